Background: an optimization exercise with open tools, aiming at a short achievable clock period and few clock cycles. Do not read the settings as production practice.
Only simulation tests tie the RTL to the original design; equivalence was not proved.
Runs are listed by start time; runs that overlapped did not see each other's results, and the first one shown may already differ from the original design.
Not every run is shown, and edits may drop behaviour that the tests do not exercise.
No activity file was given, so power comes from the tool's default toggle rates.

--- flow/run.sh ---
#!/bin/bash
# synth_recipe.tcl (not shown) runs the flow's synth.tcl, then flattens the netlist and writes it again
# the make line also repeats each setting of config.mk as NAME=value (left out here)
make -C /OpenROAD-flow-scripts/flow DESIGN_CONFIG=/design/flow/config.mk WORK_HOME=/design/flow/orfs CLKGATE_MAP_FILE= SYNTH_SCRIPT=/design/flow/synth_recipe.tcl finish
--- flow/config.mk ---
export PLATFORM = sky130hd
export DESIGN_NAME = zmips
export DESIGN_NICKNAME = zmips
export VERILOG_FILES = /design/flow/design.v
export SDC_FILE = /design/flow/constraint.sdc
export NUM_CORES = 4
export LEC_CHECK = 0
export CAP_MARGIN = 20
export CORE_MARGIN = 2
export CORE_UTILIZATION = 40
export SLEW_MARGIN = 20
--- flow/constraint.sdc ---
create_clock -name core_clock -period 9.0 [get_ports {clk}]
set_input_delay 1.8000 -clock core_clock [delete_from_list [all_inputs] [get_ports {clk}]]
set_output_delay 1.8000 -clock core_clock [all_outputs]
set_load 0.01 [all_outputs]
--- flow/design.v ---
module zmips_mux232(
    input [31:0] a, b,
    input sel,
    output [31:0] y
    );
assign y = (sel == 0) ? a : b;
endmodule: zmips_mux232
module zmips_mux432(
    input [31:0] a, b, c, d,
    input [1:0] sel,
    output reg [31:0] y
    );
always_comb begin
    case (sel)
    2'b00: begin
        y = a;
    end
    2'b01: begin
        y = b;
    end
    2'b10: begin
        y = c;
    end
    2'b11: begin
        y = d;
    end
    endcase
end
endmodule: zmips_mux432
module zmips_n_adder #(
    parameter W = 32
  ) (
    input [W-1:0] a, b,
    output [W-1:0] sum
  );
assign sum = a + b;
endmodule: zmips_n_adder
module zmips_barrel_shift(
    input [31:0] a,
    input [4:0] shift,
    input [1:0] op,
    output reg [31:0] y,
    output reg cout
    );
always_comb begin
    case (op)
    2'b01: {cout, y} = a << shift;
    2'b10: {y, cout} = {a, 1'b0} >>> shift;
    2'b11: {y, cout} = {a, 1'b0} >> shift;
    default: {y, cout} = {a, 1'b0};
    endcase
end
endmodule: zmips_barrel_shift
module zmips_alu(
    input [31:0] a, b,
    input [3:0] op,
    input [4:0] shamt,
    input cin,
    output [31:0] y,
    output zero, cout
    );
localparam A_ADD = 6'h0;  
localparam A_SUB = 6'h1;
localparam A_AND = 6'h2;
localparam A_OR  = 6'h4;
localparam A_EOR = 6'h6;
localparam A_NOP = 6'h8;  
localparam A_SLL = 6'ha;
localparam A_SRA = 6'hc;
localparam A_SRL = 6'he;
logic [31:0] b_in;            
logic [31:0] add_rslt;        
logic [31:0] and_rslt;        
logic [31:0] or_rslt;         
logic [31:0] eor_rslt;        
logic [31:0] g0_y;            
logic [31:0] g1_y;            
logic [1:0] i_op;             
logic i_group;                
logic i_cout;
logic g0_cout, g1_cout;       
assign i_op = op[2:1];
assign i_group = op[3];
assign zero = ~|y;
assign b_in = b ^ {32{op[0]}};
assign {i_cout, add_rslt} = a + b_in + {31'b0, cin};     
assign and_rslt = a & b_in;
assign or_rslt = a | b_in;
assign eor_rslt = a ^ b_in;
zmips_mux432 ALU_I_MUX(
        .a(add_rslt),
        .b(and_rslt),
        .c(or_rslt),
        .d(eor_rslt),
        .sel(i_op),
        .y(g0_y)
    );
assign g0_cout = (i_op == 2'b00) ? i_cout : 1'b0;   
zmips_barrel_shift ALU_I_BS(.a(a), .shift(shamt), .op(i_op), .y(g1_y), .cout(g1_cout));
zmips_mux232 ALU_IO_MUX(.a(g0_y), .b(g1_y), .sel(i_group), .y(y));
assign cout = i_group ? g1_cout : g0_cout;
endmodule: zmips_alu
module zmips_regfile(
    input [4:0] addr_0, addr_1, wr_addr,
    input [31:0] wr_data, pc_val,
    input pc_wr, wr, clk,
    output [31:0] data_0, data_1
    );
logic [31:0] regfile [0:29];
logic [31:0] pc_reg;
logic [1:0] regsel_0, regsel_1;
assign regsel_0 = {&addr_0[4:1], addr_0[0]};
assign regsel_1 = {&addr_1[4:1], addr_1[0]};
logic [31:0] rf_0, rf_1;
assign rf_0 = (wr && wr_addr == addr_0) ? wr_data : regfile[addr_0];
assign rf_1 = (wr && wr_addr == addr_1) ? wr_data : regfile[addr_1];
zmips_mux432 MUX_D0(
    .a(rf_0),
    .b(rf_0),
    .c(pc_reg),
    .d(pc_val),
    .sel(regsel_0),
    .y(data_0)
);
zmips_mux432 MUX_D1(
    .a(rf_1),
    .b(rf_1),
    .c(pc_reg),
    .d(pc_val),
    .sel(regsel_1),
    .y(data_1)
);
always_ff @(posedge clk) begin
    if (wr && ((&wr_addr[4:1]) == 1'b0)) begin
        regfile[wr_addr] <= wr_data;
    end
end
always_ff @(posedge clk) begin
    if (pc_wr) begin
        pc_reg <= pc_val;
    end
end
endmodule: zmips_regfile
module zmips(
    input [31:0] i_data,
    output [31:0] i_addr, d_addr, d_data_o,
    input [31:0] d_data_i,
    input clk, rst,  
    output d_wr, d_rd
    );
logic hd_if_id_flush;             
logic hd_id_ex_flush;             
logic hd_if_pc_wr;                
logic hw_reg_conflict;            
logic [1:0] fw_ex_rs_src;         
logic [1:0] fw_ex_rt_src;         
logic [1:0] fw_id_jump_rs;        
logic fw_ex_z;                    
logic fw_ex_c;                    
logic fw_ex_n;                    
logic fw_mem_ldsw;                
logic [31:0] pc_next_val;         
logic [31:0] pc_inc_val;          
logic pc_src_sel;                 
logic [31:0] pc;                  
logic [31:0] if_id_pipe_pc;       
logic [31:0] if_id_pipe_ir;       
logic [31:0] d_reg_0, d_reg_1;
logic [31:0] ir_immd_se;          
logic [31:0] ir_immd_se_sh;       
logic [31:0] pc_id_temp_branch_val;    
logic [31:0] pc_id_branch_val;    
logic [31:0] pc_id_val;           
logic [31:0] ir_addr_sh;          
logic [31:0] id_pc_alu_mem;       
logic [31:0] id_pc_reg_val;       
logic id_rfmt;                    
logic id_imfmt;                   
logic id_ifmt;                    
logic id_jfmt;                    
logic id_do_branch;               
logic id_zf;                      
logic id_cf;                      
logic id_nf;                      
logic id_r_jump;                  
logic id_immd_load;               
logic [5:0] ir_r_op;              
logic [3:0] ir_i_op;
logic [1:0] ir_j_op;
logic [4:0] ir_rs;
logic [4:0] ir_rt;
logic [4:0] ir_rd;
logic [25:0] ir_immd;
logic [29:0] ir_addr;
logic [1:0] ir_cc;
logic [5:0] ir_funct;
logic [4:0] ir_shamt;
logic [31:0] id_ex_pipe_reg_0, id_ex_pipe_reg_1;   
logic [4:0] id_ex_pipe_rs, id_ex_pipe_rt, id_ex_pipe_rd;
logic [31:0] id_ex_pipe_immd_se;
logic [4:0] id_ex_pipe_shamt;
logic [5:0] id_ex_pipe_funct;
logic id_ex_pipe_shop;            
logic id_ex_pipe_alusrc;          
logic id_ex_pipe_memrd;           
logic id_ex_pipe_memwr;           
logic id_ex_pipe_wrreg;           
logic id_ex_pipe_wrop;            
logic id_ex_pipe_wrzf;            
logic id_ex_pipe_wrcf;            
logic id_ex_pipe_wrnf;            
logic id_ex_pipe_forcef;          
logic [31:0] ex_alu_a;            
logic [31:0] ex_alu_b;            
logic [31:0] ex_alu_pre_a;        
logic [3:0] ex_alu_op;            
logic [31:0] ex_alu_rslt;         
logic ex_zf_alu, ex_cf_alu, ex_nf_alu;    
logic ex_zf, ex_cf, ex_nf;        
logic [5:0] ex_funct;             
logic [4:0] ex_shamt;             
logic ex_alu_cin;                 
logic flag_zero;                  
logic flag_carry;                 
logic flag_negative;              
logic [31:0] ex_mem_pipe_alu_rslt;    
logic [31:0] ex_mem_pipe_data;    
logic [4:0] ex_mem_pipe_wb_reg;   
logic ex_mem_pipe_memrd;          
logic ex_mem_pipe_memwr;          
logic ex_mem_pipe_wrreg;          
logic [31:0] mem_wb_pipe_memd;    
logic [31:0] mem_wb_pipe_alud;    
logic [4:0] mem_wb_pipe_wb_reg;   
logic mem_wb_pipe_memrd;          
logic mem_wb_pipe_wrreg;          
logic [4:0] wb_addr;              
logic [31:0] wb_data;             
logic wb_wr;                      
always_ff @(posedge clk) begin
    if (rst) begin
        pc <= 32'b0;
    end
    else if (hd_if_pc_wr == 1'b1) begin
        pc <= pc_next_val;
    end
end
zmips_n_adder #(.W(32)) ADD_PC_IF(.a(pc), .b(32'h4), .sum(pc_inc_val));
zmips_mux232 MUX_PC_IF(.a(pc_inc_val), .b(pc_id_val), .sel(pc_src_sel), .y(pc_next_val));
assign i_addr = pc;
always_ff @(posedge clk) begin
    if (rst) begin
        if_id_pipe_pc <= 32'b0;
    end
    else if (hd_if_pc_wr == 1'b1) begin
        if_id_pipe_pc <= pc_next_val;
    end
    if (rst || hd_if_id_flush == 1'b1) begin
        if_id_pipe_ir <= 32'b0;
    end
    else if (hd_if_pc_wr) begin  
        if_id_pipe_ir <= i_data;
    end
end
assign ir_r_op = if_id_pipe_ir[31:26];  
assign ir_i_op = if_id_pipe_ir[31:28];
assign ir_j_op = if_id_pipe_ir[31:30];
assign ir_cc = if_id_pipe_ir[27:26];
assign ir_rs = if_id_pipe_ir[25:21];
assign ir_rt = if_id_pipe_ir[20:16];
assign ir_rd = if_id_pipe_ir[15:11];
assign ir_funct = if_id_pipe_ir[5:0];
assign ir_immd = if_id_pipe_ir[25:0];
assign ir_addr = if_id_pipe_ir[29:0];
assign ir_shamt = if_id_pipe_ir[10:6];
assign ir_immd_se = {{6{ir_immd[25]}}, ir_immd};
assign ir_immd_se_sh = {ir_immd_se[29:0], 2'b00};
zmips_n_adder #(.W(32)) ADD_PC_ID(.a(if_id_pipe_pc), .b(ir_immd_se_sh), .sum(pc_id_temp_branch_val));
assign id_zf = fw_ex_z ? ex_zf : flag_zero;
assign id_cf = fw_ex_c ? ex_cf : flag_carry;
assign id_nf = fw_ex_n ? ex_nf : flag_negative;
always_comb begin
    id_do_branch = 1'b0;
    case (ir_cc)
    2'b00: id_do_branch = id_zf ~^ ir_i_op[1];
    2'b01: id_do_branch = id_cf ~^ ir_i_op[1];
    2'b10: id_do_branch = id_nf ~^ ir_i_op[1];
    2'b11: id_do_branch = 1'b1;
    endcase
end
zmips_mux232 MUX_PC_BRANCH(.a(if_id_pipe_pc), .b(pc_id_temp_branch_val), .sel(id_do_branch), .y(pc_id_branch_val));
assign ir_addr_sh = {ir_addr[29:0], 2'b00};
always_comb begin
    id_rfmt  = 1'b0;
    id_imfmt = 1'b0;
    id_ifmt  = 1'b0;
    id_jfmt  = 1'b0;
    casex (ir_j_op)
    2'b00: id_rfmt  = 1'b1;
    2'b01: id_imfmt = 1'b1;
    2'b10: id_ifmt  = 1'b1;
    2'b11: id_jfmt  = 1'b1;
    endcase
end
assign id_r_jump = (&ir_funct) & id_rfmt;
assign pc_src_sel = id_r_jump | id_jfmt | id_ifmt;
zmips_mux232 MUX_PC_ALUMEM(
        .a(ex_mem_pipe_alu_rslt),    
        .b(d_data_i),                
        .sel(ex_mem_pipe_memrd),
        .y(id_pc_alu_mem)
    );
zmips_mux432 MUX_PC_REG(
        .a(d_reg_0),             
        .b(ex_alu_rslt),         
        .c(id_pc_alu_mem),       
        .d(wb_data),             
        .sel(fw_id_jump_rs),
        .y(id_pc_reg_val)
    );
zmips_mux432 MUX_PC_ID(
        .a(id_pc_reg_val),       
        .b(32'h0),               
        .c(pc_id_branch_val),    
        .d(ir_addr_sh),          
        .sel(ir_j_op),           
        .y(pc_id_val)            
    );
zmips_regfile RF0(
        .addr_0(ir_rs), 
        .addr_1(ir_rt), 
        .wr_addr(wb_addr), 
        .wr_data(wb_data), 
        .wr(wb_wr),
        .clk(clk), 
        .data_0(d_reg_0), 
        .data_1(d_reg_1),
        .pc_val(pc),             
        .pc_wr(id_jfmt)          
    );
assign id_immd_load = id_imfmt & ir_i_op[2];
always_ff @(posedge clk) begin
    id_ex_pipe_reg_0 <= d_reg_0;         
    id_ex_pipe_reg_1 <= d_reg_1;
    id_ex_pipe_rs <= ir_rs;              
    id_ex_pipe_rt <= ir_rt;              
    id_ex_pipe_rd <= ir_rd & {5{!id_immd_load}};  
    id_ex_pipe_immd_se <= ir_immd_se;    
    id_ex_pipe_shop <= ir_r_op[0];       
    id_ex_pipe_shamt <= ir_shamt;
    id_ex_pipe_funct <= ir_funct;
    if (rst || hd_id_ex_flush == 1'b1 || (id_rfmt|id_imfmt) == 1'b0) begin  
        id_ex_pipe_alusrc <= 1'b0;
        id_ex_pipe_memrd <= 1'b0;
        id_ex_pipe_memwr <= 1'b0; 
        id_ex_pipe_wrreg <= 1'b0;
        id_ex_pipe_wrop <= 1'b0;
        id_ex_pipe_wrzf <= 1'b0;
        id_ex_pipe_wrcf <= 1'b0;
        id_ex_pipe_wrnf <= 1'b0;
        id_ex_pipe_forcef <= 1'b0;
    end
    else begin                                     
        id_ex_pipe_alusrc <= id_immd_load;               
        id_ex_pipe_memrd <= ir_r_op[3] & ir_r_op[2];     
        id_ex_pipe_memwr <= ir_r_op[3] & !ir_r_op[2];    
        id_ex_pipe_wrreg <= (id_rfmt | id_imfmt) & ir_r_op[2] & ~((&ir_rd[4:1]) & ~id_immd_load);
        id_ex_pipe_wrop <= (id_rfmt | id_imfmt) & ir_r_op[2];
        id_ex_pipe_wrzf <= id_rfmt & ir_funct[2] & ~id_r_jump;        
        id_ex_pipe_wrcf <= id_rfmt & ir_funct[1] & ~id_r_jump;        
        id_ex_pipe_wrnf <= id_rfmt & ir_funct[0] & ~id_r_jump;        
        id_ex_pipe_forcef <= id_rfmt & ir_r_op[1] & ~id_r_jump;       
    end
end
assign ex_funct = id_ex_pipe_funct;
assign ex_shamt = id_ex_pipe_shamt;
assign ex_alu_op = {id_ex_pipe_shop, ex_funct[5:3] & {3{!id_ex_pipe_alusrc}}};  
zmips_mux432 ALU_A_MUX(
        .a(id_ex_pipe_reg_0),
        .b(wb_data),
        .c(ex_mem_pipe_alu_rslt),
        .d(32'b0),  
        .sel(fw_ex_rs_src),
        .y(ex_alu_pre_a)
    );
zmips_mux232 ALU_SRC_MUX(.a(ex_alu_pre_a), .b(id_ex_pipe_immd_se), .sel(id_ex_pipe_alusrc), .y(ex_alu_a));
zmips_mux432 ALU_B_MUX(
        .a(id_ex_pipe_reg_1),
        .b(wb_data),
        .c(ex_mem_pipe_alu_rslt),
        .d(32'b0),  
        .sel(fw_ex_rt_src),
        .y(ex_alu_b)
    );
assign ex_alu_cin = (!id_ex_pipe_wrop) | flag_carry;
zmips_alu ALU0(
        .a(ex_alu_a),
        .b(ex_alu_b),
        .op(ex_alu_op),
        .y(ex_alu_rslt),
        .shamt(ex_shamt),
        .cin(ex_alu_cin),
        .zero(ex_zf_alu),
        .cout(ex_cf_alu)
    );
assign ex_nf_alu = ex_alu_rslt[31];
assign ex_zf = (id_ex_pipe_forcef == 1'b1) ? id_ex_pipe_wrzf : ex_zf_alu; 
assign ex_cf = (id_ex_pipe_forcef == 1'b1) ? id_ex_pipe_wrcf : ex_cf_alu; 
assign ex_nf = (id_ex_pipe_forcef == 1'b1) ? id_ex_pipe_wrnf : ex_nf_alu; 
always_ff @(posedge clk) begin
    if (rst) begin
        flag_zero <= 1'b0;
        flag_carry <= 1'b0;
        flag_negative <= 1'b0;
    end
    else begin
    if (id_ex_pipe_wrzf == 1'b1 || id_ex_pipe_forcef == 1'b1) begin
        flag_zero <= ex_zf;
    end
    if (id_ex_pipe_wrcf == 1'b1 || id_ex_pipe_forcef == 1'b1) begin
        flag_carry <= ex_cf;
    end
    if (id_ex_pipe_wrnf == 1'b1 || id_ex_pipe_forcef == 1'b1) begin
        flag_negative <= ex_nf;
    end
    end
end
always_ff @(posedge clk) begin
    ex_mem_pipe_alu_rslt <= ex_alu_rslt;     
    ex_mem_pipe_data <= ex_alu_b;            
    ex_mem_pipe_wb_reg <= id_ex_pipe_rd;     
    ex_mem_pipe_memrd <= id_ex_pipe_memrd & ~rst;
    ex_mem_pipe_memwr <= id_ex_pipe_memwr & ~rst;
    ex_mem_pipe_wrreg <= id_ex_pipe_wrreg & ~rst;
end
assign d_addr = ex_mem_pipe_alu_rslt;
assign d_wr = ex_mem_pipe_memwr;
assign d_rd = ex_mem_pipe_memrd;
zmips_mux232 MUX_DATA_O(.a(ex_mem_pipe_data), .b(mem_wb_pipe_memd), .sel(fw_mem_ldsw), .y(d_data_o));
always_ff @(posedge clk) begin
    mem_wb_pipe_memd <= d_data_i;                
    mem_wb_pipe_alud <= ex_mem_pipe_alu_rslt;    
    mem_wb_pipe_memrd <= ex_mem_pipe_memrd & ~rst;      
    mem_wb_pipe_wrreg <= ex_mem_pipe_wrreg & ~rst;      
    mem_wb_pipe_wb_reg <= ex_mem_pipe_wb_reg;    
end
zmips_mux232 WB_MUX(.a(mem_wb_pipe_alud), .b(mem_wb_pipe_memd), .sel(mem_wb_pipe_memrd), .y(wb_data));
assign wb_addr = mem_wb_pipe_wb_reg;
assign wb_wr = mem_wb_pipe_wrreg;
always_comb begin
    hw_reg_conflict = 1'b0;
    if (id_ex_pipe_memrd == 1'b1 &&
        ((id_ex_pipe_rd == ir_rs) || ((id_ex_pipe_rd == ir_rt) && id_r_jump == 1'b0))) begin
        hw_reg_conflict = 1'b1;
    end
end
always_comb begin
    hd_id_ex_flush = hw_reg_conflict;
    hd_if_pc_wr = (~hw_reg_conflict) | rst;                  
    hd_if_id_flush = (~hw_reg_conflict) & ((~(id_rfmt|id_imfmt)) | id_r_jump);
end
assign fw_ex_z = id_ex_pipe_wrzf | id_ex_pipe_forcef;
assign fw_ex_c = id_ex_pipe_wrcf | id_ex_pipe_forcef;
assign fw_ex_n = id_ex_pipe_wrnf | id_ex_pipe_forcef;
always_comb begin
    fw_ex_rs_src = 2'b00;            
    fw_ex_rt_src = 2'b00;
    fw_mem_ldsw = 1'b0;              
    fw_id_jump_rs = 2'b00;
    if (ex_mem_pipe_wrreg == 1'b1 && (ex_mem_pipe_wb_reg == id_ex_pipe_rs)) begin
        fw_ex_rs_src = 2'b10;
    end
    else if (mem_wb_pipe_wrreg == 1'b1 && (mem_wb_pipe_wb_reg == id_ex_pipe_rs)) begin
        fw_ex_rs_src = 2'b01;
    end
    if (ex_mem_pipe_wrreg == 1'b1 && (ex_mem_pipe_wb_reg == id_ex_pipe_rt)) begin
        fw_ex_rt_src = 2'b10;
    end
    else if (mem_wb_pipe_wrreg == 1'b1 && (mem_wb_pipe_wb_reg == id_ex_pipe_rt)) begin
        fw_ex_rt_src = 2'b01;
    end
    if (mem_wb_pipe_wb_reg == ex_mem_pipe_wb_reg && mem_wb_pipe_memrd == 1'b1 && ex_mem_pipe_wrreg == 1'b1) begin
        fw_mem_ldsw = 1'b1;
    end
    if (id_r_jump == 1'b1 && id_ex_pipe_wrreg == 1'b1 && (id_ex_pipe_rd == ir_rs)) begin
        fw_id_jump_rs = 2'b01;  
    end
    else if (id_r_jump == 1'b1 && ex_mem_pipe_wrreg == 1'b1 && (ex_mem_pipe_wb_reg == ir_rs)) begin
        fw_id_jump_rs = 2'b10;  
    end
    else if (id_r_jump == 1'b1 && mem_wb_pipe_wrreg == 1'b1 && (mem_wb_pipe_wb_reg == ir_rs)) begin
        fw_id_jump_rs = 2'b11;  
    end
end
endmodule
==> Implementation_results.wiki, run 1 <==
{| class="wikitable"
! Metric !! Value
|-
| CTS tree || done
|-
| RR Startpoint || mem_wb_pipe_wb_reg[2]
|-
| Count of port buffers added during placement || 163
|-
| Worst path slowest cell || sky130_fd_sc_hd__dfxtp_1
|-
| Highest metal used || met4
|-
| CP Class || reg2reg
|-
| Adder and majority cell fraction of the synthesized area || 0.0181
|-
| Post-synthesis cell count || 5219
|-
| Number of antenna violations at the first check in global routing || 6
|-
| Share of the clock period used by the worst path after layout || 0.941
|-
| Post-Synthesis Cell Area || 70400 um^2
|-
| Cells after DPL || 7503
|-
| Static leakage || 25.8 nW
|-
| Cell mode on critical path || sky130_fd_sc_hd__o21ai_0
|-
| Largest family of logic cells by synthesized area || multiplexers
|-
| Routed vias || a little over 50k
|-
| Wire length of the first global-routing pass || 391000 um
|-
| Wire length on met1 || 105000 um
|-
| Filler cell count || 15.3k
|-
| Number of max-capacitance violations reported || 0
|-
| Largest net degree at the start of global routing || 96
|-
| Clk pin slew, worst setup/hold paths || 0.07 ns
|-
| R2r worst-path depth || 23
|-
| Sort of element at the end of the critical path || register
|-
| Max Root-Sink Buffers || 3
|-
| Horizontal die dimension || around 420 um
|-
| Area added between synthesis and finish || 13.1%
|-
| Top flip-flop cell by instance count after synthesis || sky130_fd_sc_hd__edfxtp_1
|-
| CP peak stage delay || 0.75 ns
|-
| Area of the core || 174000 um^2
|-
| Setup violation total in the final timing report || 0
|-
| Nets || 5487
|-
| Source of the critical timing path || mem_wb_pipe_wb_reg[2]
|-
| Root cell of the clock tree || sky130_fd_sc_hd__clkbuf_16
|-
| Num CTS Buffers || 141
|-
| Global router's overall resource usage || 0.310
|-
| Post-CTS Hold Buffers || 0
|-
| Count of cell types in the netlist || slightly above 100
|-
| Max Slew Vio Count || 0
|-
| Avg Inst Size Synth || 13.5 um^2
|-
| Area used by multi-input combinational logic || 32200 um^2
|-
| Finished Layout Cells || 7751
|-
| Hold crit path type || reg2reg
|-
| Ordered list of cells on the worst path || xor2_1 > nor4_1 > and3_2 > mux2i_1 > o21ai_0 > xnor2_1 > ha_1 > o21ai_0 > or3_1 > a21boi_0 > o21ai_0 > a31o_2 > o21ai_0 > a41o_1 > a311oi_1 > o211ai_1 > and3_1 > inv_1 > nor4b_1 > and4_4 > o211a_1 > nor4_4 > o2bb2a_1
|-
| Largest reg by FF count || RF0.regfile
|-
| Parity-gate share of the synthesized area counting xor and xnor cells || 0.0151
|-
| Source-to-sink clock delay at the later pin of the worst-skew pair || between 0.7 and 0.8 ns
|-
| Summed negative setup slack over all endpoints || 0 ns
|-
| Critical path depth in cells || 23
|-
| Wire length reported by the detailed router || 281000 um
|-
| Kind of start point of the critical path || register
|-
| Number of placement rows || around 150
|-
| Worst-path fanout max || 16
|-
| Unrepaired setup endpoints after global routing || false
|-
| Drt wl/cell || 36.3 um
|-
| Number of buffer and inverter stages on the critical path || 1
|-
| Remaining routing DRC violations || 0
|-
| Resized Gates After CTS || 0
|-
| Fraction of final layout cells sized beyond drive strength 1 || 0.229
|-
| Number of global-route vias before repair || 49.7k
|-
| Cell family with most CP delay || compound AO/OA/AOI/OAI gates
|-
| Clock sinks || 1317
|-
| Share of async-settable or async-resettable flops after synthesis || 0
|-
| H-tree lvl count || 4
|-
| Final critical delay including setup and external delays || between 8 and 9 ns
|-
| Maximum resistive drop on vdd || 0.000169 V
|-
| Final GP Congestion || 1.04
|-
| Overall die height || ~420 um
|-
| Met2 Wirelength || 130000 um
|-
| Detailed Place HPWL || around 190000 um
|-
| Final Hold Violating Endpoints || 0
|-
| Detailed-routed wire length on met3 || 24100 um
|-
| Remaining number of nets flagged by the antenna check after routing || 0
|-
| Transition time at the pin with the least slew margin || 1.33 ns
|-
| IO Count || 164
|-
| Reg2Reg Setup Slack || 0.53 ns
|-
| Leftover overflow at the end of global routing || 0
|-
| Count of TritonRoute iterations in the first routing pass || 8
|-
| Arrival time worst endpoint || 9.14 ns
|-
| Portion of netlist area occupied by mux cells || 0.243
|-
| Hold path start || if_id_pipe_ir[10]
|-
| Worst slew margin relative to its limit || 0.113
|-
| Clock Skews || 0.0294 ns
|-
| Sequential cell area || roughly 36000 um^2
|-
| Pwr Density || 221 nW/um^2
|-
| Synthesis warning total || 4
|-
| Die Area || 179000 um^2
|-
| Starting DRT DRC Count || 6773
|-
| Area share of and/or/nand/nor cells after synthesis || 0.0725
|-
| Compound-Gate Fraction of Synth Area || 0.105
|-
| # Post-CTS Setup Buffers || 0
|-
| Max frequency || ~120 MHz
|-
| Largest register FFs || 960
|-
| Yosys reg bits || 1317
|-
| Run status || complete, no violations
|-
| Post-synth EDFFs || 992
|-
| Hold Crit Depth || 0
|-
| Initial Util || 0.404
|-
| Worst Path Required || 9.67 ns
|-
| Via/cell ratio || about 6.5
|-
| Seq/Total Area, Yosys || 0.516
|-
| Nets in the synthesized netlist || 5385
|}
-- synthesized netlist by cell type, types with 72 or more instances --
library cell,number,area [um^2]
sky130_fd_sc_hd__dfxtp_1,325,6510
sky130_fd_sc_hd__mux2i_1,247,2470
sky130_fd_sc_hd__buf_1,86,323
sky130_fd_sc_hd__nand2_1,429,1610
sky130_fd_sc_hd__nor2_1,229,860
sky130_fd_sc_hd__clkbuf_1,270,1010
sky130_fd_sc_hd__edfxtp_1,992,29800
sky130_fd_sc_hd__ha_1,97,1210
sky130_fd_sc_hd__o21ai_0,327,1640
sky130_fd_sc_hd__mux4_2,582,13100
sky130_fd_sc_hd__xnor2_1,72,631
sky130_fd_sc_hd__a21oi_1,208,1040
sky130_fd_sc_hd__inv_1,136,510
sky130_fd_sc_hd__mux2_2,134,1510
sky130_fd_sc_hd__nor3_1,85,425
sky130_fd_sc_hd__nand3_1,129,646
-- per-layer routing --
layer	GRT usage	vias to the layer above
met2	0.488	3001
li1	-	21000
met3	0.0585	706
met4	0.204	0
met5	0	-
met1	0.391	26000
-- report_power, final --
part / internal, mW / switching [mW]
combinational: 1.33 / 2.78
clock: 3.25 / 2.43
sequential: 7.38 / 0.394
-- final cells by class --
class                           instances  share of cell area
Antenna cell                            4            0.000126
Clock buffer                          187              0.0492
Clock inverter                         57             0.00623
Inverter                              139             0.00656
Multi-Input combinational cell       3369               0.405
Sequential cell                      1317               0.457
Tap cell                             2325              0.0366
Timing Repair Buffer                  353              0.0396
-- through the flow --
| stage | power [mW] | area (um^2) | utilization | hold slack (ns) | setup WS [ns] |
|---|---|---|---|---|---|
| CTS | 17.5 | 79600 | 0.456 | 0.398 | 0.793 |
| global route | 18.1 | 79600 | 0.456 | 0.423 | 0.222 |
| detailed placement | 11.9 | 75100 | 0.431 | 0.390 | 0.795 |
| floorplan | 9.94 | 70400 | - | 0.353 | 2.36 |
| finish | 17.6 | 79600 | 0.456 | 0.400 | 0.528 |
| global placement | 11.9 | 75100 | 0.431 | 0.390 | 0.966 |
-- logic make-up after synthesis --
| logic type | Yosys count |
|---|---|
| compound gates | 1082 |
| xor+xnor | 121 |
| fa+ha+maj | 100 |
| buf+inv | 533 |
| flops | 1317 |
| mux | 964 |
| simple gates | 1102 |
-- placed cells by master, fill, tap and decap left out, drive strengths merged, types with 15 or more instances in the layout --
cell and instances:
mux2 134, clkbuf 187, inv 145, edfxtp 992, a22oi 38, a221oi 35, o21ai 335, o21a 22
and3 20, a32oi 41, nor2b 23, clkinv 42, or3 20, o211ai 41, a31oi 34, buf 191
nand3 130, nor4 25, and2 55, o311ai 44, dfxtp 325, clkdlybuf4s50 162, nand2 429, o22ai 50
nor3 87, o31ai 33, nand2b 37, nor2 229, a21oi 208, o221ai 21, mux2i 248, ha 97
a21o 20, mux4 582, a211oi 26, xor2 49, nand4 15, xnor2 72
-- final timing paths --
| kind | endpoint |
|---|---|
| worst min-delay path | id_ex_pipe_immd_se[10] |
| worst max register to register | pc[5] |
| worst min register to register | id_ex_pipe_immd_se[10] |
| worst max-delay path | pc[5] |
Testbench counts, summed over its fixed seeds: cycles 52,144.
==> run 2: changes to the inputs <==
==> flow/design.v (replaced) <==
module zmips_mux232(
    input [31:0] a, b,
    input sel,
    output [31:0] y
    );
assign y = (sel == 0) ? a : b;
endmodule: zmips_mux232
module zmips_mux432(
    input [31:0] a, b, c, d,
    input [1:0] sel,
    output reg [31:0] y
    );
always_comb begin
    case (sel)
    2'b00: begin
        y = a;
    end
    2'b01: begin
        y = b;
    end
    2'b10: begin
        y = c;
    end
    2'b11: begin
        y = d;
    end
    endcase
end
endmodule: zmips_mux432
module zmips_n_adder #(
    parameter W = 32
  ) (
    input [W-1:0] a, b,
    output [W-1:0] sum
  );
assign sum = a + b;
endmodule: zmips_n_adder
module zmips_barrel_shift(
    input [31:0] a,
    input [4:0] shift,
    input [1:0] op,
    output reg [31:0] y,
    output reg cout
    );
always_comb begin
    case (op)
    2'b01: {cout, y} = a << shift;
    2'b10: {y, cout} = {a, 1'b0} >>> shift;
    2'b11: {y, cout} = {a, 1'b0} >> shift;
    default: {y, cout} = {a, 1'b0};
    endcase
end
endmodule: zmips_barrel_shift
module zmips_alu(
    input [31:0] a, b,
    input [3:0] op,
    input [4:0] shamt,
    input cin,
    output [31:0] y,
    output zero, cout
    );
localparam A_ADD = 6'h0;  
localparam A_SUB = 6'h1;
localparam A_AND = 6'h2;
localparam A_OR  = 6'h4;
localparam A_EOR = 6'h6;
localparam A_NOP = 6'h8;  
localparam A_SLL = 6'ha;
localparam A_SRA = 6'hc;
localparam A_SRL = 6'he;
logic [31:0] b_in;            
logic [31:0] add_rslt;        
logic [31:0] and_rslt;        
logic [31:0] or_rslt;         
logic [31:0] eor_rslt;        
logic [31:0] g0_y;            
logic [31:0] g1_y;            
logic [1:0] i_op;             
logic i_group;                
logic i_cout;
logic g0_cout, g1_cout;       
assign i_op = op[2:1];
assign i_group = op[3];
assign zero = ~|y;
assign b_in = b ^ {32{op[0]}};
assign {i_cout, add_rslt} = a + b_in + {31'b0, cin};     
assign and_rslt = a & b_in;
assign or_rslt = a | b_in;
assign eor_rslt = a ^ b_in;
zmips_mux432 ALU_I_MUX(
        .a(add_rslt),
        .b(and_rslt),
        .c(or_rslt),
        .d(eor_rslt),
        .sel(i_op),
        .y(g0_y)
    );
assign g0_cout = (i_op == 2'b00) ? i_cout : 1'b0;   
zmips_barrel_shift ALU_I_BS(.a(a), .shift(shamt), .op(i_op), .y(g1_y), .cout(g1_cout));
zmips_mux232 ALU_IO_MUX(.a(g0_y), .b(g1_y), .sel(i_group), .y(y));
assign cout = i_group ? g1_cout : g0_cout;
endmodule: zmips_alu
module zmips_regfile(
    input [4:0] addr_0, addr_1, wr_addr,
    input [31:0] wr_data, pc_val,
    input pc_wr, wr, clk,
    output [31:0] data_0, data_1
    );
logic [31:0] regfile [0:29];
logic [31:0] pc_reg;
logic [1:0] regsel_0, regsel_1;
assign regsel_0 = {&addr_0[4:1], addr_0[0]};
assign regsel_1 = {&addr_1[4:1], addr_1[0]};
logic [31:0] rf_0, rf_1;
assign rf_0 = (wr && wr_addr == addr_0) ? wr_data : regfile[addr_0];
assign rf_1 = (wr && wr_addr == addr_1) ? wr_data : regfile[addr_1];
zmips_mux432 MUX_D0(
    .a(rf_0),
    .b(rf_0),
    .c(pc_reg),
    .d(pc_val),
    .sel(regsel_0),
    .y(data_0)
);
zmips_mux432 MUX_D1(
    .a(rf_1),
    .b(rf_1),
    .c(pc_reg),
    .d(pc_val),
    .sel(regsel_1),
    .y(data_1)
);
always_ff @(posedge clk) begin
    if (wr && ((&wr_addr[4:1]) == 1'b0)) begin
        regfile[wr_addr] <= wr_data;
    end
end
always_ff @(posedge clk) begin
    if (pc_wr) begin
        pc_reg <= pc_val;
    end
end
endmodule: zmips_regfile
module zmips(
    input [31:0] i_data,
    output [31:0] i_addr, d_addr, d_data_o,
    input [31:0] d_data_i,
    input clk, rst,  
    output d_wr, d_rd
    );
localparam K = 8;    
logic [31:0] pc;
logic        d_valid;
logic [31:0] d_ir;
logic [31:0] d_pc4;
logic        d_fdone;       
logic        d_pred;        
logic        e_valid;
logic [31:0] e_a, e_b;
logic        e_fa, e_fb;    
logic        e_fbl;         
logic        e_shop;        
logic [5:0]  e_funct;
logic [4:0]  e_shamt;
logic        e_cinc;        
logic        e_wr, e_ld, e_st;
logic [4:0]  e_rd;
logic        e_wz, e_wc, e_wn, e_force;
logic        e_li;
logic        e_br, e_pred, e_bset;
logic [1:0]  e_cc;
logic [31:0] e_target, e_pc4;
logic        m_wr, m_ld, m_st, m_rd_v;
logic [4:0]  m_rd;
logic [31:0] m_res, m_data;
logic        flag_z, flag_c, flag_n;
logic [31:0] rf [0:29];
logic [31:0] r30;
assign i_addr = pc;
logic [31:0] pc4;
assign pc4 = pc + 32'd4;
logic f_jpl, f_br, f_bpred, f_jmp30, f_small, f_redirect;
assign f_jpl   = i_data[31:30] == 2'b11;
assign f_br    = i_data[31:30] == 2'b10;
assign f_bpred = f_br & ((i_data[27:26] == 2'b11) | i_data[25]);
assign f_jmp30 = (i_data[31:30] == 2'b00) & (&i_data[5:0]) & (i_data[25:21] == 5'd30);
assign f_small = (&i_data[25:K-1]) | ~(|i_data[25:K-1]);
logic [K:0]     f_lo;
logic [29-K:0]  f_hi, pc4_hi_p1, pc4_hi_m1;
assign f_lo      = {1'b0, pc4[K+1:2]} + {1'b0, i_data[K-1:0]};
assign pc4_hi_p1 = pc4[31:K+2] + 1'b1;
assign pc4_hi_m1 = pc4[31:K+2] - 1'b1;
always_comb begin
    case ({i_data[K-1], f_lo[K]})
    2'b01:   f_hi = pc4_hi_p1;
    2'b10:   f_hi = pc4_hi_m1;
    default: f_hi = pc4[31:K+2];
    endcase
end
logic d_is_jpl;
logic [31:0] f_target;
logic f_take_br, f_take_jmp;
assign f_take_br  = f_bpred & f_small;
assign f_take_jmp = f_jmp30 & ~(d_valid & d_is_jpl);
assign f_redirect = f_jpl | f_take_br | f_take_jmp;
always_comb begin
    if (f_jpl)          f_target = {i_data[29:0], 2'b00};
    else if (f_take_br) f_target = {f_hi, f_lo[K-1:0], pc4[1:0]};
    else                f_target = r30;
end
logic [4:0] d_rs, d_rt, d_rdf;
assign d_rs = d_ir[25:21];
assign d_rt = d_ir[20:16];
assign d_rdf = d_ir[15:11];
logic d_rfmt, d_li, d_brf, d_jmp;
assign d_rfmt   = d_ir[31:30] == 2'b00;
assign d_li     = d_ir[31:30] == 2'b01;
assign d_brf    = d_ir[31:30] == 2'b10;
assign d_is_jpl = d_ir[31:30] == 2'b11;
assign d_jmp    = d_rfmt & (&d_ir[5:0]);
logic d_b3, d_b2, d_b1, d_b0;
assign {d_b3, d_b2, d_b1, d_b0} = d_ir[29:26];
logic d_wen, d_ld, d_st;
logic [4:0] d_wrd;
assign d_ld  = d_rfmt & d_b3 & d_b2;
assign d_st  = d_rfmt & d_b3 & ~d_b2;
assign d_wrd = d_li ? 5'd0 : d_rdf;
assign d_wen  = d_li ? d_ir[28] : (d_rfmt & d_b2 & ~(&d_rdf[4:1]));
logic d_usea, d_useb;
assign d_usea = d_rfmt;
assign d_useb = d_rfmt & ~d_b0 & ~d_jmp;    
logic [31:0] wb_val;
logic [31:0] d_rsv, d_rtv, d_av, d_bv;
assign wb_val = m_ld ? d_data_i : m_res;
always_comb begin
    if (d_rs == 5'd31)      d_rsv = d_pc4;
    else if (d_rs == 5'd30) d_rsv = r30;
    else if (m_wr && m_rd == d_rs) d_rsv = wb_val;
    else                    d_rsv = rf[d_rs];
end
always_comb begin
    if (d_rt == 5'd31)      d_rtv = d_pc4;
    else if (d_rt == 5'd30) d_rtv = r30;
    else if (m_wr && m_rd == d_rt) d_rtv = wb_val;
    else                    d_rtv = rf[d_rt];
end
assign d_av = d_li ? {{6{d_ir[25]}}, d_ir[25:0]} : d_rsv;
assign d_bv = d_rtv;
logic e_hit_rs, e_hit_rt;
assign e_hit_rs = e_valid & e_wr & (e_rd == d_rs);
assign e_hit_rt = e_valid & e_wr & (e_rd == d_rt);
logic stall;
assign stall = d_valid & (
        (e_ld & ((d_usea & e_hit_rs) | (d_useb & e_hit_rt))) |
        (d_jmp & ~d_fdone & e_hit_rs & ~e_li));
logic [31:0] d_target;
assign d_target = d_pc4 + {d_ir[25] ? 4'hf : 4'h0, d_ir[25:0], 2'b00};
logic [31:0] d_jval;
assign d_jval = (e_hit_rs & e_li) ? e_a : d_rsv;
logic e_redirect;
logic [31:0] e_rtarget;
logic d_redirect;
assign d_redirect = d_valid & ~d_fdone & ((d_brf & d_pred) | d_jmp) & ~stall;
always_ff @(posedge clk) begin
    if (rst)              pc <= 32'b0;
    else if (e_redirect)  pc <= e_rtarget;
    else if (stall)       pc <= pc;
    else if (d_redirect)  pc <= d_brf ? d_target : d_jval;
    else if (f_redirect)  pc <= f_target;
    else                  pc <= pc4;
end
always_ff @(posedge clk) begin
    if (rst || e_redirect || (d_redirect && !stall)) begin
        d_valid <= 1'b0;
    end else if (!stall) begin
        d_valid <= 1'b1;
    end
    if (!stall) begin
        d_ir    <= i_data;
        d_pc4   <= pc4;
        d_fdone <= f_redirect;
        d_pred  <= f_bpred;
    end
end
always_ff @(posedge clk) begin
    if (d_valid && d_is_jpl && !e_redirect && !rst)
        r30 <= d_pc4;
end
always_ff @(posedge clk) begin
    if (rst || e_redirect || stall || !d_valid) begin
        e_valid <= 1'b0;
    end else begin
        e_valid <= 1'b1;
    end
    e_a      <= d_av;
    e_b      <= d_bv;
    e_fa     <= e_hit_rs & ~e_ld & d_rfmt;
    e_fb     <= e_hit_rt & ~e_ld;
    e_fbl    <= e_hit_rt & e_ld;
    e_shop   <= d_li | d_b0;
    e_funct  <= d_li ? 6'b0 : d_ir[5:0];
    e_shamt  <= d_ir[10:6];
    e_cinc   <= d_b2;
    e_wr     <= d_wen;
    e_ld     <= d_ld;
    e_st     <= d_st;
    e_rd     <= d_wrd;
    e_wz     <= d_rfmt & ~d_jmp & (d_b1 | d_ir[2]);
    e_wc     <= d_rfmt & ~d_jmp & (d_b1 | d_ir[1]);
    e_wn     <= d_rfmt & ~d_jmp & (d_b1 | d_ir[0]);
    e_force  <= d_b1;
    e_li     <= d_li;
    e_br     <= d_brf;
    e_pred   <= d_pred;
    e_bset   <= d_ir[29];
    e_cc     <= d_ir[27:26];
    e_target <= d_target;
    e_pc4    <= d_pc4;
end
logic [31:0] ea, eb, ebi;
assign ea  = e_fa ? m_res : e_a;
assign eb  = e_fb ? m_res : e_b;
assign ebi = eb ^ {32{e_funct[3]}};
logic ecin;
assign ecin = ~e_cinc | flag_c;
logic [32:0] e_sum;
assign e_sum = {1'b0, ea} + {1'b0, ebi} + {32'b0, ecin};
logic [31:0] e_g0;
always_comb begin
    case (e_funct[5:4])
    2'b00: e_g0 = e_sum[31:0];
    2'b01: e_g0 = ea & ebi;
    2'b10: e_g0 = ea | ebi;
    default: e_g0 = ea ^ ebi;
    endcase
end
logic [31:0] e_g1;
logic e_g1c;
always_comb begin
    case (e_funct[5:4])
    2'b00:   {e_g1c, e_g1} = {1'b0, ea};
    2'b01:   {e_g1c, e_g1} = {1'b0, ea} << e_shamt;
    default: {e_g1, e_g1c} = {ea, 1'b0} >> e_shamt;
    endcase
end
logic [31:0] e_y;
logic e_co;
assign e_y  = e_shop ? e_g1 : e_g0;
assign e_co = e_shop ? e_g1c : ((e_funct[5:4] == 2'b00) & e_sum[32]);
always_ff @(posedge clk) begin
    if (rst) begin
        flag_z <= 1'b0;
        flag_c <= 1'b0;
        flag_n <= 1'b0;
    end else if (e_valid) begin
        if (e_wz) flag_z <= e_force ? e_funct[2] : ~|e_y;
        if (e_wc) flag_c <= e_force ? e_funct[1] : e_co;
        if (e_wn) flag_n <= e_force ? e_funct[0] : e_y[31];
    end
end
logic e_flag, e_taken;
always_comb begin
    case (e_cc)
    2'b00: e_flag = flag_z;
    2'b01: e_flag = flag_c;
    default: e_flag = flag_n;
    endcase
end
assign e_taken    = (e_cc == 2'b11) | (e_flag == e_bset);
assign e_redirect = e_valid & e_br & (e_taken ^ e_pred);
assign e_rtarget  = e_taken ? e_target : e_pc4;
always_ff @(posedge clk) begin
    m_res  <= e_y;
    m_data <= e_fbl ? d_data_i : eb;
    m_rd   <= e_rd;
    if (rst || !e_valid) begin
        m_wr <= 1'b0;
        m_ld <= 1'b0;
        m_st <= 1'b0;
    end else begin
        m_wr <= e_wr;
        m_ld <= e_ld;
        m_st <= e_st;
    end
end
assign d_addr   = m_res;
assign d_data_o = m_data;
assign d_wr     = m_st;
assign d_rd     = m_ld;
always_ff @(posedge clk) begin
    if (m_wr) rf[m_rd] <= wb_val;
end
endmodule
==> run 2 against run 1 <==
Effect of this change:
- cell count up 0.40%
- setup slack better by 1.7 ns
- area after synthesis up 3.7%
- register-to-register slack better by 2.1 ns
- highest routed layer is now met5
==> Implementation_results.wiki, run 2 <==
{| class="wikitable"
! Metric !! Value
|-
| Clk pin slew, worst setup/hold paths || 0.07 ns
|-
| Final GP Congestion || just under 1
|-
| Setup violation total in the final timing report || 0
|-
| Worst slew margin relative to its limit || 0.119
|-
| Global router's overall resource usage || 0.281
|-
| Sort of element at the end of the critical path || register
|-
| Cells after DPL || 7510
|-
| Post-CTS Hold Buffers || 0
|-
| Ranking of synthesized cells by instance count || sky130_fd_sc_hd__edfxtp_1, sky130_fd_sc_hd__mux4_2, sky130_fd_sc_hd__nand2_1, sky130_fd_sc_hd__mux2i_1, sky130_fd_sc_hd__dfxtp_1
|-
| Largest reg by FF count || rf
|-
| Clock sinks || between 1k and 1.5k
|-
| Synthesis warning total || 1
|-
| Area of the core || about 180000 um^2
|-
| Area added between synthesis and finish || 12.7%
|-
| Share of the clock period used by the worst path after layout || 0.748
|-
| Summed negative setup slack over all endpoints || 0 ns
|-
| Min Hold Slack || 0.395 ns
|-
| Largest area contributor in the netlist || sky130_fd_sc_hd__edfxtp_1
|-
| Final Hold Violating Endpoints || 0
|-
| Remaining number of nets flagged by the antenna check after routing || 0
|-
| Avg Inst Size Synth || 13.9 um^2
|-
| Max Root-Sink Buffers || 3
|-
| Reg2Reg Setup Slack || 2.66 ns
|-
| Die Area || 186000 um^2
|-
| Count of cell types in the netlist || between 90 and 100
|-
| Number of global-route vias before repair || between 40k and 50k
|-
| Number of placement rows || approximately 160
|-
| Maximum resistive drop on vdd || 0.000216 V
|-
| Fraction of final layout cells sized beyond drive strength 1 || 0.233
|-
| Most frequent standard cell in the layout excluding fill and tap cells || sky130_fd_sc_hd__edfxtp_1
|-
| Post-synth EDFFs || approximately 1.1k
|-
| Arrival time worst endpoint || 7.37 ns
|-
| Cell types with the largest area share after synthesis || sky130_fd_sc_hd__edfxtp_1, sky130_fd_sc_hd__mux4_2, sky130_fd_sc_hd__dfxtp_1, sky130_fd_sc_hd__mux2i_1, sky130_fd_sc_hd__nand2_1
|-
| Drt wl/cell || 34.2 um
|-
| Worst-path fanout max || 33
|-
| Resized Gates After CTS || 0
|-
| Number of antenna violations at the first check in global routing || 7
|-
| Wire length reported by the detailed router || 266000 um
|-
| CTS tree || done
|-
| Finished Layout Cells || 7782
|-
| Post-Synthesis Cell Area || 73000 um^2
|-
| Nets || ~5.5k
|-
| Pwr Density || 205 nW/um^2
|-
| Static leakage || ~28 nW
|-
| Unrepaired setup endpoints after global routing || false
|-
| Proportion of netlist area held by the largest area contributor || 0.435
|-
| Sum of internal, switching and leakage power || between 15 and 20 mW
|-
| IO Count || approximately 160
|-
| Transition time at the pin with the least slew margin || 1.28 ns
|-
| Leftover overflow at the end of global routing || 0
|-
| Max Slew Vio Count || 0
|-
| Max frequency || 149 MHz
|-
| Source-to-sink clock delay at the later pin of the worst-skew pair || between 0.7 and 0.8 ns
|-
| Hold crit path type || reg2reg
|-
| Via/cell ratio || between 6 and 7
|-
| Run status || complete, no violations
|-
| Remaining routing DRC violations || 0
|-
| Clock Skews || 0.0352 ns
|-
| Number of max-capacitance violations reported || 0
|-
| CP Class || in2reg
|-
| Most used cells in the layout excluding fill and tap cells || sky130_fd_sc_hd__edfxtp_1, sky130_fd_sc_hd__mux4_2, sky130_fd_sc_hd__nand2_1
|-
| Seq/Total Area, Yosys || 0.511
|-
| Largest register FFs || 960
|-
| Count of port buffers added during placement || ~160
|-
| Root cell of the clock tree || sky130_fd_sc_hd__clkbuf_16
|-
| H-tree lvl count || 4
|-
| Worst Path Required || between 9 and 10 ns
|-
| Yosys reg bits || 1336
|-
| Overall die height || 431 um
|-
| # Post-CTS Setup Buffers || 0
|-
| Horizontal die dimension || 431 um
|-
| Top flip-flop cell by instance count after synthesis || sky130_fd_sc_hd__edfxtp_1
|-
| Share of async-settable or async-resettable flops after synthesis || 0
|-
| Starting DRT DRC Count || between 6k and 7k
|-
| Num CTS Buffers || 148
|-
| Count leader, synth || sky130_fd_sc_hd__edfxtp_1
|-
| Wire length of the first global-routing pass || ~370000 um
|-
| Count of TritonRoute iterations in the first routing pass || 7
|-
| Kind of start point of the critical path || primary input
|-
| Nets in the synthesized netlist || 5423
|-
| Routed vias || 50.6k
|-
| Final critical delay including setup and external delays || 6.73 ns
|-
| Largest net degree at the start of global routing || 123
|-
| Initial Util || 0.403
|-
| Post-synthesis cell count || roughly 5.2k
|-
| Detailed Place HPWL || 173000 um
|}
[run 2: path summary, 6_finish.rpt]
path                                to  cells past startpoint  startpoint
worst max-delay path            pc[30]                     24   i_data[0]
worst min-delay path            e_pred                      0      d_pred
worst max register to register  pc[30]                     23       pc[2]
worst min register to register  e_pred                      0      d_pred
[run 2: kinds of logic (layout without fill, tap and decap cells)]
kind of cell             Yosys count  after routing  share of synthesized area
multiplexers                    1125           1125                      0.273
buffers and inverters            574            742                     0.0316
other                              0              1                          0
AND/OR/NAND/NOR                  957            957                     0.0597
flip-flops                      1336           1336                      0.511
adder cells (fa/ha/maj)          114            114                     0.0200
XOR/XNOR                         158            158                     0.0190
AO/OA/AOI/OAI                    979            979                     0.0855
[run 2: per-layer routing]
| layer | global-route usage | wire length (um) | vias to the layer above |
|---|---|---|---|
| met5 | 0 | 41 | - |
| met1 | 0.371 | 102000 | 26100 |
| met3 | 0.0582 | 25800 | 583 |
| li1 | - | - | 21000 |
| met4 | 0.138 | 14700 | 6 |
| met2 | 0.442 | 123000 | 2910 |
[run 2: worst max-delay path, cell delays in order]
cell	delay, ns
sky130_fd_sc_hd__clkdlybuf4s50_1	0.49
sky130_fd_sc_hd__ha_1	0.26
sky130_fd_sc_hd__inv_1	0.08
sky130_fd_sc_hd__fa_1	0.18
sky130_fd_sc_hd__nor2b_1	0.06
sky130_fd_sc_hd__o21ai_0	0.14
sky130_fd_sc_hd__nand2b_1	0.12
sky130_fd_sc_hd__nand3_1	0.10
sky130_fd_sc_hd__nand2_1	0.09
sky130_fd_sc_hd__a21o_1	0.22
sky130_fd_sc_hd__a21oi_1	0.31
sky130_fd_sc_hd__ha_1	0.59
sky130_fd_sc_hd__buf_4	0.46
sky130_fd_sc_hd__ha_1	0.34
sky130_fd_sc_hd__inv_1	0.11
sky130_fd_sc_hd__a311oi_1	0.05
sky130_fd_sc_hd__o21ai_0	0.27
sky130_fd_sc_hd__a221oi_1	0.13
sky130_fd_sc_hd__a211oi_1	0.70
sky130_fd_sc_hd__o41ai_1	0.16
sky130_fd_sc_hd__a211oi_1	0.30
sky130_fd_sc_hd__xnor2_1	0.11
sky130_fd_sc_hd__a22oi_1	0.20
sky130_fd_sc_hd__a21oi_1	0.09
[run 2: layout make-up]
class	instances	area [um^2]
repair buffers	298	2730
clock inverters	86	865
inverters	173	649
well taps	2370	2970
flip-flops and latches	1336	37400
clock buffers	185	4020
multi-input cells	3333	33600
diodes	1	2.50
fillers	15900	98900
[run 2: stage by stage]
step	area (um^2)	utilization	setup WS, ns
after CTS	82200	0.454	2.33
final	82300	0.454	2.27
after detailed placement	77400	0.427	1.53
after floorplan	73000	-	2.08
after global routing	82300	0.454	1.77
after global placement	77400	0.427	1.53
[run 2: power by group]
group | internal (mW) | leakage [nW] | total, mW | switching (mW)
Clock | 3.49 | 2.36 | 6.12 | 2.63
Combinational | 1.24 | 13.3 | 3.25 | 2.01
Sequential | 7.11 | 12.0 | 7.47 | 0.359
Testbench counts for the RTL of run 2, summed over its fixed seeds: cycles 48,446.
==> run 3: changes to the inputs <==
--- a/flow/design.v
+++ b/flow/design.v
@@ -30,8 +30,33 @@
 module zmips_n_adder #(
-    parameter W = 32
+    parameter W = 32,
+    parameter L = 5      
   ) (
     input [W-1:0] a, b,
-    output [W-1:0] sum
+    input cin,
+    output [W-1:0] sum,
+    output cout
   );
-assign sum = a + b;
+logic [W-1:0] p0, g0;
+logic [W-1:0] gg [0:L];
+logic [W-1:0] pp [0:L];
+assign p0 = a ^ b;
+assign g0 = a & b;
+assign gg[0] = {g0[W-1:1], g0[0] | (p0[0] & cin)};
+assign pp[0] = p0;
+genvar l, i;
+generate
+for (l = 0; l < L; l = l + 1) begin : lvl
+    for (i = 0; i < W; i = i + 1) begin : bit_
+        if (i >= (1 << l)) begin : op
+            assign gg[l+1][i] = gg[l][i] | (pp[l][i] & gg[l][i - (1 << l)]);
+            assign pp[l+1][i] = pp[l][i] & pp[l][i - (1 << l)];
+        end else begin : pass
+            assign gg[l+1][i] = gg[l][i];
+            assign pp[l+1][i] = pp[l][i];
+        end
+    end
+end
+endgenerate
+assign sum  = p0 ^ {gg[L][W-2:0], cin};
+assign cout = gg[L][W-1];
 endmodule: zmips_n_adder
@@ -158,6 +183,6 @@
 logic        e_valid;
-logic [31:0] e_a, e_b;
-logic        e_fa, e_fb;    
+logic [31:0] e_a, e_b, e_bx;   
 logic        e_fbl;         
-logic        e_shop;        
+logic        e_s_add, e_s_and, e_s_or, e_s_xor, e_s_sh;  
+logic        e_shl, e_shr;  
 logic [5:0]  e_funct;
@@ -187,14 +212,6 @@
 assign f_small = (&i_data[25:K-1]) | ~(|i_data[25:K-1]);
-logic [K:0]     f_lo;
-logic [29-K:0]  f_hi, pc4_hi_p1, pc4_hi_m1;
-assign f_lo      = {1'b0, pc4[K+1:2]} + {1'b0, i_data[K-1:0]};
-assign pc4_hi_p1 = pc4[31:K+2] + 1'b1;
-assign pc4_hi_m1 = pc4[31:K+2] - 1'b1;
-always_comb begin
-    case ({i_data[K-1], f_lo[K]})
-    2'b01:   f_hi = pc4_hi_p1;
-    2'b10:   f_hi = pc4_hi_m1;
-    default: f_hi = pc4[31:K+2];
-    endcase
-end
+logic [K:0] f_lo;
+logic f_same_hi;
+zmips_n_adder #(.W(K), .L(3)) ADDF(.a(pc4[K+1:2]), .b(i_data[K-1:0]), .cin(1'b0), .sum(f_lo[K-1:0]), .cout(f_lo[K]));
+assign f_same_hi = f_lo[K] == i_data[K-1];
 logic d_is_jpl;
@@ -202,3 +219,3 @@
 logic f_take_br, f_take_jmp;
-assign f_take_br  = f_bpred & f_small;
+assign f_take_br  = f_bpred & f_small & f_same_hi;
 assign f_take_jmp = f_jmp30 & ~(d_valid & d_is_jpl);
@@ -207,3 +224,3 @@
     if (f_jpl)          f_target = {i_data[29:0], 2'b00};
-    else if (f_take_br) f_target = {f_hi, f_lo[K-1:0], pc4[1:0]};
+    else if (f_take_br) f_target = {pc4[31:K+2], f_lo[K-1:0], pc4[1:0]};
     else                f_target = r30;
@@ -263,9 +280,15 @@
 assign d_redirect = d_valid & ~d_fdone & ((d_brf & d_pred) | d_jmp) & ~stall;
+logic [31:0] pc_slow;
+logic f_go;
+always_comb begin
+    if (e_redirect)       pc_slow = e_rtarget;
+    else if (stall)       pc_slow = pc;
+    else if (d_redirect)  pc_slow = d_brf ? d_target : d_jval;
+    else                  pc_slow = pc4;
+end
+assign f_go = f_redirect & ~(e_redirect | stall | d_redirect);
 always_ff @(posedge clk) begin
-    if (rst)              pc <= 32'b0;
-    else if (e_redirect)  pc <= e_rtarget;
-    else if (stall)       pc <= pc;
-    else if (d_redirect)  pc <= d_brf ? d_target : d_jval;
-    else if (f_redirect)  pc <= f_target;
-    else                  pc <= pc4;
+    if (rst)        pc <= 32'b0;
+    else if (f_go)  pc <= f_target;
+    else            pc <= pc_slow;
 end
@@ -294,8 +317,13 @@
     end
-    e_a      <= d_av;
-    e_b      <= d_bv;
-    e_fa     <= e_hit_rs & ~e_ld & d_rfmt;
-    e_fb     <= e_hit_rt & ~e_ld;
+    e_a      <= (e_hit_rs & ~e_ld & d_rfmt) ? e_y : d_av;
+    e_b      <= (e_hit_rt & ~e_ld) ? e_y : d_bv;
+    e_bx     <= ((e_hit_rt & ~e_ld) ? e_y : d_bv) ^ {32{d_ir[3]}};
     e_fbl    <= e_hit_rt & e_ld;
-    e_shop   <= d_li | d_b0;
+    e_s_add  <= ~d_li & ~d_b0 & (d_ir[5:4] == 2'b00);
+    e_s_and  <= ~d_li & ~d_b0 & (d_ir[5:4] == 2'b01);
+    e_s_or   <= ~d_li & ~d_b0 & (d_ir[5:4] == 2'b10);
+    e_s_xor  <= ~d_li & ~d_b0 & (d_ir[5:4] == 2'b11);
+    e_s_sh   <= d_li | d_b0;
+    e_shl    <= ~d_li & (d_ir[5:4] == 2'b01);
+    e_shr    <= ~d_li & d_ir[5];
     e_funct  <= d_li ? 6'b0 : d_ir[5:0];
@@ -319,19 +347,16 @@
 end
-logic [31:0] ea, eb, ebi;
-assign ea  = e_fa ? m_res : e_a;
-assign eb  = e_fb ? m_res : e_b;
-assign ebi = eb ^ {32{e_funct[3]}};
 logic ecin;
 assign ecin = ~e_cinc | flag_c;
-logic [32:0] e_sum;
-assign e_sum = {1'b0, ea} + {1'b0, ebi} + {32'b0, ecin};
-logic [31:0] e_g0;
-always_comb begin
-    case (e_funct[5:4])
-    2'b00: e_g0 = e_sum[31:0];
-    2'b01: e_g0 = ea & ebi;
-    2'b10: e_g0 = ea | ebi;
-    default: e_g0 = ea ^ ebi;
-    endcase
-end
+logic [31:0] e_sum;
+logic e_sum_c;
+zmips_n_adder #(.W(32)) ADD0(.a(e_a), .b(e_bx), .cin(ecin), .sum(e_sum), .cout(e_sum_c));
+logic [31:0] e_and, e_or, e_xor;
+assign e_and = e_a & e_bx;
+assign e_or  = e_a | e_bx;
+assign e_xor = e_a ^ e_bx;
+logic e_sum_z;
+assign e_sum_z = &(~(e_xor ^ {e_or[30:0], ecin}));
+logic [32:0] e_shl_v, e_shr_v;
+assign e_shl_v = {1'b0, e_a} << e_shamt;
+assign e_shr_v = {e_a, 1'b0} >> e_shamt;
 logic [31:0] e_g1;
@@ -339,12 +364,14 @@
 always_comb begin
-    case (e_funct[5:4])
-    2'b00:   {e_g1c, e_g1} = {1'b0, ea};
-    2'b01:   {e_g1c, e_g1} = {1'b0, ea} << e_shamt;
-    default: {e_g1, e_g1c} = {ea, 1'b0} >> e_shamt;
-    endcase
+    if (e_shl)      {e_g1c, e_g1} = e_shl_v;
+    else if (e_shr) {e_g1, e_g1c} = e_shr_v;
+    else            {e_g1c, e_g1} = {1'b0, e_a};
 end
 logic [31:0] e_y;
-logic e_co;
-assign e_y  = e_shop ? e_g1 : e_g0;
-assign e_co = e_shop ? e_g1c : ((e_funct[5:4] == 2'b00) & e_sum[32]);
+logic e_co, e_zero;
+assign e_y = ({32{e_s_add}} & e_sum) | ({32{e_s_and}} & e_and) |
+             ({32{e_s_or}}  & e_or)  | ({32{e_s_xor}} & e_xor) |
+             ({32{e_s_sh}}  & e_g1);
+assign e_co = (e_s_add & e_sum_c) | (e_s_sh & e_g1c);
+assign e_zero = (e_s_add & e_sum_z) | (e_s_and & ~|e_and) | (e_s_or & ~|e_or) |
+                (e_s_xor & ~|e_xor) | (e_s_sh & ~|e_g1);
 always_ff @(posedge clk) begin
@@ -355,3 +382,3 @@
     end else if (e_valid) begin
-        if (e_wz) flag_z <= e_force ? e_funct[2] : ~|e_y;
+        if (e_wz) flag_z <= e_force ? e_funct[2] : e_zero;
         if (e_wc) flag_c <= e_force ? e_funct[1] : e_co;
@@ -373,3 +400,3 @@
     m_res  <= e_y;
-    m_data <= e_fbl ? d_data_i : eb;
+    m_data <= e_fbl ? d_data_i : e_b;
     m_rd   <= e_rd;
==> run 3 against run 2 <==
Effect of this change:
- first-iteration DRC count shrank 0.88%
- sequential share of layout area rose by 1.8 points
- maximum frequency up 33%
- sequential cell count rose by 33
- die area shrank 2.8%
- critical path depth shrank 14
- critical endpoint is now e_bx[16]
- non-clock buffer count grew 14
- worst hold slack improved by 0.0055 ns
- register-to-register slack gained 1.3 ns
- clock skew rose by 0.0080 ns
- count of clock-buffer cells in the layout is 19 higher
- largest cell class unchanged
- power grew 3.1%
==> Implementation_results.wiki, run 3 <==
{| class="wikitable"
! Metric !! Value
|-
| Source-to-sink clock delay at the later pin of the worst-skew pair || approximately 0.80 ns
|-
| Count leader, synth || sky130_fd_sc_hd__edfxtp_1
|-
| Via/cell ratio || between 6 and 7
|-
| Post-synthesis cell count || 4935
|-
| Worst path slowest cell || sky130_fd_sc_hd__dfxtp_4
|-
| Cell family with most CP delay || compound AO/OA/AOI/OAI gates
|-
| Post-Synthesis Cell Area || 70900 um^2
|-
| Static leakage || 27.6 nW
|-
| Largest reg by FF count || rf
|-
| Initial Util || 0.403
|-
| # Post-CTS Setup Buffers || 0
|-
| Hold path start || e_rd[2]
|-
| Number of antenna violations at the first check in global routing || 12
|-
| Source of the critical timing path || e_shamt[1]
|-
| Max Slew Vio Count || 0
|-
| Drt wl/cell || 37.3 um
|-
| Hold crit path type || reg2reg
|-
| Num CTS Buffers || 151
|-
| Kind of start point of the critical path || register
|-
| Fraction of final layout cells sized beyond drive strength 1 || 0.239
|-
| Count of cell types in the netlist || 94
|-
| Die Area || 181000 um^2
|-
| Number of buffer and inverter stages on the critical path || 2
|-
| Max frequency || 198 MHz
|-
| CTS tree || done
|-
| Summed negative setup slack over all endpoints || 0 ns
|-
| Overall die height || 425 um
|-
| Routed vias || 49.4k
|-
| Design area || roughly 80000 um^2
|-
| Starting DRT DRC Count || 6780
|-
| Top flip-flop cell by instance count after synthesis || sky130_fd_sc_hd__edfxtp_1
|-
| Post-place instance area || 75300 um^2
|-
| Avg Inst Size Synth || 14.4 um^2
|-
| CP Class || reg2reg
|-
| Seq/Total Area, Yosys || 0.536
|-
| IO Count || 164
|-
| Final Hold Violating Endpoints || 0
|-
| Largest register FFs || 960
|-
| Yosys reg bits || 1369
|-
| Post-CTS Hold Buffers || 0
|-
| Filler cell count || ~16k
|-
| Largest area contributor in the netlist || sky130_fd_sc_hd__edfxtp_1
|-
| Final critical delay including setup and external delays || 5.05 ns
|-
| Wire length reported by the detailed router || approximately 280000 um
|-
| Worst slew margin relative to its limit || 0.189
|-
| Wire length of the first global-routing pass || 387000 um
|-
| H-tree lvl count || 4
|-
| CP peak stage delay || 0.95 ns
|-
| Share of the clock period used by the worst path after layout || 0.561
|-
| Final GP Congestion || 1.02
|-
| Maximum resistive drop on vdd || 0.000160 V
|-
| Nets in the synthesized netlist || 5107
|-
| Clock Skews || 0.0431 ns
|-
| Clk pin slew, worst setup/hold paths || 0.06 ns
|-
| Max Root-Sink Buffers || 3
|-
| Global router's overall resource usage || 0.306
|-
| Area of the core || 176000 um^2
|-
| Clock sinks || between 1k and 1.5k
|-
| Horizontal die dimension || 425 um
|-
| Most frequent standard cell in the layout excluding fill and tap cells || sky130_fd_sc_hd__edfxtp_1
|-
| Sort of element at the end of the critical path || register
|-
| Run status || complete, no violations
|-
| Cell types with the largest area share after synthesis || sky130_fd_sc_hd__edfxtp_1, sky130_fd_sc_hd__mux4_2, sky130_fd_sc_hd__dfxtp_1, sky130_fd_sc_hd__mux2_2, sky130_fd_sc_hd__mux2i_1
|-
| Arrival time worst endpoint || 5.64 ns
|-
| Number of global-route vias before repair || 48.4k
|-
| Setup violation total in the final timing report || 0
|-
| Post-synth EDFFs || 1058
|-
| Number of placement rows || 154
|-
| Synthesis warning total || 7
|-
| Transition time at the pin with the least slew margin || 1.18 ns
|-
| Worst-path fanout max || 62
|-
| Count of port buffers added during placement || around 160
|-
| Ordered list of cells on the worst path || buf_4 > mux4_2 > mux2i_1 > o21ai_1 > nand2_1 > nand4_1 > a221oi_1 > buf_4 > o21ai_1 > xor2_1
|-
| Detailed Place HPWL || 182000 um
|-
| Hold Crit Depth || 0
|-
| Remaining routing DRC violations || 0
|-
| Resized Gates After CTS || 0
|-
| R2r worst-path depth || 10
|-
| Number of max-capacitance violations reported || 0
|-
| Ranking of synthesized cells by instance count || sky130_fd_sc_hd__edfxtp_1, sky130_fd_sc_hd__mux4_2, sky130_fd_sc_hd__dfxtp_1, sky130_fd_sc_hd__nand2_1, sky130_fd_sc_hd__nor2_1
|-
| Worst reg2reg path endpoint || e_bx[16]
|-
| Largest net degree at the start of global routing || 100
|-
| Unrepaired setup endpoints after global routing || false
|-
| Pwr Density || 216 nW/um^2
|-
| Proportion of netlist area held by the largest area contributor || 0.448
|-
| Worst Path Required || 9.59 ns
|-
| Worst hold endpoint || m_rd[2]
|-
| Area added between synthesis and finish || 13.5%
|-
| Share of async-settable or async-resettable flops after synthesis || 0
|-
| Nets || just over 5k
|-
| Root cell of the clock tree || sky130_fd_sc_hd__clkbuf_16
|-
| RR Startpoint || e_shamt[1]
|-
| Most used cells in the layout excluding fill and tap cells || sky130_fd_sc_hd__edfxtp_1, sky130_fd_sc_hd__mux4_2, sky130_fd_sc_hd__nand2_1
|-
| Count of TritonRoute iterations in the first routing pass || 6
|-
| Leftover overflow at the end of global routing || 0
|-
| Remaining number of nets flagged by the antenna check after routing || 0
|-
| Reg2Reg Setup Slack || 3.95 ns
|}
==> run 3: power breakdown <==
| group | switching (mW) | total [mW] | internal [mW] | leakage (nW) |
|---|---|---|---|---|
| registers | 0.296 | 7.60 | 7.30 | 12.3 |
| clock network | 2.68 | 6.50 | 3.83 | 2.51 |
| logic | 2.13 | 3.27 | 1.13 | 12.7 |
| total | 5.11 | 17.4 | 12.3 | 27.6 |
==> run 3: worst max path at each step <==
stage	endpoint	slack [ns]	depth (start not counted)
after floorplan	r30[0]	3.34	2
after global placement	pc[30]	3.40	14
after detailed placement	pc[30]	3.44	14
after CTS	e_bx[16]	4.12	15
after global routing	e_bx[16]	3.89	10
final	e_bx[16]	3.95	10
==> run 3: layer usage <==
layer  up-vias  global-route usage  wire length, um
met3       774              0.0617            26200
met1     25600               0.385           102000
met5         -                   0                0
met2      3131               0.480           129000
met4         0               0.204            22200
li1      19900                   -                -
==> run 3: cell families (layout without fill, tap and decap cells) <==
logic type	count (synthesis)	in the layout	share of synthesized area
multiplexers	974	974	0.250
buffers and inverters	528	734	0.0322
other	0	9	0
flip-flops	1369	1369	0.536
adder cells (fa/ha/maj)	106	106	0.0191
AND/OR/NAND/NOR	891	891	0.0582
AO/OA/AOI/OAI	902	902	0.0845
XOR/XNOR	165	165	0.0204
==> run 3: cell type report <==
| type | instances | area [um^2] | share of cell area |
|---|---|---|---|
| Sequential cell | 1369 | 38000 | 0.472 |
| Clock buffer | 204 | 4160 | 0.0517 |
| Timing Repair Buffer | 312 | 2830 | 0.0351 |
| Antenna cell | 9 | 22.5 | 0.000280 |
| Tap cell | 2340 | 2930 | 0.0364 |
| Clock inverter | 76 | 1070 | 0.0133 |
| Inverter | 142 | 533 | 0.00662 |
| Multi-Input combinational cell | 3038 | 31000 | 0.384 |
==> run 3: metrics by stage <==
| step | instances | power (mW) | hold slack (ns) | util | setup WS [ns] |
|---|---|---|---|---|---|
| detailed placement | 7200 | 10.9 | 0.387 | 0.427 | 3.44 |
| global route | 7484 | 17.8 | 0.415 | 0.457 | 3.89 |
| global placement | 7200 | 10.9 | 0.387 | 0.427 | 3.40 |
| floorplan | 4935 | 9.42 | 0.348 | - | 3.34 |
| finish | 7490 | 17.4 | 0.401 | 0.457 | 3.95 |
| CTS | 7480 | 17.3 | 0.399 | 0.457 | 4.12 |
Testbench counts for the RTL of run 3, summed over its fixed seeds: cycles 48,500.
==> run 4: changes to the inputs <==
--- a/flow/config.mk
+++ b/flow/config.mk
@@ -7,2 +7,3 @@
 export LEC_CHECK = 0
+export ABC_CLOCK_PERIOD_IN_PS = 3000
 export CAP_MARGIN = 20
@@ -10,2 +11,3 @@
 export CORE_UTILIZATION = 40
+export SETUP_SLACK_MARGIN = 5
 export SLEW_MARGIN = 20
==> run 4 against run 3 <==
Effect of this change:
- core utilization increased by 0.68 points
- critical endpoint is now e_bx[0]
- via count grew 1.9%
- cell area increased by 1.5%
- combinational power grew 5%
- sequential share of layout area down 0.67 points
- synthesized cell count unchanged
==> Implementation_results.wiki, run 4 <==
{| class="wikitable"
! Metric !! Value
|-
| Routed vias || 50.3k
|-
| Worst Path Required || 9.67 ns
|-
| Clock share of power || 0.359
|-
| Max Slew Vio Count || 0
|-
| CP peak stage delay || roughly 0.73 ns
|-
| Clk pin slew, worst setup/hold paths || 0.06 ns
|-
| Wire length reported by the detailed router || between 200000 and 300000 um
|-
| Share of async-settable or async-resettable flops after synthesis || 0
|-
| Number of global-route vias before repair || around 49k
|-
| Post-place instance area || 75400 um^2
|-
| Number of placement rows || 154
|-
| Wire length of the first global-routing pass || 393000 um
|-
| Post-synthesis cell count || 4935
|-
| Most frequent standard cell in the layout excluding fill and tap cells || sky130_fd_sc_hd__edfxtp_1
|-
| Setup violation total in the final timing report || 0
|-
| Sort of element at the end of the critical path || register
|-
| Fraction of final layout cells sized beyond drive strength 1 || 0.266
|-
| Ordered list of cells on the worst path || buf_16 > mux4_2 > mux4_2 > mux2i_1 > o21ai_0 > o211ai_1 > o21ai_1 > xor2_1
|-
| Final critical delay including setup and external delays || a little over 4 ns
|-
| Largest net degree at the start of global routing || 92
|-
| Post-CTS Hold Buffers || 0
|-
| IO Count || 164
|-
| Overall die height || 425 um
|-
| Number of max-capacitance violations reported || 0
|-
| Arrival time worst endpoint || 4.77 ns
|-
| Num CTS Buffers || 152
|-
| Ranking of synthesized cells by instance count || sky130_fd_sc_hd__edfxtp_1, sky130_fd_sc_hd__mux4_2, sky130_fd_sc_hd__dfxtp_1, sky130_fd_sc_hd__nand2_1, sky130_fd_sc_hd__nor2_1
|-
| Cell mode on critical path || sky130_fd_sc_hd__mux4_2
|-
| Seq/Total Area, Yosys || 0.536
|-
| Count of cell types in the netlist || between 90 and 100
|-
| Detailed Place HPWL || 181000 um
|-
| Initial Util || 0.403
|-
| Post-synth EDFFs || 1058
|-
| Maximum resistive drop on vdd || 0.000141 V
|-
| Nets || 5234
|-
| Synthesis warning total || 7
|-
| Count leader, synth || sky130_fd_sc_hd__edfxtp_1
|-
| Die Area || 181000 um^2
|-
| Power dissipated by switching net loads || around 5.2 mW
|-
| Worst-path fanout max || 42
|-
| Register share of total power || 0.441
|-
| Share of the clock period used by the worst path after layout || 0.455
|-
| Worst path slowest cell || sky130_fd_sc_hd__o211ai_1
|-
| Remaining number of nets flagged by the antenna check after routing || 0
|-
| Area of the core || 176000 um^2
|-
| Remaining routing DRC violations || 0
|-
| Largest reg by FF count || rf
|-
| Switching Share || 0.303
|-
| Design area || about 80000 um^2
|-
| CTS tree || done
|-
| Area added between synthesis and finish || 15.2%
|-
| Static leakage || 27.9 nW
|-
| Kind of start point of the critical path || register
|-
| Source-to-sink clock delay at the later pin of the worst-skew pair || 0.82 ns
|-
| Number of antenna violations at the first check in global routing || 9
|-
| Cell types with the largest area share after synthesis || sky130_fd_sc_hd__edfxtp_1, sky130_fd_sc_hd__mux4_2, sky130_fd_sc_hd__dfxtp_1, sky130_fd_sc_hd__mux2_2, sky130_fd_sc_hd__mux2i_1
|-
| Proportion of netlist area held by the largest area contributor || 0.448
|-
| Worst slew margin relative to its limit || 0.223
|-
| Unrepaired setup endpoints after global routing || true
|-
| Global router's overall resource usage || 0.311
|-
| Max Root-Sink Buffers || 3
|-
| Clock Skews || between 0.07 and 0.08 ns
|-
| Root cell of the clock tree || sky130_fd_sc_hd__clkbuf_16
|-
| Drt wl/cell || 37.7 um
|-
| Yosys reg bits || 1369
|-
| Cells after DPL || 7205
|-
| Number of buffer and inverter stages on the critical path || 1
|-
| Most used cells in the layout excluding fill and tap cells || sky130_fd_sc_hd__edfxtp_1, sky130_fd_sc_hd__mux4_2, sky130_fd_sc_hd__nand2_1
|-
| Pint || about 12 mW
|-
| Largest area contributor in the netlist || sky130_fd_sc_hd__edfxtp_1
|-
| Summed negative setup slack over all endpoints || 0 ns
|-
| Count of port buffers added during placement || roughly 160
|-
| Pwr Density || ~210 nW/um^2
|-
| Max frequency || 244 MHz
|-
| Count of TritonRoute iterations in the first routing pass || 8
|-
| Post-Synthesis Cell Area || 70900 um^2
|-
| Largest register FFs || 960
|-
| Filler cell count || 15.4k
|-
| Leftover overflow at the end of global routing || 0
|-
| CP Class || reg2reg
|-
| Clock sinks || 1369
|-
| Final Hold Violating Endpoints || 0
|-
| Transition time at the pin with the least slew margin || 1.17 ns
|-
| Logic pwr share || 0.200
|-
| Starting DRT DRC Count || around 7.4k
|-
| Via/cell ratio || 6.68
|-
| H-tree lvl count || 4
|-
| Avg Inst Size Synth || 14.4 um^2
|-
| Horizontal die dimension || 425 um
|-
| Final GP Congestion || 1.02
|-
| Finished Layout Cells || 7537
|-
| Top flip-flop cell by instance count after synthesis || sky130_fd_sc_hd__edfxtp_1
|-
| Min Hold Slack || 0.407 ns
|-
| Run status || complete, no violations
|-
| Cell family with most CP delay || multiplexers
|-
| Hold crit path type || reg2reg
|-
| Nets in the synthesized netlist || 5107
|}
[run 4: cell counts after synthesis]
Identical to the previous run, type by type.
[run 4: cells by family (layout without fill, tap and decap cells)]
logic type               after synthesis  count (layout)  synth area share
AO/OA/AOI/OAI                        902             905            0.0845
XOR/XNOR                             165             165            0.0204
adder cells (fa/ha/maj)              106             106            0.0191
buffers and inverters                528             778            0.0322
flip-flops                          1369            1369             0.536
multiplexers                         974             974             0.250
other                                  0               8                 0
AND/OR/NAND/NOR                      891             892            0.0582
[run 4: routing by layer]
metal | up-vias | GRT usage | part of all wire | routed length, um
met3 | 872 | 0.0683 | 0.098 | 27800
met1 | 26000 | 0.392 | 0.36 | 103000
met4 | 2 | 0.201 | 0.080 | 22900
met2 | 3375 | 0.486 | 0.46 | 131000
met5 | - | 0 | 0.000028 | 8
li1 | 20000 | - | - | -
[run 4: power groups by stage]
stage	Sequential, mW	Clock (mW)	Combinational (mW)
final	7.59	6.18	3.44
after detailed placement	7.72	0	3.17
after CTS	7.58	6.24	3.26
after global placement	7.72	0	3.16
after floorplan	7.56	0	1.87
after global routing	7.60	6.50	3.56
[run 4: through the flow]
step	utilization	total power, mW	setup WS, ns
2_1_floorplan	-	9.43	4.99
3_3_place_gp	0.428	10.9	3.25
3_5_place_dp	0.428	10.9	3.19
4_1_cts	0.461	17.1	5.00
5_1_grt	0.464	17.7	4.88
6_report	0.464	17.2	4.90
[run 4: path summary, 6_finish.rpt]
path                            depth (start not counted)  startpoint  slack [ns]  endpoint
worst min register to register                          0     e_rd[3]        0.41   m_rd[3]
worst max-delay path                                    8    register        4.90   e_bx[0]
worst min-delay path                                    0     e_rd[3]        0.41   m_rd[3]
worst max register to register                          8    register        4.90   e_bx[0]
[run 4: area by class of cell]
cell class	instances	area, um^2	area share
inverters	142	542	0.00663
repair buffers	354	3590	0.0439
clock inverters	84	825	0.0101
flip-flops and latches	1369	38100	0.466
well taps	2340	2930	0.0358
repair inverters	1	5.00	0.0000612
diodes	8	20.0	0.000245
clock buffers	197	4110	0.0502
multi-input cells	3042	31700	0.387
[run 4: timing repair]
action                                  in CTS  in global routing
gates cloned                                 8                  1
gates resized for setup                    110                 61
endpoints found under the setup margin     136                 65
setup buffers                               15                 17
pin swaps                                    5                 12
==> run 5: changes to the inputs <==
--- a/flow/design.v
+++ b/flow/design.v
@@ -185,6 +185,6 @@
 logic        e_fbl;         
-logic        e_s_add, e_s_and, e_s_or, e_s_xor, e_s_sh;  
-logic        e_shl, e_shr;  
+logic        e_s_add, e_s_and, e_s_or, e_s_xor, e_s_shl, e_s_shr;  
+logic [3:0]  e_l1, e_l2, e_r1, e_r2;    
+logic [1:0]  e_l3, e_r3;
 logic [5:0]  e_funct;
-logic [4:0]  e_shamt;
 logic        e_cinc;        
@@ -311,2 +311,12 @@
 end
+logic d_shl, d_shz;
+logic [4:0] d_sha;
+logic [3:0] d_oh1, d_oh2;
+logic [1:0] d_oh3;
+assign d_shl = ~d_li & d_b0 & (d_ir[5:4] == 2'b01);
+assign d_shz = d_li | (d_ir[5:4] == 2'b00);
+assign d_sha = d_shz ? 5'd0 : d_ir[10:6];
+assign d_oh1 = 4'b0001 << d_sha[1:0];
+assign d_oh2 = 4'b0001 << d_sha[3:2];
+assign d_oh3 = 2'b01 << d_sha[4];
 always_ff @(posedge clk) begin
@@ -325,7 +335,11 @@
     e_s_xor  <= ~d_li & ~d_b0 & (d_ir[5:4] == 2'b11);
-    e_s_sh   <= d_li | d_b0;
-    e_shl    <= ~d_li & (d_ir[5:4] == 2'b01);
-    e_shr    <= ~d_li & d_ir[5];
+    e_s_shl  <= d_shl;
+    e_s_shr  <= (d_li | d_b0) & ~d_shl;
+    e_l1     <= d_shl ? d_oh1 : 4'b0;
+    e_l2     <= d_shl ? d_oh2 : 4'b0;
+    e_l3     <= d_shl ? d_oh3 : 2'b0;
+    e_r1     <= d_shl ? 4'b0 : d_oh1;
+    e_r2     <= d_shl ? 4'b0 : d_oh2;
+    e_r3     <= d_shl ? 2'b0 : d_oh3;
     e_funct  <= d_li ? 6'b0 : d_ir[5:0];
-    e_shamt  <= d_ir[10:6];
     e_cinc   <= d_b2;
@@ -358,11 +372,16 @@
 assign e_sum_z = &(~(e_xor ^ {e_or[30:0], ecin}));
-logic [32:0] e_shl_v, e_shr_v;
-assign e_shl_v = {1'b0, e_a} << e_shamt;
-assign e_shr_v = {e_a, 1'b0} >> e_shamt;
-logic [31:0] e_g1;
-logic e_g1c;
+logic [32:0] e_lv0, e_lv1, e_lv2, e_lv3, e_rv0, e_rv1, e_rv2, e_rv3;
+assign e_lv0 = {1'b0, e_a};
+assign e_rv0 = {e_a, 1'b0};
 always_comb begin
-    if (e_shl)      {e_g1c, e_g1} = e_shl_v;
-    else if (e_shr) {e_g1, e_g1c} = e_shr_v;
-    else            {e_g1c, e_g1} = {1'b0, e_a};
+    e_lv1 = ({33{e_l1[0]}} & e_lv0)        | ({33{e_l1[1]}} & (e_lv0 << 1)) |
+            ({33{e_l1[2]}} & (e_lv0 << 2)) | ({33{e_l1[3]}} & (e_lv0 << 3));
+    e_lv2 = ({33{e_l2[0]}} & e_lv1)        | ({33{e_l2[1]}} & (e_lv1 << 4)) |
+            ({33{e_l2[2]}} & (e_lv1 << 8)) | ({33{e_l2[3]}} & (e_lv1 << 12));
+    e_lv3 = ({33{e_l3[0]}} & e_lv2)        | ({33{e_l3[1]}} & (e_lv2 << 16));
+    e_rv1 = ({33{e_r1[0]}} & e_rv0)        | ({33{e_r1[1]}} & (e_rv0 >> 1)) |
+            ({33{e_r1[2]}} & (e_rv0 >> 2)) | ({33{e_r1[3]}} & (e_rv0 >> 3));
+    e_rv2 = ({33{e_r2[0]}} & e_rv1)        | ({33{e_r2[1]}} & (e_rv1 >> 4)) |
+            ({33{e_r2[2]}} & (e_rv1 >> 8)) | ({33{e_r2[3]}} & (e_rv1 >> 12));
+    e_rv3 = ({33{e_r3[0]}} & e_rv2)        | ({33{e_r3[1]}} & (e_rv2 >> 16));
 end
@@ -372,6 +391,7 @@
              ({32{e_s_or}}  & e_or)  | ({32{e_s_xor}} & e_xor) |
-             ({32{e_s_sh}}  & e_g1);
-assign e_co = (e_s_add & e_sum_c) | (e_s_sh & e_g1c);
+             ({32{e_s_shl}} & e_lv3[31:0]) | ({32{e_s_shr}} & e_rv3[32:1]);
+assign e_co = (e_s_add & e_sum_c) | (e_s_shl & e_lv3[32]) | (e_s_shr & e_rv3[0]);
 assign e_zero = (e_s_add & e_sum_z) | (e_s_and & ~|e_and) | (e_s_or & ~|e_or) |
-                (e_s_xor & ~|e_xor) | (e_s_sh & ~|e_g1);
+                (e_s_xor & ~|e_xor) | (e_s_shl & ~|e_lv3[31:0]) |
+                (e_s_shr & ~|e_rv3[32:1]);
 always_ff @(posedge clk) begin
==> run 5 against run 4 <==
Effect of this change:
- clock power is 2% higher
- core utilization is 0.065 points lower
- highest routed layer unchanged
- worst hold slack better by 0.0025 ns
- largest power group unchanged
- sequential share of layout area is 0.23 points higher
- critical path type unchanged
- non-clock buffer count is 14 higher
==> Implementation_results.wiki, run 5 <==
{| class="wikitable"
! Metric !! Value
|-
| Run status || complete, no violations
|-
| Post-place instance area || 75500 um^2
|-
| Worst slew margin relative to its limit || 0.173
|-
| Worst-path fanout max || 31
|-
| Area of the core || roughly 180000 um^2
|-
| Count leader, synth || sky130_fd_sc_hd__edfxtp_1
|-
| Proportion of netlist area held by the largest area contributor || 0.446
|-
| Yosys reg bits || 1383
|-
| Avg Inst Size Synth || about 14 um^2
|-
| Horizontal die dimension || 426 um
|-
| Wire length reported by the detailed router || 284000 um
|-
| Global router's overall resource usage || 0.308
|-
| Routed vias || approximately 50k
|-
| Hold crit path type || reg2reg
|-
| Share of the clock period used by the worst path after layout || 0.449
|-
| Share of async-settable or async-resettable flops after synthesis || 0
|-
| Number of global-route vias before repair || 49.4k
|-
| Count of cell types in the netlist || 98
|-
| Post-Synthesis Cell Area || just over 70000 um^2
|-
| Largest reg by FF count || rf
|-
| Root cell of the clock tree || sky130_fd_sc_hd__clkbuf_16
|-
| Leftover overflow at the end of global routing || 0
|-
| Nets || 5327
|-
| Worst path slowest cell || sky130_fd_sc_hd__mux4_2
|-
| Clock Skews || around 0.058 ns
|-
| Maximum resistive drop on vdd || approximately 0.00016 V
|-
| Design area || 81900 um^2
|-
| Cell family with most CP delay || compound AO/OA/AOI/OAI gates
|-
| Final GP Congestion || slightly above 1
|-
| Source-to-sink clock delay at the later pin of the worst-skew pair || 0.81 ns
|-
| Count of TritonRoute iterations in the first routing pass || 9
|-
| Most used cells in the layout excluding fill and tap cells || sky130_fd_sc_hd__edfxtp_1, sky130_fd_sc_hd__mux4_2, sky130_fd_sc_hd__nand2_1
|-
| Clock sinks || 1383
|-
| Die Area || 182000 um^2
|-
| Max Slew Vio Count || 0
|-
| Number of placement rows || 154
|-
| Largest net degree at the start of global routing || 70
|-
| H-tree lvl count || 4
|-
| Sequential cell area || 38300 um^2
|-
| Number of antenna violations at the first check in global routing || 13
|-
| Final Hold Violating Endpoints || 0
|-
| CP peak stage delay || around 0.54 ns
|-
| Max frequency || 248 MHz
|-
| Static leakage || 28.2 nW
|-
| Detailed Place HPWL || 182000 um
|-
| Setup violation total in the final timing report || 0
|-
| Ordered list of cells on the worst path || buf_4 > buf_4 > bufbuf_16 > mux4_2 > mux4_2 > a211oi_2 > o22ai_1 > nand2_1 > o21ai_1 > a221oi_2 > a211oi_1
|-
| Max Root-Sink Buffers || 3
|-
| Overall die height || roughly 430 um
|-
| Wire length of the first global-routing pass || around 400000 um
|-
| Post-synthesis cell count || 5052
|-
| Pwr Density || 211 nW/um^2
|-
| Area added between synthesis and finish || 14.9%
|-
| Post-synth EDFFs || 1058
|-
| Transition time at the pin with the least slew margin || 1.23 ns
|-
| Seq/Total Area, Yosys || 0.537
|-
| CTS tree || done
|-
| Top flip-flop cell by instance count after synthesis || sky130_fd_sc_hd__edfxtp_1
|-
| Min Hold Slack || 0.409 ns
|-
| Arrival time worst endpoint || between 4 and 5 ns
|-
| Count of port buffers added during placement || 163
|-
| IO Count || 164
|-
| Summed negative setup slack over all endpoints || 0 ns
|-
| Remaining number of nets flagged by the antenna check after routing || 0
|-
| Nets in the synthesized netlist || 5224
|-
| Kind of start point of the critical path || register
|-
| Largest area contributor in the netlist || sky130_fd_sc_hd__edfxtp_1
|-
| Worst Path Required || 9.65 ns
|-
| Num CTS Buffers || 151
|-
| Synthesis warning total || 7
|-
| Most frequent standard cell in the layout excluding fill and tap cells || sky130_fd_sc_hd__edfxtp_1
|-
| Area used by multi-input combinational logic || about 31000 um^2
|-
| Unrepaired setup endpoints after global routing || true
|-
| Ranking of synthesized cells by instance count || sky130_fd_sc_hd__edfxtp_1, sky130_fd_sc_hd__mux4_2, sky130_fd_sc_hd__nand2_1, sky130_fd_sc_hd__dfxtp_1, sky130_fd_sc_hd__clkbuf_1
|-
| Reg2Reg Setup Slack || about 5.0 ns
|-
| Starting DRT DRC Count || 6950
|-
| Via/cell ratio || approximately 6.6
|-
| Clk pin slew, worst setup/hold paths || 0.06 ns
|-
| Remaining routing DRC violations || 0
|-
| Largest register FFs || 960
|-
| Initial Util || 0.403
|-
| Cell types with the largest area share after synthesis || sky130_fd_sc_hd__edfxtp_1, sky130_fd_sc_hd__mux4_2, sky130_fd_sc_hd__dfxtp_1, sky130_fd_sc_hd__mux2_2, sky130_fd_sc_hd__mux2i_1
|-
| Number of buffer and inverter stages on the critical path || 3
|-
| Final critical delay including setup and external delays || roughly 4.0 ns
|-
| Core occupancy in the finished layout || 0.463
|-
| Sort of element at the end of the critical path || register
|-
| Cells after DPL || 7288
|-
| Fraction of final layout cells sized beyond drive strength 1 || 0.247
|-
| Filler cell count || between 15k and 20k
|-
| Drt wl/cell || 37.2 um
|-
| CP Class || reg2reg
|-
| Finished Layout Cells || between 7k and 8k
|-
| Number of max-capacitance violations reported || 0
|}
run 5: cell types whose count changed in the layout (fill, tap and decap cells not counted), sizes merged, moves of 17 or more:
cell    previous run  this run
a21o              30        47
mux4             620       565
a21oi            219       154
a221o             13        30
nor2b             25        47
a211oi            69        92
a22o              15        62
nand2            307       356
clkinv            68        48
a22oi             22       195
mux2i            182       155
nor2             249       205
mux2             172       143
o211ai            62        36
run 5: cell families after synthesis:
family / count (synthesis) / synth area share
AOI/OAI and AO/OA: 1043 / 0.104
xor gates and xnor gates: 164 / 0.0201
buffers and inverters: 546 / 0.0341
and+or+nand+nor: 947 / 0.0633
DFF: 1383 / 0.537
muxes: 863 / 0.223
adders and majority gates: 106 / 0.0190
run 5: layout make-up:
class                   count  share of cell area
repair buffers            368              0.0456
well taps                2340              0.0358
clock inverters            74             0.00966
diodes                      8            0.000244
inverters                 126             0.00582
flip-flops and latches   1383               0.468
clock buffers             199              0.0509
repair inverters            1           0.0000611
multi-input cells        3124               0.384
run 5: final timing paths:
path,from,depth (start not counted),to
worst min-delay path,e_rd[3],0,m_rd[3]
worst max-delay path,register,11,pc[16]
worst min register to register,e_rd[3],0,m_rd[3]
worst max register to register,register,11,pc[16]
run 5: per-layer routing:
| layer | up-vias | routed length, um | part of all wire | global-route usage |
|---|---|---|---|---|
| li1 | 20400 | - | - | - |
| met2 | 3175 | 129000 | 0.45 | 0.474 |
| met1 | 26200 | 104000 | 0.37 | 0.389 |
| met5 | - | 27 | 0.000095 | 0 |
| met3 | 818 | 27700 | 0.097 | 0.0723 |
| met4 | 4 | 22800 | 0.080 | 0.206 |
run 5: worst reg2reg max path: stages, from the launching register on:
cell	delay [ns]
sky130_fd_sc_hd__dfxtp_4	0.48
sky130_fd_sc_hd__buf_4	0.20
sky130_fd_sc_hd__buf_4	0.13
sky130_fd_sc_hd__bufbuf_16	0.40
sky130_fd_sc_hd__mux4_2	0.56
sky130_fd_sc_hd__mux4_2	0.48
sky130_fd_sc_hd__a211oi_2	0.50
sky130_fd_sc_hd__o22ai_1	0.34
sky130_fd_sc_hd__nand2_1	0.14
sky130_fd_sc_hd__o21ai_1	0.21
sky130_fd_sc_hd__a221oi_2	0.34
sky130_fd_sc_hd__a211oi_1	0.11
run 5: through the flow:
step	setup WS, ns	power, mW
3_3_place_gp	2.92	10.9
6_report	4.96	17.3
2_1_floorplan	4.95	9.44
4_1_cts	4.93	17.2
3_5_place_dp	2.94	10.9
5_1_grt	4.92	17.7
run 5: what timing repair did:
action,in CTS,in global routing
resized for setup,101,53
buffers inserted,34,11
pin swaps,6,10
setup endpoints to repair,135,48
gates cloned,8,0
hold buffers,0,0
run 5: report_power, final:
group	internal, mW	total, mW	switching (mW)
clock network	3.60	6.30	2.70
registers	7.37	7.67	0.299
logic	1.15	3.31	2.17
Testbench counts for the RTL of run 5, summed over its fixed seeds: cycles 48,500.
==> run 6: changes to the inputs <==
--- a/flow/design.v
+++ b/flow/design.v
@@ -38,9 +38,8 @@
   );
-logic [W-1:0] p0, g0;
+logic [W-1:0] x;
 logic [W-1:0] gg [0:L];
 logic [W-1:0] pp [0:L];
-assign p0 = a ^ b;
-assign g0 = a & b;
-assign gg[0] = {g0[W-1:1], g0[0] | (p0[0] & cin)};
-assign pp[0] = p0;
+assign x     = a ^ b;
+assign gg[0] = a & b;
+assign pp[0] = a | b;
 genvar l, i;
@@ -59,4 +58,6 @@
 endgenerate
-assign sum  = p0 ^ {gg[L][W-2:0], cin};
-assign cout = gg[L][W-1];
+logic [W:0] c;
+assign c    = {gg[L] | (pp[L] & {W{cin}}), cin};
+assign sum  = x ^ c[W-1:0];
+assign cout = c[W];
 endmodule: zmips_n_adder
@@ -181,3 +182,2 @@
 logic        d_fdone;       
-logic        d_pred;        
 logic        e_valid;
@@ -185,3 +185,5 @@
 logic        e_fbl;         
-logic        e_s_add, e_s_and, e_s_or, e_s_xor, e_s_shl, e_s_shr;  
+logic        e_lda, e_ldb;  
+logic        e_inv;         
+logic        e_s_add, e_s_and, e_s_or, e_s_xor, e_s_shl, e_s_shr, e_s_pass;  
 logic [3:0]  e_l1, e_l2, e_r1, e_r2;    
@@ -194,5 +196,2 @@
 logic        e_li;
-logic        e_br, e_pred, e_bset;
-logic [1:0]  e_cc;
-logic [31:0] e_target, e_pc4;
 logic        m_wr, m_ld, m_st, m_rd_v;
@@ -268,6 +267,13 @@
 assign e_hit_rt = e_valid & e_wr & (e_rd == d_rt);
+logic d_a_fast, d_b_fast;
+assign d_a_fast = d_b0 ? (d_ir[5:4] == 2'b00) : (d_ir[5:4] != 2'b00);
+assign d_b_fast = d_ir[5:4] != 2'b00;
+logic e_lfw;
+assign e_lfw = e_valid & (e_lda | e_ldb) & ~e_force & (e_wz | e_wn);
 logic stall;
 assign stall = d_valid & (
-        (e_ld & ((d_usea & e_hit_rs) | (d_useb & e_hit_rt))) |
-        (d_jmp & ~d_fdone & e_hit_rs & ~e_li));
+        (e_ld & ((d_usea & e_hit_rs & (d_jmp | ~d_a_fast)) |
+                 (d_useb & e_hit_rt & ~d_b_fast))) |
+        (d_jmp & ~d_fdone & e_hit_rs & ~e_li) |
+        (d_brf & (d_ir[27:26] != 2'b11) & e_lfw));
 logic [31:0] d_target;
@@ -276,6 +282,15 @@
 assign d_jval = (e_hit_rs & e_li) ? e_a : d_rsv;
-logic e_redirect;
-logic [31:0] e_rtarget;
+logic nf_z, nf_c, nf_n, nfb_z, nfb_n;
+logic d_flag, d_taken;
+always_comb begin
+    case (d_ir[27:26])
+    2'b00: d_flag = nfb_z;
+    2'b01: d_flag = nf_c;
+    default: d_flag = nfb_n;
+    endcase
+end
+assign d_taken = (d_ir[27:26] == 2'b11) | (d_flag == d_ir[29]);
 logic d_redirect;
-assign d_redirect = d_valid & ~d_fdone & ((d_brf & d_pred) | d_jmp) & ~stall;
+assign d_redirect = d_valid & ~stall &
+                    ((d_brf & (d_taken ^ d_fdone)) | (d_jmp & ~d_fdone));
 logic [31:0] pc_slow;
@@ -283,8 +298,7 @@
 always_comb begin
-    if (e_redirect)       pc_slow = e_rtarget;
-    else if (stall)       pc_slow = pc;
-    else if (d_redirect)  pc_slow = d_brf ? d_target : d_jval;
+    if (stall)            pc_slow = pc;
+    else if (d_redirect)  pc_slow = d_brf ? (d_taken ? d_target : d_pc4) : d_jval;
     else                  pc_slow = pc4;
 end
-assign f_go = f_redirect & ~(e_redirect | stall | d_redirect);
+assign f_go = f_redirect & ~(stall | d_redirect);
 always_ff @(posedge clk) begin
@@ -295,3 +309,3 @@
 always_ff @(posedge clk) begin
-    if (rst || e_redirect || (d_redirect && !stall)) begin
+    if (rst || d_redirect) begin
         d_valid <= 1'b0;
@@ -304,3 +318,2 @@
         d_fdone <= f_redirect;
-        d_pred  <= f_bpred;
     end
@@ -308,3 +321,3 @@
 always_ff @(posedge clk) begin
-    if (d_valid && d_is_jpl && !e_redirect && !rst)
+    if (d_valid && d_is_jpl && !rst)
         r30 <= d_pc4;
@@ -322,3 +335,3 @@
 always_ff @(posedge clk) begin
-    if (rst || e_redirect || stall || !d_valid) begin
+    if (rst || stall || !d_valid) begin
         e_valid <= 1'b0;
@@ -331,2 +344,5 @@
     e_fbl    <= e_hit_rt & e_ld;
+    e_lda    <= e_hit_rs & e_ld & d_rfmt;
+    e_ldb    <= e_hit_rt & e_ld & d_useb;
+    e_inv    <= d_ir[3];
     e_s_add  <= ~d_li & ~d_b0 & (d_ir[5:4] == 2'b00);
@@ -336,3 +352,4 @@
     e_s_shl  <= d_shl;
-    e_s_shr  <= (d_li | d_b0) & ~d_shl;
+    e_s_shr  <= ~d_li & d_b0 & d_ir[5];
+    e_s_pass <= d_li | (d_b0 & (d_ir[5:4] == 2'b00));
     e_l1     <= d_shl ? d_oh1 : 4'b0;
@@ -354,8 +371,2 @@
     e_li     <= d_li;
-    e_br     <= d_brf;
-    e_pred   <= d_pred;
-    e_bset   <= d_ir[29];
-    e_cc     <= d_ir[27:26];
-    e_target <= d_target;
-    e_pc4    <= d_pc4;
 end
@@ -366,8 +377,11 @@
 zmips_n_adder #(.W(32)) ADD0(.a(e_a), .b(e_bx), .cin(ecin), .sum(e_sum), .cout(e_sum_c));
+logic [31:0] e_la, e_lb;
+assign e_la = e_lda ? d_data_i : e_a;
+assign e_lb = e_ldb ? (d_data_i ^ {32{e_inv}}) : e_bx;
 logic [31:0] e_and, e_or, e_xor;
-assign e_and = e_a & e_bx;
-assign e_or  = e_a | e_bx;
-assign e_xor = e_a ^ e_bx;
+assign e_and = e_la & e_lb;
+assign e_or  = e_la | e_lb;
+assign e_xor = e_la ^ e_lb;
 logic e_sum_z;
-assign e_sum_z = &(~(e_xor ^ {e_or[30:0], ecin}));
+assign e_sum_z = &(~((e_a ^ e_bx) ^ {e_a[30:0] | e_bx[30:0], ecin}));
 logic [32:0] e_lv0, e_lv1, e_lv2, e_lv3, e_rv0, e_rv1, e_rv2, e_rv3;
@@ -391,3 +405,4 @@
              ({32{e_s_or}}  & e_or)  | ({32{e_s_xor}} & e_xor) |
-             ({32{e_s_shl}} & e_lv3[31:0]) | ({32{e_s_shr}} & e_rv3[32:1]);
+             ({32{e_s_shl}} & e_lv3[31:0]) | ({32{e_s_shr}} & e_rv3[32:1]) |
+             ({32{e_s_pass}} & e_la);
 assign e_co = (e_s_add & e_sum_c) | (e_s_shl & e_lv3[32]) | (e_s_shr & e_rv3[0]);
@@ -395,3 +410,19 @@
                 (e_s_xor & ~|e_xor) | (e_s_shl & ~|e_lv3[31:0]) |
-                (e_s_shr & ~|e_rv3[32:1]);
+                (e_s_shr & ~|e_rv3[32:1]) | (e_s_pass & ~|e_la);
+logic [31:0] e_andb, e_orb, e_xorb;
+assign e_andb = e_a & e_bx;
+assign e_orb  = e_a | e_bx;
+assign e_xorb = e_a ^ e_bx;
+logic e_zb, e_nb;
+assign e_zb = (e_s_add & e_sum_z) | (e_s_and & ~|e_andb) | (e_s_or & ~|e_orb) |
+              (e_s_xor & ~|e_xorb) | (e_s_shl & ~|e_lv3[31:0]) |
+              (e_s_shr & ~|e_rv3[32:1]) | (e_s_pass & ~|e_a);
+assign e_nb = (e_s_add & e_sum[31]) | (e_s_and & e_andb[31]) | (e_s_or & e_orb[31]) |
+              (e_s_xor & e_xorb[31]) | (e_s_shl & e_lv3[31]) | (e_s_shr & e_rv3[32]) |
+              (e_s_pass & e_a[31]);
+assign nf_z  = (e_valid & e_wz) ? (e_force ? e_funct[2] : e_zero) : flag_z;
+assign nf_c  = (e_valid & e_wc) ? (e_force ? e_funct[1] : e_co) : flag_c;
+assign nf_n  = (e_valid & e_wn) ? (e_force ? e_funct[0] : e_y[31]) : flag_n;
+assign nfb_z = (e_valid & e_wz) ? (e_force ? e_funct[2] : e_zb) : flag_z;
+assign nfb_n = (e_valid & e_wn) ? (e_force ? e_funct[0] : e_nb) : flag_n;
 always_ff @(posedge clk) begin
@@ -401,19 +432,8 @@
         flag_n <= 1'b0;
-    end else if (e_valid) begin
-        if (e_wz) flag_z <= e_force ? e_funct[2] : e_zero;
-        if (e_wc) flag_c <= e_force ? e_funct[1] : e_co;
-        if (e_wn) flag_n <= e_force ? e_funct[0] : e_y[31];
+    end else begin
+        flag_z <= nf_z;
+        flag_c <= nf_c;
+        flag_n <= nf_n;
     end
 end
-logic e_flag, e_taken;
-always_comb begin
-    case (e_cc)
-    2'b00: e_flag = flag_z;
-    2'b01: e_flag = flag_c;
-    default: e_flag = flag_n;
-    endcase
-end
-assign e_taken    = (e_cc == 2'b11) | (e_flag == e_bset);
-assign e_redirect = e_valid & e_br & (e_taken ^ e_pred);
-assign e_rtarget  = e_taken ? e_target : e_pc4;
 always_ff @(posedge clk) begin
==> run 6 against run 5 <==
Effect of this change:
- critical path type unchanged
- global-route usage is 0.54 points higher
- cell area is 2.3% higher
- setup slack worse by 0.32 ns
- maximum frequency is 7.4% lower
- non-clock buffer count is 45 higher
- wire length is 2.5% higher
- still clean
- largest cell class unchanged
- cell count is 4.3% higher
- area after synthesis is 0.51% higher
==> Implementation_results.wiki, run 6 <==
{| class="wikitable"
! Metric !! Value
|-
| Final WS setup || 4.64 ns
|-
| Parity-gate share of the synthesized area counting xor and xnor cells || 0.0238
|-
| Worst slew margin relative to its limit || 0.181
|-
| Count of port buffers added during placement || 163
|-
| Share of the clock period used by the worst path after layout || 0.485
|-
| Sort of element at the end of the critical path || register
|-
| H-tree lvl count || 4
|-
| Largest family of logic cells by synthesized area || multiplexers
|-
| Seq/Total Area, Yosys || 0.516
|-
| Global router's overall resource usage || 0.314
|-
| CP peak stage delay || 0.88 ns
|-
| Adder and majority cell fraction of the synthesized area || 0.0312
|-
| Count of cell types in the netlist || 90
|-
| Transition time at the pin with the least slew margin || between 1 and 1.5 ns
|-
| Count leader, synth || sky130_fd_sc_hd__edfxtp_1
|-
| Post-synth EDFFs || 1057
|-
| Worst Path Required || 9.69 ns
|-
| Sum of internal, switching and leakage power || 17.2 mW
|-
| GR Layer Usage met3 || 0.0677
|-
| Arrival time worst endpoint || approximately 5.1 ns
|-
| Root cell of the clock tree || sky130_fd_sc_hd__clkbuf_16
|-
| Proportion of netlist area held by the largest area contributor || 0.443
|-
| Worst-path fanout max || 34
|-
| Initial Util || 0.402
|-
| Hold Crit Depth || 0
|-
| Nets in the synthesized netlist || 5542
|-
| CTS tree || done
|-
| Final critical delay including setup and external delays || between 4 and 5 ns
|-
| Filler cell count || 15.4k
|-
| Number of global-route vias before repair || 50.3k
|-
| Remaining routing DRC violations || 0
|-
| Ranking of synthesized cells by instance count || sky130_fd_sc_hd__edfxtp_1, sky130_fd_sc_hd__mux4_2, sky130_fd_sc_hd__o21ai_0, sky130_fd_sc_hd__nor2_1, sky130_fd_sc_hd__nand2_1
|-
| Wire length of the first global-routing pass || ~400000 um
|-
| Clock Skews || 0.0835 ns
|-
| Source-to-sink clock delay at the later pin of the worst-skew pair || roughly 0.83 ns
|-
| Detailed Place HPWL || 189000 um
|-
| Cell types with the largest area share after synthesis || sky130_fd_sc_hd__edfxtp_1, sky130_fd_sc_hd__mux4_2, sky130_fd_sc_hd__dfxtp_1, sky130_fd_sc_hd__ha_1, sky130_fd_sc_hd__mux2_2
|-
| Final GP Congestion || 1.07
|-
| Count of TritonRoute iterations in the first routing pass || 8
|-
| Summed negative setup slack over all endpoints || 0 ns
|-
| Setup violation total in the final timing report || 0
|-
| Critical path depth in cells || 14
|-
| Source of the critical timing path || e_l1[0]
|-
| Synthesis warning total || 7
|-
| CP Class || reg2reg
|-
| Most crowded layer after global routing || met2
|-
| Routing usage on met2 || 0.489
|-
| Cell family with most CP delay || compound AO/OA/AOI/OAI gates
|-
| Portion of netlist area occupied by mux cells || 0.223
|-
| Max Root-Sink Buffers || 3
|-
| Max Slew Vio Count || 0
|-
| Number of max-capacitance violations reported || 0
|-
| Num CTS Buffers || between 100 and 150
|-
| Overall die height || 427 um
|-
| Via/cell ratio || 6.59
|-
| Remaining number of nets flagged by the antenna check after routing || 0
|-
| Ordered list of cells on the worst path || buf_4 > a22oi_1 > and2_1 > o21ai_0 > nor3b_1 > a31oi_2 > a21boi_1 > nand4bb_4 > a41o_4 > buf_6 > a31oi_4 > clkbuf_16 > o211ai_1 > a31o_2
|-
| Post-Place Setup Slack || 3.02 ns
|-
| IO Count || 164
|-
| Largest area contributor in the netlist || sky130_fd_sc_hd__edfxtp_1
|-
| Hold path start || e_rd[0]
|-
| Avg Inst Size Synth || 13.5 um^2
|-
| Number of buffer and inverter stages on the critical path || 3
|-
| Die Area || between 150000 and 200000 um^2
|-
| R2r worst-path depth || 14
|-
| Number of placement rows || 155
|-
| Hold crit path type || reg2reg
|-
| Largest reg by FF count || rf
|-
| Yosys reg bits || around 1.3k
|-
| Top flip-flop cell by instance count after synthesis || sky130_fd_sc_hd__edfxtp_1
|-
| Core occupancy in the finished layout || 0.470
|-
| Pwr Density || 205 nW/um^2
|-
| Area share of and/or/nand/nor cells after synthesis || 0.0653
|-
| Static leakage || 28.6 nW
|-
| Post-synthesis cell count || ~5.3k
|-
| Worst path slowest cell || sky130_fd_sc_hd__o21ai_0
|-
| Final Hold Violating Endpoints || 0
|-
| Largest register FFs || 960
|-
| Clk pin slew, worst setup/hold paths || 0.06 ns
|-
| Met1 Use GR || 0.398
|-
| Starting DRT DRC Count || 7504
|-
| Horizontal die dimension || 427 um
|-
| Most used cells in the layout excluding fill and tap cells || sky130_fd_sc_hd__edfxtp_1, sky130_fd_sc_hd__mux4_2, sky130_fd_sc_hd__o21ai_0
|-
| Reg2Reg Setup Slack || 4.64 ns
|-
| Kind of start point of the critical path || register
|-
| Max frequency || 229 MHz
|-
| Clock sinks || 1320
|-
| Share of async-settable or async-resettable flops after synthesis || 0
|-
| Maximum resistive drop on vdd || around 0.00018 V
|-
| Worst hold endpoint || m_rd[0]
|-
| Post-Synthesis Cell Area || 71600 um^2
|-
| Nets || ~5.7k
|-
| Largest net degree at the start of global routing || 97
|-
| Unrepaired setup endpoints after global routing || true
|-
| Routed vias || 52.4k
|-
| Post-CTS Hold Buffers || 0
|-
| Most frequent standard cell in the layout excluding fill and tap cells || sky130_fd_sc_hd__edfxtp_1
|-
| Fraction of final layout cells sized beyond drive strength 1 || 0.268
|-
| Area of the core || ~180000 um^2
|-
| Run status || complete, no violations
|-
| Area added between synthesis and finish || 16.9%
|-
| Wire length reported by the detailed router || 291000 um
|-
| Min Hold Slack || around 0.42 ns
|-
| Leftover overflow at the end of global routing || 0
|-
| Compound-Gate Fraction of Synth Area || 0.105
|-
| Drt wl/cell || approximately 37 um
|-
| RR Startpoint || e_l1[0]
|-
| Number of antenna violations at the first check in global routing || 20
|-
| Worst reg2reg path endpoint || pc[10]
|}
-- run 6: report_power, final --
| group | switching, mW | leakage (nW) | internal, mW |
|---|---|---|---|
| Sequential | 0.337 | 12.0 | 7.03 |
| Combinational | 2.25 | 14.2 | 1.30 |
| Clock | 2.65 | 2.40 | 3.60 |
| Total | 5.24 | 28.6 | 11.9 |
-- run 6: metrics by stage --
step | cell area (um^2) | instances
2_1_floorplan | 71800 | 5299
3_3_place_gp | 76300 | 7569
3_5_place_dp | 76300 | 7570
4_1_cts | 83000 | 7915
5_1_grt | 83700 | 7940
6_report | 83800 | 7954
-- run 6: final cells by class --
type	instances	area [um^2]	area share
sequential	1320	37100	0.443
multi-input combinational	3343	33600	0.401
timing repair buffer	413	4200	0.0502
clock buffer	178	3840	0.0458
tap	2355	2950	0.0352
clock inverter	91	1130	0.0135
inverter	239	911	0.0109
antenna	15	37.5	0.000448
-- run 6: kinds of logic after synthesis --
kind of cell | count (synthesis)
compound gates | 1131
buf+inv | 639
xor+xnor | 195
mux | 863
simple gates | 974
fa+ha+maj | 177
flops | 1320
-- run 6: how the worst max path moves through the flow --
stage / end / slack (ns)
2_1_floorplan: pc[12] / 4.59
3_3_place_gp: pc[10] / 3.03
3_5_place_dp: pc[10] / 3.02
4_1_cts: pc[6] / 4.85
5_1_grt: pc[4] / 4.69
6_report: pc[10] / 4.64
-- run 6: worst reg2reg max path: stages (launching register included) --
cell and delay, ns:
sky130_fd_sc_hd__dfxtp_1 0.31, sky130_fd_sc_hd__buf_4 0.37, sky130_fd_sc_hd__a22oi_1 0.17, sky130_fd_sc_hd__and2_1 0.27
sky130_fd_sc_hd__o21ai_0 0.88, sky130_fd_sc_hd__nor3b_1 0.18, sky130_fd_sc_hd__a31oi_2 0.39, sky130_fd_sc_hd__a21boi_1 0.13
sky130_fd_sc_hd__nand4bb_4 0.31, sky130_fd_sc_hd__a41o_4 0.34, sky130_fd_sc_hd__buf_6 0.12, sky130_fd_sc_hd__a31oi_4 0.22
sky130_fd_sc_hd__clkbuf_16 0.21, sky130_fd_sc_hd__o211ai_1 0.09, sky130_fd_sc_hd__a31o_2 0.25
-- run 6: repair_timing --
| action | 4_1_cts | 5_1_grt |
|---|---|---|
| pin swaps | 29 | 30 |
| buffers inserted | 67 | 19 |
| gates cloned | 9 | 5 |
| endpoints found under the setup margin | 178 | 138 |
| resized for setup | 298 | 126 |
-- run 6: metal layers --
| layer | wire length, um | share of wire |
|---|---|---|
| met3 | 27400 | 0.094 |
| met2 | 135000 | 0.46 |
| met4 | 21600 | 0.074 |
| met5 | 94 | 0.00032 |
| met1 | 107000 | 0.37 |
Testbench counts for the RTL of run 6, summed over its fixed seeds: cycles 45,178.
==> run 7: changes to the inputs <==
--- a/flow/design.v
+++ b/flow/design.v
@@ -176,3 +176,3 @@
     );
-localparam K = 8;    
+localparam K = 10;   
 logic [31:0] pc;
@@ -205,3 +205,3 @@
 assign pc4 = pc + 32'd4;
-logic f_jpl, f_br, f_bpred, f_jmp30, f_small, f_redirect;
+logic f_jpl, f_br, f_bpred, f_jmp30, f_redirect;
 assign f_jpl   = i_data[31:30] == 2'b11;
@@ -210,7 +210,7 @@
 assign f_jmp30 = (i_data[31:30] == 2'b00) & (&i_data[5:0]) & (i_data[25:21] == 5'd30);
-assign f_small = (&i_data[25:K-1]) | ~(|i_data[25:K-1]);
-logic [K:0] f_lo;
-logic f_same_hi;
-zmips_n_adder #(.W(K), .L(3)) ADDF(.a(pc4[K+1:2]), .b(i_data[K-1:0]), .cin(1'b0), .sum(f_lo[K-1:0]), .cout(f_lo[K]));
-assign f_same_hi = f_lo[K] == i_data[K-1];
+logic f_fwd_ok, f_bwd_ok;
+assign f_fwd_ok = ~(|i_data[25:4]) & ~(&pc4[K+1:6]);
+assign f_bwd_ok = (&i_data[25:5]) & (|pc4[K+1:7]);
+logic [K-1:0] f_lo;
+assign f_lo = pc4[K+1:2] + i_data[K-1:0];
 logic d_is_jpl;
@@ -218,3 +218,3 @@
 logic f_take_br, f_take_jmp;
-assign f_take_br  = f_bpred & f_small & f_same_hi;
+assign f_take_br  = f_bpred & (f_fwd_ok | f_bwd_ok);
 assign f_take_jmp = f_jmp30 & ~(d_valid & d_is_jpl);
@@ -292,17 +292,21 @@
 assign d_taken = (d_ir[27:26] == 2'b11) | (d_flag == d_ir[29]);
-logic d_redirect;
-assign d_redirect = d_valid & ~stall &
-                    ((d_brf & (d_taken ^ d_fdone)) | (d_jmp & ~d_fdone));
-logic [31:0] pc_slow;
-logic f_go;
-always_comb begin
-    if (stall)            pc_slow = pc;
-    else if (d_redirect)  pc_slow = d_brf ? (d_taken ? d_target : d_pc4) : d_jval;
-    else                  pc_slow = pc4;
-end
-assign f_go = f_redirect & ~(stall | d_redirect);
+logic d_brok, d_jr, d_tk1, d_tk0, d_red1, d_red0, d_redirect;
+assign d_brok = d_valid & ~stall & d_brf;
+assign d_jr   = d_valid & ~stall & d_jmp & ~d_fdone;
+assign d_tk1  = (d_ir[27:26] == 2'b11) | d_ir[29];
+assign d_tk0  = (d_ir[27:26] == 2'b11) | ~d_ir[29];
+assign d_red1 = d_brok & (d_tk1 ^ d_fdone);
+assign d_red0 = d_brok & (d_tk0 ^ d_fdone);
+assign d_redirect = d_jr | (d_flag ? d_red1 : d_red0);
+logic [31:0] pc_f, pc_nb, pc_t, pc_n, pc_b1, pc_b0, pc_next;
+assign pc_f  = f_redirect ? f_target : pc4;
+assign pc_nb = stall ? pc : (d_jr ? d_jval : pc_f);
+assign pc_t  = d_fdone ? pc_f : d_target;
+assign pc_n  = d_fdone ? d_pc4 : pc_f;
+assign pc_b1 = d_tk1 ? pc_t : pc_n;
+assign pc_b0 = d_tk0 ? pc_t : pc_n;
+assign pc_next = d_brok ? (d_flag ? pc_b1 : pc_b0) : pc_nb;
 always_ff @(posedge clk) begin
-    if (rst)        pc <= 32'b0;
-    else if (f_go)  pc <= f_target;
-    else            pc <= pc_slow;
+    if (rst) pc <= 32'b0;
+    else     pc <= pc_next;
 end
--- a/flow/config.mk
+++ b/flow/config.mk
@@ -8,3 +8,3 @@
 export ABC_CLOCK_PERIOD_IN_PS = 3000
-export CAP_MARGIN = 20
+export CAP_MARGIN = 30
 export CORE_MARGIN = 2
@@ -12,2 +12,2 @@
 export SETUP_SLACK_MARGIN = 5
-export SLEW_MARGIN = 20
+export SLEW_MARGIN = 30
==> run 7 against run 6 <==
Effect of this change:
- combinational power rose by 5%
- via count rose by 1.4%
- non-clock buffer count rose by 33
- critical path type unchanged
- critical endpoint is now pc[16]
- largest power group unchanged
- highest routed layer unchanged
==> Implementation_results.wiki, run 7 <==
{| class="wikitable"
! Metric !! Value
|-
| Run status || complete, no violations
|-
| Pint || roughly 12 mW
|-
| Clk pin slew, worst setup/hold paths || 0.07 ns
|-
| Post-synthesis cell count || 5377
|-
| Initial Util || 0.403
|-
| Count of port buffers added during placement || 163
|-
| Kind of start point of the critical path || register
|-
| Final critical delay including setup and external delays || ~4.3 ns
|-
| Yosys reg bits || 1320
|-
| Core occupancy in the finished layout || 0.475
|-
| Max Slew Vio Count || 0
|-
| Fraction of final layout cells sized beyond drive strength 1 || 0.271
|-
| Post-synth EDFFs || 1057
|-
| Number of buffer and inverter stages on the critical path || 4
|-
| Summed negative setup slack over all endpoints || 0 ns
|-
| Number of antenna violations at the first check in global routing || 17
|-
| R2r worst-path depth || 17
|-
| Nets in the synthesized netlist || approximately 5.6k
|-
| CP Class || reg2reg
|-
| Arrival time worst endpoint || 5.04 ns
|-
| Most used cells in the layout excluding fill and tap cells || sky130_fd_sc_hd__edfxtp_1, sky130_fd_sc_hd__mux4_2, sky130_fd_sc_hd__nand2_1
|-
| Largest area contributor in the netlist || sky130_fd_sc_hd__edfxtp_1
|-
| Worst slew margin relative to its limit || 0.273
|-
| Pwr Density || 205 nW/um^2
|-
| Global router's overall resource usage || 0.315
|-
| Share of the clock period used by the worst path after layout || 0.483
|-
| Via/cell ratio || 6.59
|-
| Number of global-route vias before repair || slightly above 50k
|-
| H-tree lvl count || 4
|-
| Setup violation total in the final timing report || 0
|-
| Largest register FFs || between 900 and 1k
|-
| Share of async-settable or async-resettable flops after synthesis || 0
|-
| Hold crit path type || reg2reg
|-
| Wire length on met1 || 109000 um
|-
| Final GP Congestion || 1.05
|-
| Largest net degree at the start of global routing || between 90 and 100
|-
| Final Hold Violating Endpoints || 0
|-
| Detailed Place HPWL || 192000 um
|-
| Post-Synthesis Cell Area || 72100 um^2
|-
| Critical path depth in cells || 17
|-
| Seq/Total Area, Yosys || 0.513
|-
| Cell family with most CP delay || simple AND/OR/NAND/NOR gates
|-
| Hold Crit Depth || 0
|-
| Max Root-Sink Buffers || 3
|-
| Transition time at the pin with the least slew margin || 1.09 ns
|-
| Highest metal used || met5
|-
| IO Count || 164
|-
| Num CTS Buffers || ~150
|-
| Number of max-capacitance violations reported || 0
|-
| Max frequency || 230 MHz
|-
| Clock share of power || 0.362
|-
| CP peak stage delay || around 0.55 ns
|-
| Leftover overflow at the end of global routing || 0
|-
| Power dissipated by switching net loads || 5.35 mW
|-
| Clock Skews || 0.0571 ns
|-
| Sort of element at the end of the critical path || register
|-
| Sum of internal, switching and leakage power || between 15 and 20 mW
|-
| Die Area || 184000 um^2
|-
| Count of cell types in the netlist || 87
|-
| Worst Path Required || 9.69 ns
|-
| Ranking of synthesized cells by instance count || sky130_fd_sc_hd__edfxtp_1, sky130_fd_sc_hd__mux4_2, sky130_fd_sc_hd__nand2_1, sky130_fd_sc_hd__o21ai_0, sky130_fd_sc_hd__clkbuf_1
|-
| Worst path slowest cell || sky130_fd_sc_hd__nor4_1
|-
| Area of the core || 179000 um^2
|-
| Count of TritonRoute iterations in the first routing pass || 7
|-
| Avg Inst Size Synth || 13.4 um^2
|-
| Wire length reported by the detailed router || 296000 um
|-
| Detailed-routed wire length on met3 || about 27000 um
|-
| Register share of total power || 0.424
|-
| Remaining routing DRC violations || 0
|-
| Drt wl/cell || 36.7 um
|-
| Ordered list of cells on the worst path || buf_4 > inv_1 > ha_4 > nor4_1 > nand2_1 > nor4b_1 > a211oi_2 > nand3_1 > nor3_1 > and4b_1 > a211oi_4 > and2_4 > buf_12 > nor2_8 > buf_12 > mux2_4 > a221o_1
|-
| Wire length of the first global-routing pass || 407000 um
|-
| Synthesis warning total || 4
|-
| Worst-path fanout max || 12
|-
| Largest reg by FF count || rf
|-
| Nets || between 5k and 6k
|-
| Proportion of netlist area held by the largest area contributor || 0.440
|-
| Root cell of the clock tree || sky130_fd_sc_hd__clkbuf_16
|-
| Count leader, synth || sky130_fd_sc_hd__edfxtp_1
|-
| Logic pwr share || 0.214
|-
| Horizontal die dimension || around 430 um
|-
| Area added between synthesis and finish || 17.9%
|-
| Clock sinks || roughly 1.3k
|-
| Maximum resistive drop on vdd || 0.000204 V
|-
| Static leakage || 29.7 nW
|-
| Remaining number of nets flagged by the antenna check after routing || 0
|-
| Source-to-sink clock delay at the later pin of the worst-skew pair || around 0.84 ns
|-
| Most frequent standard cell in the layout excluding fill and tap cells || sky130_fd_sc_hd__edfxtp_1
|-
| Overall die height || approximately 430 um
|-
| Cell mode on critical path || sky130_fd_sc_hd__buf_12
|-
| Top flip-flop cell by instance count after synthesis || sky130_fd_sc_hd__edfxtp_1
|-
| Number of placement rows || around 160
|-
| Met2 Wirelength || about 140000 um
|-
| Switching Share || 0.307
|-
| Cell types with the largest area share after synthesis || sky130_fd_sc_hd__edfxtp_1, sky130_fd_sc_hd__mux4_2, sky130_fd_sc_hd__dfxtp_1, sky130_fd_sc_hd__ha_1, sky130_fd_sc_hd__o21ai_0
|-
| CTS tree || done
|-
| Routed vias || 53.1k
|-
| Starting DRT DRC Count || between 7k and 8k
|-
| Unrepaired setup endpoints after global routing || true
|}
-- run 7: changes by cell type after synthesis, moves of 21 or more --
cell,change
sky130_fd_sc_hd__a21oi_1,+53
sky130_fd_sc_hd__nand2_1,+34
sky130_fd_sc_hd__nand3_1,+28
sky130_fd_sc_hd__xor2_1,+27
sky130_fd_sc_hd__mux2i_1,+24
sky130_fd_sc_hd__a211oi_1,-21
sky130_fd_sc_hd__xnor2_1,-21
-- run 7: cell families after synthesis --
group | Yosys count | synth area share
mux | 892 | 0.227
compound gates | 1161 | 0.106
fa+ha+maj | 171 | 0.0300
simple gates | 1004 | 0.0657
xor+xnor | 201 | 0.0244
buf+inv | 628 | 0.0335
flops | 1320 | 0.513
-- run 7: final cells by class --
| class | count | area, um^2 |
|---|---|---|
| sequential | 1320 | 37100 |
| timing repair buffer | 446 | 4820 |
| fill | 15500 | 93800 |
| inverter | 225 | 848 |
| clock inverter | 82 | 1000 |
| multi-input combinational | 3433 | 34200 |
| antenna | 7 | 17.5 |
| clock buffer | 193 | 4020 |
| tap | 2355 | 2950 |
-- run 7: path summary, 6_finish.rpt --
check	endpoint	startpoint	slack (ns)
setup reg to reg	pc[16]	e_a[15]	4.65
setup / recovery	pc[16]	e_a[15]	4.65
hold reg to reg	m_rd[3]	e_rd[3]	0.43
hold / removal	m_rd[3]	e_rd[3]	0.43
-- run 7: metrics by stage --
| stage | instances | hold slack (ns) | setup WS [ns] | area (um^2) |
|---|---|---|---|---|
| after global placement | 7640 | 0.392 | 3.12 | 76600 |
| after global routing | 8054 | 0.430 | 4.66 | 85000 |
| final | 8061 | 0.433 | 4.65 | 85000 |
| after detailed placement | 7643 | 0.397 | 3.02 | 76700 |
| after CTS | 8017 | 0.425 | 4.65 | 83900 |
| after floorplan | 5377 | 0.373 | 4.75 | 72100 |
-- run 7: power by group through the flow --
| stage | Combinational, mW | Clock, mW | Sequential, mW |
|---|---|---|---|
| final | 3.72 | 6.30 | 7.38 |
| after CTS | 3.48 | 6.36 | 7.36 |
| after global routing | 3.85 | 6.61 | 7.38 |
| after floorplan | 1.91 | 0 | 7.29 |
| after detailed placement | 3.20 | 0 | 7.51 |
| after global placement | 3.20 | 0 | 7.51 |
-- run 7: per-layer routing --
metal | track usage | vias to the layer above
met5 | 0 | -
met4 | 0.213 | 8
met3 | 0.0683 | 834
met2 | 0.488 | 3333
met1 | 0.395 | 27300
li1 | - | 21700
-- run 7: what timing repair did --
| item | CTS | global route |
|---|---|---|
| endpoints found under the setup margin | 147 | 90 |
| pin swaps | 55 | 69 |
| gates cloned | 16 | 3 |
| hold buffers | 0 | 0 |
| gates resized for setup | 254 | 173 |
| buffers inserted | 83 | 31 |
Testbench counts for the RTL of run 7, summed over its fixed seeds: cycles 45,148.
==> run 8: changes to the inputs <==
--- a/flow/design.v
+++ b/flow/design.v
@@ -182,2 +182,3 @@
 logic        d_fdone;       
+logic        d_pred;        
 logic        e_valid;
@@ -196,2 +197,5 @@
 logic        e_li;
+logic        e_br, e_pred, e_bset;
+logic [1:0]  e_cc;
+logic [31:0] e_target, e_pc4;
 logic        m_wr, m_ld, m_st, m_rd_v;
@@ -270,4 +274,2 @@
 assign d_b_fast = d_ir[5:4] != 2'b00;
-logic e_lfw;
-assign e_lfw = e_valid & (e_lda | e_ldb) & ~e_force & (e_wz | e_wn);
 logic stall;
@@ -276,4 +278,3 @@
                  (d_useb & e_hit_rt & ~d_b_fast))) |
-        (d_jmp & ~d_fdone & e_hit_rs & ~e_li) |
-        (d_brf & (d_ir[27:26] != 2'b11) & e_lfw));
+        (d_jmp & ~d_fdone & e_hit_rs & ~e_li));
 logic [31:0] d_target;
@@ -282,34 +283,22 @@
 assign d_jval = (e_hit_rs & e_li) ? e_a : d_rsv;
-logic nf_z, nf_c, nf_n, nfb_z, nfb_n;
-logic d_flag, d_taken;
+logic e_redirect;
+logic [31:0] e_rtarget;
+logic d_redirect;
+assign d_redirect = d_valid & ~d_fdone & ((d_brf & d_pred) | d_jmp) & ~stall;
+logic [31:0] pc_slow;
+logic f_go;
 always_comb begin
-    case (d_ir[27:26])
-    2'b00: d_flag = nfb_z;
-    2'b01: d_flag = nf_c;
-    default: d_flag = nfb_n;
-    endcase
+    if (e_redirect)       pc_slow = e_rtarget;
+    else if (stall)       pc_slow = pc;
+    else if (d_redirect)  pc_slow = d_brf ? d_target : d_jval;
+    else                  pc_slow = pc4;
 end
-assign d_taken = (d_ir[27:26] == 2'b11) | (d_flag == d_ir[29]);
-logic d_brok, d_jr, d_tk1, d_tk0, d_red1, d_red0, d_redirect;
-assign d_brok = d_valid & ~stall & d_brf;
-assign d_jr   = d_valid & ~stall & d_jmp & ~d_fdone;
-assign d_tk1  = (d_ir[27:26] == 2'b11) | d_ir[29];
-assign d_tk0  = (d_ir[27:26] == 2'b11) | ~d_ir[29];
-assign d_red1 = d_brok & (d_tk1 ^ d_fdone);
-assign d_red0 = d_brok & (d_tk0 ^ d_fdone);
-assign d_redirect = d_jr | (d_flag ? d_red1 : d_red0);
-logic [31:0] pc_f, pc_nb, pc_t, pc_n, pc_b1, pc_b0, pc_next;
-assign pc_f  = f_redirect ? f_target : pc4;
-assign pc_nb = stall ? pc : (d_jr ? d_jval : pc_f);
-assign pc_t  = d_fdone ? pc_f : d_target;
-assign pc_n  = d_fdone ? d_pc4 : pc_f;
-assign pc_b1 = d_tk1 ? pc_t : pc_n;
-assign pc_b0 = d_tk0 ? pc_t : pc_n;
-assign pc_next = d_brok ? (d_flag ? pc_b1 : pc_b0) : pc_nb;
+assign f_go = f_redirect & ~(e_redirect | stall | d_redirect);
 always_ff @(posedge clk) begin
-    if (rst) pc <= 32'b0;
-    else     pc <= pc_next;
+    if (rst)        pc <= 32'b0;
+    else if (f_go)  pc <= f_target;
+    else            pc <= pc_slow;
 end
 always_ff @(posedge clk) begin
-    if (rst || d_redirect) begin
+    if (rst || e_redirect || (d_redirect && !stall)) begin
         d_valid <= 1'b0;
@@ -322,2 +311,3 @@
         d_fdone <= f_redirect;
+        d_pred  <= f_bpred;
     end
@@ -325,3 +315,3 @@
 always_ff @(posedge clk) begin
-    if (d_valid && d_is_jpl && !rst)
+    if (d_valid && d_is_jpl && !e_redirect && !rst)
         r30 <= d_pc4;
@@ -339,3 +329,3 @@
 always_ff @(posedge clk) begin
-    if (rst || stall || !d_valid) begin
+    if (rst || e_redirect || stall || !d_valid) begin
         e_valid <= 1'b0;
@@ -375,2 +365,8 @@
     e_li     <= d_li;
+    e_br     <= d_brf;
+    e_pred   <= d_pred;
+    e_bset   <= d_ir[29];
+    e_cc     <= d_ir[27:26];
+    e_target <= d_target;
+    e_pc4    <= d_pc4;
 end
@@ -415,18 +411,2 @@
                 (e_s_shr & ~|e_rv3[32:1]) | (e_s_pass & ~|e_la);
-logic [31:0] e_andb, e_orb, e_xorb;
-assign e_andb = e_a & e_bx;
-assign e_orb  = e_a | e_bx;
-assign e_xorb = e_a ^ e_bx;
-logic e_zb, e_nb;
-assign e_zb = (e_s_add & e_sum_z) | (e_s_and & ~|e_andb) | (e_s_or & ~|e_orb) |
-              (e_s_xor & ~|e_xorb) | (e_s_shl & ~|e_lv3[31:0]) |
-              (e_s_shr & ~|e_rv3[32:1]) | (e_s_pass & ~|e_a);
-assign e_nb = (e_s_add & e_sum[31]) | (e_s_and & e_andb[31]) | (e_s_or & e_orb[31]) |
-              (e_s_xor & e_xorb[31]) | (e_s_shl & e_lv3[31]) | (e_s_shr & e_rv3[32]) |
-              (e_s_pass & e_a[31]);
-assign nf_z  = (e_valid & e_wz) ? (e_force ? e_funct[2] : e_zero) : flag_z;
-assign nf_c  = (e_valid & e_wc) ? (e_force ? e_funct[1] : e_co) : flag_c;
-assign nf_n  = (e_valid & e_wn) ? (e_force ? e_funct[0] : e_y[31]) : flag_n;
-assign nfb_z = (e_valid & e_wz) ? (e_force ? e_funct[2] : e_zb) : flag_z;
-assign nfb_n = (e_valid & e_wn) ? (e_force ? e_funct[0] : e_nb) : flag_n;
 always_ff @(posedge clk) begin
@@ -436,8 +416,19 @@
         flag_n <= 1'b0;
-    end else begin
-        flag_z <= nf_z;
-        flag_c <= nf_c;
-        flag_n <= nf_n;
+    end else if (e_valid) begin
+        if (e_wz) flag_z <= e_force ? e_funct[2] : e_zero;
+        if (e_wc) flag_c <= e_force ? e_funct[1] : e_co;
+        if (e_wn) flag_n <= e_force ? e_funct[0] : e_y[31];
     end
 end
+logic e_flag, e_taken;
+always_comb begin
+    case (e_cc)
+    2'b00: e_flag = flag_z;
+    2'b01: e_flag = flag_c;
+    default: e_flag = flag_n;
+    endcase
+end
+assign e_taken    = (e_cc == 2'b11) | (e_flag == e_bset);
+assign e_redirect = e_valid & e_br & (e_taken ^ e_pred);
+assign e_rtarget  = e_taken ? e_target : e_pc4;
 always_ff @(posedge clk) begin
==> run 8 against run 7 <==
Effect of this change:
- still clean
- cell count up 3.4%
- area after synthesis increased by 2.3%
- combinational power decreased by 2%
- clock power increased by 0.8%
- setup slack improved by 0.23 ns
- register-to-register slack improved by 0.34 ns
- critical path depth is 8 lower
- via count up 4.1%
==> Implementation_results.wiki, run 8 <==
{| class="wikitable"
! Metric !! Value
|-
| Number of antenna violations at the first check in global routing || 21
|-
| Post-CTS Hold Buffers || 0
|-
| Number of global-route vias before repair || 53.1k
|-
| Wire length reported by the detailed router || ~320000 um
|-
| Num CTS Buffers || between 150 and 200
|-
| Clk pin slew, worst setup/hold paths || 0.06 ns
|-
| Sum of internal, switching and leakage power || 17.7 mW
|-
| Max frequency || 243 MHz
|-
| Most used cells in the layout excluding fill and tap cells || sky130_fd_sc_hd__edfxtp_1, sky130_fd_sc_hd__mux4_2, sky130_fd_sc_hd__nand2_1
|-
| Leftover overflow at the end of global routing || 0
|-
| Number of max-capacitance violations reported || 0
|-
| Routed vias || 55.3k
|-
| Ordered list of cells on the worst path || clkdlybuf4s50_1 > xnor2_1 > a21oi_1 > ha_1 > a221oi_1 > nand2_1 > a221oi_2 > o21ai_0 > xor2_1
|-
| Worst-path fanout max || 4
|-
| Count of cell types in the netlist || 102
|-
| Largest register FFs || 960
|-
| Static leakage || 29.9 nW
|-
| Synthesis warning total || 4
|-
| Clock sinks || about 1.4k
|-
| Ranking of synthesized cells by instance count || sky130_fd_sc_hd__edfxtp_1, sky130_fd_sc_hd__mux4_2, sky130_fd_sc_hd__nand2_1, sky130_fd_sc_hd__dfxtp_1, sky130_fd_sc_hd__nor2_1
|-
| RR Startpoint || d_ir[23]
|-
| Wire length of the first global-routing pass || approximately 430000 um
|-
| Nets in the synthesized netlist || 5845
|-
| Detailed Place HPWL || 211000 um
|-
| H-tree lvl count || 4
|-
| Largest reg by FF count || rf
|-
| Worst reg2reg path endpoint || pc[31]
|-
| Hold path start || e_rd[3]
|-
| Area used by multi-input combinational logic || 33700 um^2
|-
| Filler cell count || approximately 16k
|-
| Count of TritonRoute iterations in the first routing pass || 7
|-
| Hold Crit Depth || 0
|-
| CP Class || in2reg
|-
| Post-synth EDFFs || about 1.1k
|-
| Share of async-settable or async-resettable flops after synthesis || 0
|-
| Horizontal die dimension || between 400 and 500 um
|-
| CTS tree || done
|-
| Sort of element at the end of the critical path || register
|-
| Largest area contributor in the netlist || sky130_fd_sc_hd__edfxtp_1
|-
| Fraction of final layout cells sized beyond drive strength 1 || 0.228
|-
| Remaining number of nets flagged by the antenna check after routing || 0
|-
| Cell types with the largest area share after synthesis || sky130_fd_sc_hd__edfxtp_1, sky130_fd_sc_hd__mux4_2, sky130_fd_sc_hd__dfxtp_1, sky130_fd_sc_hd__ha_1, sky130_fd_sc_hd__mux2i_1
|-
| Final critical delay including setup and external delays || between 4 and 5 ns
|-
| Post-place instance area || 78400 um^2
|-
| Via/cell ratio || 6.64
|-
| R2r worst-path depth || 10
|-
| Unrepaired setup endpoints after global routing || true
|-
| Arrival time worst endpoint || 4.79 ns
|-
| Proportion of netlist area held by the largest area contributor || 0.431
|-
| Top flip-flop cell by instance count after synthesis || sky130_fd_sc_hd__edfxtp_1
|-
| Post-Synthesis Cell Area || around 74000 um^2
|-
| Final GP Congestion || 1.03
|-
| Pwr Density || approximately 210 nW/um^2
|-
| Count of port buffers added during placement || about 160
|-
| Design area || 84900 um^2
|-
| Seq/Total Area, Yosys || 0.520
|-
| IO Count || between 150 and 200
|-
| Remaining routing DRC violations || 0
|-
| Min Hold Slack || roughly 0.4 ns
|-
| Max Root-Sink Buffers || 3
|-
| Reg2Reg Setup Slack || roughly 5.0 ns
|-
| Source-to-sink clock delay at the later pin of the worst-skew pair || 0.83 ns
|-
| Count leader, synth || sky130_fd_sc_hd__edfxtp_1
|-
| Yosys reg bits || approximately 1.4k
|-
| Number of placement rows || 157
|-
| Worst Path Required || 9.68 ns
|-
| Initial Util || 0.403
|-
| Area of the core || 183000 um^2
|-
| Starting DRT DRC Count || 8553
|-
| Hold crit path type || reg2reg
|-
| Die Area || 188000 um^2
|-
| Worst slew margin relative to its limit || 0.251
|-
| Sequential cell area || 38400 um^2
|-
| Maximum resistive drop on vdd || roughly 0.00017 V
|-
| Final Hold Violating Endpoints || 0
|-
| Clock Skews || 0.0499 ns
|-
| Worst path slowest cell || sky130_fd_sc_hd__clkdlybuf4s50_1
|-
| Summed negative setup slack over all endpoints || 0 ns
|-
| Most frequent standard cell in the layout excluding fill and tap cells || sky130_fd_sc_hd__edfxtp_1
|-
| Worst hold endpoint || m_rd[3]
|-
| Post-synthesis cell count || 5601
|-
| Nets || 5981
|-
| Share of the clock period used by the worst path after layout || 0.457
|-
| Largest net degree at the start of global routing || 95
|-
| Run status || complete, no violations
|-
| Global router's overall resource usage || 0.333
|-
| Avg Inst Size Synth || ~13 um^2
|-
| Setup violation total in the final timing report || 0
|-
| Transition time at the pin with the least slew margin || 1.09 ns
|-
| Area added between synthesis and finish || 15.2%
|-
| Max Slew Vio Count || 0
|-
| Root cell of the clock tree || sky130_fd_sc_hd__clkbuf_16
|-
| Kind of start point of the critical path || primary input
|-
| Drt wl/cell || 38.1 um
|-
| CP peak stage delay || 0.61 ns
|-
| Overall die height || 433 um
|}
## run 8: changes by cell type after synthesis, sizes merged, moves of 25 or more
cell | previous run | this run
a22oi | 41 | 230
o211ai | 78 | 53
clkbuf | 284 | 252
nand2 | 332 | 452
nand3 | 59 | 95
o22ai | 5 | 30
o21ai | 342 | 173
a22o | 126 | 39
dfxtp | 263 | 329
buf | 119 | 161
mux4 | 573 | 513
## run 8: worst max path at each step
stage / startpoint / slack (ns) / cells past startpoint / end
after floorplan: rst / 5.01 / 3 / r30[0]
after global placement: d_data_i[13] / 3.24 / 11 / e_bx[13]
after detailed placement: i_data[8] / 3.43 / 10 / pc[22]
after CTS: d_data_i[24] / 4.85 / 10 / e_bx[24]
after global routing: d_data_i[21] / 4.87 / 10 / e_bx[21]
final: d_data_i[17] / 4.89 / 9 / e_bx[17]
## run 8: critical path, delay by kind of cell
| family | cells | cell delay (ns) |
|---|---|---|
| and+or+nand+nor | 1 | 0.18 |
| buffers and inverters | 1 | 0.61 |
| adders and majority gates | 1 | 0.32 |
| AOI/OAI and AO/OA | 4 | 1.44 |
| xor gates and xnor gates | 2 | 0.44 |
## run 8: per-layer routing
| metal | global-route usage | vias up | part of all wire |
|---|---|---|---|
| li1 | - | 22300 | - |
| met1 | 0.419 | 28300 | 0.37 |
| met2 | 0.508 | 3757 | 0.45 |
| met3 | 0.0897 | 871 | 0.11 |
| met4 | 0.214 | 20 | 0.077 |
| met5 | 0 | - | 0.00047 |
## run 8: cells by family (layout without fill, tap and decap cells)
family,after synthesis,count (layout),share of synthesized area
flops,1387,1387,0.520
simple gates,1193,1193,0.0768
compound gates,1169,1169,0.110
mux,837,837,0.203
buf+inv,640,902,0.0355
xor+xnor,197,197,0.0235
fa+ha+maj,178,178,0.0305
other cells,0,6,0
## run 8: metrics by stage
stage / worst slack [ns] / utilization / std cells
6_report: 4.89 / 0.464 / 8333
5_1_grt: 4.87 / 0.464 / 8327
4_1_cts: 4.85 / 0.460 / 8307
3_5_place_dp: 3.43 / 0.428 / 7995
3_3_place_gp: 3.24 / 0.428 / 7990
2_1_floorplan: 5.01 / - / 5601
## run 8: power by group
| part | leakage (nW) | switching (mW) | internal (mW) |
|---|---|---|---|
| registers | 12.5 | 0.343 | 7.38 |
| logic | 15.0 | 2.43 | 1.23 |
| clock network | 2.44 | 2.79 | 3.57 |
| total | 29.9 | 5.56 | 12.2 |
## run 8: what timing repair did
item / in CTS / in global routing
resized for setup: 123 / 97
hold endpoints to repair: 0 / 0
cloned: 4 / 0
setup endpoints to repair: 121 / 75
pin swaps: 10 / 17
buffers inserted: 27 / 18
## run 8: area by class of cell
type                       count  share of cell area
inverter                     227              0.0101
timing repair buffer         394              0.0445
clock buffer                 190              0.0483
sequential                  1387               0.453
clock inverter                91              0.0107
antenna                        6            0.000177
tap                         2464              0.0363
multi-input combinational   3574               0.397
Testbench counts for the RTL of run 8, summed over its fixed seeds: cycles 46,209.
==> run 9: changes to the inputs <==
==> flow/flow/run.sh (new file) <==
#!/bin/bash
set -eo pipefail
bash standard.sh SETUP_SLACK_MARGIN=6 finish > standard.log 2>&1
==> flow/standard.sh (new file) <==
#!/bin/bash
# synth_recipe.tcl (not shown) runs the flow's synth.tcl, then flattens the netlist and writes it again
# the make line also repeats each setting of config.mk as NAME=value (left out here)
make -C /OpenROAD-flow-scripts/flow DESIGN_CONFIG=/design/flow/config.mk WORK_HOME=/design/flow/orfs CLKGATE_MAP_FILE= SYNTH_SCRIPT=/design/flow/synth_recipe.tcl "${@:-finish}"
--- a/flow/config.mk
+++ b/flow/config.mk
@@ -11,3 +11,2 @@
 export CORE_UTILIZATION = 40
-export SETUP_SLACK_MARGIN = 5
 export SLEW_MARGIN = 30
removed: flow/run.sh
==> run 9 against run 8 <==
Effect of this change:
- largest power group unchanged
- still clean
- largest cell class unchanged
- core utilization increased by 6.3 points
- first-iteration DRC count grew 5.6%
- cell count rose by 6.6%
==> Implementation_results.wiki, run 9 <==
{| class="wikitable"
! Metric !! Value
|-
| Nets in the synthesized netlist || around 5.8k
|-
| Cells after DPL || 7985
|-
| Count leader, synth || sky130_fd_sc_hd__edfxtp_1
|-
| H-tree lvl count || 4
|-
| CTS tree || done
|-
| Reg2Reg Setup Slack || about 5.3 ns
|-
| Largest net degree at the start of global routing || 67
|-
| Static leakage || roughly 35 nW
|-
| CP Class || reg2reg
|-
| Remaining routing DRC violations || 0
|-
| Worst-path fanout max || 7
|-
| Leftover overflow at the end of global routing || 0
|-
| Finished Layout Cells || 8887
|-
| Via/cell ratio || 6.69
|-
| Largest register FFs || 960
|-
| Wire length reported by the detailed router || 346000 um
|-
| Area added between synthesis and finish || 30.9%
|-
| Overall die height || 433 um
|-
| Max Root-Sink Buffers || 3
|-
| Horizontal die dimension || 433 um
|-
| Count of port buffers added during placement || ~160
|-
| Yosys reg bits || around 1.4k
|-
| Largest reg by FF count || rf
|-
| Drt wl/cell || 39.0 um
|-
| Summed negative setup slack over all endpoints || 0 ns
|-
| Filler cell count || between 15k and 20k
|-
| Unrepaired setup endpoints after global routing || true
|-
| Register share of total power || 0.407
|-
| Global router's overall resource usage || 0.361
|-
| Number of max-capacitance violations reported || 0
|-
| Hold crit path type || reg2reg
|-
| Initial Util || 0.403
|-
| Clock Skews || 0.0505 ns
|-
| Share of async-settable or async-resettable flops after synthesis || 0
|-
| Clock share of power || 0.332
|-
| Most used cells in the layout excluding fill and tap cells || sky130_fd_sc_hd__edfxtp_1, sky130_fd_sc_hd__buf_4, sky130_fd_sc_hd__mux4_2
|-
| IO Count || 164
|-
| Hold Crit Depth || 0
|-
| Remaining number of nets flagged by the antenna check after routing || 0
|-
| Largest area contributor in the netlist || sky130_fd_sc_hd__edfxtp_1
|-
| Number of placement rows || 157
|-
| Routed vias || 59.5k
|-
| Starting DRT DRC Count || around 9k
|-
| Wire length of the first global-routing pass || between 400000 and 500000 um
|-
| Source-to-sink clock delay at the later pin of the worst-skew pair || roughly 0.85 ns
|-
| Kind of start point of the critical path || register
|-
| Final GP Congestion || 1.01
|-
| Share of the clock period used by the worst path after layout || 0.409
|-
| Hold path start || d_ir[29]
|-
| Proportion of netlist area held by the largest area contributor || 0.431
|-
| Worst hold endpoint || e_bset
|-
| Most frequent standard cell in the layout excluding fill and tap cells || sky130_fd_sc_hd__edfxtp_1
|-
| Setup violation total in the final timing report || 0
|-
| Max Slew Vio Count || 0
|-
| Sort of element at the end of the critical path || register
|-
| Count of cell types in the netlist || slightly above 100
|-
| Worst Path Required || about 10 ns
|-
| Post-Synthesis Cell Area || 73700 um^2
|-
| Switching Share || 0.320
|-
| Clk pin slew, worst setup/hold paths || roughly 0.060 ns
|-
| Post-synth EDFFs || between 1k and 1.5k
|-
| Transition time at the pin with the least slew margin || about 1.3 ns
|-
| Max frequency || 272 MHz
|-
| Detailed Place HPWL || 214000 um
|-
| Worst slew margin relative to its limit || 0.132
|-
| Post-synthesis cell count || 5601
|-
| Count of TritonRoute iterations in the first routing pass || 7
|-
| Power dissipated by switching net loads || 6.08 mW
|-
| Cell types with the largest area share after synthesis || sky130_fd_sc_hd__edfxtp_1, sky130_fd_sc_hd__mux4_2, sky130_fd_sc_hd__dfxtp_1, sky130_fd_sc_hd__ha_1, sky130_fd_sc_hd__mux2i_1
|-
| Number of antenna violations at the first check in global routing || 16
|-
| Seq/Total Area, Yosys || 0.520
|-
| Num CTS Buffers || between 150 and 200
|-
| Pint || 12.9 mW
|-
| Avg Inst Size Synth || 13.2 um^2
|-
| Logic pwr share || 0.261
|-
| Arrival time worst endpoint || 4.39 ns
|-
| Synthesis warning total || 4
|-
| Die Area || 188000 um^2
|-
| Pwr Density || 197 nW/um^2
|-
| Ranking of synthesized cells by instance count || sky130_fd_sc_hd__edfxtp_1, sky130_fd_sc_hd__mux4_2, sky130_fd_sc_hd__nand2_1, sky130_fd_sc_hd__dfxtp_1, sky130_fd_sc_hd__nor2_1
|-
| Maximum resistive drop on vdd || 0.000198 V
|-
| Fraction of final layout cells sized beyond drive strength 1 || 0.419
|-
| Worst reg2reg path endpoint || pc[20]
|-
| Number of global-route vias before repair || 56.4k
|-
| Nets || 6539
|-
| Final critical delay including setup and external delays || roughly 3.7 ns
|-
| Root cell of the clock tree || sky130_fd_sc_hd__clkbuf_16
|-
| Run status || complete, no violations
|-
| Final Hold Violating Endpoints || 0
|-
| R2r worst-path depth || 11
|-
| Area of the core || approximately 180000 um^2
|-
| Clock sinks || 1387
|-
| Top flip-flop cell by instance count after synthesis || sky130_fd_sc_hd__edfxtp_1
|}
run 9: final cells by class:
type	count	area, um^2	share of cell area
clock inverters	70	759	0.00787
repair inverters	1	5.00	0.0000519
diodes	3	7.51	0.0000778
multi-input cells	3578	38300	0.397
flip-flops and latches	1387	38700	0.401
clock buffers	210	4180	0.0433
inverters	227	918	0.00952
repair buffers	947	10500	0.109
well taps	2464	3080	0.0320
run 9: timing repair:
item,CTS,global route
gates cloned,41,12
gates resized for setup,1765,354
pin swaps,261,186
setup endpoints to repair,573,252
hold buffers,0,0
endpoints found under the hold margin,0,0
setup buffers,384,180
run 9: metrics by stage:
stage               power, mW  worst slack [ns]  hold WS [ns]  utilization  area (um^2)
floorplan                9.65              5.08         0.348            -        75000
global placement         11.3              3.43         0.407        0.434        79400
detailed placement       11.3              3.37         0.413        0.435        79600
CTS                      18.4              5.35         0.424        0.509        93100
global route             19.4              5.28         0.433        0.527        96500
finish                   19.0              5.32         0.428        0.527        96500
run 9: cell families (layout without fill, tap and decap cells):
kind of cell,count (synthesis),count (layout),share of synthesized area
flops,1387,1387,0.520
simple gates,1193,1196,0.0768
compound gates,1169,1169,0.110
mux,837,838,0.203
buf+inv,640,1455,0.0355
xor+xnor,197,197,0.0235
fa+ha+maj,178,178,0.0305
other cells,0,3,0
run 9: worst max path at each step:
stage	from	endpoint	slack (ns)	depth (start not counted)
finish	register	pc[20]	5.32	11
global route	register	pc[20]	5.28	11
CTS	register	pc[20]	5.35	11
detailed placement	i_data[8]	pc[26]	3.37	12
global placement	i_data[8]	pc[26]	3.43	12
floorplan	i_data[9]	pc[11]	5.08	11
run 9: power groups by stage:
stage	combinational [mW]	sequential, mW	clock, mW
floorplan	2.02	7.63	0
finish	4.96	7.72	6.31
detailed placement	3.40	7.89	0
global route	5.08	7.72	6.57
CTS	4.39	7.71	6.32
global placement	3.39	7.89	0
run 9: metal layers:
metal | part of all wire | vias to the layer above | GRT usage
li1 | - | 23500 | -
met1 | 0.35 | 30400 | 0.445
met2 | 0.44 | 4337 | 0.545
met3 | 0.11 | 1239 | 0.0934
met4 | 0.093 | 12 | 0.270
met5 | 0.00021 | - | 0
run 9: critical path, cell delays in order (launching register included):
cell and delay (ns):
sky130_fd_sc_hd__dfxtp_4 0.38, sky130_fd_sc_hd__buf_12 0.12, sky130_fd_sc_hd__buf_16 0.13, sky130_fd_sc_hd__mux4_2 0.51, sky130_fd_sc_hd__mux4_2 0.48, sky130_fd_sc_hd__o211ai_1 0.69
sky130_fd_sc_hd__o211ai_1 0.18, sky130_fd_sc_hd__buf_4 0.21, sky130_fd_sc_hd__mux2i_4 0.22, sky130_fd_sc_hd__o221ai_2 0.12, sky130_fd_sc_hd__a21o_1 0.22, sky130_fd_sc_hd__a221o_1 0.30
==> run 10: changes to the inputs <==
--- a/flow/design.v
+++ b/flow/design.v
@@ -197,2 +197,3 @@
 logic        e_li;
+logic        e_jr;          
 logic        e_br, e_pred, e_bset;
@@ -277,8 +278,5 @@
         (e_ld & ((d_usea & e_hit_rs & (d_jmp | ~d_a_fast)) |
-                 (d_useb & e_hit_rt & ~d_b_fast))) |
-        (d_jmp & ~d_fdone & e_hit_rs & ~e_li));
+                 (d_useb & e_hit_rt & ~d_b_fast))));
 logic [31:0] d_target;
 assign d_target = d_pc4 + {d_ir[25] ? 4'hf : 4'h0, d_ir[25:0], 2'b00};
-logic [31:0] d_jval;
-assign d_jval = (e_hit_rs & e_li) ? e_a : d_rsv;
 logic e_redirect;
@@ -286,3 +284,3 @@
 logic d_redirect;
-assign d_redirect = d_valid & ~d_fdone & ((d_brf & d_pred) | d_jmp) & ~stall;
+assign d_redirect = d_valid & ~d_fdone & d_brf & d_pred & ~stall;
 logic [31:0] pc_slow;
@@ -292,3 +290,3 @@
     else if (stall)       pc_slow = pc;
-    else if (d_redirect)  pc_slow = d_brf ? d_target : d_jval;
+    else if (d_redirect)  pc_slow = d_target;
     else                  pc_slow = pc4;
@@ -365,2 +363,3 @@
     e_li     <= d_li;
+    e_jr     <= d_jmp & ~d_fdone;
     e_br     <= d_brf;
@@ -431,4 +430,4 @@
 assign e_taken    = (e_cc == 2'b11) | (e_flag == e_bset);
-assign e_redirect = e_valid & e_br & (e_taken ^ e_pred);
-assign e_rtarget  = e_taken ? e_target : e_pc4;
+assign e_redirect = e_valid & ((e_br & (e_taken ^ e_pred)) | e_jr);
+assign e_rtarget  = e_jr ? e_a : e_taken ? e_target : e_pc4;
 always_ff @(posedge clk) begin
==> run 10 against run 9 <==
Effect of this change:
- clock power up 5.4%
- critical path depth up 1
- wire length decreased by 4.6%
- setup slack better by 0.071 ns
- first-iteration DRC count increased by 2.8%
- power decreased by 0.34%
- cell count decreased by 2.4%
- worst hold slack worse by 0.025 ns
- synthesized cell count fell by 1.2%
- register-to-register slack better by 0.14 ns
- non-clock buffer count down 143
- combinational power shrank 8.3%
- largest power group unchanged
- highest routed layer unchanged
==> Implementation_results.wiki, run 10 <==
{| class="wikitable"
! Metric !! Value
|-
| Run status || complete, no violations
|-
| Largest register FFs || 960
|-
| Hold path start || d_ir[29]
|-
| Final Hold Violating Endpoints || 0
|-
| RR Startpoint || e_ldb
|-
| Transition time at the pin with the least slew margin || 1.02 ns
|-
| Min Hold Slack || around 0.40 ns
|-
| Seq/Total Area, Yosys || 0.521
|-
| Count of cell types in the netlist || 97
|-
| Count leader, synth || sky130_fd_sc_hd__edfxtp_1
|-
| R2r worst-path depth || 12
|-
| H-tree lvl count || 4
|-
| Clock sinks || ~1.4k
|-
| Via/cell ratio || 6.74
|-
| Drt wl/cell || 38.0 um
|-
| Max frequency || roughly 280 MHz
|-
| IO Count || 164
|-
| CP Class || in2reg
|-
| Kind of start point of the critical path || primary input
|-
| Post-Synthesis Cell Area || 73600 um^2
|-
| Largest net degree at the start of global routing || 59
|-
| CTS tree || done
|-
| Ranking of synthesized cells by instance count || sky130_fd_sc_hd__edfxtp_1, sky130_fd_sc_hd__mux4_2, sky130_fd_sc_hd__nand2_1, sky130_fd_sc_hd__dfxtp_1, sky130_fd_sc_hd__clkbuf_1
|-
| Post-Place Setup Slack || 3.39 ns
|-
| Source-to-sink clock delay at the later pin of the worst-skew pair || 0.84 ns
|-
| Nets || 6325
|-
| Clock Skews || 0.0553 ns
|-
| Routed vias || 58.5k
|-
| Worst path slowest cell || sky130_fd_sc_hd__a221oi_2
|-
| Overall die height || ~430 um
|-
| Area added between synthesis and finish || 29.0%
|-
| Largest area contributor in the netlist || sky130_fd_sc_hd__edfxtp_1
|-
| Core occupancy in the finished layout || 0.519
|-
| Post-synthesis cell count || ~5.5k
|-
| Synthesis warning total || 4
|-
| Initial Util || 0.402
|-
| Remaining routing DRC violations || 0
|-
| Number of antenna violations at the first check in global routing || 14
|-
| Leftover overflow at the end of global routing || 0
|-
| Clk pin slew, worst setup/hold paths || about 0.070 ns
|-
| Cell types with the largest area share after synthesis || sky130_fd_sc_hd__edfxtp_1, sky130_fd_sc_hd__mux4_2, sky130_fd_sc_hd__dfxtp_1, sky130_fd_sc_hd__ha_1, sky130_fd_sc_hd__a22oi_1
|-
| Cell family with most CP delay || compound AO/OA/AOI/OAI gates
|-
| Share of the clock period used by the worst path after layout || 0.401
|-
| Wire length of the first global-routing pass || between 400000 and 500000 um
|-
| Count of port buffers added during placement || 163
|-
| Hold crit path type || reg2reg
|-
| Worst hold endpoint || e_bset
|-
| Die Area || 187000 um^2
|-
| Number of max-capacitance violations reported || 0
|-
| Max Root-Sink Buffers || 3
|-
| Proportion of netlist area held by the largest area contributor || 0.432
|-
| Arrival time worst endpoint || 4.33 ns
|-
| Global router's overall resource usage || 0.342
|-
| Most used cells in the layout excluding fill and tap cells || sky130_fd_sc_hd__edfxtp_1, sky130_fd_sc_hd__mux4_2, sky130_fd_sc_hd__buf_4
|-
| Unrepaired setup endpoints after global routing || true
|-
| Largest reg by FF count || rf
|-
| Nets in the synthesized netlist || 5778
|-
| Worst Path Required || between 9 and 10 ns
|-
| Final GP Congestion || 1.07
|-
| Worst slew margin relative to its limit || 0.301
|-
| Number of placement rows || 157
|-
| Most frequent standard cell in the layout excluding fill and tap cells || sky130_fd_sc_hd__edfxtp_1
|-
| Share of async-settable or async-resettable flops after synthesis || 0
|-
| Setup violation total in the final timing report || 0
|-
| Detailed Place HPWL || 205000 um
|-
| Pwr Density || 199 nW/um^2
|-
| Post-synth EDFFs || roughly 1.1k
|-
| Final critical delay including setup and external delays || between 3 and 4 ns
|-
| Avg Inst Size Synth || 13.3 um^2
|-
| Hold Crit Depth || 0
|-
| Worst reg2reg path endpoint || e_bx[28]
|-
| Area of the core || between 150000 and 200000 um^2
|-
| Count of TritonRoute iterations in the first routing pass || 9
|-
| CP peak stage delay || 0.44 ns
|-
| Worst-path fanout max || 3
|-
| Starting DRT DRC Count || 9278
|-
| Ordered list of cells on the worst path || buf_12 > xnor2_4 > a21oi_4 > ha_4 > nand2_2 > o211ai_1 > a221oi_2 > o221ai_4 > a31o_1 > a211oi_2 > o311ai_4 > xor2_1
|-
| Number of global-route vias before repair || 55.6k
|-
| Top flip-flop cell by instance count after synthesis || sky130_fd_sc_hd__edfxtp_1
|-
| Root cell of the clock tree || sky130_fd_sc_hd__clkbuf_16
|-
| Static leakage || approximately 34 nW
|-
| Number of buffer and inverter stages on the critical path || 1
|-
| Maximum resistive drop on vdd || 0.000167 V
|-
| Summed negative setup slack over all endpoints || 0 ns
|-
| Sort of element at the end of the critical path || register
|-
| Source of the critical timing path || d_data_i[28]
|-
| Num CTS Buffers || roughly 150
|-
| Fraction of final layout cells sized beyond drive strength 1 || 0.405
|-
| Max Slew Vio Count || 0
|-
| Sum of internal, switching and leakage power || 18.9 mW
|-
| Final WS setup || 5.39 ns
|-
| Wire length reported by the detailed router || 330000 um
|-
| Reg2Reg Setup Slack || 5.46 ns
|-
| Horizontal die dimension || approximately 430 um
|-
| Remaining number of nets flagged by the antenna check after routing || 0
|-
| Yosys reg bits || roughly 1.4k
|}
run 10: cell count changes in the layout (fill, tap and decap cells not counted), sizes merged, moves of 24 or more:
cell | previous run | this run
a211oi | 52 | 81
a21oi | 254 | 219
buf | 902 | 767
clkbuf | 227 | 203
mux4 | 513 | 543
nor3 | 57 | 88
run 10: cell type report:
| class | count | area, um^2 |
|---|---|---|
| fill | 15100 | 87900 |
| sequential | 1387 | 38800 |
| antenna | 4 | 10.0 |
| timing repair buffer | 804 | 9200 |
| tap | 2464 | 3080 |
| clock buffer | 187 | 4030 |
| inverter | 237 | 940 |
| clock inverter | 95 | 1240 |
| timing repair inverter | 2 | 15.0 |
| multi-input combinational | 3497 | 37700 |
run 10: power by group:
part | leakage [nW] | total (mW) | switching, mW | internal, mW
Sequential | 12.6 | 7.72 | 0.327 | 7.39
Clock | 2.56 | 6.65 | 2.82 | 3.84
Combinational | 18.8 | 4.55 | 2.74 | 1.81
Total | 33.9 | 18.9 | 5.88 | 13.0
run 10: cell families after synthesis:
kind of cell / after synthesis / share of synthesized area
multiplexers: 832 / 0.208
buffers and inverters: 655 / 0.0353
XOR/XNOR: 191 / 0.0227
AO/OA/AOI/OAI: 1145 / 0.110
flip-flops: 1387 / 0.521
adder cells (fa/ha/maj): 178 / 0.0306
AND/OR/NAND/NOR: 1146 / 0.0728
run 10: metrics by stage:
step,area [um^2],std cells
2_1_floorplan,74500,5534
3_3_place_gp,78900,7886
3_5_place_dp,78900,7886
4_1_cts,91900,8517
5_1_grt,95000,8673
6_report,95000,8677
run 10: how the worst max path moves through the flow:
stage / endpoint / slack, ns / cells after the start
after floorplan: pc[27] / 5.08 / 9
after global placement: e_bx[28] / 3.19 / 13
after detailed placement: pc[20] / 3.39 / 10
after CTS: e_bx[28] / 5.38 / 12
after global routing: e_bx[28] / 5.44 / 12
final: e_bx[28] / 5.39 / 12
run 10: repair_timing:
action | CTS | global route
pin swaps | 215 | 161
buffers inserted | 310 | 141
resized for setup | 1759 | 299
endpoints found under the setup margin | 705 | 294
cloned | 39 | 15
hold buffers | 0 | 0
run 10: metal layers:
| layer | wire length (um) | vias up | global-route usage |
|---|---|---|---|
| met5 | 61 | - | 0 |
| met4 | 33200 | 10 | 0.272 |
| met3 | 35400 | 1288 | 0.0810 |
| met2 | 148000 | 4472 | 0.523 |
| met1 | 114000 | 29700 | 0.415 |
| li1 | - | 23000 | - |
Testbench counts for the RTL of run 10, summed over its fixed seeds: cycles 46,622.
==> run 11: changes to the inputs <==
--- a/flow/design.v
+++ b/flow/design.v
@@ -180,2 +180,3 @@
 logic [31:0] d_ir;
+logic [29:0] d_rs_oh, d_rt_oh;   
 logic [31:0] d_pc4;
@@ -254,2 +255,11 @@
 logic [31:0] d_rsv, d_rtv, d_av, d_bv;
+logic [31:0] d_rf_rs, d_rf_rt;
+always_comb begin
+    d_rf_rs = 32'b0;
+    d_rf_rt = 32'b0;
+    for (int i = 0; i < 30; i++) begin
+        d_rf_rs = d_rf_rs | (rf[i] & {32{d_rs_oh[i]}});
+        d_rf_rt = d_rf_rt | (rf[i] & {32{d_rt_oh[i]}});
+    end
+end
 assign wb_val = m_ld ? d_data_i : m_res;
@@ -259,3 +269,3 @@
     else if (m_wr && m_rd == d_rs) d_rsv = wb_val;
-    else                    d_rsv = rf[d_rs];
+    else                    d_rsv = d_rf_rs;
 end
@@ -265,3 +275,3 @@
     else if (m_wr && m_rd == d_rt) d_rtv = wb_val;
-    else                    d_rtv = rf[d_rt];
+    else                    d_rtv = d_rf_rt;
 end
@@ -283,4 +293,16 @@
 logic [31:0] e_rtarget;
+logic d_fready, d_fval, d_ftaken;
+always_comb begin
+    case (d_ir[27:26])
+    2'b00:   begin d_fready = ~(e_valid & e_wz); d_fval = flag_z; end
+    2'b01:   begin d_fready = ~(e_valid & e_wc); d_fval = flag_c; end
+    2'b10:   begin d_fready = ~(e_valid & e_wn); d_fval = flag_n; end
+    default: begin d_fready = 1'b1;              d_fval = 1'b1;   end
+    endcase
+end
+assign d_ftaken = (d_ir[27:26] == 2'b11) | (d_fval == d_ir[29]);
+logic d_btaken;    
+assign d_btaken = d_fready ? d_ftaken : d_pred;
 logic d_redirect;
-assign d_redirect = d_valid & ~d_fdone & d_brf & d_pred & ~stall;
+assign d_redirect = d_valid & d_brf & (d_btaken ^ d_fdone) & ~stall;
 logic [31:0] pc_slow;
@@ -290,3 +312,3 @@
     else if (stall)       pc_slow = pc;
-    else if (d_redirect)  pc_slow = d_target;
+    else if (d_redirect)  pc_slow = d_btaken ? d_target : d_pc4;
     else                  pc_slow = pc4;
@@ -307,2 +329,6 @@
         d_ir    <= i_data;
+        for (int i = 0; i < 30; i++) begin
+            d_rs_oh[i] <= i_data[25:21] == i[4:0];
+            d_rt_oh[i] <= i_data[20:16] == i[4:0];
+        end
         d_pc4   <= pc4;
@@ -365,3 +391,3 @@
     e_br     <= d_brf;
-    e_pred   <= d_pred;
+    e_pred   <= d_btaken;
     e_bset   <= d_ir[29];
==> run 11 against run 10 <==
Effect of this change:
- sequential power is 4.4% higher
- sequential share of layout area is 4.6 points higher
- largest power group unchanged
- clock skew is 0.013 ns lower
- still clean on timing, DRC and antenna
- core utilization is 0.91 points lower
- first-iteration DRC count is 37% higher
- count of clock-buffer cells in the layout is 5 higher
==> Implementation_results.wiki, run 11 <==
{| class="wikitable"
! Metric !! Value
|-
| Largest reg by FF count || rf
|-
| Maximum resistive drop on vdd || 0.000221 V
|-
| Number of global-route vias before repair || 60.1k
|-
| Ranking of synthesized cells by instance count || sky130_fd_sc_hd__edfxtp_1, sky130_fd_sc_hd__a22o_1, sky130_fd_sc_hd__a221oi_1, sky130_fd_sc_hd__nand2_1, sky130_fd_sc_hd__clkbuf_1
|-
| CP peak stage delay || between 1 and 1.5 ns
|-
| Static leakage || 32.0 nW
|-
| Most used cells in the layout excluding fill and tap cells || sky130_fd_sc_hd__edfxtp_1, sky130_fd_sc_hd__a22o_1, sky130_fd_sc_hd__buf_4
|-
| Post-synth EDFFs || 1118
|-
| Leftover overflow at the end of global routing || 0
|-
| Core occupancy in the finished layout || 0.510
|-
| Max Root-Sink Buffers || 3
|-
| Overall die height || 422 um
|-
| Fraction of final layout cells sized beyond drive strength 1 || 0.281
|-
| Post-Synthesis Cell Area || 69900 um^2
|-
| Number of antenna violations at the first check in global routing || 13
|-
| Kind of start point of the critical path || primary input
|-
| H-tree lvl count || 4
|-
| Remaining number of nets flagged by the antenna check after routing || 0
|-
| Logic pwr share || 0.230
|-
| Starting DRT DRC Count || 12.7k
|-
| CTS tree || done
|-
| Nets || 6651
|-
| Final Hold Violating Endpoints || 0
|-
| Count of port buffers added during placement || 163
|-
| Number of placement rows || 153
|-
| Area added between synthesis and finish || 26.9%
|-
| Ordered list of cells on the worst path || buf_8 > mux2i_2 > clkinvlp_2
|-
| Area of the core || between 150000 and 200000 um^2
|-
| Post-CTS Hold Buffers || 0
|-
| Pwr Density || 213 nW/um^2
|-
| Sum of internal, switching and leakage power || ~19 mW
|-
| Routing usage on met2 || 0.582
|-
| Count of cell types in the netlist || 99
|-
| Run status || complete, no violations
|-
| Pint || 13.0 mW
|-
| Arrival time worst endpoint || approximately 4.0 ns
|-
| Seq/Total Area, Yosys || 0.572
|-
| Sequential cell area || 40300 um^2
|-
| Largest area contributor in the netlist || sky130_fd_sc_hd__edfxtp_1
|-
| Yosys reg bits || 1437
|-
| Wire length of the first global-routing pass || just under 500000 um
|-
| Share of async-settable or async-resettable flops after synthesis || 0
|-
| Via/cell ratio || 7.30
|-
| Clock Skews || 0.0427 ns
|-
| Count leader, synth || sky130_fd_sc_hd__edfxtp_1
|-
| Max Slew Vio Count || 0
|-
| Most frequent standard cell in the layout excluding fill and tap cells || sky130_fd_sc_hd__edfxtp_1
|-
| Register share of total power || 0.427
|-
| Worst slew margin relative to its limit || 0.0637
|-
| Min Hold Slack || between 0.4 and 0.5 ns
|-
| Setup violation total in the final timing report || 0
|-
| Number of max-capacitance violations reported || 0
|-
| Worst-path fanout max || 15
|-
| Post-synthesis cell count || 5921
|-
| Clock sinks || 1437
|-
| Root cell of the clock tree || sky130_fd_sc_hd__clkbuf_16
|-
| Number of buffer and inverter stages on the critical path || 2
|-
| Initial Util || 0.402
|-
| Switching Share || 0.313
|-
| Largest net degree at the start of global routing || 65
|-
| Top flip-flop cell by instance count after synthesis || sky130_fd_sc_hd__edfxtp_1
|-
| Clk pin slew, worst setup/hold paths || 0.06 ns
|-
| Filler cell count || around 15k
|-
| Final critical delay including setup and external delays || between 3 and 4 ns
|-
| Wire length reported by the detailed router || 370000 um
|-
| Detailed Place HPWL || 218000 um
|-
| Source-to-sink clock delay at the later pin of the worst-skew pair || 0.85 ns
|-
| Transition time at the pin with the least slew margin || 1.38 ns
|-
| Area used by multi-input combinational logic || around 32000 um^2
|-
| Synthesis warning total || 4
|-
| Worst Path Required || 9.37 ns
|-
| Worst path slowest cell || sky130_fd_sc_hd__mux2i_2
|-
| Nets in the synthesized netlist || 6158
|-
| Share of the clock period used by the worst path after layout || 0.400
|-
| Unrepaired setup endpoints after global routing || true
|-
| Max frequency || approximately 280 MHz
|-
| GR Layer Usage met3 || 0.147
|-
| Power dissipated by switching net loads || about 5.9 mW
|-
| Num CTS Buffers || 153
|-
| Cell types with the largest area share after synthesis || sky130_fd_sc_hd__edfxtp_1, sky130_fd_sc_hd__dfxtp_1, sky130_fd_sc_hd__a22o_1, sky130_fd_sc_hd__a221oi_1, sky130_fd_sc_hd__a22oi_1
|-
| Met1 Use GR || 0.463
|-
| Die Area || 178000 um^2
|-
| Drt wl/cell || ~42 um
|-
| Remaining routing DRC violations || 0
|-
| Clock share of power || 0.343
|-
| Summed negative setup slack over all endpoints || 0 ns
|-
| Hold crit path type || reg2reg
|-
| CP Class || in2reg
|-
| Proportion of netlist area held by the largest area contributor || 0.480
|-
| Sort of element at the end of the critical path || register
|-
| Cell family with most CP delay || buffers and inverters
|-
| Largest register FFs || 960
|-
| Horizontal die dimension || 422 um
|-
| Final GP Congestion || 0.980
|-
| Count of TritonRoute iterations in the first routing pass || 10
|-
| Routed vias || 64.7k
|-
| Most crowded layer after global routing || met2
|-
| Global router's overall resource usage || 0.396
|-
| IO Count || 164
|-
| Avg Inst Size Synth || approximately 12 um^2
|}
run 11: cell types whose count changed after synthesis, moves of 76 or more:
cell                       before  now
sky130_fd_sc_hd__a221oi_1      35  483
sky130_fd_sc_hd__a22o_1        40  484
sky130_fd_sc_hd__clkbuf_1     282  358
sky130_fd_sc_hd__mux2_2       129   45
sky130_fd_sc_hd__mux4_2       543    0
sky130_fd_sc_hd__nand4_1       53  168
run 11: power groups by stage:
stage / clock network (mW) / logic (mW) / registers, mW
final: 6.48 / 4.35 / 8.06
after global routing: 6.71 / 4.46 / 8.06
after global placement: 0 / 3.09 / 8.20
after floorplan: 0 / 1.87 / 7.98
after CTS: 6.46 / 3.80 / 8.04
after detailed placement: 0 / 3.12 / 8.21
run 11: repair_timing:
item                                    4_1_cts  5_1_grt
gates cloned                                 14        5
setup buffers                               290      123
pin swaps                                   210      216
endpoints found under the setup margin     1160      422
gates resized for setup                    1522      411
run 11: per-stage QoR:
stage | worst slack [ns] | instance area (um^2) | instances
floorplan | 5.18 | 70900 | 5921
global placement | 3.34 | 75300 | 8145
detailed placement | 3.53 | 75400 | 8150
CTS | 5.58 | 85800 | 8736
global route | 5.49 | 88700 | 8867
finish | 5.40 | 88700 | 8873
run 11: cells by family (layout without fill, tap and decap cells):
logic type                 count (synthesis)  after routing  share of synthesized area
AOI/OAI and AO/OA                       2006           2009                      0.223
xor gates and xnor gates                 203            203                     0.0254
adders and majority gates                171            171                     0.0309
buffers and inverters                    692           1305                     0.0383
DFF                                     1437           1437                      0.572
muxes                                    174            174                     0.0258
other                                      0              7                          0
and+or+nand+nor                         1238           1242                     0.0846
run 11: path summary, 6_finish.rpt:
check / startpoint / end / slack [ns] / depth (start not counted)
setup / recovery: d_data_i[27] / rf[24][27] / 5.40 / 3
hold / removal: e_rd[4] / m_rd[4] / 0.41 / 0
hold reg to reg: e_rd[4] / m_rd[4] / 0.41 / 0
setup reg to reg: e_a[10] / e_bx[29] / 5.55 / 16
run 11: cell type report:
cell class,count,share of cell area
clock buffers,192,0.0460
repair inverters,2,0.000141
inverters,240,0.0104
clock inverters,90,0.0105
well taps,2325,0.0328
repair buffers,781,0.0863
diodes,7,0.000198
flip-flops and latches,1437,0.455
multi-input cells,3799,0.359
run 11: routing by layer:
layer / routed length [um] / up-vias
met5: 150 / -
met1: 121000 / 31400
met3: 55300 / 2033
li1: - / 24700
met4: 39400 / 14
met2: 154000 / 6675
Testbench counts for the RTL of run 11, summed over its fixed seeds: cycles 46,347.
==> run 12: changes to the inputs <==
--- a/flow/design.v
+++ b/flow/design.v
@@ -190,2 +190,3 @@
 logic        e_s_add, e_s_and, e_s_or, e_s_xor, e_s_shl, e_s_shr, e_s_pass;  
+logic        e_q_and, e_q_or, e_q_xor, e_q_pass;  
 logic [3:0]  e_l1, e_l2, e_r1, e_r2;    
@@ -294,8 +295,12 @@
 logic d_fready, d_fval, d_ftaken;
+logic e_fz, e_fc, e_fn;
+assign e_fz = (e_valid & e_wz) ? e_funct[2] : flag_z;
+assign e_fc = (e_valid & e_wc) ? e_funct[1] : flag_c;
+assign e_fn = (e_valid & e_wn) ? e_funct[0] : flag_n;
 always_comb begin
     case (d_ir[27:26])
-    2'b00:   begin d_fready = ~(e_valid & e_wz); d_fval = flag_z; end
-    2'b01:   begin d_fready = ~(e_valid & e_wc); d_fval = flag_c; end
-    2'b10:   begin d_fready = ~(e_valid & e_wn); d_fval = flag_n; end
-    default: begin d_fready = 1'b1;              d_fval = 1'b1;   end
+    2'b00:   begin d_fready = ~(e_valid & e_wz & ~e_force); d_fval = e_fz; end
+    2'b01:   begin d_fready = ~(e_valid & e_wc & ~e_force); d_fval = e_fc; end
+    2'b10:   begin d_fready = ~(e_valid & e_wn & ~e_force); d_fval = e_fn; end
+    default: begin d_fready = 1'b1;                         d_fval = 1'b1; end
     endcase
@@ -352,2 +357,4 @@
 assign d_oh3 = 2'b01 << d_sha[4];
+logic d_lfw;
+assign d_lfw = e_ld & ((e_hit_rs & d_rfmt) | (e_hit_rt & d_useb));
 always_ff @(posedge clk) begin
@@ -366,8 +373,12 @@
     e_s_add  <= ~d_li & ~d_b0 & (d_ir[5:4] == 2'b00);
-    e_s_and  <= ~d_li & ~d_b0 & (d_ir[5:4] == 2'b01);
-    e_s_or   <= ~d_li & ~d_b0 & (d_ir[5:4] == 2'b10);
-    e_s_xor  <= ~d_li & ~d_b0 & (d_ir[5:4] == 2'b11);
+    e_s_and  <= ~d_li & ~d_b0 & (d_ir[5:4] == 2'b01) & ~d_lfw;
+    e_s_or   <= ~d_li & ~d_b0 & (d_ir[5:4] == 2'b10) & ~d_lfw;
+    e_s_xor  <= ~d_li & ~d_b0 & (d_ir[5:4] == 2'b11) & ~d_lfw;
+    e_q_and  <= ~d_li & ~d_b0 & (d_ir[5:4] == 2'b01) & d_lfw;
+    e_q_or   <= ~d_li & ~d_b0 & (d_ir[5:4] == 2'b10) & d_lfw;
+    e_q_xor  <= ~d_li & ~d_b0 & (d_ir[5:4] == 2'b11) & d_lfw;
+    e_q_pass <= (d_li | (d_b0 & (d_ir[5:4] == 2'b00))) & d_lfw;
     e_s_shl  <= d_shl;
     e_s_shr  <= ~d_li & d_b0 & d_ir[5];
-    e_s_pass <= d_li | (d_b0 & (d_ir[5:4] == 2'b00));
+    e_s_pass <= (d_li | (d_b0 & (d_ir[5:4] == 2'b00))) & ~d_lfw;
     e_l1     <= d_shl ? d_oh1 : 4'b0;
@@ -405,6 +416,9 @@
 assign e_lb = e_ldb ? (d_data_i ^ {32{e_inv}}) : e_bx;
-logic [31:0] e_and, e_or, e_xor;
-assign e_and = e_la & e_lb;
-assign e_or  = e_la | e_lb;
-assign e_xor = e_la ^ e_lb;
+logic [31:0] e_and, e_or, e_xor, e_qand, e_qor, e_qxor;
+assign e_and  = e_a & e_bx;
+assign e_or   = e_a | e_bx;
+assign e_xor  = e_a ^ e_bx;
+assign e_qand = e_la & e_lb;
+assign e_qor  = e_la | e_lb;
+assign e_qxor = e_la ^ e_lb;
 logic e_sum_z;
@@ -428,6 +442,10 @@
 logic e_co, e_zero;
-assign e_y = ({32{e_s_add}} & e_sum) | ({32{e_s_and}} & e_and) |
-             ({32{e_s_or}}  & e_or)  | ({32{e_s_xor}} & e_xor) |
-             ({32{e_s_shl}} & e_lv3[31:0]) | ({32{e_s_shr}} & e_rv3[32:1]) |
-             ({32{e_s_pass}} & e_la);
+logic [31:0] e_yr, e_yq;
+assign e_yr = ({32{e_s_add}} & e_sum) | ({32{e_s_and}} & e_and) |
+              ({32{e_s_or}}  & e_or)  | ({32{e_s_xor}} & e_xor) |
+              ({32{e_s_shl}} & e_lv3[31:0]) | ({32{e_s_shr}} & e_rv3[32:1]) |
+              ({32{e_s_pass}} & e_a);
+assign e_yq = ({32{e_q_and}} & e_qand) | ({32{e_q_or}} & e_qor) |
+              ({32{e_q_xor}} & e_qxor) | ({32{e_q_pass}} & e_la);
+assign e_y = e_yr | e_yq;
 assign e_co = (e_s_add & e_sum_c) | (e_s_shl & e_lv3[32]) | (e_s_shr & e_rv3[0]);
@@ -435,3 +453,5 @@
                 (e_s_xor & ~|e_xor) | (e_s_shl & ~|e_lv3[31:0]) |
-                (e_s_shr & ~|e_rv3[32:1]) | (e_s_pass & ~|e_la);
+                (e_s_shr & ~|e_rv3[32:1]) | (e_s_pass & ~|e_a) |
+                (e_q_and & ~|e_qand) | (e_q_or & ~|e_qor) | (e_q_xor & ~|e_qxor) |
+                (e_q_pass & ~|e_la);
 always_ff @(posedge clk) begin
==> run 12 against run 11 <==
Effect of this change:
- synthesized cell count is 2.9% higher
- combinational power is 15% higher
- first-iteration DRC count is 11% higher
- setup slack better by 0.078 ns
- wire length is 7.4% higher
- largest power group unchanged
==> Implementation_results.wiki, run 12 <==
{| class="wikitable"
! Metric !! Value
|-
| Maximum resistive drop on vdd || 0.000167 V
|-
| Most used cells in the layout excluding fill and tap cells || sky130_fd_sc_hd__edfxtp_1, sky130_fd_sc_hd__buf_4, sky130_fd_sc_hd__a22o_1
|-
| Largest area contributor in the netlist || sky130_fd_sc_hd__edfxtp_1
|-
| Via/cell ratio || 7.43
|-
| Design area || 91300 um^2
|-
| Number of global-route vias before repair || 62.7k
|-
| Seq/Total Area, Yosys || 0.562
|-
| Most frequent standard cell in the layout excluding fill and tap cells || sky130_fd_sc_hd__edfxtp_1
|-
| Die Area || 181000 um^2
|-
| CP Class || reg2reg
|-
| Final critical delay including setup and external delays || 3.52 ns
|-
| Worst path slowest cell || sky130_fd_sc_hd__nor4b_1
|-
| Arrival time worst endpoint || 4.27 ns
|-
| Num CTS Buffers || 155
|-
| Setup violation total in the final timing report || 0
|-
| Count leader, synth || sky130_fd_sc_hd__edfxtp_1
|-
| Initial Util || 0.403
|-
| Filler cell count || about 15k
|-
| Post-place instance area || 76900 um^2
|-
| Number of buffer and inverter stages on the critical path || 1
|-
| Largest register FFs || 960
|-
| Summed negative setup slack over all endpoints || 0 ns
|-
| Number of placement rows || 154
|-
| Largest reg by FF count || rf
|-
| Wire length reported by the detailed router || roughly 400000 um
|-
| Kind of start point of the critical path || register
|-
| Detailed Place HPWL || 239000 um
|-
| Root cell of the clock tree || sky130_fd_sc_hd__clkbuf_16
|-
| Final GP Congestion || around 1.1
|-
| Ranking of synthesized cells by instance count || sky130_fd_sc_hd__edfxtp_1, sky130_fd_sc_hd__a221oi_1, sky130_fd_sc_hd__a22o_1, sky130_fd_sc_hd__clkbuf_1, sky130_fd_sc_hd__nand2_1
|-
| Count of port buffers added during placement || between 150 and 200
|-
| Fraction of final layout cells sized beyond drive strength 1 || 0.294
|-
| Top flip-flop cell by instance count after synthesis || sky130_fd_sc_hd__edfxtp_1
|-
| Final WS setup || about 5.5 ns
|-
| Number of max-capacitance violations reported || 0
|-
| Post-CTS Hold Buffers || 0
|-
| Cell types with the largest area share after synthesis || sky130_fd_sc_hd__edfxtp_1, sky130_fd_sc_hd__dfxtp_1, sky130_fd_sc_hd__a221oi_1, sky130_fd_sc_hd__a22o_1, sky130_fd_sc_hd__a22oi_1
|-
| Horizontal die dimension || around 430 um
|-
| IO Count || 164
|-
| Routed vias || 67.7k
|-
| Static leakage || 32.7 nW
|-
| Clock sinks || 1441
|-
| Number of antenna violations at the first check in global routing || 20
|-
| CP peak stage delay || 0.74 ns
|-
| Worst slew margin relative to its limit || 0.157
|-
| Cell family with most CP delay || simple AND/OR/NAND/NOR gates
|-
| Starting DRT DRC Count || about 14k
|-
| Post-Place Setup Slack || 3.45 ns
|-
| Run status || complete, no violations
|-
| Worst Path Required || 9.75 ns
|-
| Share of the clock period used by the worst path after layout || 0.391
|-
| H-tree lvl count || 4
|-
| Core occupancy in the finished layout || 0.517
|-
| Wire length of the first global-routing pass || approximately 530000 um
|-
| Sum of internal, switching and leakage power || roughly 20 mW
|-
| CTS tree || done
|-
| Count of cell types in the netlist || 100
|-
| Synthesis warning total || 4
|-
| Transition time at the pin with the least slew margin || between 1 and 1.5 ns
|-
| Cells after DPL || 8339
|-
| Final Hold Violating Endpoints || 0
|-
| Min Hold Slack || about 0.41 ns
|-
| Leftover overflow at the end of global routing || 0
|-
| Post-synthesis cell count || ~6k
|-
| Hold crit path type || reg2reg
|-
| Max frequency || 284 MHz
|-
| Clk pin slew, worst setup/hold paths || 0.06 ns
|-
| Remaining number of nets flagged by the antenna check after routing || 0
|-
| Finished Layout Cells || 9116
|-
| Worst-path fanout max || 13
|-
| Yosys reg bits || 1441
|-
| Max Root-Sink Buffers || 3
|-
| Area of the core || around 180000 um^2
|-
| Avg Inst Size Synth || 11.7 um^2
|-
| Largest net degree at the start of global routing || 65
|-
| Ordered list of cells on the worst path || buf_4 > ha_1 > nor4b_1 > nand4_1 > nor3_2 > nor3_2 > nand4_1 > nor3_2 > a311oi_1
|-
| Drt wl/cell || between 40 and 50 um
|-
| Count of TritonRoute iterations in the first routing pass || 10
|-
| Clock Skews || 0.0351 ns
|-
| Sort of element at the end of the critical path || register
|-
| Pwr Density || between 200 and 250 nW/um^2
|-
| Share of async-settable or async-resettable flops after synthesis || 0
|-
| Nets in the synthesized netlist || ~6.3k
|-
| Post-synth EDFFs || 1118
|-
| Max Slew Vio Count || 0
|-
| Overall die height || 426 um
|-
| Nets || approximately 6.9k
|-
| Global router's overall resource usage || 0.420
|-
| Cell mode on critical path || sky130_fd_sc_hd__nor3_2
|-
| Area added between synthesis and finish || 28.3%
|-
| Source-to-sink clock delay at the later pin of the worst-skew pair || 0.86 ns
|-
| Remaining routing DRC violations || 0
|-
| Proportion of netlist area held by the largest area contributor || 0.472
|-
| Unrepaired setup endpoints after global routing || true
|-
| Post-Synthesis Cell Area || 71200 um^2
|}
[run 12: cell count changes after synthesis, sizes merged, moves of 22 or more]
| cell | change |
|---|---|
| a222oi | +28 |
| nand4 | +38 |
| a211oi | +27 |
| nand3 | +35 |
| o211ai | -22 |
| a21oi | +31 |
| nand2 | -58 |
[run 12: routing by layer]
metal | wire length, um | share of wire | global-route usage
met1 | 131000 | 0.33 | 0.490
met2 | 165000 | 0.42 | 0.613
met3 | 58200 | 0.15 | 0.163
met4 | 42900 | 0.11 | 0.345
met5 | 223 | 0.00056 | 0
[run 12: final cells by class]
type | count | area [um^2] | area share
clock inverters | 76 | 850 | 0.00930
clock buffers | 205 | 4190 | 0.0459
multi-input cells | 3940 | 33500 | 0.367
repair buffers | 857 | 8530 | 0.0934
flip-flops and latches | 1441 | 40400 | 0.442
diodes | 15 | 37.5 | 0.000411
repair inverters | 1 | 7.51 | 0.0000822
inverters | 241 | 933 | 0.0102
well taps | 2340 | 2930 | 0.0321
[run 12: final timing paths]
| path | startpoint | to | slack (ns) | depth (start not counted) |
|---|---|---|---|---|
| max | e_a[28] | flag_z | 5.48 | 9 |
| min | e_rd[4] | m_rd[4] | 0.41 | 0 |
| max reg2reg | e_a[28] | flag_z | 5.48 | 9 |
| min reg2reg | e_rd[4] | m_rd[4] | 0.41 | 0 |
[run 12: cells by family (layout without fill, tap and decap cells)]
group                      count (synthesis)  count (layout)  share of synthesized area
AOI/OAI and AO/OA                       2071            2071                      0.225
DFF                                     1441            1441                      0.562
and+or+nand+nor                         1301            1310                     0.0913
buffers and inverters                    720            1380                     0.0391
xor gates and xnor gates                 202             202                     0.0250
muxes                                    186             186                     0.0268
adders and majority gates                171             171                     0.0304
other                                      0              15                          0
[run 12: what timing repair did]
item                                    in CTS  in global routing
cloned                                      16                 10
setup buffers                              321                133
pin swaps                                  177                227
gates resized for setup                   1557                479
endpoints found under the setup margin    1237                950
[run 12: power by group]
| group | leakage [nW] | total [mW] | switching [mW] | internal (mW) |
|---|---|---|---|---|
| clock | 2.44 | 6.52 | 2.87 | 3.65 |
| combinational | 17.0 | 5.01 | 3.16 | 1.85 |
| sequential | 13.2 | 8.05 | 0.301 | 7.75 |
Testbench counts for the RTL of run 12, summed over its fixed seeds: cycles 46,278.
==> run 13: changes to the inputs <==
--- a/flow/design.v
+++ b/flow/design.v
@@ -204,2 +204,5 @@
 logic        m_wr, m_ld, m_st, m_rd_v;
+logic        w_wr;          
+logic [4:0]  w_rd;          
+logic [31:0] w_val;         
 logic [4:0]  m_rd;
@@ -270,2 +273,3 @@
     else if (m_wr && m_rd == d_rs) d_rsv = wb_val;
+    else if (w_wr && w_rd == d_rs) d_rsv = w_val;
     else                    d_rsv = d_rf_rs;
@@ -276,2 +280,3 @@
     else if (m_wr && m_rd == d_rt) d_rtv = wb_val;
+    else if (w_wr && w_rd == d_rt) d_rtv = w_val;
     else                    d_rtv = d_rf_rt;
@@ -497,3 +502,7 @@
 always_ff @(posedge clk) begin
-    if (m_wr) rf[m_rd] <= wb_val;
+    w_rd  <= m_rd;
+    w_val <= wb_val;
+    if (rst) w_wr <= 1'b0;
+    else     w_wr <= m_wr;
+    if (w_wr) rf[w_rd] <= w_val;
 end
==> run 13 against run 12 <==
Effect of this change:
- wire length grew 2.9%
- die area increased by 2.4%
- global-route usage up 0.081 points
- still clean
- cell count rose by 4.3%
- register-to-register slack gained 0.21 ns
- critical path depth grew 2
- sequential power up 7.0%
- maximum frequency grew 5.4%
- first-iteration DRC count is 0.63% higher
==> Implementation_results.wiki, run 13 <==
{| class="wikitable"
! Metric !! Value
|-
| Run status || complete, no violations
|-
| Sum of internal, switching and leakage power || 20.5 mW
|-
| Power dissipated by switching net loads || 6.63 mW
|-
| Count of TritonRoute iterations in the first routing pass || 9
|-
| CP Class || in2reg
|-
| Max Root-Sink Buffers || 3
|-
| Area of the core || approximately 180000 um^2
|-
| Nets in the synthesized netlist || 6697
|-
| CTS tree || done
|-
| Worst-path fanout max || 3
|-
| Routed vias || 70.2k
|-
| Largest area contributor in the netlist || sky130_fd_sc_hd__edfxtp_1
|-
| Clk pin slew, worst setup/hold paths || 0.06 ns
|-
| Post-synth EDFFs || 1118
|-
| Kind of start point of the critical path || primary input
|-
| Starting DRT DRC Count || 14.1k
|-
| Most frequent standard cell in the layout excluding fill and tap cells || sky130_fd_sc_hd__edfxtp_1
|-
| Register share of total power || 0.420
|-
| Static leakage || around 33 nW
|-
| Number of buffer and inverter stages on the critical path || 1
|-
| Logic pwr share || 0.240
|-
| Fraction of final layout cells sized beyond drive strength 1 || 0.292
|-
| Most used cells in the layout excluding fill and tap cells || sky130_fd_sc_hd__edfxtp_1, sky130_fd_sc_hd__a22oi_1, sky130_fd_sc_hd__buf_4
|-
| Count leader, synth || sky130_fd_sc_hd__edfxtp_1
|-
| Die Area || 186000 um^2
|-
| Top flip-flop cell by instance count after synthesis || sky130_fd_sc_hd__edfxtp_1
|-
| Share of async-settable or async-resettable flops after synthesis || 0
|-
| Clock share of power || 0.341
|-
| Number of max-capacitance violations reported || 0
|-
| Largest net degree at the start of global routing || 81
|-
| Summed negative setup slack over all endpoints || 0 ns
|-
| Largest reg by FF count || rf
|-
| Routing usage on met2 || 0.611
|-
| Met1 Use GR || 0.499
|-
| Max Slew Vio Count || 0
|-
| Hold crit path type || reg2reg
|-
| Worst path slowest cell || sky130_fd_sc_hd__or3_4
|-
| Setup violation total in the final timing report || 0
|-
| Drt wl/cell || 43.0 um
|-
| Remaining routing DRC violations || 0
|-
| Cell types with the largest area share after synthesis || sky130_fd_sc_hd__edfxtp_1, sky130_fd_sc_hd__a22oi_1, sky130_fd_sc_hd__dfxtp_1, sky130_fd_sc_hd__ha_1, sky130_fd_sc_hd__clkbuf_1
|-
| Wire length reported by the detailed router || 409000 um
|-
| Count of cell types in the netlist || 94
|-
| Final GP Congestion || 1.08
|-
| Number of global-route vias before repair || about 65k
|-
| Wire length of the first global-routing pass || 543000 um
|-
| Worst Path Required || between 9 and 10 ns
|-
| Via/cell ratio || 7.39
|-
| Horizontal die dimension || 431 um
|-
| Most crowded layer after global routing || met2
|-
| Remaining number of nets flagged by the antenna check after routing || 0
|-
| Clock sinks || 1479
|-
| Yosys reg bits || 1479
|-
| Initial Util || 0.403
|-
| Source-to-sink clock delay at the later pin of the worst-skew pair || about 0.85 ns
|-
| Seq/Total Area, Yosys || 0.559
|-
| H-tree lvl count || 4
|-
| Pint || 13.9 mW
|-
| Max frequency || 300 MHz
|-
| Ordered list of cells on the worst path || buf_8 > xnor2_4 > a21oi_4 > ha_4 > a222oi_1 > nand3_1 > a21oi_2 > o21ai_2 > or3_4 > a21o_1 > xor2_1
|-
| Final critical delay including setup and external delays || 3.34 ns
|-
| Count of port buffers added during placement || 163
|-
| Worst slew margin relative to its limit || 0.212
|-
| CP peak stage delay || 0.47 ns
|-
| Num CTS Buffers || 162
|-
| Proportion of netlist area held by the largest area contributor || 0.460
|-
| Share of the clock period used by the worst path after layout || 0.371
|-
| Clock Skews || 0.0804 ns
|-
| Avg Inst Size Synth || 11.3 um^2
|-
| Maximum resistive drop on vdd || 0.000185 V
|-
| Overall die height || 431 um
|-
| Pwr Density || 219 nW/um^2
|-
| Unrepaired setup endpoints after global routing || true
|-
| Area added between synthesis and finish || 28.6%
|-
| Final Hold Violating Endpoints || 0
|-
| Transition time at the pin with the least slew margin || 1.18 ns
|-
| Cell family with most CP delay || compound AO/OA/AOI/OAI gates
|-
| Global router's overall resource usage || 0.421
|-
| Post-synthesis cell count || 6460
|-
| Switching Share || 0.323
|-
| Root cell of the clock tree || sky130_fd_sc_hd__clkbuf_16
|-
| Nets || 7224
|-
| Number of antenna violations at the first check in global routing || 18
|-
| Detailed Place HPWL || 249000 um
|-
| Synthesis warning total || 4
|-
| Sort of element at the end of the critical path || register
|-
| GR Layer Usage met3 || 0.157
|-
| Leftover overflow at the end of global routing || 0
|-
| Largest register FFs || 960
|-
| Ranking of synthesized cells by instance count || sky130_fd_sc_hd__edfxtp_1, sky130_fd_sc_hd__a22oi_1, sky130_fd_sc_hd__clkbuf_1, sky130_fd_sc_hd__nand2_1, sky130_fd_sc_hd__dfxtp_1
|-
| Arrival time worst endpoint || slightly above 4 ns
|-
| IO Count || 164
|-
| Number of placement rows || ~160
|-
| Post-Synthesis Cell Area || 72900 um^2
|}
==> run 13: cell types whose count changed after synthesis, moves of 56 or more <==
cell                       previous run  this run
sky130_fd_sc_hd__nor4_1              64       131
sky130_fd_sc_hd__a22o_1             477       122
sky130_fd_sc_hd__mux2i_1            148        74
sky130_fd_sc_hd__nor2_1             270       326
sky130_fd_sc_hd__nand3_1             88       201
sky130_fd_sc_hd__a211oi_1            63       187
sky130_fd_sc_hd__a221oi_1           484       135
sky130_fd_sc_hd__a22oi_1            301      1013
==> run 13: final timing paths <==
check / start / to / slack, ns / depth (start not counted)
worst max-delay path: d_data_i[21] / e_bx[21] / 5.66 / 11
worst min-delay path: m_rd[4] / w_rd[4] / 0.40 / 0
worst max register to register: e_a[2] / e_bx[21] / 5.69 / 11
worst min register to register: m_rd[4] / w_rd[4] / 0.40 / 0
==> run 13: area by class of cell <==
type | instances | area [um^2]
Fill cell | 15600 | 87100
Sequential cell | 1479 | 41100
Multi-Input combinational cell | 4273 | 35100
Timing Repair Buffer | 862 | 8270
Clock buffer | 201 | 4350
Tap cell | 2370 | 2970
Clock inverter | 98 | 1110
Inverter | 209 | 820
Antenna cell | 14 | 35.0
==> run 13: per-stage QoR <==
stage / area, um^2 / utilization / cells / hold slack [ns] / worst slack [ns]
final: 93800 / 0.518 / 9506 / 0.400 / 5.66
after global placement: 78600 / 0.435 / 8728 / 0.388 / 3.62
after detailed placement: 78800 / 0.435 / 8735 / 0.386 / 3.50
after global routing: 93800 / 0.518 / 9494 / 0.403 / 5.60
after CTS: 90500 / 0.500 / 9330 / 0.406 / 5.72
after floorplan: 74000 / - / 6460 / 0.346 / 5.07
==> run 13: cell families (layout without fill, tap and decap cells) <==
logic type,after synthesis,count (layout),share of synthesized area
buffers and inverters,714,1370,0.0373
and+or+nand+nor,1541,1545,0.106
DFF,1479,1479,0.559
other,0,14,0
muxes,151,151,0.0220
adders and majority gates,171,171,0.0296
xor gates and xnor gates,198,198,0.0238
AOI/OAI and AO/OA,2206,2208,0.222
==> run 13: power groups by stage <==
stage / logic (mW) / registers, mW / clock network (mW)
finish: 4.92 / 8.61 / 6.99
global placement: 3.37 / 8.71 / 0
floorplan: 1.85 / 8.39 / 0
CTS: 4.31 / 8.56 / 6.96
detailed placement: 3.36 / 8.72 / 0
global route: 4.98 / 8.62 / 7.22
==> run 13: layer usage <==
metal / wire length, um / vias up / part of all wire
met2: 168000 / 7272 / 0.41
met3: 61600 / 2247 / 0.15
li1: - / 26800 / -
met4: 43600 / 12 / 0.11
met1: 135000 / 33900 / 0.33
met5: 187 / - / 0.00046
==> run 13: timing repair <==
action                                  CTS  global route
setup endpoints to repair               416           577
resized for setup                      1699           408
hold buffers                              0             0
pin swaps                               230           205
cloned                                    8             4
endpoints found under the hold margin     0             0
buffers inserted                        288           158
Testbench counts for the RTL of run 13, summed over its fixed seeds: cycles 46,278.
==> run 14: changes to the inputs <==
--- a/flow/design.v
+++ b/flow/design.v
@@ -191,2 +191,4 @@
 logic        e_q_and, e_q_or, e_q_xor, e_q_pass;  
+logic        e_zs_add, e_zs_and, e_zs_or, e_zs_xor, e_zs_shl, e_zs_shr, e_zs_pass;
+logic        e_zq_and, e_zq_or, e_zq_xor, e_zq_pass;
 logic [3:0]  e_l1, e_l2, e_r1, e_r2;    
@@ -204,5 +206,2 @@
 logic        m_wr, m_ld, m_st, m_rd_v;
-logic        w_wr;          
-logic [4:0]  w_rd;          
-logic [31:0] w_val;         
 logic [4:0]  m_rd;
@@ -273,3 +272,2 @@
     else if (m_wr && m_rd == d_rs) d_rsv = wb_val;
-    else if (w_wr && w_rd == d_rs) d_rsv = w_val;
     else                    d_rsv = d_rf_rs;
@@ -280,3 +278,2 @@
     else if (m_wr && m_rd == d_rt) d_rtv = wb_val;
-    else if (w_wr && w_rd == d_rt) d_rtv = w_val;
     else                    d_rtv = d_rf_rt;
@@ -364,2 +361,4 @@
 assign d_lfw = e_ld & ((e_hit_rs & d_rfmt) | (e_hit_rt & d_useb));
+logic d_wzr;
+assign d_wzr = d_rfmt & ~d_jmp & ~d_b1 & d_ir[2];
 always_ff @(posedge clk) begin
@@ -385,2 +384,13 @@
     e_q_pass <= (d_li | (d_b0 & (d_ir[5:4] == 2'b00))) & d_lfw;
+    e_zs_add  <= d_wzr & ~d_b0 & (d_ir[5:4] == 2'b00);
+    e_zs_and  <= d_wzr & ~d_b0 & (d_ir[5:4] == 2'b01) & ~d_lfw;
+    e_zs_or   <= d_wzr & ~d_b0 & (d_ir[5:4] == 2'b10) & ~d_lfw;
+    e_zs_xor  <= d_wzr & ~d_b0 & (d_ir[5:4] == 2'b11) & ~d_lfw;
+    e_zs_shl  <= d_wzr & d_b0 & (d_ir[5:4] == 2'b01);
+    e_zs_shr  <= d_wzr & d_b0 & d_ir[5];
+    e_zs_pass <= d_wzr & d_b0 & (d_ir[5:4] == 2'b00) & ~d_lfw;
+    e_zq_and  <= d_wzr & ~d_b0 & (d_ir[5:4] == 2'b01) & d_lfw;
+    e_zq_or   <= d_wzr & ~d_b0 & (d_ir[5:4] == 2'b10) & d_lfw;
+    e_zq_xor  <= d_wzr & ~d_b0 & (d_ir[5:4] == 2'b11) & d_lfw;
+    e_zq_pass <= d_wzr & d_b0 & (d_ir[5:4] == 2'b00) & d_lfw;
     e_s_shl  <= d_shl;
@@ -456,7 +466,7 @@
 assign e_co = (e_s_add & e_sum_c) | (e_s_shl & e_lv3[32]) | (e_s_shr & e_rv3[0]);
-assign e_zero = (e_s_add & e_sum_z) | (e_s_and & ~|e_and) | (e_s_or & ~|e_or) |
-                (e_s_xor & ~|e_xor) | (e_s_shl & ~|e_lv3[31:0]) |
-                (e_s_shr & ~|e_rv3[32:1]) | (e_s_pass & ~|e_a) |
-                (e_q_and & ~|e_qand) | (e_q_or & ~|e_qor) | (e_q_xor & ~|e_qxor) |
-                (e_q_pass & ~|e_la);
+assign e_zero = (e_zs_add & e_sum_z) | (e_zs_and & ~|e_and) | (e_zs_or & ~|e_or) |
+                (e_zs_xor & ~|e_xor) | (e_zs_shl & ~|e_lv3[31:0]) |
+                (e_zs_shr & ~|e_rv3[32:1]) | (e_zs_pass & ~|e_a) |
+                (e_zq_and & ~|e_qand) | (e_zq_or & ~|e_qor) | (e_zq_xor & ~|e_qxor) |
+                (e_zq_pass & ~|e_la);
 always_ff @(posedge clk) begin
@@ -502,7 +512,3 @@
 always_ff @(posedge clk) begin
-    w_rd  <= m_rd;
-    w_val <= wb_val;
-    if (rst) w_wr <= 1'b0;
-    else     w_wr <= m_wr;
-    if (w_wr) rf[w_rd] <= w_val;
+    if (m_wr) rf[m_rd] <= wb_val;
 end
==> run 14 against run 13 <==
Effect of this change:
- sequential cell count fell by 27
- clock skew fell by 0.018 ns
- worst hold slack improved by 0.0034 ns
- non-clock buffer count fell by 21
- first-iteration DRC count rose by 0.64%
- critical endpoint is now pc[31]
- cell area fell by 1.7%
- synthesized cell count fell by 5.4%
- area after synthesis fell by 2.4%
- cell count fell by 3.9%
- register-to-register slack got worse by 0.15 ns
- maximum frequency fell by 3.5%
- count of clock-buffer cells in the layout rose by 3
- largest cell class unchanged
==> Implementation_results.wiki, run 14 <==
{| class="wikitable"
! Metric !! Value
|-
| Number of buffer and inverter stages on the critical path || 1
|-
| Static leakage || 33.1 nW
|-
| Transition time at the pin with the least slew margin || 1.16 ns
|-
| Largest area contributor in the netlist || sky130_fd_sc_hd__edfxtp_1
|-
| Source-to-sink clock delay at the later pin of the worst-skew pair || 0.88 ns
|-
| Remaining routing DRC violations || 0
|-
| Pwr Density || between 200 and 250 nW/um^2
|-
| Unrepaired setup endpoints after global routing || true
|-
| Top flip-flop cell by instance count after synthesis || sky130_fd_sc_hd__edfxtp_1
|-
| Post-Place Setup Slack || 3.44 ns
|-
| Post-CTS Hold Buffers || 0
|-
| Clock Skews || 0.0620 ns
|-
| Initial Util || 0.403
|-
| Remaining number of nets flagged by the antenna check after routing || 0
|-
| Reg2Reg Setup Slack || 5.54 ns
|-
| Largest net degree at the start of global routing || 69
|-
| Maximum resistive drop on vdd || 0.000201 V
|-
| CP Class || reg2reg
|-
| Ranking of synthesized cells by instance count || sky130_fd_sc_hd__edfxtp_1, sky130_fd_sc_hd__a221oi_1, sky130_fd_sc_hd__a22o_1, sky130_fd_sc_hd__clkbuf_1, sky130_fd_sc_hd__nand2_1
|-
| Synthesis warning total || 4
|-
| Worst reg2reg path endpoint || pc[31]
|-
| H-tree lvl count || 4
|-
| Drt wl/cell || 44.0 um
|-
| Hold path start || e_rd[3]
|-
| Number of antenna violations at the first check in global routing || 23
|-
| RR Startpoint || d_ir[18]
|-
| Num CTS Buffers || ~160
|-
| Root cell of the clock tree || sky130_fd_sc_hd__clkbuf_16
|-
| Cell types with the largest area share after synthesis || sky130_fd_sc_hd__edfxtp_1, sky130_fd_sc_hd__dfxtp_1, sky130_fd_sc_hd__a221oi_1, sky130_fd_sc_hd__a22o_1, sky130_fd_sc_hd__ha_1
|-
| Detailed Place HPWL || roughly 240000 um
|-
| Area added between synthesis and finish || 29.5%
|-
| Starting DRT DRC Count || 14.2k
|-
| Clk pin slew, worst setup/hold paths || about 0.060 ns
|-
| Filler cell count || about 15k
|-
| Arrival time worst endpoint || 4.20 ns
|-
| Most frequent standard cell in the layout excluding fill and tap cells || sky130_fd_sc_hd__edfxtp_1
|-
| Number of max-capacitance violations reported || 0
|-
| Global router's overall resource usage || 0.424
|-
| Final GP Congestion || 1.06
|-
| Max frequency || 289 MHz
|-
| Post-Synthesis Cell Area || 71200 um^2
|-
| Count leader, synth || sky130_fd_sc_hd__edfxtp_1
|-
| Count of cell types in the netlist || 89
|-
| Max Root-Sink Buffers || 3
|-
| Number of global-route vias before repair || 62.6k
|-
| Proportion of netlist area held by the largest area contributor || 0.472
|-
| Worst path slowest cell || sky130_fd_sc_hd__edfxtp_1
|-
| Nets in the synthesized netlist || roughly 6.3k
|-
| Final critical delay including setup and external delays || about 3.5 ns
|-
| Share of the clock period used by the worst path after layout || 0.384
|-
| Largest register FFs || 960
|-
| Horizontal die dimension || 426 um
|-
| Leftover overflow at the end of global routing || 0
|-
| Run status || complete, no violations
|-
| Ordered list of cells on the worst path || buf_4 > ha_4 > and3_4 > and3_2 > nand3_4 > a211oi_4 > o32ai_2 > o21bai_1 > a21o_1 > mux2_2 > a211o_1 > a211oi_1
|-
| R2r worst-path depth || 12
|-
| Count of TritonRoute iterations in the first routing pass || 10
|-
| Count of port buffers added during placement || roughly 160
|-
| Design area || 92200 um^2
|-
| Nets || 6879
|-
| Avg Inst Size Synth || 11.6 um^2
|-
| Seq/Total Area, Yosys || 0.566
|-
| Fraction of final layout cells sized beyond drive strength 1 || 0.291
|-
| Setup violation total in the final timing report || 0
|-
| Post-synthesis cell count || 6111
|-
| Kind of start point of the critical path || register
|-
| Most used cells in the layout excluding fill and tap cells || sky130_fd_sc_hd__edfxtp_1, sky130_fd_sc_hd__a22o_1, sky130_fd_sc_hd__buf_4
|-
| Yosys reg bits || between 1k and 1.5k
|-
| Hold crit path type || reg2reg
|-
| Wire length reported by the detailed router || approximately 400000 um
|-
| Worst hold endpoint || m_rd[3]
|-
| Summed negative setup slack over all endpoints || 0 ns
|-
| Worst-path fanout max || 5
|-
| Max Slew Vio Count || 0
|-
| CP peak stage delay || 0.53 ns
|-
| Hold Crit Depth || 0
|-
| Share of async-settable or async-resettable flops after synthesis || 0
|-
| Area of the core || 176000 um^2
|-
| Cell family with most CP delay || compound AO/OA/AOI/OAI gates
|-
| Routed vias || 68.4k
|-
| Final WS setup || roughly 5.5 ns
|-
| Post-synth EDFFs || 1118
|-
| Final Hold Violating Endpoints || 0
|-
| Sort of element at the end of the critical path || register
|-
| CTS tree || done
|-
| Via/cell ratio || 7.49
|-
| Worst Path Required || 9.74 ns
|-
| Post-place instance area || 76900 um^2
|-
| Worst slew margin relative to its limit || 0.229
|-
| Die Area || 181000 um^2
|-
| Overall die height || 426 um
|-
| IO Count || 164
|-
| Number of placement rows || 154
|-
| Largest reg by FF count || rf
|-
| Clock sinks || 1452
|-
| Wire length of the first global-routing pass || 530000 um
|}
## run 14: how the worst max path moves through the flow
stage,from,end,slack (ns),cells past startpoint
floorplan,i_data[24],pc[20],4.84,12
global placement,d_data_i[13],e_a[13],3.44,7
detailed placement,i_data[22],pc[20],3.44,11
CTS,i_data[20],pc[30],5.57,12
global route,d_ir[0],pc[30],5.40,13
finish,d_ir[18],pc[31],5.54,12
## run 14: metrics by stage
stage                     cells  total power [mW]  utilization  hold WS (ns)
after detailed placement   8354              11.7        0.436         0.390
after CTS                  8930              19.1        0.501         0.405
after floorplan            6111              9.95            -         0.371
after global routing       9116              20.2        0.522         0.411
final                      9131              19.9        0.522         0.404
after global placement     8354              11.7        0.435         0.403
## run 14: layout make-up
cell class	instances	area, um^2	area share
Timing Repair Buffer	841	8650	0.0938
Inverter	244	963	0.0105
Clock buffer	204	4260	0.0462
Antenna cell	16	40.0	0.000434
Timing Repair inverter	1	7.51	0.0000815
Tap cell	2340	2930	0.0318
Sequential cell	1452	40600	0.440
Clock inverter	89	941	0.0102
Multi-Input combinational cell	3944	33800	0.367
## run 14: power breakdown
part           leakage [nW]  switching (mW)  total (mW)  internal (mW)
combinational          17.2            3.23        5.15           1.92
sequential             13.3           0.297        8.08           7.79
clock                  2.50            2.99        6.70           3.71
## run 14: what timing repair did
item,in CTS,in global routing
resized for setup,1636,481
pin swaps,213,231
endpoints found under the setup margin,1250,511
setup buffers,266,178
cloned,17,7
## run 14: cell families (layout without fill, tap and decap cells)
group	count (synthesis)	in the layout	synth area share
flip-flops	1452	1452	0.566
multiplexers	189	189	0.0274
buffers and inverters	722	1379	0.0386
AND/OR/NAND/NOR	1295	1302	0.0886
AO/OA/AOI/OAI	2081	2081	0.225
adder cells (fa/ha/maj)	171	171	0.0304
other	0	16	0
XOR/XNOR	201	201	0.0247
## run 14: metal layers
| metal | wire length, um | vias to the layer above | GRT usage | part of all wire |
|---|---|---|---|---|
| li1 | - | 25600 | - | - |
| met5 | 132 | - | 0.000529 | 0.00033 |
| met3 | 61900 | 2362 | 0.173 | 0.15 |
| met1 | 129000 | 33200 | 0.486 | 0.32 |
| met4 | 44700 | 20 | 0.360 | 0.11 |
| met2 | 166000 | 7219 | 0.616 | 0.41 |
Testbench counts for the RTL of run 14, summed over its fixed seeds: cycles 46,278.
==> run 15: changes to the inputs <==
--- a/flow/design.v
+++ b/flow/design.v
@@ -206,2 +206,5 @@
 logic        m_wr, m_ld, m_st, m_rd_v;
+logic        w_wr;          
+logic [4:0]  w_rd;          
+logic [31:0] w_val;         
 logic [4:0]  m_rd;
@@ -272,2 +275,3 @@
     else if (m_wr && m_rd == d_rs) d_rsv = wb_val;
+    else if (w_wr && w_rd == d_rs) d_rsv = w_val;
     else                    d_rsv = d_rf_rs;
@@ -278,2 +282,3 @@
     else if (m_wr && m_rd == d_rt) d_rtv = wb_val;
+    else if (w_wr && w_rd == d_rt) d_rtv = w_val;
     else                    d_rtv = d_rf_rt;
@@ -512,3 +517,7 @@
 always_ff @(posedge clk) begin
-    if (m_wr) rf[m_rd] <= wb_val;
+    w_rd  <= m_rd;
+    w_val <= wb_val;
+    if (rst) w_wr <= 1'b0;
+    else     w_wr <= m_wr;
+    if (w_wr) rf[w_rd] <= w_val;
 end
==> run 15 against run 14 <==
Effect of this change:
- still clean
- wire length grew 2.8%
- clock skew rose by 0.0094 ns
- cell area grew 4.3%
- maximum frequency is 0.71% lower
- area after synthesis is 2.3% higher
- core utilization grew 0.98 points
- sequential share of layout area decreased by 0.99 points
- clock power increased by 7.3%
- via count increased by 2.9%
- critical path type is now in2reg
- critical endpoint is now flag_z
- largest cell class unchanged
- highest routed layer unchanged
==> Implementation_results.wiki, run 15 <==
{| class="wikitable"
! Metric !! Value
|-
| Nets in the synthesized netlist || 6647
|-
| Number of max-capacitance violations reported || 0
|-
| Max Slew Vio Count || 0
|-
| Max Root-Sink Buffers || 3
|-
| Final Hold Violating Endpoints || 0
|-
| Worst slew margin relative to its limit || 0.236
|-
| R2r worst-path depth || 14
|-
| Cell types with the largest area share after synthesis || sky130_fd_sc_hd__edfxtp_1, sky130_fd_sc_hd__a22oi_1, sky130_fd_sc_hd__dfxtp_1, sky130_fd_sc_hd__ha_1, sky130_fd_sc_hd__clkbuf_1
|-
| Synthesis warning total || 4
|-
| Starting DRT DRC Count || between 10k and 15k
|-
| Logic pwr share || 0.226
|-
| IO Count || 164
|-
| Proportion of netlist area held by the largest area contributor || 0.461
|-
| Remaining number of nets flagged by the antenna check after routing || 0
|-
| H-tree lvl count || 4
|-
| Yosys reg bits || 1490
|-
| Run status || complete, no violations
|-
| Share of the clock period used by the worst path after layout || 0.387
|-
| Worst path slowest cell || sky130_fd_sc_hd__or4_1
|-
| Nets || 7279
|-
| Initial Util || 0.403
|-
| Final GP Congestion || around 1.1
|-
| Summed negative setup slack over all endpoints || 0 ns
|-
| CP peak stage delay || 0.54 ns
|-
| Sort of element at the end of the critical path || register
|-
| Wire length reported by the detailed router || 413000 um
|-
| Pint || 13.9 mW
|-
| Horizontal die dimension || 431 um
|-
| Root cell of the clock tree || sky130_fd_sc_hd__clkbuf_16
|-
| Power dissipated by switching net loads || 6.60 mW
|-
| Worst Path Required || between 9 and 10 ns
|-
| Setup violation total in the final timing report || 0
|-
| Largest reg by FF count || rf
|-
| Reg2Reg Setup Slack || about 5.6 ns
|-
| Routed vias || 70.4k
|-
| Detailed Place HPWL || between 200000 and 250000 um
|-
| Source-to-sink clock delay at the later pin of the worst-skew pair || 0.86 ns
|-
| Post-CTS Hold Buffers || 0
|-
| Most frequent standard cell in the layout excluding fill and tap cells || sky130_fd_sc_hd__edfxtp_1
|-
| Top flip-flop cell by instance count after synthesis || sky130_fd_sc_hd__edfxtp_1
|-
| Number of placement rows || 156
|-
| Clk pin slew, worst setup/hold paths || 0.08 ns
|-
| Share of async-settable or async-resettable flops after synthesis || 0
|-
| Number of global-route vias before repair || 65.3k
|-
| Drt wl/cell || approximately 43 um
|-
| Kind of start point of the critical path || primary input
|-
| Hold crit path type || reg2reg
|-
| Worst reg2reg path endpoint || pc[27]
|-
| Via/cell ratio || 7.35
|-
| Post-Synthesis Cell Area || 72800 um^2
|-
| Wire length of the first global-routing pass || 545000 um
|-
| Pwr Density || 213 nW/um^2
|-
| Count of port buffers added during placement || between 150 and 200
|-
| Unrepaired setup endpoints after global routing || true
|-
| Largest register FFs || 960
|-
| Most used cells in the layout excluding fill and tap cells || sky130_fd_sc_hd__edfxtp_1, sky130_fd_sc_hd__a22oi_1, sky130_fd_sc_hd__buf_4
|-
| Final critical delay including setup and external delays || 3.48 ns
|-
| Post-place instance area || slightly below 80000 um^2
|-
| Number of antenna violations at the first check in global routing || 25
|-
| Hold path start || e_rd[1]
|-
| Area added between synthesis and finish || 32.1%
|-
| Clock sinks || 1490
|-
| Filler cell count || 15.3k
|-
| Number of buffer and inverter stages on the critical path || 2
|-
| Seq/Total Area, Yosys || 0.563
|-
| Arrival time worst endpoint || between 4 and 5 ns
|-
| Design area || roughly 96000 um^2
|-
| Clock Skews || 0.0714 ns
|-
| CTS tree || done
|-
| Post-synthesis cell count || 6410
|-
| Global router's overall resource usage || 0.425
|-
| Ranking of synthesized cells by instance count || sky130_fd_sc_hd__edfxtp_1, sky130_fd_sc_hd__a22oi_1, sky130_fd_sc_hd__clkbuf_1, sky130_fd_sc_hd__dfxtp_1, sky130_fd_sc_hd__nor2_1
|-
| Overall die height || about 430 um
|-
| Ordered list of cells on the worst path || buf_12 > xnor2_4 > a21oi_4 > inv_2 > ha_4 > nand4_1 > nor4_2 > nand4_1 > or4_1 > nand4_1 > nor3_2 > a311oi_1
|-
| Transition time at the pin with the least slew margin || 1.15 ns
|-
| Count of cell types in the netlist || 93
|-
| Largest area contributor in the netlist || sky130_fd_sc_hd__edfxtp_1
|-
| Clock share of power || 0.351
|-
| Max frequency || 287 MHz
|-
| Num CTS Buffers || 160
|-
| Die Area || 185000 um^2
|-
| Count leader, synth || sky130_fd_sc_hd__edfxtp_1
|-
| Register share of total power || 0.424
|-
| Avg Inst Size Synth || ~11 um^2
|-
| Hold Crit Depth || 0
|-
| Maximum resistive drop on vdd || 0.000183 V
|-
| Post-synth EDFFs || approximately 1.1k
|-
| Area of the core || 181000 um^2
|-
| Cell mode on critical path || sky130_fd_sc_hd__nand4_1
|-
| Worst hold endpoint || m_rd[1]
|-
| Fraction of final layout cells sized beyond drive strength 1 || 0.313
|-
| Count of TritonRoute iterations in the first routing pass || 10
|-
| Cell family with most CP delay || simple AND/OR/NAND/NOR gates
|-
| CP Class || in2reg
|-
| Remaining routing DRC violations || 0
|-
| Switching Share || 0.322
|-
| RR Startpoint || flag_z
|-
| Leftover overflow at the end of global routing || 0
|-
| Worst-path fanout max || 4
|-
| Static leakage || 34.5 nW
|-
| Min Hold Slack || 0.397 ns
|-
| Largest net degree at the start of global routing || 65
|}
==> run 15: cell types whose count changed in the layout (fill, tap and decap cells not counted), moves of 28 or more <==
cell,change
sky130_fd_sc_hd__nand3_1,+125
sky130_fd_sc_hd__nor2_1,+57
sky130_fd_sc_hd__mux2_2,+28
sky130_fd_sc_hd__a22oi_1,+761
sky130_fd_sc_hd__a22o_1,-380
sky130_fd_sc_hd__nand2_1,-28
sky130_fd_sc_hd__a211oi_1,+49
sky130_fd_sc_hd__nor4_4,+31
sky130_fd_sc_hd__buf_4,+66
sky130_fd_sc_hd__nor3_1,-29
sky130_fd_sc_hd__buf_12,+30
sky130_fd_sc_hd__a221oi_1,-403
sky130_fd_sc_hd__a211oi_2,+48
==> run 15: through the flow <==
step                      cells  utilization  total power, mW  setup slack [ns]
final                      9569        0.532             20.5              5.52
after global routing       9545        0.532             20.8              5.53
after CTS                  9379        0.511             19.8              5.59
after detailed placement   8681        0.435             12.0              3.60
after global placement     8677        0.434             12.0              3.69
after floorplan            6410            -             10.2              4.61
==> run 15: logic make-up (layout without fill, tap and decap cells) <==
| kind of cell | count (synthesis) | after routing | share of synthesized area |
|---|---|---|---|
| flops | 1490 | 1490 | 0.563 |
| mux | 190 | 190 | 0.0274 |
| simple gates | 1474 | 1478 | 0.100 |
| compound gates | 2163 | 2163 | 0.217 |
| xor+xnor | 209 | 209 | 0.0251 |
| fa+ha+maj | 171 | 171 | 0.0297 |
| buf+inv | 713 | 1474 | 0.0373 |
| other cells | 0 | 24 | 0 |
==> run 15: cell type report <==
class	instances	area (um^2)	share of cell area
timing repair buffer	955	10500	0.109
clock buffer	192	4240	0.0441
multi-input combinational	4211	34800	0.362
tap	2370	2970	0.0308
sequential	1490	41400	0.430
antenna	24	60.1	0.000625
clock inverter	103	1400	0.0146
inverter	224	860	0.00894
==> run 15: repair_timing <==
action,4_1_cts,5_1_grt
cloned,20,14
setup buffers,383,151
setup endpoints to repair,514,495
hold endpoints to repair,0,0
resized for setup,1879,493
pin swaps,274,315
==> run 15: worst max path at each step <==
stage	startpoint	endpoint	slack, ns	cells after the start
after floorplan	d_ir[20]	pc[28]	4.61	11
after detailed placement	i_data[25]	pc[10]	3.60	10
after CTS	d_data_i[1]	flag_z	5.59	12
final	d_data_i[31]	flag_z	5.52	12
after global routing	i_data[1]	pc[11]	5.53	12
after global placement	i_data[25]	pc[10]	3.69	10
==> run 15: power groups by stage <==
stage / Sequential, mW / Clock (mW) / Combinational (mW)
2_1_floorplan: 8.44 / 0 / 1.78
3_3_place_gp: 8.78 / 0 / 3.25
3_5_place_dp: 8.79 / 0 / 3.24
4_1_cts: 8.63 / 7.14 / 4.08
5_1_grt: 8.69 / 7.42 / 4.68
6_report: 8.69 / 7.19 / 4.62
==> run 15: metal layers <==
layer	share of wire	vias up	track usage
met3	0.15	2213	0.164
met2	0.41	7239	0.607
met1	0.33	34100	0.500
met5	0.00075	-	0
met4	0.11	18	0.366
li1	-	26800	-
Testbench counts for the RTL of run 15, summed over its fixed seeds: cycles 46,278.

-- re-timing with driven ports --
No port has a modelled driver above. Below, the same layouts with a new extraction and two added sets of constraints. Step 1, drivers: a clkbuf_16 drives clk and a buf_2 each remaining input, both assumed. Step 2 adds t to the input delays and takes it off the output delays; t is the mean of the earliest and latest rising clock arrival at the registers after step 1. Input paths then give back, and output paths get back, about the clock's delay inside the block. Three values: ideal ports, drivers, drivers and shift; two values: the first two.
run | t (ns) | setup WS [ns] | worst setup path at the end
run 1 | 0.863 | 0.528 / 0.528 / 0.528 | register to register
run 2 | 0.858 | 2.268 / 2.327 / 1.469 | input to register
run 3 | 0.870 | 3.954 / 3.954 / 3.195 | input to register
run 4 | 0.863 | 4.901 / 4.901 / 4.159 | input to register
run 5 | 0.866 | 4.960 / 4.960 / 4.126 | input to register
run 6 | 0.869 | 4.637 / 4.637 / 4.024 | input to register
run 7 | 0.893 | 4.652 / 4.652 / 3.984 | input to register
run 8 | 0.891 | 4.886 / 4.937 / 4.047 | input to register
run 9 | 0.911 | 5.318 / 5.318 / 4.614 | input to register
run 10 | 0.895 | 5.388 / 5.410 / 4.515 | input to register
run 11 | 0.921 | 5.403 / 5.449 / 4.528 | input to register
run 12 | 0.916 | 5.481 / 5.481 / 4.744 | input to register
run 13 | 0.901 | 5.662 / 5.657 / 4.756 | input to register
run 14 | 0.930 | 5.540 / 5.540 / 4.672 | input to register
run 15 | 0.916 | 5.515 / 5.551 / 4.635 | input to register
After both steps setup and hold are still met in every run listed. The setup slack of run 13, which loses most, moves by -0.005 ns with the drivers and by -0.906 ns with both steps.
